Background: an optimization exercise with open tools, aiming at small area. Do not read the settings as production practice. At most, simulation tests tie the RTL to the original design; equivalence was not proved. Order is by start time. A run may have started before the one above it ended, and the first run may already hold edits. The series may have gaps, and a smaller design here may also do less where the tests do not look. Function not checked in runs 3 to 5, 13 and 17: the RTL went through the layout flow alone. Power and IR drop assume default switching activity. No driver is modelled on the clock port, so clocking that relies on it looks cheaper here than on a real chip.

$ cat design.v
`timescale 1 ns / 1 ps
module data_fifo
  #(
    parameter DEPTH = 64,
    parameter WIDTH = 8
    )
   (
    input		 clk,
    input		 srst,
    input [WIDTH-1:0]	 din,
    input		 wr_en,
    input		 rd_en,
    output [WIDTH-1:0]	 dout,
    output		 full,
    output		 empty,
    output [11:0]	 data_count
    );
   localparam AW = $clog2(DEPTH);
   logic [WIDTH-1:0]	 mem [0:DEPTH-1];
   logic [AW-1:0]	 wr_ptr;
   logic [AW-1:0]	 rd_ptr;
   logic [AW:0]		 count;
   logic		 do_wr;
   logic		 do_rd;
   assign full  = (count == DEPTH);
   assign empty = (count == 0);
   assign do_wr = wr_en & ~full;
   assign do_rd = rd_en & ~empty;
   assign dout = mem[rd_ptr];
   assign data_count = 12'(count);
   always @(posedge clk) begin
      if (do_wr)
	mem[wr_ptr] <= din;
   end
   always @(posedge clk) begin
      if (srst) begin
	 wr_ptr <= '0;
	 rd_ptr <= '0;
	 count  <= '0;
      end
      else begin
	 if (do_wr)
	   wr_ptr <= wr_ptr + 1'b1;
	 if (do_rd)
	   rd_ptr <= rd_ptr + 1'b1;
	 count <= count + {{AW{1'b0}}, do_wr} - {{AW{1'b0}}, do_rd};
      end
   end
endmodule
`timescale 1ps / 1ps
module crc_gen
  (
   input [1:0]   data_in,
   input         crc_en,
   output [31:0] crc_out,
   input         rst,
   input         clk);
   logic [31:0]  lfsr_q,lfsr_c;
   assign crc_out = lfsr_c ^ 32'hffffffff;
   assign lfsr_c[0] = lfsr_q[2];
   assign lfsr_c[1] = lfsr_q[3];
   assign lfsr_c[2] = lfsr_q[4];
   assign lfsr_c[3] = lfsr_q[5];
   assign lfsr_c[4] = (data_in[0] ^ lfsr_q[0] ^ lfsr_q[6]);
   assign lfsr_c[5] = (data_in[1] ^ lfsr_q[1] ^ lfsr_q[7]);
   assign lfsr_c[6] = lfsr_q[8];
   assign lfsr_c[7] = (data_in[0] ^ lfsr_q[0] ^ lfsr_q[9]);
   assign lfsr_c[8] = (data_in[0] ^ data_in[1] ^ lfsr_q[0] ^ lfsr_q[1] ^ lfsr_q[10]);
   assign lfsr_c[9] = (data_in[1] ^ lfsr_q[1] ^ lfsr_q[11]);
   assign lfsr_c[10] = lfsr_q[12];
   assign lfsr_c[11] = lfsr_q[13];
   assign lfsr_c[12] = lfsr_q[14];
   assign lfsr_c[13] = lfsr_q[15];
   assign lfsr_c[14] = (data_in[0] ^ lfsr_q[0] ^ lfsr_q[16]);
   assign lfsr_c[15] = (data_in[1] ^ lfsr_q[1] ^ lfsr_q[17]);
   assign lfsr_c[16] = lfsr_q[18];
   assign lfsr_c[17] = lfsr_q[19];
   assign lfsr_c[18] = (data_in[0] ^ lfsr_q[0] ^ lfsr_q[20]);
   assign lfsr_c[19] = (data_in[0] ^ data_in[1] ^ lfsr_q[0] ^ lfsr_q[1] ^ lfsr_q[21]);
   assign lfsr_c[20] = (data_in[0] ^ data_in[1] ^ lfsr_q[0] ^ lfsr_q[1] ^ lfsr_q[22]);
   assign lfsr_c[21] = (data_in[1] ^ lfsr_q[1] ^ lfsr_q[23]);
   assign lfsr_c[22] = (data_in[0] ^ lfsr_q[0] ^ lfsr_q[24]);
   assign lfsr_c[23] = (data_in[0] ^ data_in[1] ^ lfsr_q[0] ^ lfsr_q[1] ^ lfsr_q[25]);
   assign lfsr_c[24] = (data_in[1] ^ lfsr_q[1] ^ lfsr_q[26]);
   assign lfsr_c[25] = (data_in[0] ^ lfsr_q[0] ^ lfsr_q[27]);
   assign lfsr_c[26] = (data_in[0] ^ data_in[1] ^ lfsr_q[0] ^ lfsr_q[1] ^ lfsr_q[28]);
   assign lfsr_c[27] = (data_in[1] ^ lfsr_q[1] ^ lfsr_q[29]);
   assign lfsr_c[28] = (data_in[0] ^ lfsr_q[0] ^ lfsr_q[30]);
   assign lfsr_c[29] = (data_in[0] ^ data_in[1] ^ lfsr_q[0] ^ lfsr_q[1] ^ lfsr_q[31]);
   assign lfsr_c[30] = (data_in[0] ^ data_in[1] ^ lfsr_q[0] ^ lfsr_q[1]);
   assign lfsr_c[31] = (data_in[1] ^ lfsr_q[1]);
  always @(posedge clk) begin
    if(rst) begin
      lfsr_q <= {32{1'b1}};
    end
    else begin
      lfsr_q <= crc_en ? lfsr_c : lfsr_q;
    end
  end  
endmodule  
`timescale 1ns / 1ps
module eth_header_gen
  #(
    parameter [31:0] FPGA_IP = 32'hC0A80164,
    parameter [31:0] HOST_IP = 32'hC0A80165,
    parameter [15:0] FPGA_PORT = 16'h4567,
    parameter [15:0] HOST_PORT = 16'h4567,
    parameter [47:0] FPGA_MAC = 48'he86a64e7e830,
    parameter [47:0] HOST_MAC = 48'he86a64e7e829,
    parameter [15:0] HEADER_CHECKSUM = 16'h65ba
    )
   (
    input [11:0]   payload_bytes,
    output [499:0] output_header
    );
   typedef struct      packed {
      logic [1:0][7:0] udp_checksum;
      logic [1:0][7:0] length;
      logic [1:0][7:0] port_destination;
      logic [1:0][7:0] port_source;
   } udp_header;
   typedef struct      packed {
      udp_header udp;
      logic [3:0][7:0] ip_destination;
      logic [3:0][7:0] ip_source;
      logic [1:0][7:0] header_checksum;
      logic [7:0] protocol;
      logic [7:0] time_to_live;
      logic [1:0][7:0] flags_fragment_offset;
      logic [1:0][7:0] identification;
      logic [1:0][7:0] total_length;
      logic [7:0] dcsp_ecn;
      logic [7:0] version_ihl;
   } ipv4_header;
   typedef struct      packed {
      ipv4_header ipv4;
      logic [1:0][7:0] eth_type_length;
      logic [5:0][7:0] mac_source;
      logic [5:0][7:0] mac_destination;
   } ethernet_header;
   localparam [15:0] ETHERTYPE = 16'h0800;
   localparam [7:0]  VERSION_IHL = 8'h45;
   localparam [7:0]  DCSP_ECN = 8'h00;
   localparam [15:0] IDENTIFICATION = 16'h0000;
   localparam [15:0] FLAGS_FRAGMENT_OFFSET = 16'h0000;
   localparam [7:0]  TIME_TO_LIVE = 8'h40;
   localparam [7:0]  PROTOCOL = 8'h11;
   localparam [15:0] UDP_CHECKSUM = 16'h0000;
   localparam [15:0] UDP_HEADER_BYTES = 8;  
   localparam [15:0] IPV4_HEADER_BYTES = 28;  
   logic [15:0]	     UDP_LENGTH;
   assign UDP_LENGTH = UDP_HEADER_BYTES + payload_bytes;
   logic [15:0]	     IPV4_LENGTH;
   assign IPV4_LENGTH = IPV4_HEADER_BYTES + payload_bytes;
   ethernet_header header;
   assign header.mac_source = {FPGA_MAC[7:0],FPGA_MAC[15:8],FPGA_MAC[23:16],FPGA_MAC[31:24],FPGA_MAC[39:32],FPGA_MAC[47:40]};
   assign header.mac_destination = {HOST_MAC[7:0],HOST_MAC[15:8],HOST_MAC[23:16],HOST_MAC[31:24],HOST_MAC[39:32],HOST_MAC[47:40]};
   assign header.eth_type_length = {ETHERTYPE[7:0],ETHERTYPE[15:8]};
   assign header.ipv4.version_ihl = VERSION_IHL;
   assign header.ipv4.dcsp_ecn = DCSP_ECN;
   assign header.ipv4.total_length = {IPV4_LENGTH[7:0],IPV4_LENGTH[15:8]};
   assign header.ipv4.identification = {IDENTIFICATION[7:0],IDENTIFICATION[15:8]};
   assign header.ipv4.flags_fragment_offset = {FLAGS_FRAGMENT_OFFSET[7:0],FLAGS_FRAGMENT_OFFSET[15:8]};
   assign header.ipv4.time_to_live = TIME_TO_LIVE;
   assign header.ipv4.protocol = PROTOCOL;
   assign header.ipv4.header_checksum = {HEADER_CHECKSUM[7:0],HEADER_CHECKSUM[15:8]};
   assign header.ipv4.ip_source = {FPGA_IP[7:0],FPGA_IP[15:8],FPGA_IP[23:16],FPGA_IP[31:24]};
   assign header.ipv4.ip_destination = {HOST_IP[7:0],HOST_IP[15:8],HOST_IP[23:16],HOST_IP[31:24]};
   assign header.ipv4.udp.port_source = {FPGA_PORT[7:0],FPGA_PORT[15:8]};
   assign header.ipv4.udp.port_destination = {HOST_PORT[7:0],HOST_PORT[15:8]};
   assign header.ipv4.udp.length = {UDP_LENGTH[7:0],UDP_LENGTH[15:8]};
   assign header.ipv4.udp.udp_checksum = {UDP_CHECKSUM[7:0],UDP_CHECKSUM[15:8]};
   assign output_header = {164'd0, header};
endmodule
`timescale 1ns / 1ps
module packet_gen
  #(
   parameter [31:0] FPGA_IP = 32'hC0A80164,
   parameter [31:0] HOST_IP = 32'hC0A80165,
   parameter [15:0] FPGA_PORT = 16'h4567,
   parameter [15:0] HOST_PORT = 16'h4567,
   parameter [47:0] FPGA_MAC = 48'he86a64e7e830,
   parameter [47:0] HOST_MAC = 48'he86a64e7e829,
   parameter [15:0] HEADER_CHECKSUM = 16'h65ba,
   parameter	    MII_WIDTH = 2,
   parameter	    WORD_BYTES = 1
    )
   (
    input			 CLK,
    input			 RST,
    input [WORD_BYTES*8-1:0]	 S_AXIS_TDATA,
    input			 S_AXIS_TVALID,
    input			 S_AXIS_TLAST,
    output			 S_AXIS_TREADY,
    input [11:0]		 S_AXIS_TUSER,
    output logic		 TX_EN,
    output logic [MII_WIDTH-1:0] TXD
    );
   logic			 s_axis_tfirst;
   always_ff @(posedge CLK)
     begin
	if(RST) begin
           s_axis_tfirst <= 1;
	end
	else begin
           if (S_AXIS_TVALID && S_AXIS_TREADY) begin
              if (S_AXIS_TLAST) begin
                 s_axis_tfirst <= 1;
              end
              else begin
                 s_axis_tfirst <= 0;
              end
           end
	end
     end
   typedef struct      packed {
      logic [1:0][7:0] udp_checksum;
      logic [1:0][7:0] length;
      logic [1:0][7:0] port_destination;
      logic [1:0][7:0] port_source;
   } udp_header;
   typedef struct      packed {
      udp_header udp;
      logic [3:0][7:0] ip_destination;
      logic [3:0][7:0] ip_source;
      logic [1:0][7:0] header_checksum;
      logic [7:0] protocol;
      logic [7:0] time_to_live;
      logic [1:0][7:0] flags_fragment_offset;
      logic [1:0][7:0] identification;
      logic [1:0][7:0] total_length;
      logic [7:0] dcsp_ecn;
      logic [7:0] version_ihl;
   } ipv4_header;
   typedef struct      packed {
      ipv4_header ipv4;
      logic [1:0][7:0] eth_type_length;
      logic [5:0][7:0] mac_source;
      logic [5:0][7:0] mac_destination;
   } ethernet_header;
   ethernet_header header;
   logic [336-1 : 0] header_buffer;  
   logic [WORD_BYTES*8-1:0]		data_buffer;
   logic [7*8-1:0]			preamble_buffer;
   logic [1*8-1:0]			sfd_buffer;
   logic [4*8-1:0]			fcs;
   logic [4*8-1:0]			fcs_buffer;
   localparam				HEADER_BYTES = 42;  
   logic [15:0]				DATA_BYTES;
   assign DATA_BYTES = S_AXIS_TUSER*WORD_BYTES;
   localparam				WAIT_BYTES = 12;
   localparam				SFD_BYTES = 1;
   localparam				PREAMBLE_BYTES = 7;
   localparam				FCS_BYTES = 4;
   localparam				HEADER_LENGTH = HEADER_BYTES*8/MII_WIDTH;
   localparam				WAIT_LENGTH = WAIT_BYTES*8/MII_WIDTH;
   localparam				SFD_LENGTH = SFD_BYTES*8/MII_WIDTH;
   localparam				PREAMBLE_LENGTH = PREAMBLE_BYTES*8/MII_WIDTH;
   localparam				FCS_LENGTH = FCS_BYTES*8/MII_WIDTH;
   logic [31:0]				DATA_LENGTH;
   assign DATA_LENGTH = DATA_BYTES*8/MII_WIDTH;
   localparam				DATA_COUNTER_BITS = $clog2(WORD_BYTES*8/MII_WIDTH);
   typedef enum logic [2:0]		{IDLE, PREAMBLE, SFD, HEADER, DATA, FCS, WAIT}  state_type;
   state_type current_state;
   state_type next_state;
   logic				fifo_full;
   logic				fifo_empty;
   logic [11:0]				fifo_count;
   logic [WORD_BYTES*8-1:0]		fifo_out;
   logic				fifo_rd_en;
   logic				fifo_wr_en;
   logic				packet_start_valid;
   logic				packet_valid;
   logic				fifo_has_space;
   localparam				FIFO_DEPTH = 64;
   assign fifo_has_space = (fifo_count < FIFO_DEPTH-(S_AXIS_TUSER*WORD_BYTES)) ? 1 : 0;
   assign packet_start_valid = S_AXIS_TVALID && S_AXIS_TREADY && s_axis_tfirst && fifo_has_space;
   always_ff @(posedge CLK)
     begin
	if(RST) begin
           packet_valid <= 0;
	end
	else begin
           if (packet_start_valid) begin
              packet_valid <= 1;
           end
           if (packet_valid && S_AXIS_TVALID && S_AXIS_TREADY && S_AXIS_TLAST) begin
              packet_valid <= 0;
           end
	end
     end
   assign fifo_wr_en = S_AXIS_TVALID & S_AXIS_TREADY & (packet_start_valid || packet_valid);
   assign S_AXIS_TREADY = (fifo_has_space & s_axis_tfirst) | packet_valid;
   logic [499:0]			header_full;
   assign header = header_full[335:0];
   eth_header_gen
     #(
       .FPGA_MAC(FPGA_MAC),
       .HOST_MAC(HOST_MAC),
       .FPGA_IP(FPGA_IP),
       .HOST_IP(HOST_IP),
       .FPGA_PORT(FPGA_PORT),
       .HOST_PORT(HOST_PORT),
       .HEADER_CHECKSUM(HEADER_CHECKSUM)
       )
   eth_header_gen
     (
      .payload_bytes(12'(S_AXIS_TUSER*WORD_BYTES)),
      .output_header(header_full)
      );
   data_fifo #(.DEPTH(FIFO_DEPTH)) data_fifo_i
     (
      .clk(CLK),
      .srst(RST),
      .din(S_AXIS_TDATA),
      .wr_en(fifo_wr_en),
      .rd_en(fifo_rd_en),
      .dout(fifo_out),
      .full(fifo_full),
      .empty(fifo_empty),
      .data_count(fifo_count)
      );
   logic [31:0]                         state_counter;
   always @(posedge CLK)
     begin
	if(RST) begin
           state_counter  <= '0;
	end
	else begin
           if (current_state != next_state) begin
              state_counter  <= '0;
           end
           else begin
              state_counter <= state_counter  + 'd1;
           end
	end
     end
   always @(*)
     begin
        case (current_state)
          IDLE   :
            begin
               if (fifo_count >= S_AXIS_TUSER*WORD_BYTES) begin
                  next_state = PREAMBLE;
               end
               else begin
                  next_state = current_state;
               end
            end
          PREAMBLE:
            begin
               if (state_counter == PREAMBLE_LENGTH-1) begin
                  next_state = SFD;
               end
               else begin
                  next_state = current_state;
               end
            end
          SFD:
            begin
               if (state_counter == SFD_LENGTH-1) begin
                  next_state = HEADER;
               end
               else begin
                  next_state = current_state;
               end
            end
          HEADER  :
            begin
               if (state_counter == HEADER_LENGTH-1) begin
                  next_state = DATA;
               end
               else begin
                  next_state = current_state;
               end
            end
          DATA  :
            begin
               if (state_counter == DATA_LENGTH-1) begin
                  next_state = FCS;
               end
               else begin
                  next_state = current_state;
               end
            end
          FCS  :
            begin
               if (state_counter == FCS_LENGTH-1) begin
                  next_state = WAIT;
               end
               else begin
                  next_state = current_state;
               end
            end
          WAIT   :
            begin
               if (state_counter == WAIT_LENGTH-1) begin
                  next_state = IDLE;
               end
               else begin
                  next_state = current_state;
               end
            end
          default:
            next_state = current_state;
        endcase
     end
   always @(posedge CLK)
     begin
	if(RST) begin
           current_state <= IDLE;
	end
	else begin
           current_state <= next_state;
	end
     end
   logic [MII_WIDTH-1:0]                          tx_data;
   logic					  tx_valid;
   logic					  fcs_en;
   logic					  fcs_rst;
   always @(*)
     begin
        case (current_state)
          IDLE   :
            begin
               tx_valid = 0;
               tx_data  = 0;
               fcs_en   = 0;
               fcs_rst   = 1;
            end
          PREAMBLE  :
            begin
               tx_valid = 1;
               tx_data  = preamble_buffer[MII_WIDTH-1:0];
               fcs_en   = 0;
               fcs_rst   = 0;
            end
          SFD  :
            begin
               tx_valid = 1;
               tx_data  = sfd_buffer[MII_WIDTH-1:0];
               fcs_en   = 0;
               fcs_rst   = 0;
            end
          HEADER  :
            begin
               tx_valid = 1;
               tx_data  = header_buffer[MII_WIDTH-1:0];
               fcs_en   = 1;
               fcs_rst   = 0;
            end
          DATA  :
            begin
               tx_valid = 1;
               tx_data  = data_buffer[MII_WIDTH-1:0];
               fcs_en   = 1;
               fcs_rst   = 0;
            end
          FCS:
            begin
               tx_valid = 1;
               tx_data  = fcs_buffer[MII_WIDTH-1:0];
               fcs_en   = 0;
               fcs_rst  = 0;
            end
          WAIT   :
            begin
               tx_valid = 0;
               tx_data  = 0;
               fcs_en   = 0;
               fcs_rst  = 0;
            end
          default:
            begin
               tx_valid = 0;
               tx_data  = 0;
               fcs_en   = 0;
               fcs_rst  = 0;
            end
        endcase
     end
   logic [DATA_COUNTER_BITS-1:0] data_ones;
   assign data_ones = '1;
   always_ff@(posedge CLK) begin
      if (RST == 1) begin
         header_buffer   <= 0;
         preamble_buffer <= 0;
         fifo_rd_en      <= 0;
      end
      else begin
         fifo_rd_en      <= 0;
         if (current_state == IDLE) begin
            header_buffer   <= header;
            preamble_buffer <= 56'h55555555555555;
            sfd_buffer      <= 8'hd5;
         end
         if (next_state == FCS && current_state != FCS) begin
            fcs_buffer <= fcs;
         end
         if (next_state == DATA && current_state != DATA) begin
            data_buffer <= fifo_out;
            fifo_rd_en  <= 1;
         end
         if (current_state == HEADER) begin
            header_buffer <= header_buffer >> MII_WIDTH;
         end
         if (current_state == PREAMBLE) begin
            preamble_buffer <= preamble_buffer >> MII_WIDTH;
         end
         if (current_state == SFD) begin
            sfd_buffer <= sfd_buffer >> MII_WIDTH;
         end
         if (current_state == DATA && next_state == DATA ) begin
            if (state_counter[DATA_COUNTER_BITS-1:0] == data_ones) begin
               data_buffer <= fifo_out;
               fifo_rd_en  <= 1;
            end
            else begin
               data_buffer <= data_buffer >> MII_WIDTH;
            end
         end
         if (current_state == FCS) begin
            fcs_buffer <= fcs_buffer >> MII_WIDTH;
         end
      end
   end
   crc_gen crc_gen_i
     (
      .clk(CLK),
      .rst(RST || fcs_rst),
      .data_in(tx_data),
      .crc_en(fcs_en),
      .crc_out(fcs)
      );
   always @(posedge CLK)
     begin
	if(RST) begin
           TX_EN <= 0;
	end
	else begin
           TX_EN <= tx_valid;
           TXD   <= tx_data;
	end
     end
endmodule
`timescale 1 ns / 1 ps
module packet_recv 
  #(
   parameter [31:0]  FPGA_IP = 32'hC0A80164,
   parameter [31:0]  HOST_IP = 32'hC0A80165,
   parameter [15:0]  FPGA_PORT = 16'h4567,
   parameter [15:0]  HOST_PORT = 16'h4567,
   parameter [47:0]  FPGA_MAC = 48'he86a64e7e830,
   parameter [47:0]  HOST_MAC = 48'he86a64e7e829,
   parameter CHECK_DESTINATION = 1
    )
   (
    input [1:0]	   RXD,
    input	   RXDV,
    input	   clk,
    input	   rst,
    output	   M_AXIS_TVALID,
    output [7 : 0] M_AXIS_TDATA,
    output	   M_AXIS_TLAST
  );
   localparam	   WORD_BYTES = 4;
   localparam integer MII_WIDTH = 2;
   logic [2:0][MII_WIDTH-1:0] rxd_z;
   logic [2:0]		      rxdv_z;
   logic [7:0]	    first_packet_count;
   logic	    packet_done;
   logic	    packet_start;
   localparam	    FIRST_PACKET_IGNORE = 0;
   always @(posedge clk)                                             
     begin                                                                     
	if (rst)                                                    
	  begin                 
             rxd_z <= 0;
	     rxdv_z <= 0;
	     first_packet_count <= 0;
	  end                                                                   
	else begin
	   rxd_z[0] <= RXD;
	   rxd_z[2:1] <= rxd_z[1:0];
	   rxdv_z[0] <= RXDV;
	   rxdv_z[2:1] <= rxdv_z[1:0];
	   if (packet_done & first_packet_count < FIRST_PACKET_IGNORE) begin
	      first_packet_count <= first_packet_count + 1;
	   end
	end
     end  
   typedef struct      packed {
      logic [1:0][7:0] udp_checksum;
      logic [1:0][7:0] length;
      logic [1:0][7:0] port_destination;
      logic [1:0][7:0] port_source;
   } udp_header;
   typedef struct      packed {
      udp_header udp;
      logic [3:0][7:0] ip_destination;
      logic [3:0][7:0] ip_source;
      logic [1:0][7:0] header_checksum;
      logic [7:0] protocol;
      logic [7:0] time_to_live;
      logic [1:0][7:0] flags_fragment_offset;
      logic [1:0][7:0] identification;
      logic [1:0][7:0] total_length;
      logic [7:0] dcsp_ecn;
      logic [7:0] version_ihl;
   } ipv4_header;
   typedef struct      packed {
      ipv4_header ipv4;
      logic [1:0][7:0] eth_type_length;
      logic [5:0][7:0] mac_source;
      logic [5:0][7:0] mac_destination;
   } ethernet_header;
   assign packet_start = (rxdv_z[2] == 0 && rxdv_z[1] == 1) ? 1 : 0;
   assign packet_done = (rxdv_z[2] == 1 && rxdv_z[1] == 0) ? 1 : 0;
   localparam					 HEADER_BYTES = 336/2;  
   localparam					 PREAMBLE_SFD_BYTES = 8*8/2;
   localparam					 FCS_BYTES = 4*8/2;
   logic [7:0]					 data_buffer;
   logic [63:0]					 preamble_sfd_buffer;
   logic [63:0]					 preamble_sfd_buffer_next;
   ethernet_header	header_buffer;
   typedef enum logic [1:0]			 {IDLE, PREAMBLE_SFD, HEADER, DATA }  state_type;
   state_type current_state;
   state_type next_state;
   logic [31:0]					 state_counter;
   always @(posedge clk)
     begin
	if(rst) begin
	   state_counter  <= '0;
	end
	else begin
	   if (current_state != next_state) begin
	      state_counter  <= '0;
	   end
	   else begin
	      state_counter <= state_counter  + 1'b1;
	   end
	end
     end  
   always @(*)
     begin
	next_state = current_state;
	case (current_state)
	  IDLE   :
	    begin
	       if (packet_start) begin
		  next_state = PREAMBLE_SFD;
	       end
	    end
	  PREAMBLE_SFD :
	    begin
	       if (preamble_sfd_buffer_next == 64'hd555555555555555 ) begin
		  next_state = HEADER;
	       end
	    end
	  HEADER  :
	    begin
	       if (state_counter == HEADER_BYTES-1) begin
		  next_state = DATA;
	       end
	       if (packet_done) begin
		  next_state = IDLE;
	       end
	    end
	  DATA  :
	    begin
	       if (packet_done) begin
		  next_state = IDLE;
	       end
	    end
	  default:
	    next_state = current_state;
	endcase
     end
   always @(posedge clk)
     begin
	if(rst) begin
	   current_state <= IDLE;
	end
	else begin
	   current_state <= next_state;
	end
     end
   logic data_valid;
   logic data_last;
   logic [47:0]	packet_destination;
   assign packet_destination = {header_buffer.mac_destination[0], header_buffer.mac_destination[1],
				 header_buffer.mac_destination[2], header_buffer.mac_destination[3],
				 header_buffer.mac_destination[4], header_buffer.mac_destination[5]};
   assign preamble_sfd_buffer_next[63:62] = rst ? 0 : rxd_z[2];
   assign preamble_sfd_buffer_next[61:0] = rst ? 64'b0 : preamble_sfd_buffer[63:2];
   always_ff@(posedge clk) begin
      if (rst == 1) begin
	 preamble_sfd_buffer <= 0;
	 header_buffer       <= 0;
	 data_buffer         <= 0;
	 data_valid <= 0;
	 data_last <= 0;
      end
      else begin
	 data_valid <= 0;
	 data_last <= 0;
	 if (current_state == PREAMBLE_SFD) begin
	    preamble_sfd_buffer <= preamble_sfd_buffer_next ;
	 end
	 if (current_state == HEADER) begin
	    header_buffer[(HEADER_BYTES*2)-1 -: 2] <= rxd_z[2];
	    header_buffer[(HEADER_BYTES*2)-3:0] <= header_buffer[(HEADER_BYTES*2)-1:2];
	 end
	 if (current_state == DATA) begin
	    data_buffer[7:6] <= rxd_z[2];
	    data_buffer[5:0] <= data_buffer[7:2];
	    if ((state_counter[1:0]==3) && (!CHECK_DESTINATION || (packet_destination == FPGA_MAC))) begin
	       data_valid <= 1;
	    end
	    if (packet_done) begin
	       data_last <= 1;
	    end
	 end
      end
   end
   assign M_AXIS_TVALID = data_valid;
   assign M_AXIS_TDATA = data_buffer;
   assign M_AXIS_TLAST = data_last;
endmodule
`timescale 1 ns / 1 ps
module rmii_axis_v1_0 #
  (
   parameter [7:0]  FPGA_IP_1 = 10,
   parameter [7:0]  FPGA_IP_2 = 0,
   parameter [7:0]  FPGA_IP_3 = 0,
   parameter [7:0]  FPGA_IP_4 = 240,
   parameter [7:0]  HOST_IP_1 = 10,
   parameter [7:0]  HOST_IP_2 = 0,
   parameter [7:0]  HOST_IP_3 = 0,
   parameter [7:0]  HOST_IP_4 = 10,
   parameter [15:0] FPGA_PORT = 17767,
   parameter [15:0] HOST_PORT = 17767,
   parameter [47:0] FPGA_MAC = 48'he86a64e7e830,
   parameter [47:0] HOST_MAC = 48'he86a64e7e829,
   parameter [15:0] HEADER_CHECKSUM = 16'h65b3,
   parameter	    CHECK_DESTINATION = 1
   )
   (
    input wire		aclk,
    input wire		aresetn,
    input wire		ETH_CRSDV,
    input wire [1:0]	ETH_RXD,
    output wire		ETH_TXEN,
    output wire [1:0]	ETH_TXD,
    output wire		m00_axis_tvalid,
    output wire [7 : 0]	m00_axis_tdata,
    output wire		m00_axis_tlast,
    output wire		s00_axis_tready,
    input wire [7 : 0]	s00_axis_tdata,
    input wire		s00_axis_tlast,
    input wire [11:0]	s00_axis_tuser,
    input wire		s00_axis_tvalid
    );
   localparam		WORD_BYTES = 1;
   localparam		HOST_IP = {HOST_IP_1,HOST_IP_2,HOST_IP_3,HOST_IP_4};
   localparam		FPGA_IP = {FPGA_IP_1,FPGA_IP_2,FPGA_IP_3,FPGA_IP_4};
   packet_gen
     #(
       .WORD_BYTES(WORD_BYTES),
       .FPGA_MAC(FPGA_MAC),
       .HOST_MAC(HOST_MAC),
       .FPGA_IP(FPGA_IP),
       .HOST_IP(HOST_IP),
       .FPGA_PORT(FPGA_PORT),
       .HOST_PORT(HOST_PORT),
       .HEADER_CHECKSUM(HEADER_CHECKSUM)
       )
   packet_gen_i
     (
      .CLK(aclk),
      .RST(~aresetn),
      .S_AXIS_TDATA(s00_axis_tdata),
      .S_AXIS_TVALID(s00_axis_tvalid),
      .S_AXIS_TLAST(s00_axis_tlast),
      .S_AXIS_TREADY(s00_axis_tready),
      .S_AXIS_TUSER(s00_axis_tuser),
      .TX_EN(ETH_TXEN),
      .TXD(ETH_TXD)
      );
   packet_recv
     #(
       .FPGA_MAC(FPGA_MAC),
       .HOST_MAC(HOST_MAC),
       .FPGA_IP(FPGA_IP),
       .HOST_IP(HOST_IP),
       .FPGA_PORT(FPGA_PORT),
       .HOST_PORT(HOST_PORT),
       .CHECK_DESTINATION(CHECK_DESTINATION)
       )
   packet_recv_i
     (
      .clk(aclk),
      .rst(~aresetn),
      .M_AXIS_TDATA(m00_axis_tdata),
      .M_AXIS_TVALID(m00_axis_tvalid),
      .M_AXIS_TLAST(m00_axis_tlast),
      .RXDV(ETH_CRSDV),
      .RXD(ETH_RXD)
      );
endmodule
$ cat run.sh
#!/bin/bash
# synth_recipe.tcl (not shown) runs the flow's synth.tcl, then flattens the netlist and writes it again
# the make line also repeats each setting of config.mk as NAME=value (left out here)
make -C /OpenROAD-flow-scripts/flow DESIGN_CONFIG=/design/flow/config.mk WORK_HOME=/design/flow/orfs CLKGATE_MAP_FILE= SYNTH_SCRIPT=/design/flow/synth_recipe.tcl finish
$ cat config.mk
export PLATFORM = sky130hd
export DESIGN_NAME = rmii_axis_v1_0
export DESIGN_NICKNAME = rmii_axis_v1_0
export VERILOG_FILES = /design/flow/design.v
export SDC_FILE = /design/flow/constraint.sdc
export NUM_CORES = 4
export LEC_CHECK = 0
export CAP_MARGIN = 20
export CORE_MARGIN = 2
export CORE_UTILIZATION = 40
export SLEW_MARGIN = 20
$ cat constraint.sdc
create_clock -name core_clock -period 10.0 [get_ports {aclk}]
set_input_delay 2.0000 -clock core_clock [delete_from_list [all_inputs] [get_ports {aclk}]]
set_output_delay 2.0000 -clock core_clock [all_outputs]
set_load 0.01 [all_outputs]
==> results of run 1 <==
[metal layers]
layer / routed length, um / up-vias / part of all wire / global-route usage
li1: - / 16840 / - / -
met1: 53470 / 17020 / 0.46 / 0.2179
met2: 53330 / 675 / 0.46 / 0.2522
met3: 6172 / 146 / 0.054 / 0.03345
met4: 2266 / 0 / 0.020 / 0.04582
met5: 0 / - / 0 / 0
[through the flow]
step                      hold WS, ps  cell area [um2]
after CTS                       446.3            62770
after floorplan                 411.9            56340
after global routing            457.6            62780
after global placement          425.1            58030
final                           442.9            62780
after detailed placement        422.6            58030
[kinds of logic after synthesis]
family / synth area share
AO/OA/AOI/OAI: 0.1252
XOR/XNOR: 0.02028
adder cells (fa/ha/maj): 0.007462
buffers and inverters: 0.02718
flip-flops: 0.6171
multiplexers: 0.06534
AND/OR/NAND/NOR: 0.1374
[tightest hold or removal path, stage by stage (launching register included)]
cell and delay [ps]:
dfxtp_1 310, nand2_1 50, a21boi_0 60
[power by group through the flow]
stage | logic, uW | registers (uW) | clock network, uW
finish | 655 | 6330 | 5380
global route | 728 | 6340 | 5770
CTS | 661 | 6330 | 5530
detailed placement | 658 | 6460 | 0
global placement | 653 | 6460 | 0
floorplan | 490 | 6430 | 0
[cell type report]
class / instances / area [um2]
Multi-Input combinational cell: 2947 / 20120
Clock buffer: 196 / 4108
Timing Repair Buffer: 74 / 678.2
Fill cell: 12710 / 76930
Antenna cell: 1 / 2.502
Clock inverter: 59 / 628.1
Tap cell: 1876 / 2347
Sequential cell: 1456 / 34780
Inverter: 32 / 120.1
[cells in the mapped netlist (10+ instances only)]
library cell | n | area share
a21boi_0 | 415 | 0.055
a21oi_1 | 57 | 0.0051
a22oi_1 | 217 | 0.029
and2_1 | 25 | 0.0028
and3_1 | 25 | 0.0028
buf_1 | 34 | 0.0023
buf_2 | 14 | 0.0012
clkbuf_1 | 304 | 0.020
dfxtp_1 | 895 | 0.32
edfxtp_1 | 561 | 0.30
ha_1 | 32 | 0.0071
inv_1 | 32 | 0.0021
mux2i_1 | 28 | 0.0050
mux4_2 | 148 | 0.059
nand2_1 | 975 | 0.065
nand3_1 | 77 | 0.0068
nand4_1 | 34 | 0.0038
nor2_1 | 212 | 0.014
nor2_2 | 10 | 0.0011
nor2b_1 | 227 | 0.025
nor3_1 | 23 | 0.0020
nor4_1 | 19 | 0.0021
o21ai_0 | 25 | 0.0022
o221a_2 | 116 | 0.023
o221ai_1 | 12 | 0.0019
or3_1 | 10 | 0.0011
or4_1 | 10 | 0.0013
xnor2_1 | 72 | 0.011
xor2_1 | 49 | 0.0076
[flip-flops by register name, summed over array words and instances (netlist names), 2 cells and up, named ones only]
register / cells
packet_gen_i.TXD: 2
packet_gen_i.crc_gen_i.lfsr_q: 32
packet_gen_i.current_state: 3
packet_gen_i.data_buffer: 8
packet_gen_i.data_fifo_i.count: 7
packet_gen_i.data_fifo_i.mem: 512
packet_gen_i.data_fifo_i.rd_ptr: 6
packet_gen_i.data_fifo_i.wr_ptr: 6
packet_gen_i.fcs_buffer: 32
packet_gen_i.header_buffer: 320
packet_gen_i.preamble_buffer: 28
packet_gen_i.sfd_buffer: 7
packet_gen_i.state_counter: 32
packet_recv_i.current_state: 2
packet_recv_i.data_buffer: 8
packet_recv_i.header_buffer: 336
packet_recv_i.preamble_sfd_buffer: 62
packet_recv_i.rxd_z: 6
packet_recv_i.rxdv_z: 3
packet_recv_i.state_counter: 32
[worst paths after layout]
| check | cells after the start | slack, ps | to |
|---|---|---|---|
| max | 11 | 2080 | s00_axis_tready |
| min | 2 | 440 | packet_recv_i.header_buffer[230] |
| max reg2reg | 17 | 5870 | packet_gen_i.data_fifo_i.count[6] |
| min reg2reg | 2 | 440 | packet_recv_i.header_buffer[230] |
==> run_results.csv, run 1 <==
group,metric,value,unit
die,core,0.1397,mm2
worst_setup_path,r2r-start,"packet_gen_i.data_fifo_i.count[1]",
drt,drtIter0Drc,3116,
power,p_seq_frac,0.512,
timing,final_max_slew_viol_count,0,
drt,ant_nets,0,
timing,maxSlewHeadroom,0.1865,
grt,grt_max_degree,293,
timing,fin_skew,24.17,ps
synth,syn-num-nets,4854,
outcome,status,"timing/DRC/antenna clean",
clock_network,clk_latency,770,ps
synth,syn_avg_cell_area,11.75,um2
die,initial_core_util,0.4033,
place,gp_congestion,0.8031,
worst_setup_path,crit_start,"s00_axis_tuser[4]",
cells_and_area,layout.cells.most_common,"nand2_1",
timing,period_needed,7919,ps
cells_and_area,finish.utilization,0.4494,
drt,drc,0,
cells_and_area,final_cell_mix,"971 x nand2_1, 891 x dfxtp_1, 561 x edfxtp_1",
die,die_x,379.3,um
grt,overflow,0,
clock_network,clk_pin_slew,60,ps
cells_and_area,drive_above_1_share,0.1220,
clock_network,clockBufferDepth,3,
worst_setup_path,crit_family,"buffers and inverters",
grt,grt_use_total,0.1585,
power,p_switching,2715,uW
cells_and_area,layout.nets,4717,
drt,vias,34690,
synth,synthCells,4794,
synth,ys_seq_area_frac,0.6171,
place,hpwlAfterDp,63.95,mm
grt,grt_pass1_wl,183.2,mm
worst_setup_path,critical_path_class,"input pin to primary output",
power,p_total,12370,uW
power,power_frac_clock,0.435,
clock_network,root_buffer,"clkbuf_16",
synth,ys_types,80,
power,power.density,197.0,mW/mm2
synth,synth_edf_count,561,
clock_network,post-cts-setup-buffers,0,
synth,synth_area,0.05634,mm2
place,place_inst,6385,
worst_hold_path,hold_class,"flip-flop to flip-flop",
grt,antenna_found_initial,0,
clock_network,cts-resized-gates,0,
clock_network,numClockSinks,1456,
drt,via_per_inst,5.223,
clock_network,cts_tree,"yes",
worst_setup_path,worstPathCellList,"clkdlybuf4s50_1 -> inv_1 -> ha_1 -> or4b_1 -> xnor2_1 -> ha_1 -> a2111oi_0 -> o21a_1 -> o41a_1 -> or2_2 -> clkdlybuf4s50_1",
power,peakVddDrop,0.0001361,V
power,p_sw_frac,0.2195,
timing,rsz0062_at_grt,"false",
worst_setup_path,crit_path_top_delay_cell,"clkdlybuf4s50_1",
die,die-area,0.1439,mm2
timing,fmax,126.3,MHz
place,io_buffers,40,
worst_setup_path,crit_fanout,10,
die,die_h,379.3,um
timing,setup_tns,0,ps
drt,routed_wirelength,115.2,mm
power,p_leak,0.01993,uW
drt,dr.pass1.iters,5,
worst_setup_path,max_stage_delay,610,ps
cells_and_area,area.growth.synth_to_final,11.43,%
worst_hold_path,holdCritStartpoint,"packet_recv_i.header_buffer[232]",
timing,fin_crit_sh,0.7919,
power,comb_power_share,0.053,
place,place_ws,2112,ps
synth,ys.warnings.count,4,
timing,setup_viol,0,
worst_setup_path,worstPathRequired,8000,ps
timing,worst_pin_slew,1220,ps
worst_setup_path,critPathBufInv,3,
clock_network,h-tree-depth,4,
grt,grt_pass1_vias,33080,
drt,detail_route.wl_per_cell,17.35,um
flow_run,maxCapViolCount,0,
die,row_count,137,
worst_setup_path,startpoint_type,"input pin",
die,ioPinCount,41,
synth,synthFlopType,"dfxtp_1",
power,internal_power,9654,uW
synth,async_reset_ff_frac,0,
clock_network,cts_made_buffers,146,
timing,hold_viol,0,
synth,synth-seq-cells,1456,
timing,worst_slack,2081,ps
worst_setup_path,endpoint_kind,"primary output",
clock_network,cts_hold_buffers,0,
worst_setup_path,cp.arrival,5920,ps
cells_and_area,fin_cells,6641,
==> run 2: changes to the inputs <==
==> design.v (replaced) <==
`timescale 1 ns / 1 ps
module data_fifo
  #(
    parameter DEPTH = 63,
    parameter WIDTH = 8
    )
   (
    input		 clk,
    input		 srst,
    input [WIDTH-1:0]	 din,
    input		 wr_en,
    input		 rd_en,
    output [WIDTH-1:0]	 dout,
    output [5:0]	 count
    );
   logic [WIDTH-1:0]	 mem [1:DEPTH];
   logic [5:0]		 cnt;
   assign dout  = mem[cnt];
   assign count = cnt;
   always @(posedge clk) begin
      if (wr_en) begin
	 mem[1] <= din;
	 for (int i = 2; i <= DEPTH; i++)
	   mem[i] <= mem[i-1];
      end
   end
   always @(posedge clk) begin
      if (srst)
	cnt <= '0;
      else
	cnt <= cnt + {5'd0, wr_en} - {5'd0, rd_en};
   end
endmodule
`timescale 1ps / 1ps
module crc_gen
  (
   input [1:0]	     data_in,
   input	     crc_en,
   input	     init,
   output [31:0]     lfsr,
   input	     clk);
   logic [31:0]	     lfsr_q;
   logic [1:0]	     x;
   logic [31:0]	     lfsr_c;
   assign lfsr = lfsr_q;
   assign x = crc_en ? (data_in ^ lfsr_q[1:0]) : 2'b00;
   localparam [31:0] P0 = (32'd1<<4)|(32'd1<<7)|(32'd1<<8)|(32'd1<<14)|(32'd1<<18)|(32'd1<<19)|
			  (32'd1<<20)|(32'd1<<22)|(32'd1<<23)|(32'd1<<25)|(32'd1<<26)|(32'd1<<28)|
			  (32'd1<<29)|(32'd1<<30);
   localparam [31:0] P1 = (32'd1<<5)|(32'd1<<8)|(32'd1<<9)|(32'd1<<15)|(32'd1<<19)|(32'd1<<20)|
			  (32'd1<<21)|(32'd1<<23)|(32'd1<<24)|(32'd1<<26)|(32'd1<<27)|(32'd1<<29)|
			  (32'd1<<30)|(32'd1<<31);
   assign lfsr_c = {2'b00, lfsr_q[31:2]} ^ ({32{x[0]}} & P0) ^ ({32{x[1]}} & P1);
   always @(posedge clk) begin
      if (init)
	lfsr_q <= {32{1'b1}};
      else
	lfsr_q <= lfsr_c;
   end
endmodule
`timescale 1ns / 1ps
module eth_header_gen
  #(
    parameter [31:0] FPGA_IP = 32'hC0A80164,
    parameter [31:0] HOST_IP = 32'hC0A80165,
    parameter [15:0] FPGA_PORT = 16'h4567,
    parameter [15:0] HOST_PORT = 16'h4567,
    parameter [47:0] FPGA_MAC = 48'he86a64e7e830,
    parameter [47:0] HOST_MAC = 48'he86a64e7e829,
    parameter [15:0] HEADER_CHECKSUM = 16'h65ba
    )
   (
    input [5:0]	 payload_bytes,
    input [7:0]	 pos,
    output [1:0] dibit
    );
   localparam [335:0] HDR = {
      16'h0000,                                    
      8'd8, 8'h00,                                 
      HOST_PORT[7:0], HOST_PORT[15:8],             
      FPGA_PORT[7:0], FPGA_PORT[15:8],             
      HOST_IP[7:0], HOST_IP[15:8], HOST_IP[23:16], HOST_IP[31:24],    
      FPGA_IP[7:0], FPGA_IP[15:8], FPGA_IP[23:16], FPGA_IP[31:24],    
      HEADER_CHECKSUM[7:0], HEADER_CHECKSUM[15:8], 
      8'h11, 8'h40,                                
      16'h0000, 16'h0000,                          
      8'd28, 8'h00,                                
      8'h00, 8'h45,                                
      8'h00, 8'h08,                                
      FPGA_MAC[7:0], FPGA_MAC[15:8], FPGA_MAC[23:16], FPGA_MAC[31:24], FPGA_MAC[39:32], FPGA_MAC[47:40],
      HOST_MAC[7:0], HOST_MAC[15:8], HOST_MAC[23:16], HOST_MAC[31:24], HOST_MAC[39:32], HOST_MAC[47:40]
   };
   logic [7:0]	 ipv4_len;
   logic [7:0]	 udp_len;
   assign ipv4_len = 8'd28 + {2'b00, payload_bytes};
   assign udp_len  = 8'd8  + {2'b00, payload_bytes};
   logic [1:0]	 seq [0:255];
   genvar	 p;
   generate
      for (p = 0; p < 256; p = p + 1) begin : g_seq
	 if (p < 87)
	   assign seq[p] = 2'b01;
	 else if (p == 87)
	   assign seq[p] = 2'b11;
	 else if ((p - 88) / 4 == 17)
	   assign seq[p] = ipv4_len[2*((p-88)%4) +: 2];
	 else if ((p - 88) / 4 == 39)
	   assign seq[p] = udp_len[2*((p-88)%4) +: 2];
	 else
	   assign seq[p] = HDR[2*(p-88) +: 2];
      end
   endgenerate
   assign dibit = seq[pos];
endmodule
`timescale 1ns / 1ps
module packet_gen
  #(
   parameter [31:0] FPGA_IP = 32'hC0A80164,
   parameter [31:0] HOST_IP = 32'hC0A80165,
   parameter [15:0] FPGA_PORT = 16'h4567,
   parameter [15:0] HOST_PORT = 16'h4567,
   parameter [47:0] FPGA_MAC = 48'he86a64e7e830,
   parameter [47:0] HOST_MAC = 48'he86a64e7e829,
   parameter [15:0] HEADER_CHECKSUM = 16'h65ba
    )
   (
    input		CLK,
    input		RST,
    input [7:0]		S_AXIS_TDATA,
    input		S_AXIS_TVALID,
    input		S_AXIS_TLAST,
    output		S_AXIS_TREADY,
    input [11:0]	S_AXIS_TUSER,
    output logic	TX_EN,
    output logic [1:0]	TXD
    );
   logic [5:0]		n;
   assign n = S_AXIS_TUSER[5:0];
   logic		in_pkt;      
   logic [5:0]		fifo_count;
   logic [6:0]		space_sum;
   logic		fifo_wr_en;
   logic		fifo_rd_en;
   logic [7:0]		fifo_out;
   assign space_sum = {1'b0, fifo_count} + {1'b0, n};
   assign S_AXIS_TREADY = in_pkt | ~space_sum[6];
   assign fifo_wr_en = S_AXIS_TVALID & S_AXIS_TREADY;
   always_ff @(posedge CLK) begin
      if (RST)
	in_pkt <= 1'b0;
      else if (fifo_wr_en)
	in_pkt <= ~S_AXIS_TLAST;
   end
   data_fifo data_fifo_i
     (
      .clk(CLK),
      .srst(RST),
      .din(S_AXIS_TDATA),
      .wr_en(fifo_wr_en),
      .rd_en(fifo_rd_en),
      .dout(fifo_out),
      .count(fifo_count)
      );
   localparam [1:0] IDLE = 2'd0, HDR = 2'd1, DATA = 2'd2, TAIL = 2'd3;
   logic [1:0]		state;
   logic [7:0]		pos;
   logic [7:0]		pos_inc;
   logic		pos_last;
   logic		data_end;
   assign pos_inc  = pos + 8'd1;
   assign pos_last = &pos;
   assign data_end = (&pos[1:0]) && (pos_inc[7:2] == n);
   always_ff @(posedge CLK) begin
      if (RST)
	state <= IDLE;
      else
	case (state)
	  IDLE: if (fifo_count >= n) state <= HDR;
	  HDR:  if (pos_last) state <= DATA;
	  DATA: if (data_end) state <= TAIL;
	  TAIL: if (pos_last) state <= IDLE;
	endcase
   end
   always_ff @(posedge CLK) begin
      if (state == IDLE)
	pos <= 8'd56;
      else if (state == DATA && data_end)
	pos <= 8'd192;
      else
	pos <= pos_inc;
   end
   logic [1:0]		hdr_dibit;
   logic [7:0]		data_buffer;
   logic [31:0]		crc;
   logic		byte_load;
   logic [1:0]		tx_data;
   logic		tx_valid;
   logic		crc_en;
   logic		crc_init;
   eth_header_gen
     #(
       .FPGA_MAC(FPGA_MAC),
       .HOST_MAC(HOST_MAC),
       .FPGA_IP(FPGA_IP),
       .HOST_IP(HOST_IP),
       .FPGA_PORT(FPGA_PORT),
       .HOST_PORT(HOST_PORT),
       .HEADER_CHECKSUM(HEADER_CHECKSUM)
       )
   eth_header_gen
     (
      .payload_bytes(n),
      .pos(pos),
      .dibit(hdr_dibit)
      );
   assign byte_load = (state == HDR && pos_last) || (state == DATA && (&pos[1:0]));
   always_ff @(posedge CLK) begin
      if (byte_load)
	data_buffer <= fifo_out;
      else
	data_buffer <= {2'b00, data_buffer[7:2]};
   end
   always_ff @(posedge CLK) begin
      if (RST)
	fifo_rd_en <= 1'b0;
      else
	fifo_rd_en <= byte_load && !(state == DATA && data_end);
   end
   always_comb begin
      case (state)
	HDR:     tx_data = hdr_dibit;
	DATA:    tx_data = data_buffer[1:0];
	default: tx_data = ~crc[1:0];
      endcase
   end
   assign tx_valid = (state == HDR) || (state == DATA) || (state == TAIL && pos[5:4] == 2'b00);
   assign crc_en   = (state == DATA) || (state == HDR && pos >= 8'd88);
   assign crc_init = (state == IDLE) || (state == HDR && pos < 8'd88);
   crc_gen crc_gen_i
     (
      .clk(CLK),
      .init(crc_init),
      .data_in(tx_data),
      .crc_en(crc_en),
      .lfsr(crc)
      );
   always_ff @(posedge CLK) begin
      if (RST)
	TX_EN <= 1'b0;
      else
	TX_EN <= tx_valid;
      TXD <= tx_data;
   end
endmodule
`timescale 1 ns / 1 ps
module packet_recv
  #(
   parameter [47:0]  FPGA_MAC = 48'he86a64e7e830,
   parameter CHECK_DESTINATION = 1
    )
   (
    input [1:0]	   RXD,
    input	   RXDV,
    input	   clk,
    input	   rst,
    output	   M_AXIS_TVALID,
    output [7 : 0] M_AXIS_TDATA,
    output	   M_AXIS_TLAST
  );
   logic [2:0][1:0] rxd_z;
   logic [2:0]	    rxdv_z;
   always @(posedge clk) begin
      rxd_z[0]   <= RXD;
      rxd_z[2:1] <= rxd_z[1:0];
      if (rst)
	rxdv_z <= '0;
      else
	rxdv_z <= {rxdv_z[1:0], RXDV};
   end
   logic	    packet_start;
   logic	    packet_done;
   assign packet_start = !rxdv_z[2] && rxdv_z[1];
   assign packet_done  = rxdv_z[2] && !rxdv_z[1];
   localparam [1:0] IDLE = 2'd0, PREAMBLE_SFD = 2'd1, HEADER = 2'd2, DATA = 2'd3;
   logic [1:0]	    state;
   logic [7:0]	    cnt;           
   logic [4:0]	    run;           
   logic	    sfd_found;
   logic	    mac_ok;
   logic [1:0]	    mac_dibit;
   logic [7:0]	    data_buffer;
   logic	    data_valid;
   logic	    data_last;
   assign sfd_found = (rxd_z[2] == 2'b11) && (&run);
   always @(posedge clk) begin
      if (rst)
	state <= IDLE;
      else
	case (state)
	  IDLE:         if (packet_start) state <= PREAMBLE_SFD;
	  PREAMBLE_SFD: if (sfd_found) state <= HEADER;
	  HEADER:       if (packet_done) state <= IDLE;
			else if (cnt == 8'd167) state <= DATA;
	  DATA:         if (packet_done) state <= IDLE;
	endcase
   end
   always @(posedge clk) begin
      if (state == HEADER && !packet_done && cnt != 8'd167)
	cnt <= cnt + 8'd1;
      else if (state == DATA && !packet_done)
	cnt <= cnt + 8'd1;
      else
	cnt <= '0;
   end
   always @(posedge clk) begin
      if (rst)
	run <= '0;
      else if (state == PREAMBLE_SFD) begin
	 if (rxd_z[2] == 2'b01)
	   run <= run + {4'd0, ~&run};
	 else
	   run <= '0;
      end
   end
   localparam [47:0] MAC_SEQ = {FPGA_MAC[7:0], FPGA_MAC[15:8], FPGA_MAC[23:16],
				FPGA_MAC[31:24], FPGA_MAC[39:32], FPGA_MAC[47:40]};
   assign mac_dibit = MAC_SEQ[2*cnt[4:0] +: 2];
   always @(posedge clk) begin
      if (state == HEADER && cnt < 8'd24)
	mac_ok <= (mac_ok || cnt == 8'd0) && (rxd_z[2] == mac_dibit);
   end
   always @(posedge clk) begin
      data_buffer <= {rxd_z[2], data_buffer[7:2]};
      if (rst) begin
	 data_valid <= 1'b0;
	 data_last  <= 1'b0;
      end
      else begin
	 data_valid <= state == DATA && (&cnt[1:0]) && (!CHECK_DESTINATION || mac_ok);
	 data_last  <= state == DATA && packet_done;
      end
   end
   assign M_AXIS_TVALID = data_valid;
   assign M_AXIS_TDATA  = data_buffer;
   assign M_AXIS_TLAST  = data_last;
endmodule
`timescale 1 ns / 1 ps
module rmii_axis_v1_0 #
  (
   parameter [7:0]  FPGA_IP_1 = 10,
   parameter [7:0]  FPGA_IP_2 = 0,
   parameter [7:0]  FPGA_IP_3 = 0,
   parameter [7:0]  FPGA_IP_4 = 240,
   parameter [7:0]  HOST_IP_1 = 10,
   parameter [7:0]  HOST_IP_2 = 0,
   parameter [7:0]  HOST_IP_3 = 0,
   parameter [7:0]  HOST_IP_4 = 10,
   parameter [15:0] FPGA_PORT = 17767,
   parameter [15:0] HOST_PORT = 17767,
   parameter [47:0] FPGA_MAC = 48'he86a64e7e830,
   parameter [47:0] HOST_MAC = 48'he86a64e7e829,
   parameter [15:0] HEADER_CHECKSUM = 16'h65b3,
   parameter	    CHECK_DESTINATION = 1
   )
   (
    input wire		aclk,
    input wire		aresetn,
    input wire		ETH_CRSDV,
    input wire [1:0]	ETH_RXD,
    output wire		ETH_TXEN,
    output wire [1:0]	ETH_TXD,
    output wire		m00_axis_tvalid,
    output wire [7 : 0]	m00_axis_tdata,
    output wire		m00_axis_tlast,
    output wire		s00_axis_tready,
    input wire [7 : 0]	s00_axis_tdata,
    input wire		s00_axis_tlast,
    input wire [11:0]	s00_axis_tuser,
    input wire		s00_axis_tvalid
    );
   localparam		HOST_IP = {HOST_IP_1,HOST_IP_2,HOST_IP_3,HOST_IP_4};
   localparam		FPGA_IP = {FPGA_IP_1,FPGA_IP_2,FPGA_IP_3,FPGA_IP_4};
   packet_gen
     #(
       .FPGA_MAC(FPGA_MAC),
       .HOST_MAC(HOST_MAC),
       .FPGA_IP(FPGA_IP),
       .HOST_IP(HOST_IP),
       .FPGA_PORT(FPGA_PORT),
       .HOST_PORT(HOST_PORT),
       .HEADER_CHECKSUM(HEADER_CHECKSUM)
       )
   packet_gen_i
     (
      .CLK(aclk),
      .RST(~aresetn),
      .S_AXIS_TDATA(s00_axis_tdata),
      .S_AXIS_TVALID(s00_axis_tvalid),
      .S_AXIS_TLAST(s00_axis_tlast),
      .S_AXIS_TREADY(s00_axis_tready),
      .S_AXIS_TUSER(s00_axis_tuser),
      .TX_EN(ETH_TXEN),
      .TXD(ETH_TXD)
      );
   packet_recv
     #(
       .FPGA_MAC(FPGA_MAC),
       .CHECK_DESTINATION(CHECK_DESTINATION)
       )
   packet_recv_i
     (
      .clk(aclk),
      .rst(~aresetn),
      .M_AXIS_TDATA(m00_axis_tdata),
      .M_AXIS_TVALID(m00_axis_tvalid),
      .M_AXIS_TLAST(m00_axis_tlast),
      .RXDV(ETH_CRSDV),
      .RXD(ETH_RXD)
      );
endmodule
==> run_results.csv, run 2 <==
group,metric,value,unit
grt,grt_use_total,0.2347,
clock_network,post-cts-setup-buffers,0,
timing,final_max_slew_viol_count,0,
clock_network,cts_hold_buffers,0,
timing,fin_skew,50.14,ps
timing,hold_viol,0,
die,die_x,246.8,um
synth,synthCells,1563,
cells_and_area,reg_top3,"packet_gen_i.data_fifo_i.mem: 504 flops, packet_gen_i.crc_gen_i.lfsr_q: 32 flops",
timing,setup_viol,0,
synth,syn-num-nets,1637,
clock_network,clockBufferDepth,3,
cells_and_area,fill_cells,5103,
drt,routed_wirelength,72.16,mm
cells_and_area,layout.nets,1734,
power,peakVddDrop,0.0002174,V
power,p_leak,0.009003,uW
worst_setup_path,crit_fanout,3,
worst_setup_path,ff2ff_path_depth,12,
clock_network,h-tree-depth,2,
grt,grt_pass1_wl,102.3,mm
power,p_sw_frac,0.2858,
cells_and_area,finish.utilization,0.4596,
worst_hold_path,holdCritStartpoint,"packet_recv_i.rxd_z[0]",
power,power.density,250.5,mW/mm2
grt,antenna_found_initial,3,
power,p_seq_frac,0.549,
synth,yosys.area.top_type,"edfxtp_1",
worst_setup_path,critical_path_class,"input pin to primary output",
synth,synth_area_leaders,"edfxtp_1 64%, dfxtp_1 8.1%, a22oi_1 5.1%, ha_1 2.4%, nor2_1 1.9%",
synth,synth-seq-cells,600,
worst_setup_path,crit_path_top_delay_cell,"clkdlybuf4s50_1",
die,row_count,89,
grt,grt_pass1_vias,14920,
flow_run,maxCapViolCount,0,
die,die-area,0.06091,mm2
worst_setup_path,cp.arrival,4180,ps
clock_network,cts_made_buffers,58,
synth,ys_seq_area_frac,0.7237,
synth,yosys-top-cells-count,"505 x edfxtp_1, 159 x a22oi_1, 117 x nor2_1",
drt,wl_met2,30.89,mm
synth,ys_types,77,
clock_network,clk_pin_slew,60,ps
timing,period_needed,6182,ps
clock_network,numClockSinks,600,
timing,worst_pin_slew,1304,ps
cells_and_area,seq_area,0.01707,mm2
worst_hold_path,min_path_cells,0,
worst_setup_path,worstPathRequired,8000,ps
die,core,0.05869,mm2
worst_setup_path,r2r-start,"packet_gen_i.pos[0]",
die,initial_core_util,0.4018,
power,comb_power_share,0.139,
cells_and_area,largest_reg_flops,504,
timing,maxSlewHeadroom,0.1295,
synth,synth_edf_count,505,
place,hpwlAfterDp,44.99,mm
cells_and_area,fin_cells,2483,
worst_setup_path,crit_start,"s00_axis_tuser[1]",
cells_and_area,final_cell_mix,"505 x edfxtp_1, 159 x a22oi_1, 95 x dfxtp_1",
drt,drc,0,
timing,fmax,161.8,MHz
outcome,status,"timing/DRC/antenna clean",
timing,setup_tns,0,ps
power,p_switching,1931,uW
place,io_buffers,34,
synth,synthFlopType,"edfxtp_1",
power,internal_power,4826,uW
synth,yosysMostFrequentCell,"edfxtp_1",
worst_setup_path,startpoint_type,"input pin",
worst_hold_path,hold_class,"flip-flop to flip-flop",
worst_setup_path,critPathBufInv,3,
synth,synth_area,0.02358,mm2
clock_network,root_buffer,"clkbuf_16",
clock_network,cts-resized-gates,0,
synth,yosysTopAreaCellShare,0.6431,
worst_setup_path,max_stage_delay,540,ps
grt,grt_max_degree,192,
die,die_h,246.8,um
drt,drtIter0Drc,2528,
synth,ys.warnings.count,15,
drt,vias,15760,
clock_network,cts_tree,"yes",
cells_and_area,area.growth.synth_to_final,14.37,%
cells_and_area,regMostFlops,"packet_gen_i.data_fifo_i.mem",
drt,via_per_inst,6.346,
synth,syn_avg_cell_area,15.09,um2
drt,top_layer,"met5",
drt,ant_nets,0,
cells_and_area,design_area,0.02697,mm2
die,ioPinCount,41,
drt,dr.pass1.iters,6,
cells_and_area,drive_above_1_share,0.1030,
drt,detail_route.wl_per_cell,29.06,um
grt,overflow,0,
cells_and_area,layout.cells.most_common,"edfxtp_1",
power,p_total,6757,uW
worst_setup_path,path_depth,11,
cells_and_area,multi_input_area,0.006281,mm2
clock_network,clk_latency,660,ps
synth,async_reset_ff_frac,0,
worst_setup_path,worstPathCellList,"clkdlybuf4s50_1 -> inv_1 -> ha_1 -> nand2b_1 -> a21oi_1 -> o21bai_1 -> a21oi_1 -> nor2_1 -> nor2_1 -> o21bai_1 -> clkdlybuf4s50_1",
worst_setup_path,crit_family,"buffers and inverters",
timing,fin_crit_sh,0.6182,
drt,wl_met1,27.68,mm
worst_setup_path,endpoint_kind,"primary output",
drt,met3_length,10.41,mm
power,power_frac_clock,0.312,
place,gp_congestion,0.9010,
timing,rsz0062_at_grt,"false",
place,place_inst,2373,
place,placed_area,0.02516,mm2
-- run 2: cell families after synthesis --
group / share of synthesized area
flip-flops: 0.7237
adder cells (fa/ha/maj): 0.02526
AO/OA/AOI/OAI: 0.1271
XOR/XNOR: 0.02313
buffers and inverters: 0.01427
multiplexers: 0.003502
AND/OR/NAND/NOR: 0.08304
-- run 2: power by group through the flow --
| stage | combinational (uW) | sequential [uW] | clock (uW) |
|---|---|---|---|
| 2_1_floorplan | 603 | 3630 | 0 |
| 3_3_place_gp | 895 | 3720 | 0 |
| 3_5_place_dp | 913 | 3740 | 0 |
| 4_1_cts | 915 | 3700 | 2140 |
| 5_1_grt | 1010 | 3750 | 2230 |
| 6_report | 939 | 3710 | 2110 |
-- run 2: metrics by stage --
| step | hold slack (ps) | setup WS, ps |
|---|---|---|
| floorplan | 309.6 | 1903 |
| global placement | 318.0 | 3783 |
| detailed placement | 312.1 | 3819 |
| CTS | 326.5 | 3801 |
| global route | 328.9 | 3628 |
| finish | 326.2 | 3818 |
-- run 2: area by class of cell --
| class | count | share of cell area |
|---|---|---|
| Antenna cell | 2 | 0.0001856 |
| Clock buffer | 78 | 0.05776 |
| Clock inverter | 30 | 0.008907 |
| Inverter | 33 | 0.004593 |
| Multi-Input combinational cell | 884 | 0.2329 |
| Sequential cell | 600 | 0.6328 |
| Tap cell | 773 | 0.03586 |
| Timing Repair Buffer | 83 | 0.02700 |
-- run 2: final timing paths --
path | endpoint | slack [ps]
worst min register to register | packet_recv_i.rxd_z[2] | 330
worst max-delay path | s00_axis_tready | 3820
worst max register to register | packet_gen_i.crc_gen_i.lfsr_q[8] | 5590
worst min-delay path | packet_recv_i.rxd_z[2] | 330
-- run 2: metal layers --
metal	vias up	GRT usage
li1	6460	-
met5	-	0
met1	7902	0.3172
met4	6	0.09887
met3	218	0.08096
met2	1172	0.3440
==> run 3: changes to the inputs <==
--- a/design.v
+++ b/design.v
@@ -95,21 +95,26 @@
    assign ipv4_len = 8'd28 + {2'b00, payload_bytes};
    assign udp_len  = 8'd8  + {2'b00, payload_bytes};
-   logic [1:0]	 seq [0:255];
-   genvar	 p;
-   generate
-      for (p = 0; p < 256; p = p + 1) begin : g_seq
-	 if (p < 87)
-	   assign seq[p] = 2'b01;
-	 else if (p == 87)
-	   assign seq[p] = 2'b11;
-	 else if ((p - 88) / 4 == 17)
-	   assign seq[p] = ipv4_len[2*((p-88)%4) +: 2];
-	 else if ((p - 88) / 4 == 39)
-	   assign seq[p] = udp_len[2*((p-88)%4) +: 2];
-	 else
-	   assign seq[p] = HDR[2*(p-88) +: 2];
-      end
-   endgenerate
-   assign dibit = seq[pos];
+   logic [7:0]	 b;
+   always_comb begin
+      case (pos[7:2])
+	6'd21: b = 8'hd5;
+	6'd22: b = HDR[0 +: 8];  6'd23: b = HDR[8 +: 8];  6'd24: b = HDR[16 +: 8];
+	6'd25: b = HDR[24 +: 8];  6'd26: b = HDR[32 +: 8];  6'd27: b = HDR[40 +: 8];
+	6'd28: b = HDR[48 +: 8];  6'd29: b = HDR[56 +: 8];  6'd30: b = HDR[64 +: 8];
+	6'd31: b = HDR[72 +: 8];  6'd32: b = HDR[80 +: 8]; 6'd33: b = HDR[88 +: 8];
+	6'd34: b = HDR[96 +: 8]; 6'd35: b = HDR[104 +: 8]; 6'd36: b = HDR[112 +: 8];
+	6'd37: b = HDR[120 +: 8]; 6'd38: b = HDR[128 +: 8]; 6'd39: b = ipv4_len;
+	6'd40: b = HDR[144 +: 8]; 6'd41: b = HDR[152 +: 8]; 6'd42: b = HDR[160 +: 8];
+	6'd43: b = HDR[168 +: 8]; 6'd44: b = HDR[176 +: 8]; 6'd45: b = HDR[184 +: 8];
+	6'd46: b = HDR[192 +: 8]; 6'd47: b = HDR[200 +: 8]; 6'd48: b = HDR[208 +: 8];
+	6'd49: b = HDR[216 +: 8]; 6'd50: b = HDR[224 +: 8]; 6'd51: b = HDR[232 +: 8];
+	6'd52: b = HDR[240 +: 8]; 6'd53: b = HDR[248 +: 8]; 6'd54: b = HDR[256 +: 8];
+	6'd55: b = HDR[264 +: 8]; 6'd56: b = HDR[272 +: 8]; 6'd57: b = HDR[280 +: 8];
+	6'd58: b = HDR[288 +: 8]; 6'd59: b = HDR[296 +: 8]; 6'd60: b = HDR[304 +: 8];
+	6'd61: b = udp_len;      6'd62: b = HDR[320 +: 8]; 6'd63: b = HDR[328 +: 8];
+	default: b = 8'h55;       
+      endcase
+   end
+   assign dibit = b[2*pos[1:0] +: 2];
 endmodule
 `timescale 1ns / 1ps
@@ -221,10 +226,5 @@
 	data_buffer <= {2'b00, data_buffer[7:2]};
    end
-   always_ff @(posedge CLK) begin
-      if (RST)
-	fifo_rd_en <= 1'b0;
-      else
-	fifo_rd_en <= byte_load && !(state == DATA && data_end);
-   end
+   assign fifo_rd_en = state == DATA && pos[1:0] == 2'b00;
    always_comb begin
       case (state)
@@ -284,13 +284,12 @@
    localparam [1:0] IDLE = 2'd0, PREAMBLE_SFD = 2'd1, HEADER = 2'd2, DATA = 2'd3;
    logic [1:0]	    state;
-   logic [7:0]	    cnt;           
-   logic [4:0]	    run;           
+   logic [7:0]	    cnt;
    logic	    sfd_found;
-   logic	    mac_ok;
+   logic	    mac_bad;
    logic [1:0]	    mac_dibit;
    logic [7:0]	    data_buffer;
    logic	    data_valid;
    logic	    data_last;
-   assign sfd_found = (rxd_z[2] == 2'b11) && (&run);
+   assign sfd_found = (rxd_z[2] == 2'b11) && (&cnt[4:0]);
    always @(posedge clk) begin
       if (rst)
@@ -306,20 +305,12 @@
    end
    always @(posedge clk) begin
-      if (state == HEADER && !packet_done && cnt != 8'd167)
-	cnt <= cnt + 8'd1;
-      else if (state == DATA && !packet_done)
-	cnt <= cnt + 8'd1;
-      else
-	cnt <= '0;
-   end
-   always @(posedge clk) begin
-      if (rst)
-	run <= '0;
-      else if (state == PREAMBLE_SFD) begin
-	 if (rxd_z[2] == 2'b01)
-	   run <= run + {4'd0, ~&run};
-	 else
-	   run <= '0;
-      end
+      case (state)
+	IDLE:         cnt <= '0;
+	PREAMBLE_SFD: if (rxd_z[2] == 2'b01)
+			cnt <= cnt + {7'd0, ~&cnt[4:0]};
+		      else
+			cnt <= '0;
+	default:      cnt <= cnt + 8'd1;
+      endcase
    end
    localparam [47:0] MAC_SEQ = {FPGA_MAC[7:0], FPGA_MAC[15:8], FPGA_MAC[23:16],
@@ -327,6 +318,8 @@
    assign mac_dibit = MAC_SEQ[2*cnt[4:0] +: 2];
    always @(posedge clk) begin
-      if (state == HEADER && cnt < 8'd24)
-	mac_ok <= (mac_ok || cnt == 8'd0) && (rxd_z[2] == mac_dibit);
+      if (state == PREAMBLE_SFD)
+	mac_bad <= 1'b0;
+      else if (state == HEADER && cnt < 8'd24 && rxd_z[2] != mac_dibit)
+	mac_bad <= 1'b1;
    end
    always @(posedge clk) begin
@@ -337,5 +330,5 @@
       end
       else begin
-	 data_valid <= state == DATA && (&cnt[1:0]) && (!CHECK_DESTINATION || mac_ok);
+	 data_valid <= state == DATA && (&cnt[1:0]) && (!CHECK_DESTINATION || !mac_bad);
 	 data_last  <= state == DATA && packet_done;
       end
--- a/config.mk
+++ b/config.mk
@@ -8,4 +8,4 @@
 export CAP_MARGIN = 20
 export CORE_MARGIN = 2
-export CORE_UTILIZATION = 40
+export CORE_UTILIZATION = 85
 export SLEW_MARGIN = 20
==> run_results.csv, run 3 <==
group,metric,value,unit
outcome,status,"did not finish",
outcome,haltStage,"global routing",
outcome,tool.error,"[ERROR GRT-0232] Routing congestion too high. Check the congestion heatmap in the GUI.",
grt,grt_use_total,0.8051,
place,io_buffers,34,
clock_network,h-tree-depth,2,
synth,syn_avg_cell_area,15.25,um2
clock_network,clockBufferDepth,3,
synth,synth_area,0.02322,mm2
synth,ys_types,72,
place,hpwlAfterDp,45.66,mm
synth,ys_seq_area_frac,0.7293,
synth,syn-num-nets,1600,
synth,yosysTopAreaCellShare,0.6517,
clock_network,cts-resized-gates,0,
clock_network,cts_made_buffers,53,
synth,ys.warnings.count,14,
place,place_ws,3554,ps
clock_network,post-cts-setup-buffers,0,
clock_network,cts_hold_buffers,0,
synth,yosys.area.top_type,"edfxtp_1",
clock_network,root_buffer,"clkbuf_16",
grt,grt_max_degree,189,
synth,synth_area_leaders,"edfxtp_1 65%, dfxtp_1 7.8%, a22oi_1 5.0%, ha_1 2.6%, a22o_1 1.7%",
place,gp_congestion,1.047,
clock_network,numClockSinks,594,
synth,async_reset_ff_frac,0,
die,die_x,169.3,um
die,row_count,60,
grt,overflow,13,
synth,synthCells,1523,
synth,synth_edf_count,504,
synth,synthFlopType,"edfxtp_1",
die,die_h,169.3,um
die,ioPinCount,41,
die,initial_core_util,0.8641,
synth,yosysMostFrequentCell,"edfxtp_1",
synth,synth-seq-cells,594,
synth,yosys-top-cells-count,"504 x edfxtp_1, 156 x a22oi_1, 90 x dfxtp_1",
## run 3: cell types whose count changed after synthesis, moves of 6 or more
cell      previous run  this run
nor2_1             117        82
a21oi_1             28        41
o21ai_0             17        30
clkbuf_1            28        17
nand3b_1             4        14
nand2_1             74        65
xor2_1              23        15
nand3_1             33        40
nor3b_1              1         8
xnor2_1             23        16
a221oi_1            49        43
xor3_1               6         0
## run 3: power by group through the flow
stage / Clock [uW] / Sequential, uW / Combinational (uW)
floorplan: 0 / 3650 / 654
global placement: 0 / 3740 / 913
detailed placement: 0 / 3790 / 973
CTS: 2080 / 3840 / 1090
## run 3: how the worst max path moves through the flow
stage | depth (start not counted) | to | start | slack [ps]
after floorplan | 17 | packet_gen_i.data_fifo_i.cnt[4] | s00_axis_tuser[1] | 1950
after CTS | 9 | s00_axis_tready | s00_axis_tuser[2] | 3560
after global placement | 9 | s00_axis_tready | s00_axis_tuser[2] | 3680
after detailed placement | 11 | packet_gen_i.data_fifo_i.mem[34][7] | s00_axis_tuser[2] | 3550
## run 3: kinds of logic after synthesis
logic type,after synthesis,share of synthesized area
buffers and inverters,76,0.01422
DFF,594,0.7293
xor gates and xnor gates,33,0.01363
AOI/OAI and AO/OA,408,0.1331
muxes,10,0.004472
adders and majority gates,50,0.02726
and+or+nand+nor,352,0.07807
## run 3: metal layers
| metal | overflow | track usage |
|---|---|---|
| met5 | 0 | 0.4191 |
| met4 | 9 | 0.7897 |
| met3 | 0 | 0.7146 |
| met2 | 2 | 0.9281 |
| met1 | 2 | 0.7979 |
## run 3: stage by stage
step,cell area [um2],instances,total power [uW]
after CTS,26020,2018,7007
after detailed placement,24290,1920,4758
after global placement,24270,1918,4654
after floorplan,23230,1523,4300
==> run 4: changes to the inputs <==
--- a/config.mk
+++ b/config.mk
@@ -8,4 +8,4 @@
 export CAP_MARGIN = 20
 export CORE_MARGIN = 2
-export CORE_UTILIZATION = 85
+export CORE_UTILIZATION = 65
 export SLEW_MARGIN = 20
==> run_results.csv, run 4 <==
group,metric,value,unit
clock_network,cts-resized-gates,0,
worst_setup_path,crit_fanout,8,
clock_network,cts_hold_buffers,0,
timing,final_max_slew_viol_count,0,
cells_and_area,area.growth.synth_to_final,13.25,%
grt,overflow,0,
timing,fin_skew,25.71,ps
die,die_h,193.0,um
timing,setup_viol,0,
cells_and_area,largest_reg_flops,504,
die,initial_core_util,0.6561,
synth,synth_area_leaders,"edfxtp_1 65%, dfxtp_1 7.8%, a22oi_1 5.0%, ha_1 2.6%, a22o_1 1.7%",
timing,maxSlewHeadroom,0.1544,
clock_network,post-cts-setup-buffers,0,
drt,routed_wirelength,67.84,mm
cells_and_area,regMostFlops,"packet_gen_i.data_fifo_i.mem",
power,power_frac_clock,0.313,
power,p_seq_frac,0.543,
synth,ys.warnings.count,14,
worst_setup_path,startpoint_type,"input pin",
outcome,status,"timing/DRC/antenna clean",
grt,grt_use_total,0.3678,
grt,antenna_found_initial,2,
worst_setup_path,critical_path_class,"input pin to primary output",
cells_and_area,fin_cells,2143,
clock_network,clockBufferDepth,3,
die,die_x,193.0,um
place,io_buffers,34,
place,hpwlAfterDp,43.31,mm
cells_and_area,multi_input_area,0.005996,mm2
clock_network,cts_tree,"yes",
drt,ant_nets,0,
synth,yosys.area.top_type,"edfxtp_1",
clock_network,numClockSinks,594,
synth,ys_seq_area_frac,0.7293,
worst_hold_path,hold_class,"flip-flop to flip-flop",
grt,grt_max_degree,185,
worst_setup_path,worstPathRequired,8000,ps
worst_setup_path,crit_family,"buffers and inverters",
place,place_inst,2036,
worst_setup_path,crit_path_top_delay_cell,"clkdlybuf4s50_1",
synth,synth_compound_area_frac,0.1331,
place,gp_congestion,0.9446,
die,core,0.03540,mm2
grt,grt_pass1_vias,14280,
cells_and_area,seq_area,0.01694,mm2
timing,setup_tns,0,ps
worst_setup_path,worstPathCellList,"clkdlybuf4s50_1 -> inv_1 -> ha_1 -> o21bai_1 -> a21oi_1 -> o21bai_1 -> a21oi_1 -> o21bai_1 -> clkdlybuf4s50_1",
worst_setup_path,crit_top_cell,"o21bai_1",
synth,ys_types,72,
power,peakVddDrop,0.0002222,V
power,p_leak,0.008998,uW
die,row_count,69,
drt,drc,0,
die,die-area,0.03726,mm2
worst_setup_path,cp.arrival,4400,ps
power,p_sw_frac,0.2823,
synth,synth_area,0.02322,mm2
worst_setup_path,max_stage_delay,630,ps
synth,synth-simple-area-share,0.07807,
timing,worst_pin_slew,1264,ps
synth,syn_avg_cell_area,15.25,um2
power,internal_power,4967,uW
synth,synthXorXnorAreaFrac,0.01363,
synth,synthFlopType,"edfxtp_1",
synth,synth_top_family_by_area,"compound AO/OA/AOI/OAI gates",
timing,rsz0062_at_grt,"false",
flow_run,maxCapViolCount,0,
clock_network,root_buffer,"clkbuf_16",
clock_network,cts_made_buffers,57,
timing,hold_viol,0,
power,power.density,263.1,mW/mm2
timing,period_needed,6402,ps
power,comb_power_share,0.145,
timing,fin_crit_sh,0.6402,
synth,synth_edf_count,504,
cells_and_area,final_cell_mix,"504 x edfxtp_1, 156 x a22oi_1, 90 x dfxtp_1",
timing,hold_slack,327.0,ps
cells_and_area,drive_above_1_share,0.1029,
synth,synth-seq-cells,594,
power,p_switching,1954,uW
drt,drtIter0Drc,2799,
cells_and_area,layout.cells.most_common,"edfxtp_1",
worst_setup_path,critPathBufInv,3,
synth,synthCells,1523,
die,ioPinCount,41,
drt,dr.pass1.iters,7,
clock_network,clk_pin_slew,60,ps
synth,yosysTopAreaCellShare,0.6517,
synth,yosysMostFrequentCell,"edfxtp_1",
timing,fmax,156.2,MHz
synth,synth.area.mux_share,0.004472,
cells_and_area,fill_cells,2269,
worst_setup_path,endpoint_kind,"primary output",
synth,yosys-top-cells-count,"504 x edfxtp_1, 156 x a22oi_1, 90 x dfxtp_1",
synth,synthAdderAreaFrac,0.02726,
cells_and_area,reg_top3,"packet_gen_i.data_fifo_i.mem: 504 flops, packet_gen_i.crc_gen_i.lfsr_q: 32 flops",
clock_network,h-tree-depth,2,
grt,grt_pass1_wl,95.48,mm
drt,via_per_inst,7.190,
drt,vias,15410,
synth,syn-num-nets,1600,
clock_network,clk_latency,620,ps
drt,detail_route.wl_per_cell,31.66,um
synth,async_reset_ff_frac,0,
cells_and_area,layout.nets,1711,
-- run 4: cell counts after synthesis --
No cell type changed its count.
-- run 4: metrics by stage --
stage / total power (uW) / instance area (um2) / util / setup slack, ps
global placement: 4710 / 24420 / 0.6900 / 3659
global route: 7130 / 26300 / 0.7430 / 3462
CTS: 6892 / 26300 / 0.7429 / 3622
detailed placement: 4747 / 24420 / 0.6900 / 3637
finish: 6921 / 26300 / 0.7431 / 3598
floorplan: 4300 / 23230 / - / 1946
-- run 4: cells by family after synthesis --
group,after synthesis
DFF,594
AOI/OAI and AO/OA,408
and+or+nand+nor,352
buffers and inverters,76
adders and majority gates,50
xor gates and xnor gates,33
muxes,10
-- run 4: worst paths after layout --
check	startpoint	endpoint	slack (ps)	depth (start not counted)
worst max-delay path	s00_axis_tuser[2]	s00_axis_tready	3600	9
worst min-delay path	packet_recv_i.rxd_z[1]	packet_recv_i.rxd_z[3]	330	0
worst max register to register	packet_gen_i.data_fifo_i.cnt[1]	packet_gen_i.data_fifo_i.mem[28][7]	5780	9
worst min register to register	packet_recv_i.rxd_z[1]	packet_recv_i.rxd_z[3]	330	0
-- run 4: power by group through the flow --
stage	Sequential, uW	Clock [uW]	Combinational [uW]
floorplan	3650	0	654
global placement	3760	0	954
detailed placement	3780	0	972
CTS	3740	2180	976
global route	3790	2270	1070
finish	3760	2160	1000
-- run 4: layer usage --
metal  GRT usage  up-vias  wire (um)
li1            -     6362          -
met3      0.1262      271      10380
met4      0.1652        4       3727
met5     0.01857        -        108
met1      0.5088     7508      24690
met2      0.5316     1264      28940
-- run 4: worst register-to-register path, cell delays in order, from the launching register on --
cell and delay (ps):
dfxtp_1 920, ha_1 250, nor2b_1 50, o21bai_1 140
a21oi_1 90, o21bai_1 130, a21oi_1 80, o21bai_1 290
and2_4 840, buf_4 990
-- run 4: area by class of cell --
type / instances / share of cell area
Sequential cell: 594 / 0.6439
Inverter: 38 / 0.005423
Antenna cell: 1 / 0.00009514
Clock buffer: 77 / 0.05984
Clock inverter: 29 / 0.01127
Multi-Input combinational cell: 853 / 0.2280
Timing Repair Buffer: 90 / 0.02954
Tap cell: 461 / 0.02193
==> run 5: changes to the inputs <==
--- a/design.v
+++ b/design.v
@@ -14,20 +14,51 @@
     output [5:0]	 count
     );
-   logic [WIDTH-1:0]	 mem [1:DEPTH];
+   localparam GROUPS = (DEPTH + 6) / 8;    
+   logic [WIDTH-1:0]	 mem [0:DEPTH-1];
+   logic [DEPTH-1:0]	 valid;
+   logic [DEPTH-1:0]	 mv;       
+   logic [DEPTH-1:0]	 leave;    
+   logic [GROUPS:0]	 gleave;   
    logic [5:0]		 cnt;
-   assign dout  = mem[cnt];
+   assign dout  = mem[0];
    assign count = cnt;
-   always @(posedge clk) begin
-      if (wr_en) begin
-	 mem[1] <= din;
-	 for (int i = 2; i <= DEPTH; i++)
-	   mem[i] <= mem[i-1];
+   always_comb begin
+      logic g, p;
+      gleave[0] = rd_en;
+      for (int j = 0; j < GROUPS; j++) begin
+	 g = 1'b0;
+	 p = 1'b1;
+	 for (int i = 8*j; i < 8*j+8 && i < DEPTH-1; i++) begin
+	    g = (valid[i+1] & ~valid[i]) | (valid[i+1] & g);
+	    p = p & valid[i+1];
+	 end
+	 gleave[j+1] = g | (p & gleave[j]);
+      end
+      for (int i = 0; i < DEPTH; i++) begin
+	 if (i % 8 == 0)
+	   leave[i] = gleave[i/8];
+	 else
+	   leave[i] = valid[i] & (~valid[i-1] | leave[i-1]);
       end
+      for (int i = 0; i < DEPTH-1; i++)
+	mv[i] = leave[i+1];
+      mv[DEPTH-1] = wr_en;
+   end
+   always @(posedge clk) begin
+      for (int i = 0; i < DEPTH-1; i++)
+	if (mv[i])
+	  mem[i] <= mem[i+1];
+      if (wr_en)
+	mem[DEPTH-1] <= din;
    end
    always @(posedge clk) begin
-      if (srst)
-	cnt <= '0;
-      else
-	cnt <= cnt + {5'd0, wr_en} - {5'd0, rd_en};
+      if (srst) begin
+	 valid <= '0;
+	 cnt   <= '0;
+      end
+      else begin
+	 valid <= mv | (valid & ~leave);
+	 cnt   <= cnt + {5'd0, wr_en} - {5'd0, rd_en};
+      end
    end
 endmodule
--- a/config.mk
+++ b/config.mk
@@ -9,3 +9,4 @@
 export CORE_MARGIN = 2
 export CORE_UTILIZATION = 65
+export CTS_BUF_LIST = sky130_fd_sc_hd__clkbuf_4
 export SLEW_MARGIN = 20
==> run_results.csv, run 5 <==
group,metric,value,unit
grt,met1_usage,0.2560,
clock_network,clockBufferDepth,3,
synth,synth_area,0.02290,mm2
flow_run,maxCapViolCount,0,
worst_hold_path,holdCritStartpoint,"packet_recv_i.rxd_z[3]",
grt,antenna_found_initial,1,
synth,synth_area_leaders,"edfxtp_1 66%, dfxtp_1 13%, ha_1 2.3%, nor2b_1 1.8%, o21a_1 1.3%",
cells_and_area,area.growth.synth_to_final,11.86,%
outcome,status,"timing/DRC/antenna clean",
grt,grt_pass1_vias,10940,
drt,via_per_inst,5.328,
die,ioPinCount,41,
die,core,0.03463,mm2
clock_network,cts_made_buffers,157,
drt,ant_nets,0,
clock_network,post-cts-setup-buffers,0,
synth,synthCells,1346,
cells_and_area,largest_reg_flops,504,
worst_setup_path,ff2ff_path_depth,10,
die,die-area,0.03675,mm2
timing,fin_skew,47.16,ps
power,p_leak,0.008878,uW
timing,fin_crit_sh,0.6155,
worst_setup_path,worstReg2RegEnd,"packet_gen_i.data_fifo_i.mem[61][0]",
grt,grt_max_degree,81,
synth,ys.warnings.count,6,
grt,grt_use_total,0.1886,
grt,grt_use_met3,0.05573,
grt,grt_pass1_wl,53.56,mm
worst_setup_path,r2r-start,"packet_gen_i.pos[0]",
clock_network,h-tree-depth,4,
synth,yosysTopAreaCellShare,0.6608,
worst_setup_path,worstPathRequired,8000,ps
cells_and_area,reg_top3,"packet_gen_i.data_fifo_i.mem: 504 flops, packet_gen_i.data_fifo_i.valid: 63 flops, packet_gen_i.crc_gen_i.lfsr_q: 32 flops",
worst_setup_path,reg2reg_slack,5910,ps
cells_and_area,regMostFlops,"packet_gen_i.data_fifo_i.mem",
place,placed_area,0.02357,mm2
synth,yosysMostFrequentCell,"edfxtp_1",
worst_setup_path,critical_path_class,"input pin to primary output",
clock_network,cts_tree,"yes",
worst_hold_path,whs_endpoint,"packet_recv_i.rxd_z[5]",
synth,async_reset_ff_frac,0,
synth,syn_avg_cell_area,17.01,um2
worst_hold_path,min_path_cells,0,
die,row_count,68,
grt,grt.busiest_layer,"met2",
timing,hold_viol,0,
drt,drtIter0Drc,677,
synth,yosys.area.top_type,"edfxtp_1",
synth,synth-seq-cells,657,
cells_and_area,fin_cells,2082,
cells_and_area,design_area,0.02562,mm2
timing,worst_pin_slew,999.7,ps
synth,ys_types,85,
grt,global_route.usage.met2,0.2896,
timing,final_max_slew_viol_count,0,
worst_setup_path,cp.arrival,4160,ps
synth,syn-num-nets,1416,
cells_and_area,final_cell_mix,"504 x edfxtp_1, 235 x clkbuf_4, 153 x dfxtp_1",
timing,period_needed,6155,ps
drt,dr.pass1.iters,6,
worst_setup_path,endpoint_kind,"primary output",
clock_network,cts_hold_buffers,0,
power,peakVddDrop,0.0001398,V
synth,synthFlopType,"edfxtp_1",
clock_network,numClockSinks,657,
timing,setup_viol,0,
cells_and_area,layout.nets,1579,
drt,detail_route.wl_per_cell,15.88,um
cells_and_area,fill_cells,2113,
place,gp_congestion,0.8819,
worst_hold_path,hold_class,"flip-flop to flip-flop",
synth,yosys-top-cells-count,"504 x edfxtp_1, 153 x dfxtp_1, 65 x nor2b_1",
clock_network,root_buffer,"clkbuf_4",
timing,fmax,162.5,MHz
clock_network,clk_pin_slew,60,ps
grt,overflow,0,
drt,vias,11090,
timing,maxSlewHeadroom,0.3326,
place,place_inst,1804,
die,die_x,191.7,um
die,die_h,191.7,um
place,io_buffers,34,
cells_and_area,layout.cells.most_common,"edfxtp_1",
timing,setup_tns,0,ps
timing,rsz0062_at_grt,"false",
power,power.density,216.8,mW/mm2
clock_network,cts-resized-gates,0,
worst_setup_path,crit_fanout,4,
cells_and_area,drive_above_1_share,0.1814,
worst_setup_path,startpoint_type,"input pin",
clock_network,clk_latency,810,ps
place,hpwlAfterDp,20.04,mm
synth,synth_edf_count,504,
synth,ys_seq_area_frac,0.7946,
drt,routed_wirelength,33.06,mm
die,initial_core_util,0.6614,
drt,drc,0,
## run 5: cell count changes in the layout (fill, tap and decap cells not counted), sizes merged, moves of 37 or more
cell    change
clkbuf    +159
dfxtp      +63
o21a       +37
nor2b      +51
a221oi     -40
a22oi     -152
a22o       -43
buf        -53
nor2       -57
## run 5: stage by stage
| stage | worst slack [ps] | power, uW | hold WS (ps) | utilization |
|---|---|---|---|---|
| global route | 3694 | 5853 | 344.2 | 0.7398 |
| CTS | 3807 | 5652 | 329.4 | 0.7396 |
| detailed placement | 3818 | 3476 | 315.3 | 0.6807 |
| global placement | 3819 | 3464 | 311.5 | 0.6807 |
| finish | 3845 | 5555 | 326.3 | 0.7398 |
| floorplan | 5051 | 3376 | 309.6 | - |
## run 5: worst max-delay path by stage
stage                      start         endpoint  slack, ps  cells past startpoint
2_1_floorplan  s00_axis_tuser[2]  s00_axis_tready       5050                      7
3_3_place_gp   s00_axis_tuser[1]  s00_axis_tready       3820                     10
3_5_place_dp   s00_axis_tuser[1]  s00_axis_tready       3820                     10
4_1_cts        s00_axis_tuser[1]  s00_axis_tready       3810                     10
5_1_grt        s00_axis_tuser[1]  s00_axis_tready       3690                     10
6_report       s00_axis_tuser[1]  s00_axis_tready       3840                     10
## run 5: area by class of cell
cell class	count	area, um2	area share
antenna	1	2.502	0.00009768
clock buffer	235	1764	0.06886
clock inverter	41	276.5	0.01079
inverter	42	157.7	0.006154
multi-input combinational	614	4295	0.1677
sequential	657	18200	0.7103
tap	455	569.3	0.02222
timing repair buffer	37	355.3	0.01387
## run 5: kinds of logic (layout without fill, tap and decap cells)
| logic type | Yosys count | in the layout | share of synthesized area |
|---|---|---|---|
| XOR/XNOR | 40 | 40 | 0.01563 |
| other | 0 | 1 | 0 |
| flip-flops | 657 | 657 | 0.7946 |
| adder cells (fa/ha/maj) | 44 | 44 | 0.02426 |
| multiplexers | 8 | 8 | 0.003824 |
| AO/OA/AOI/OAI | 215 | 215 | 0.06398 |
| buffers and inverters | 75 | 355 | 0.01803 |
| AND/OR/NAND/NOR | 307 | 307 | 0.07971 |
## run 5: report_power, final
group	switching [uW]	internal (uW)
Combinational	230	184
Clock	963	1180
Sequential	41.5	2960
Total	1230	4320
## run 5: layer usage
metal | wire length [um] | part of all wire
met5 | 0 | 0
met3 | 1710 | 0.052
met2 | 15600 | 0.47
met4 | 490 | 0.015
met1 | 15260 | 0.46
## run 5: critical path, cell delays in order
cell and delay [ps]:
clkdlybuf4s50_1 620, inv_1 80, ha_1 300, nor2b_1 50
o21bai_1 110, a21oi_1 80, o21bai_1 140, a21oi_1 90
o21bai_1 140, clkdlybuf4s50_1 560
==> run 6: changes to the inputs <==
--- a/design.v
+++ b/design.v
@@ -175,10 +175,8 @@
    logic		in_pkt;      
    logic [5:0]		fifo_count;
-   logic [6:0]		space_sum;
    logic		fifo_wr_en;
    logic		fifo_rd_en;
    logic [7:0]		fifo_out;
-   assign space_sum = {1'b0, fifo_count} + {1'b0, n};
-   assign S_AXIS_TREADY = in_pkt | ~space_sum[6];
+   assign S_AXIS_TREADY = in_pkt | (fifo_count <= ~n);
    assign fifo_wr_en = S_AXIS_TVALID & S_AXIS_TREADY;
    always_ff @(posedge CLK) begin
--- a/config.mk
+++ b/config.mk
@@ -9,4 +9,6 @@
 export CORE_MARGIN = 2
 export CORE_UTILIZATION = 65
-export CTS_BUF_LIST = sky130_fd_sc_hd__clkbuf_4
+export CTS_BUF_LIST = sky130_fd_sc_hd__clkbuf_16
+export CTS_CLUSTER_DIAMETER = 80
+export CTS_CLUSTER_SIZE = 28
 export SLEW_MARGIN = 20
==> run_results.csv, run 6 <==
group,metric,value,unit
synth,yosys.area.top_type,"edfxtp_1",
worst_hold_path,holdCritStartpoint,"packet_recv_i.rxd_z[0]",
clock_network,clockBufferDepth,3,
timing,hold_viol,0,
grt,grt_use_total,0.1783,
synth,synthCells,1391,
power,peakVddDrop,0.0001422,V
worst_setup_path,crit_start,"s00_axis_tuser[4]",
timing,fin_skew,18.49,ps
worst_setup_path,worstPathCellList,"clkdlybuf4s50_1 -> inv_1 -> ha_1 -> inv_1 -> a21oi_1 -> nor2_1 -> o31ai_1 -> clkdlybuf4s50_1",
worst_setup_path,crit_family,"buffers and inverters",
clock_network,h-tree-depth,1,
worst_setup_path,startpoint_type,"input pin",
die,die-area,0.03646,mm2
die,row_count,68,
worst_setup_path,r2r-start,"packet_gen_i.pos[0]",
grt,grt_pass1_wl,51.08,mm
die,initial_core_util,0.6592,
flow_run,maxCapViolCount,0,
cells_and_area,fin_cells,1895,
synth,yosysMostFrequentCell,"edfxtp_1",
clock_network,root_buffer,"clkbuf_16",
drt,routed_wirelength,32.00,mm
cells_and_area,drive_above_1_share,0.04375,
worst_setup_path,crit_path_top_delay_cell,"clkdlybuf4s50_1",
timing,rsz0062_at_grt,"false",
drt,ant_nets,0,
timing,setup_tns,0,ps
timing,worst_pin_slew,923.1,ps
clock_network,post-cts-setup-buffers,0,
die,core,0.03446,mm2
cells_and_area,area.growth.synth_to_final,7.161,%
synth,syn_avg_cell_area,16.33,um2
synth,async_reset_ff_frac,0,
clock_network,clk_latency,580,ps
place,gp_congestion,0.8005,
drt,via_per_inst,5.515,
die,ioPinCount,41,
synth,ys.warnings.count,6,
worst_setup_path,cp.arrival,4260,ps
clock_network,cts_made_buffers,28,
cells_and_area,reg_top3,"packet_gen_i.data_fifo_i.mem: 504 flops, packet_gen_i.data_fifo_i.valid: 63 flops, packet_gen_i.crc_gen_i.lfsr_q: 32 flops",
drt,drc,0,
timing,setup_viol,0,
cells_and_area,final_cell_mix,"504 x edfxtp_1, 153 x dfxtp_1, 107 x nor2_1",
clock_network,numClockSinks,657,
timing,period_needed,6262,ps
worst_setup_path,max_stage_delay,630,ps
power,power.density,194.1,mW/mm2
synth,yosysTopAreaCellShare,0.6663,
clock_network,cts_tree,"yes",
grt,grt_pass1_vias,9870,
synth,synthFlopType,"edfxtp_1",
drt,drtIter0Drc,575,
cells_and_area,design_area,0.02434,mm2
synth,ys_seq_area_frac,0.8011,
synth,synth_area_leaders,"edfxtp_1 67%, dfxtp_1 13%, ha_1 2.3%, nor2_1 1.8%, nor2b_1 1.2%",
drt,detail_route.wl_per_cell,16.89,um
grt,antenna_found_initial,0,
outcome,status,"timing/DRC/antenna clean",
grt,overflow,0,
synth,synth_edf_count,504,
worst_setup_path,crit_fanout,6,
drt,dr.pass1.iters,5,
cells_and_area,regMostFlops,"packet_gen_i.data_fifo_i.mem",
place,place_inst,1844,
synth,ys_types,71,
synth,yosys-top-cells-count,"504 x edfxtp_1, 153 x dfxtp_1, 107 x nor2_1",
worst_setup_path,endpoint_kind,"primary output",
grt,grt_max_degree,56,
worst_setup_path,critPathBufInv,4,
timing,fin_crit_sh,0.6262,
worst_setup_path,critical_path_class,"input pin to primary output",
synth,synth_area,0.02271,mm2
worst_hold_path,hold_class,"flip-flop to flip-flop",
clock_network,cts_hold_buffers,0,
timing,final_max_slew_viol_count,0,
clock_network,clk_pin_slew,90,ps
die,die_x,190.9,um
timing,fmax,159.7,MHz
cells_and_area,n_antenna_cell,0,
drt,vias,10450,
place,io_buffers,34,
cells_and_area,layout.cells.most_common,"edfxtp_1",
worst_setup_path,worstPathRequired,8000,ps
power,p_leak,0.008081,uW
die,die_h,190.9,um
synth,synth-seq-cells,657,
cells_and_area,largest_reg_flops,504,
place,hpwlAfterDp,20.74,mm
synth,syn-num-nets,1461,
clock_network,cts-resized-gates,0,
timing,maxSlewHeadroom,0.3838,
cells_and_area,fill_cells,2233,
cells_and_area,layout.nets,1489,
place,placed_area,0.02347,mm2
-- run 6: final cells by class --
cell class | count | area [um2] | share of cell area
Inverter | 44 | 166.4 | 0.006837
Clock buffer | 29 | 725.7 | 0.02981
Clock inverter | 22 | 146.4 | 0.006014
Tap cell | 455 | 569.3 | 0.02339
Sequential cell | 657 | 18200 | 0.7476
Multi-Input combinational cell | 651 | 4173 | 0.1714
Timing Repair Buffer | 37 | 362.8 | 0.01491
-- run 6: final timing paths --
check / to / slack (ps) / depth (start not counted)
setup / recovery: s00_axis_tready / 3740 / 8
hold reg to reg: packet_recv_i.rxd_z[2] / 340 / 0
hold / removal: packet_recv_i.rxd_z[2] / 340 / 0
setup reg to reg: packet_gen_i.data_fifo_i.mem[61][7] / 6150 / 10
-- run 6: cells by family (layout without fill, tap and decap cells) --
family,after synthesis,after routing,share of synthesized area
flops,657,657,0.8011
xor+xnor,40,40,0.01575
mux,9,9,0.004296
compound gates,184,184,0.05233
simple gates,375,375,0.08714
buf+inv,83,132,0.01531
fa+ha+maj,43,43,0.02402
-- run 6: layer usage --
metal / part of all wire / wire (um) / GRT usage / vias up
li1: - / - / - / 5144
met1: 0.47 / 15020 / 0.2633 / 5113
met2: 0.48 / 15350 / 0.2943 / 162
met3: 0.038 / 1204 / 0.01983 / 31
met4: 0.013 / 430 / 0.03399 / 0
met5: 0 / 0 / 0 / -
-- run 6: report_power, final --
group	switching (uW)	internal [uW]
sequential	42.6	2960
combinational	230	173
clock	756	565
total	1030	3700
-- run 6: through the flow --
step | hold slack (ps) | total power, uW | setup slack [ps] | util
finish | 336.3 | 4725 | 3738 | 0.7064
detailed placement | 313.5 | 3468 | 3707 | 0.6810
floorplan | 309.6 | 3365 | 4898 | -
CTS | 336.9 | 4784 | 3702 | 0.7064
global placement | 315.0 | 3456 | 3679 | 0.6810
global route | 341.7 | 4937 | 3575 | 0.7064
==> run 7: changes to the inputs <==
--- a/config.mk
+++ b/config.mk
@@ -9,6 +9,6 @@
 export CORE_MARGIN = 2
 export CORE_UTILIZATION = 65
-export CTS_BUF_LIST = sky130_fd_sc_hd__clkbuf_16
-export CTS_CLUSTER_DIAMETER = 80
-export CTS_CLUSTER_SIZE = 28
+export CTS_BUF_LIST = sky130_fd_sc_hd__clkbuf_8
+export CTS_CLUSTER_DIAMETER = 60
+export CTS_CLUSTER_SIZE = 18
 export SLEW_MARGIN = 20
==> run_results.csv, run 7 <==
group,metric,value,unit
place,gp_congestion,0.8005,
clock_network,cts_tree,"yes",
synth,synth.area.mux_share,0.004297,
worst_setup_path,critical_path_class,"input pin to primary output",
clock_network,root_buffer,"clkbuf_8",
synth,synthFlopType,"edfxtp_1",
synth,synth_edf_count,504,
clock_network,clockBufferDepth,3,
cells_and_area,final_cell_mix,"504 x edfxtp_1, 153 x dfxtp_1, 107 x nor2_1",
drt,via_per_inst,5.463,
clock_network,h-tree-depth,2,
cells_and_area,drive_above_1_share,0.05381,
cells_and_area,area.growth.synth_to_final,6.880,%
synth,syn-num-nets,1461,
timing,final_max_slew_viol_count,0,
die,row_count,68,
timing,fin_skew,31.59,ps
synth,yosys.area.top_type,"edfxtp_1",
timing,setup_viol,0,
drt,ant_nets,0,
synth,ys_seq_area_frac,0.8011,
synth,ys.warnings.count,6,
worst_setup_path,worstReg2RegEnd,"packet_gen_i.data_fifo_i.mem[61][2]",
grt,grt_use_total,0.1817,
cells_and_area,n_antenna_cell,0,
drt,vias,10510,
clock_network,cts_hold_buffers,0,
cells_and_area,regMostFlops,"packet_gen_i.data_fifo_i.mem",
cells_and_area,multi_input_area,0.004173,mm2
synth,ys_types,71,
die,ioPinCount,41,
synth,synth_compound_area_frac,0.05233,
synth,synthAdderAreaFrac,0.02402,
synth,synth_area_leaders,"edfxtp_1 67%, dfxtp_1 13%, ha_1 2.3%, nor2_1 1.8%, nor2b_1 1.2%",
timing,worst_pin_slew,922.6,ps
place,hpwlAfterDp,20.74,mm
synth,yosysTopAreaCellShare,0.6663,
die,initial_core_util,0.6592,
grt,grt_max_degree,56,
place,io_buffers,34,
grt,grt_pass1_wl,51.29,mm
cells_and_area,largest_reg_flops,504,
place,place_ws,3707,ps
clock_network,clk_latency,610,ps
cells_and_area,layout.cells.most_common,"edfxtp_1",
power,p_leak,0.008108,uW
die,core,0.03446,mm2
clock_network,post-cts-setup-buffers,0,
cells_and_area,fill_cells,2245,
cells_and_area,seq_area,0.01820,mm2
worst_setup_path,ff2ff_path_depth,10,
worst_hold_path,hold_class,"flip-flop to flip-flop",
timing,hold_slack,336.9,ps
timing,worst_slack,3735,ps
clock_network,numClockSinks,657,
flow_run,maxCapViolCount,0,
synth,synth-simple-area-share,0.08714,
synth,synth_top_family_by_area,"simple AND/OR/NAND/NOR gates",
worst_setup_path,worstPathRequired,8000,ps
die,die-area,0.03646,mm2
worst_setup_path,reg2reg_slack,6110,ps
worst_setup_path,r2r-start,"packet_gen_i.pos[0]",
power,peakVddDrop,0.0001662,V
timing,setup_tns,0,ps
die,die_x,190.9,um
grt,overflow,0,
synth,async_reset_ff_frac,0,
drt,drtIter0Drc,555,
worst_setup_path,endpoint_kind,"primary output",
timing,hold_viol,0,
timing,fin_crit_sh,0.6265,
outcome,status,"timing/DRC/antenna clean",
synth,synthCells,1391,
synth,syn_avg_cell_area,16.33,um2
synth,synth-seq-cells,657,
power,power.density,191.1,mW/mm2
worst_setup_path,cp.arrival,4260,ps
cells_and_area,layout.nets,1505,
timing,fmax,159.6,MHz
synth,synth_area,0.02271,mm2
worst_setup_path,crit_fanout,6,
timing,period_needed,6265,ps
worst_setup_path,endpoint,"s00_axis_tready",
timing,maxSlewHeadroom,0.3849,
clock_network,cts-resized-gates,0,
worst_setup_path,crit_start,"s00_axis_tuser[4]",
die,die_h,190.9,um
grt,grt_pass1_vias,10020,
synth,yosysMostFrequentCell,"edfxtp_1",
drt,dr.pass1.iters,4,
timing,rsz0062_at_grt,"false",
drt,drc,0,
drt,detail_route.wl_per_cell,16.70,um
clock_network,clk_pin_slew,100,ps
clock_network,cts_made_buffers,44,
cells_and_area,reg_top3,"packet_gen_i.data_fifo_i.mem: 504 flops, packet_gen_i.data_fifo_i.valid: 63 flops, packet_gen_i.crc_gen_i.lfsr_q: 32 flops",
drt,routed_wirelength,32.11,mm
synth,synthXorXnorAreaFrac,0.01575,
synth,yosys-top-cells-count,"504 x edfxtp_1, 153 x dfxtp_1, 107 x nor2_1",
grt,antenna_found_initial,0,
worst_setup_path,startpoint_type,"input pin",
==> run 7: worst min-delay path by stage <==
stage / startpoint / to / slack (ps) / depth (start not counted)
2_1_floorplan: packet_recv_i.rxd_z[0] / packet_recv_i.rxd_z[2] / 310 / 0
3_3_place_gp: packet_recv_i.rxd_z[3] / packet_recv_i.rxd_z[5] / 320 / 0
3_5_place_dp: packet_recv_i.rxd_z[0] / packet_recv_i.rxd_z[2] / 310 / 0
4_1_cts: packet_recv_i.rxd_z[0] / packet_recv_i.rxd_z[2] / 340 / 0
5_1_grt: packet_recv_i.data_buffer[6] / packet_recv_i.data_buffer[4] / 350 / 0
6_report: packet_recv_i.rxd_z[0] / packet_recv_i.rxd_z[2] / 340 / 0
==> run 7: kinds of logic (layout without fill, tap and decap cells) <==
logic type	after synthesis	after routing
buf+inv	83	160
xor+xnor	40	40
compound gates	184	184
flops	657	657
mux	9	9
simple gates	375	375
fa+ha+maj	43	43
==> run 7: through the flow <==
step / util / cells / total power, uW / cell area, um2
after global placement: 0.6810 / 1844 / 3456 / 23470
after detailed placement: 0.6810 / 1844 / 3468 / 23470
after floorplan: - / 1391 / 3365 / 22710
final: 0.7045 / 1923 / 4640 / 24280
after global routing: 0.7045 / 1923 / 4860 / 24280
after CTS: 0.7045 / 1923 / 4701 / 24280
==> run 7: worst max-delay path, cell delays in order <==
cell and delay [ps]:
clkdlybuf4s50_1 630, inv_1 150, ha_1 320, inv_1 50, a21oi_1 110, nor2_1 50, o31ai_1 320, clkdlybuf4s50_1 620
==> run 7: power by group <==
part	internal [uW]	leakage [uW]	switching (uW)
clock	459	0.000515	778
combinational	173	0.00181	230
sequential	2960	0.00578	42.5
==> run 7: routing by layer <==
| metal | up-vias | global-route usage | wire length (um) |
|---|---|---|---|
| met5 | - | 0 | 0 |
| met4 | 0 | 0.04830 | 587 |
| met3 | 44 | 0.03543 | 1257 |
| met2 | 165 | 0.2915 | 15100 |
| met1 | 5113 | 0.2592 | 15160 |
| li1 | 5183 | - | - |
==> run 7: layout make-up <==
type                    instances  share of cell area
clock buffers                  45             0.02551
clock inverters                34            0.007782
inverters                      44            0.006855
multi-input cells             651              0.1719
flip-flops and latches        657              0.7496
well taps                     455             0.02345
repair buffers                 37             0.01495
==> run 8: changes to the inputs <==
==> flow/run.sh (new file) <==
#!/bin/bash
# The standard layout (standard.sh), with two changes to how it is made:
#  - ports are buffered with the smallest buffer instead of the default
#    clkdlybuf4s50_1 (every input and output port still gets a buffer);
#  - clock tree synthesis uses larger sink clusters of clkbuf_16 leaves and
#    no dummy loads.
# Synthesis, floorplan, power grid, tap cells, placement and routing are
# the standard flow's.  The make output goes to standard.log.
set -euo pipefail
export BUFFER_PORTS_ARGS="-buffer_cell sky130_fd_sc_hd__buf_1"
export CTS_ARGS="-sink_clustering_enable -repair_clock_nets -dont_use_dummy_load -buf_list sky130_fd_sc_hd__clkbuf_16 -sink_clustering_size 30 -sink_clustering_max_diameter 80"
bash standard.sh > standard.log 2>&1
==> standard.sh (new file) <==
#!/bin/bash
# synth_recipe.tcl (not shown) runs the flow's synth.tcl, then flattens the netlist and writes it again
# the make line also repeats each setting of config.mk as NAME=value (left out here)
make -C /OpenROAD-flow-scripts/flow DESIGN_CONFIG=/design/flow/config.mk WORK_HOME=/design/flow/orfs CLKGATE_MAP_FILE= SYNTH_SCRIPT=/design/flow/synth_recipe.tcl "${@:-finish}"
--- a/config.mk
+++ b/config.mk
@@ -9,6 +9,3 @@
 export CORE_MARGIN = 2
 export CORE_UTILIZATION = 65
-export CTS_BUF_LIST = sky130_fd_sc_hd__clkbuf_8
-export CTS_CLUSTER_DIAMETER = 60
-export CTS_CLUSTER_SIZE = 18
 export SLEW_MARGIN = 20
removed: run.sh
==> run_results.csv, run 8 <==
group,metric,value,unit
outcome,status,"timing/DRC/antenna clean",
worst_setup_path,cp.arrival,3570,ps
synth,synth-simple-area-share,0.08714,
drt,dr.pass1.iters,5,
worst_setup_path,crit_start,"s00_axis_tuser[4]",
cells_and_area,layout.cells.most_common,"edfxtp_1",
synth,synth_area_leaders,"edfxtp_1 67%, dfxtp_1 13%, ha_1 2.3%, nor2_1 1.8%, nor2b_1 1.2%",
drt,detail_route.wl_per_cell,16.83,um
synth,async_reset_ff_frac,0,
drt,ant_nets,0,
drt,drc,0,
power,p_leak,0.007830,uW
timing,final_max_slew_viol_count,0,
worst_setup_path,endpoint_kind,"primary output",
grt,grt_max_degree,56,
place,place_ws,4411,ps
cells_and_area,fin_cells,1870,
place,hpwlAfterDp,20.78,mm
clock_network,root_buffer,"clkbuf_16",
worst_setup_path,reg2reg_slack,6060,ps
timing,setup_viol,0,
place,io_buffers,34,
grt,grt_use_total,0.1774,
die,die_h,190.9,um
cells_and_area,n_antenna_cell,0,
die,die_x,190.9,um
place,place_inst,1843,
cells_and_area,final_cell_mix,"504 x edfxtp_1, 153 x dfxtp_1, 107 x nor2_1",
synth,synth_compound_area_frac,0.05233,
synth,yosysTopAreaCellShare,0.6663,
worst_setup_path,endpoint,"s00_axis_tready",
grt,overflow,0,
worst_setup_path,critical_path_class,"input pin to primary output",
clock_network,cts_made_buffers,27,
synth,syn-num-nets,1461,
worst_hold_path,min_path_cells,0,
cells_and_area,regMostFlops,"packet_gen_i.data_fifo_i.mem",
drt,vias,10440,
power,peakVddDrop,0.0001891,V
clock_network,clk_latency,590,ps
worst_setup_path,crit_fanout,6,
cells_and_area,drive_above_1_share,0.03887,
worst_setup_path,ff2ff_path_depth,10,
clock_network,cts_tree,"yes",
cells_and_area,largest_reg_flops,504,
synth,synth_area,0.02271,mm2
clock_network,numClockSinks,657,
clock_network,h-tree-depth,1,
synth,synthXorXnorAreaFrac,0.01575,
grt,grt_pass1_wl,51.27,mm
synth,syn_avg_cell_area,16.33,um2
drt,routed_wirelength,31.47,mm
die,initial_core_util,0.6592,
synth,yosys-top-cells-count,"504 x edfxtp_1, 153 x dfxtp_1, 107 x nor2_1",
timing,hold_slack,314.9,ps
clock_network,clk_pin_slew,90,ps
worst_setup_path,worstPathRequired,8000,ps
die,row_count,68,
timing,worst_slack,4430,ps
synth,ys_seq_area_frac,0.8011,
timing,maxSlewHeadroom,0.3139,
timing,fin_crit_sh,0.5570,
clock_network,cts_hold_buffers,0,
timing,fin_skew,79.42,ps
timing,worst_pin_slew,1020,ps
place,gp_congestion,0.8289,
cells_and_area,area.growth.synth_to_final,5.327,%
timing,hold_viol,0,
synth,synth_top_family_by_area,"simple AND/OR/NAND/NOR gates",
synth,synthAdderAreaFrac,0.02402,
worst_setup_path,r2r-start,"packet_gen_i.pos[0]",
grt,antenna_found_initial,0,
synth,synthFlopType,"edfxtp_1",
timing,setup_tns,0,ps
die,ioPinCount,41,
clock_network,post-cts-setup-buffers,0,
synth,synth-seq-cells,657,
clock_network,cts-resized-gates,0,
cells_and_area,layout.nets,1487,
drt,drtIter0Drc,649,
clock_network,clockBufferDepth,3,
synth,yosys.area.top_type,"edfxtp_1",
synth,yosysMostFrequentCell,"edfxtp_1",
synth,synth.area.mux_share,0.004297,
die,die-area,0.03646,mm2
timing,rsz0062_at_grt,"false",
worst_hold_path,holdCritStartpoint,"packet_recv_i.data_buffer[5]",
power,power.density,191.3,mW/mm2
worst_setup_path,startpoint_type,"input pin",
flow_run,maxCapViolCount,0,
synth,ys.warnings.count,6,
grt,grt_pass1_vias,10120,
timing,period_needed,5570,ps
die,core,0.03446,mm2
synth,synthCells,1391,
synth,synth_edf_count,504,
worst_hold_path,hold_class,"flip-flop to flip-flop",
timing,fmax,179.5,MHz
power,p_total,4576,uW
drt,via_per_inst,5.580,
worst_setup_path,worstReg2RegEnd,"packet_gen_i.data_fifo_i.mem[61][5]",
cells_and_area,reg_top3,"packet_gen_i.data_fifo_i.mem: 504 flops, packet_gen_i.data_fifo_i.valid: 63 flops, packet_gen_i.crc_gen_i.lfsr_q: 32 flops",
synth,ys_types,71,
## run 8: cell counts after synthesis
Identical to the previous run, type by type.
## run 8: through the flow
stage          utilization  area, um2
6_report            0.6943      23920
2_1_floorplan            -      22710
3_3_place_gp        0.6747      23250
4_1_cts             0.6943      23920
5_1_grt             0.6943      23920
3_5_place_dp        0.6747      23250
## run 8: worst min-delay path by stage
stage               slack, ps                           end
floorplan                 310        packet_recv_i.rxd_z[2]
global placement          320        packet_recv_i.rxd_z[2]
detailed placement        310        packet_recv_i.rxd_z[5]
CTS                       320  packet_recv_i.data_buffer[3]
global route              310  packet_recv_i.data_buffer[3]
finish                    310  packet_recv_i.data_buffer[3]
## run 8: power breakdown
group,internal [uW],switching (uW)
Combinational,161,231
Sequential,2960,41.7
Clock,484,701
Total,3600,974
## run 8: logic make-up (layout without fill, tap and decap cells)
group,Yosys count,in the layout
flip-flops,657,657
AND/OR/NAND/NOR,375,375
AO/OA/AOI/OAI,184,184
buffers and inverters,83,107
adder cells (fa/ha/maj),43,43
XOR/XNOR,40,40
multiplexers,9,9
## run 8: routing by layer
metal	up-vias	routed length, um	global-route usage
li1	5119	-	-
met1	5118	14880	0.2607
met2	169	14870	0.2921
met3	29	1276	0.02166
met4	0	445	0.03518
met5	-	0	0
## run 8: area by class of cell
type	count	area, um2
Clock buffer	27	675.6
Fill cell	2288	10530
Inverter	44	166.4
Multi-Input combinational cell	651	4173
Sequential cell	657	18200
Tap cell	455	569.3
Timing Repair Buffer	36	142.6
## run 8: worst max-delay path, cell delays in order
cell and delay (ps):
buf_1 310, inv_1 170, ha_1 330, inv_1 50, a21oi_1 120, nor2_1 50, o31ai_1 340, buf_1 190
==> run 9: changes to the inputs <==
--- a/config.mk
+++ b/config.mk
@@ -8,4 +8,4 @@
 export CAP_MARGIN = 20
 export CORE_MARGIN = 2
-export CORE_UTILIZATION = 65
+export CORE_UTILIZATION = 75
 export SLEW_MARGIN = 20
==> run_results.csv, run 9 <==
group,metric,value,unit
grt,overflow,0,
cells_and_area,regMostFlops,"packet_gen_i.data_fifo_i.mem",
timing,fin_crit_sh,0.5535,
cells_and_area,drive_above_1_share,0.03955,
worst_setup_path,critical_path_class,"input pin to primary output",
synth,async_reset_ff_frac,0,
synth,synth_edf_count,504,
clock_network,h-tree-depth,1,
timing,setup_viol,0,
clock_network,numClockSinks,657,
flow_run,maxCapViolCount,0,
power,peakVddDrop,0.0001779,V
drt,ant_nets,0,
worst_setup_path,worstPathRequired,8000,ps
drt,drtIter0Drc,1066,
worst_setup_path,crit_path_top_delay_cell,"ha_1",
drt,dr.pass1.iters,5,
clock_network,cts_hold_buffers,0,
clock_network,cts_made_buffers,26,
grt,antenna_found_initial,0,
grt,grt_pass1_vias,10860,
outcome,status,"timing/DRC/antenna clean",
power,p_total,4582,uW
cells_and_area,layout.nets,1488,
die,ioPinCount,41,
timing,hold_viol,0,
timing,hold_slack,332.6,ps
worst_setup_path,crit_fanout,6,
worst_setup_path,max_stage_delay,340,ps
clock_network,clk_latency,570,ps
synth,synth-seq-cells,657,
die,row_count,63,
synth,yosysMostFrequentCell,"edfxtp_1",
synth,yosysTopAreaCellShare,0.6663,
synth,syn_avg_cell_area,16.33,um2
synth,yosys.area.top_type,"edfxtp_1",
place,io_buffers,34,
grt,grt_use_total,0.2421,
clock_network,post-cts-setup-buffers,0,
cells_and_area,largest_reg_flops,504,
timing,fin_skew,38.90,ps
grt,grt_pass1_wl,57.59,mm
die,core,0.02972,mm2
synth,synth_area_leaders,"edfxtp_1 67%, dfxtp_1 13%, ha_1 2.3%, nor2_1 1.8%, nor2b_1 1.2%",
cells_and_area,area.growth.synth_to_final,4.914,%
timing,period_needed,5535,ps
cells_and_area,layout.cells.most_common,"edfxtp_1",
synth,yosys-top-cells-count,"504 x edfxtp_1, 153 x dfxtp_1, 107 x nor2_1",
worst_setup_path,worstPathCellList,"buf_1 -> inv_1 -> ha_1 -> inv_1 -> a21oi_1 -> nor2_1 -> o31ai_1 -> buf_1",
synth,syn-num-nets,1461,
clock_network,cts_tree,"yes",
synth,ys_types,71,
synth,synthCells,1391,
die,die-area,0.03169,mm2
clock_network,clk_pin_slew,80,ps
worst_setup_path,cp.arrival,3530,ps
worst_hold_path,hold_class,"flip-flop to flip-flop",
timing,worst_pin_slew,1065,ps
cells_and_area,final_cell_mix,"504 x edfxtp_1, 153 x dfxtp_1, 107 x nor2_1",
synth,ys.warnings.count,6,
place,gp_congestion,0.8334,
cells_and_area,reg_top3,"packet_gen_i.data_fifo_i.mem: 504 flops, packet_gen_i.data_fifo_i.valid: 63 flops, packet_gen_i.crc_gen_i.lfsr_q: 32 flops",
timing,setup_tns,0,ps
place,hpwlAfterDp,24.16,mm
die,initial_core_util,0.7643,
timing,rsz0062_at_grt,"false",
drt,via_per_inst,6.000,
synth,synth_area,0.02271,mm2
worst_setup_path,endpoint_kind,"primary output",
timing,final_max_slew_viol_count,0,
die,die_h,178.0,um
drt,vias,10840,
cells_and_area,n_antenna_cell,0,
die,die_x,178.0,um
drt,detail_route.wl_per_cell,20.80,um
clock_network,cts-resized-gates,0,
clock_network,clockBufferDepth,3,
grt,grt_max_degree,56,
power,power.density,192.3,mW/mm2
timing,fmax,180.7,MHz
synth,synthFlopType,"edfxtp_1",
timing,maxSlewHeadroom,0.2833,
worst_setup_path,startpoint_type,"input pin",
synth,ys_seq_area_frac,0.8011,
place,place_inst,1778,
clock_network,root_buffer,"clkbuf_16",
power,p_leak,0.007826,uW
drt,routed_wirelength,37.57,mm
cells_and_area,fin_cells,1806,
drt,drc,0,
[run 9: path summary, 6_finish.rpt]
path | startpoint | to | slack (ps) | cells after the start
setup / recovery | s00_axis_tuser[4] | s00_axis_tready | 4470 | 8
hold / removal | packet_recv_i.rxd_z[1] | packet_recv_i.rxd_z[3] | 330 | 0
setup reg to reg | packet_gen_i.pos[0] | packet_gen_i.data_fifo_i.mem[61][6] | 5980 | 10
hold reg to reg | packet_recv_i.rxd_z[1] | packet_recv_i.rxd_z[3] | 330 | 0
[run 9: area by class of cell]
cell class                 instances  area [um2]
sequential                       657       18200
inverter                          44       166.4
multi-input combinational        651        4173
clock buffer                      26       650.6
timing repair buffer              38       155.1
tap                              390       488.0
fill                            1429        5887
[run 9: worst max-delay path: cells and delay by family]
family,cells,cell delay (ps)
buffers and inverters,4,710
AOI/OAI and AO/OA,2,420
adders and majority gates,1,340
and+or+nand+nor,1,60
[run 9: per-layer routing]
metal,vias up,routed length [um],global-route usage,share of wire
met5,-,0,0,0
met4,0,775,0.05943,0.021
met3,64,2019,0.02643,0.054
met2,376,19550,0.4381,0.52
met1,5269,15230,0.3183,0.41
li1,5127,-,-,-
[run 9: cell families after synthesis]
logic type,Yosys count,synth area share
DFF,657,0.8011
buffers and inverters,83,0.01531
AOI/OAI and AO/OA,184,0.05233
muxes,9,0.004296
xor gates and xnor gates,40,0.01575
adders and majority gates,43,0.02402
and+or+nand+nor,375,0.08714
[run 9: power breakdown]
group / switching [uW] / internal, uW / total [uW]
sequential: 45.0 / 2960 / 3000
clock: 711 / 468 / 1180
combinational: 240 / 161 / 401
[run 9: through the flow]
stage                     area, um2  utilization  setup slack [ps]
after floorplan               22710            -              4898
after global placement        23170       0.7795              4522
after detailed placement      23170       0.7795              4474
after CTS                     23820       0.8014              4468
after global routing          23830       0.8019              4285
final                         23830       0.8019              4465
==> run 10: changes to the inputs <==
--- a/flow/run.sh
+++ b/flow/run.sh
@@ -9,4 +9,4 @@
 set -euo pipefail
 export BUFFER_PORTS_ARGS="-buffer_cell sky130_fd_sc_hd__buf_1"
-export CTS_ARGS="-sink_clustering_enable -repair_clock_nets -dont_use_dummy_load -buf_list sky130_fd_sc_hd__clkbuf_16 -sink_clustering_size 30 -sink_clustering_max_diameter 80"
+export CTS_ARGS="-sink_clustering_enable -repair_clock_nets -dont_use_dummy_load -buf_list sky130_fd_sc_hd__clkbuf_16 -sink_clustering_size 38 -sink_clustering_max_diameter 70"
 bash standard.sh > standard.log 2>&1
--- a/config.mk
+++ b/config.mk
@@ -8,4 +8,4 @@
 export CAP_MARGIN = 20
 export CORE_MARGIN = 2
-export CORE_UTILIZATION = 75
+export CORE_UTILIZATION = 65
 export SLEW_MARGIN = 20
==> run_results.csv, run 10 <==
group,metric,value,unit
outcome,status,"timing/DRC/antenna clean",
clock_network,post-cts-setup-buffers,0,
clock_network,numClockSinks,657,
cells_and_area,layout.nets,1494,
die,initial_core_util,0.6592,
synth,synth-seq-cells,657,
timing,fin_skew,70.50,ps
drt,drtIter0Drc,684,
cells_and_area,design_area,0.02410,mm2
timing,setup_viol,0,
timing,worst_pin_slew,1028,ps
timing,hold_viol,0,
clock_network,cts_made_buffers,34,
cells_and_area,largest_reg_flops,504,
place,gp_congestion,0.8289,
die,die-area,0.03646,mm2
cells_and_area,regMostFlops,"packet_gen_i.data_fifo_i.mem",
clock_network,cts_hold_buffers,0,
timing,setup_tns,0,ps
cells_and_area,layout.cells.most_common,"edfxtp_1",
synth,yosys.area.top_type,"edfxtp_1",
synth,synthFlopType,"edfxtp_1",
drt,ant_nets,0,
clock_network,clockBufferDepth,3,
clock_network,cts-resized-gates,0,
drt,detail_route.wl_per_cell,16.97,um
drt,drc,0,
timing,fin_crit_sh,0.5572,
synth,yosysTopAreaCellShare,0.6663,
cells_and_area,fin_cells,1877,
grt,overflow,0,
synth,syn-num-nets,1461,
clock_network,clk_latency,540,ps
worst_hold_path,hold_class,"flip-flop to flip-flop",
drt,vias,10480,
synth,synth_edf_count,504,
die,core,0.03446,mm2
synth,async_reset_ff_frac,0,
timing,final_max_slew_viol_count,0,
timing,maxSlewHeadroom,0.3086,
worst_setup_path,worstPathRequired,8000,ps
worst_setup_path,cp.arrival,3570,ps
grt,grt_use_total,0.1801,
place,place_inst,1843,
drt,dr.pass1.iters,5,
worst_setup_path,ff2ff_path_depth,10,
clock_network,h-tree-depth,2,
worst_setup_path,critical_path_class,"input pin to primary output",
worst_setup_path,startpoint_type,"input pin",
synth,yosys-top-cells-count,"504 x edfxtp_1, 153 x dfxtp_1, 107 x nor2_1",
synth,synth_area,0.02271,mm2
timing,fmax,179.5,MHz
synth,ys_types,71,
drt,routed_wirelength,31.86,mm
timing,rsz0062_at_grt,"false",
place,place_ws,4411,ps
place,placed_area,0.02325,mm2
synth,synthCells,1391,
drt,via_per_inst,5.581,
cells_and_area,reg_top3,"packet_gen_i.data_fifo_i.mem: 504 flops, packet_gen_i.data_fifo_i.valid: 63 flops, packet_gen_i.crc_gen_i.lfsr_q: 32 flops",
timing,period_needed,5572,ps
die,ioPinCount,41,
cells_and_area,n_antenna_cell,0,
grt,grt_pass1_vias,10190,
clock_network,clk_pin_slew,80,ps
grt,antenna_found_initial,0,
grt,grt_max_degree,56,
cells_and_area,final_cell_mix,"504 x edfxtp_1, 153 x dfxtp_1, 107 x nor2_1",
worst_hold_path,min_path_cells,0,
die,die_x,190.9,um
power,peakVddDrop,0.0001705,V
cells_and_area,drive_above_1_share,0.04360,
grt,grt_pass1_wl,51.67,mm
synth,yosysMostFrequentCell,"edfxtp_1",
clock_network,root_buffer,"clkbuf_16",
worst_setup_path,crit_fanout,6,
worst_setup_path,endpoint_kind,"primary output",
die,die_h,190.9,um
place,io_buffers,34,
power,p_leak,0.007916,uW
timing,worst_slack,4428,ps
power,power.density,196.3,mW/mm2
synth,syn_avg_cell_area,16.33,um2
flow_run,maxCapViolCount,0,
synth,synth_area_leaders,"edfxtp_1 67%, dfxtp_1 13%, ha_1 2.3%, nor2_1 1.8%, nor2b_1 1.2%",
cells_and_area,area.growth.synth_to_final,6.098,%
clock_network,cts_tree,"yes",
die,row_count,68,
synth,ys.warnings.count,6,
cells_and_area,finish.utilization,0.6994,
synth,ys_seq_area_frac,0.8011,
place,hpwlAfterDp,20.78,mm
run 10: routing by layer:
layer | wire, um | track usage | vias up
met5 | 0 | 0 | -
met4 | 513 | 0.04085 | 0
met3 | 1193 | 0.02552 | 39
met2 | 15160 | 0.2931 | 176
met1 | 14990 | 0.2635 | 5124
li1 | - | - | 5136
run 10: metrics by stage:
stage | hold slack (ps) | total power, uW
floorplan | 309.6 | 3365
global placement | 316.3 | 3442
detailed placement | 312.1 | 3456
CTS | 317.7 | 4786
global route | 332.1 | 4935
finish | 315.9 | 4730
run 10: area by class of cell:
class	instances	area, um2
well taps	455	569.3
inverters	44	166.4
flip-flops and latches	657	18200
multi-input cells	651	4173
fillers	2273	10360
clock buffers	34	850.8
repair buffers	36	142.6
run 10: logic make-up (layout without fill, tap and decap cells):
family          Yosys count  after routing  share of synthesized area
simple gates            375            375                    0.08714
xor+xnor                 40             40                    0.01575
buf+inv                  83            114                    0.01531
compound gates          184            184                    0.05233
mux                       9              9                   0.004296
flops                   657            657                     0.8011
fa+ha+maj                43             43                    0.02402
run 10: final timing paths:
kind                          startpoint  slack, ps                                   to
setup / recovery       s00_axis_tuser[4]       4430                      s00_axis_tready
hold / removal    packet_recv_i.rxd_z[3]        320               packet_recv_i.rxd_z[5]
setup reg to reg     packet_gen_i.pos[0]       6050  packet_gen_i.data_fifo_i.mem[61][1]
hold reg to reg   packet_recv_i.rxd_z[3]        320               packet_recv_i.rxd_z[5]
run 10: critical path: stages:
cell	delay (ps)
buf_1	310
inv_1	170
ha_1	330
inv_1	50
a21oi_1	120
nor2_1	50
o31ai_1	340
buf_1	190
run 10: power breakdown:
| group | internal (uW) | switching, uW | total [uW] |
|---|---|---|---|
| logic | 162 | 233 | 394 |
| registers | 2960 | 42.0 | 3000 |
| clock network | 609 | 727 | 1340 |
==> run 11: changes to the inputs <==
--- a/flow/run.sh
+++ b/flow/run.sh
@@ -9,4 +9,4 @@
 set -euo pipefail
 export BUFFER_PORTS_ARGS="-buffer_cell sky130_fd_sc_hd__buf_1"
-export CTS_ARGS="-sink_clustering_enable -repair_clock_nets -dont_use_dummy_load -buf_list sky130_fd_sc_hd__clkbuf_16 -sink_clustering_size 38 -sink_clustering_max_diameter 70"
+export CTS_ARGS="-sink_clustering_enable -repair_clock_nets -dont_use_dummy_load -buf_list sky130_fd_sc_hd__clkbuf_8 -sink_clustering_size 20 -sink_clustering_max_diameter 60"
 bash standard.sh > standard.log 2>&1
==> run_results.csv, run 11 <==
group,metric,value,unit
cells_and_area,layout.nets,1500,
die,die-area,0.03646,mm2
worst_setup_path,startpoint_type,"input pin",
timing,final_max_slew_viol_count,0,
cells_and_area,drive_above_1_share,0.04762,
cells_and_area,seq_area,0.01820,mm2
grt,overflow,0,
clock_network,numClockSinks,657,
cells_and_area,largest_reg_flops,504,
place,place_inst,1843,
power,internal_power,3482,uW
clock_network,cts_tree,"yes",
synth,synth_area,0.02271,mm2
drt,vias,10400,
timing,setup_viol,0,
cells_and_area,fill_cells,2320,
drt,detail_route.wl_per_cell,16.85,um
clock_network,root_buffer,"clkbuf_8",
synth,synth_area_leaders,"edfxtp_1 67%, dfxtp_1 13%, ha_1 2.3%, nor2_1 1.8%, nor2b_1 1.2%",
cells_and_area,fin_cells,1883,
timing,rsz0062_at_grt,"false",
worst_hold_path,hold_class,"flip-flop to flip-flop",
clock_network,clk_latency,590,ps
power,p_switching,974.1,uW
grt,grt_use_total,0.1800,
timing,fin_skew,38.49,ps
clock_network,h-tree-depth,2,
drt,drc,0,
cells_and_area,area.growth.synth_to_final,4.776,%
cells_and_area,n_antenna_cell,0,
timing,fmax,179.8,MHz
synth,yosysMostFrequentCell,"edfxtp_1",
power,p_seq_frac,0.673,
grt,grt_max_degree,56,
die,core,0.03446,mm2
timing,period_needed,5560,ps
synth,ys.warnings.count,6,
worst_setup_path,cp.arrival,3560,ps
synth,synthFlopType,"edfxtp_1",
clock_network,clockBufferDepth,3,
place,io_buffers,34,
synth,synth_edf_count,504,
grt,grt_pass1_wl,51.34,mm
worst_setup_path,endpoint_kind,"primary output",
clock_network,post-cts-setup-buffers,0,
cells_and_area,layout.cells.most_common,"edfxtp_1",
synth,yosys-top-cells-count,"504 x edfxtp_1, 153 x dfxtp_1, 107 x nor2_1",
flow_run,maxCapViolCount,0,
power,peakVddDrop,0.0001531,V
drt,drtIter0Drc,692,
drt,via_per_inst,5.523,
synth,ys_seq_area_frac,0.8011,
cells_and_area,final_cell_mix,"504 x edfxtp_1, 153 x dfxtp_1, 107 x nor2_1",
clock_network,cts-resized-gates,0,
synth,synth-seq-cells,657,
synth,synthCells,1391,
drt,dr.pass1.iters,5,
die,ioPinCount,41,
timing,hold_viol,0,
synth,syn-num-nets,1461,
worst_setup_path,crit_fanout,6,
synth,yosysTopAreaCellShare,0.6663,
die,die_x,190.9,um
power,power_frac_clock,0.239,
clock_network,cts_made_buffers,40,
power,comb_power_share,0.088,
timing,setup_tns,0,ps
cells_and_area,reg_top3,"packet_gen_i.data_fifo_i.mem: 504 flops, packet_gen_i.data_fifo_i.valid: 63 flops, packet_gen_i.crc_gen_i.lfsr_q: 32 flops",
die,initial_core_util,0.6592,
timing,worst_pin_slew,902.2,ps
worst_setup_path,critical_path_class,"input pin to primary output",
synth,async_reset_ff_frac,0,
timing,fin_crit_sh,0.5560,
cells_and_area,multi_input_area,0.004173,mm2
place,gp_congestion,0.8289,
synth,yosys.area.top_type,"edfxtp_1",
die,die_h,190.9,um
power,p_sw_frac,0.2186,
cells_and_area,regMostFlops,"packet_gen_i.data_fifo_i.mem",
die,row_count,68,
timing,maxSlewHeadroom,0.3985,
synth,ys_types,71,
drt,routed_wirelength,31.72,mm
grt,antenna_found_initial,0,
worst_setup_path,worstPathRequired,8000,ps
clock_network,cts_hold_buffers,0,
power,p_leak,0.007786,uW
power,power.density,187.2,mW/mm2
drt,ant_nets,0,
clock_network,clk_pin_slew,120,ps
place,hpwlAfterDp,20.78,mm
cells_and_area,finish.utilization,0.6907,
synth,syn_avg_cell_area,16.33,um2
outcome,status,"timing/DRC/antenna clean",
grt,grt_pass1_vias,10140,
[run 11: kinds of logic after synthesis]
| family | share of synthesized area |
|---|---|
| AO/OA/AOI/OAI | 0.05233 |
| XOR/XNOR | 0.01575 |
| adder cells (fa/ha/maj) | 0.02402 |
| buffers and inverters | 0.01531 |
| flip-flops | 0.8011 |
| multiplexers | 0.004296 |
| AND/OR/NAND/NOR | 0.08714 |
[run 11: metrics by stage]
step	instance area, um2	hold WS, ps	setup slack (ps)	total power (uW)
after floorplan	22710	309.6	4898	3365
after CTS	23800	293.5	4407	4515
final	23800	292.3	4440	4456
after global placement	23250	316.3	4443	3442
after detailed placement	23250	312.1	4411	3456
after global routing	23800	292.0	4200	4660
[run 11: path summary, 6_finish.rpt]
path	startpoint	end	slack (ps)	cells past startpoint
min reg2reg	packet_recv_i.rxd_z[2]	packet_recv_i.rxd_z[4]	290	0
max reg2reg	packet_gen_i.pos[0]	packet_gen_i.data_fifo_i.mem[61][7]	5980	10
max	s00_axis_tuser[4]	s00_axis_tready	4440	8
min	packet_recv_i.rxd_z[2]	packet_recv_i.rxd_z[4]	290	0
[run 11: critical path, cell delays in order]
cell and delay, ps:
buf_1 300, inv_1 160, ha_1 330, inv_1 50, a21oi_1 120, nor2_1 50
o31ai_1 340, buf_1 190
[run 11: layout make-up]
cell class / instances / share of cell area
sequential: 657 / 0.7646
multi-input combinational: 651 / 0.1753
tap: 455 / 0.02392
clock buffer: 40 / 0.02313
inverter: 44 / 0.006992
timing repair buffer: 36 / 0.005993
[run 11: routing by layer]
layer | vias to the layer above | GRT usage | wire length (um) | share of wire
met5 | - | 0 | 0 | 0
met4 | 0 | 0.04562 | 464 | 0.015
met3 | 37 | 0.03084 | 1286 | 0.041
met2 | 146 | 0.2933 | 15110 | 0.48
met1 | 5075 | 0.2566 | 14860 | 0.47
li1 | 5142 | - | - | -
[run 11: power by group through the flow]
stage                     Clock (uW)  Combinational (uW)  Sequential [uW]
after CTS                       1120                 396             3000
final                           1060                 393             3000
after global placement             0                 382             3060
after global routing            1200                 450             3010
after floorplan                    0                 317             3050
after detailed placement           0                 393             3060
==> run 12: changes to the inputs <==
==> flow/run.sh (replaced) <==
#!/bin/bash
# The standard layout (standard.sh), with two changes to how it is made:
#  - ports are buffered with the smallest buffer instead of the default
#    clkdlybuf4s50_1 (every input and output port still gets a buffer);
#  - clock tree synthesis uses larger sink clusters of clkbuf_8 leaves and
#    no dummy loads.
# Synthesis, floorplan, power grid, tap cells, placement and routing are
# the standard flow's.  The make output goes to standard.log.
set -euo pipefail
export BUFFER_PORTS_ARGS="-buffer_cell sky130_fd_sc_hd__buf_1"
export CTS_ARGS="-sink_clustering_enable -repair_clock_nets -dont_use_dummy_load -buf_list sky130_fd_sc_hd__clkbuf_8 -sink_clustering_size 18 -sink_clustering_max_diameter 50"
bash standard.sh > standard.log 2>&1
==> run_results.csv, run 12 <==
group,metric,value,unit
flow_run,maxCapViolCount,0,
synth,syn-num-nets,1461,
worst_setup_path,endpoint_kind,"primary output",
clock_network,numClockSinks,657,
place,place_inst,1843,
worst_setup_path,worstPathRequired,8000,ps
synth,syn_avg_cell_area,16.33,um2
cells_and_area,layout.cells.most_common,"edfxtp_1",
synth,synth_edf_count,504,
clock_network,cts-resized-gates,0,
grt,grt_pass1_vias,10190,
synth,ys.warnings.count,6,
cells_and_area,n_antenna_cell,0,
timing,worst_pin_slew,896.5,ps
cells_and_area,final_cell_mix,"504 x edfxtp_1, 153 x dfxtp_1, 107 x nor2_1",
cells_and_area,fin_cells,1890,
power,power.density,189.8,mW/mm2
synth,synth-seq-cells,657,
power,peakVddDrop,0.0001451,V
cells_and_area,drive_above_1_share,0.05226,
synth,yosysTopAreaCellShare,0.6663,
synth,synth_area_leaders,"edfxtp_1 67%, dfxtp_1 13%, ha_1 2.3%, nor2_1 1.8%, nor2b_1 1.2%",
die,row_count,68,
synth,synthCells,1391,
cells_and_area,fill_cells,2315,
synth,ys_seq_area_frac,0.8011,
drt,ant_nets,0,
synth,synth_area,0.02271,mm2
timing,hold_slack,327.7,ps
timing,setup_tns,0,ps
cells_and_area,area.growth.synth_to_final,5.200,%
worst_setup_path,crit_fanout,6,
timing,final_max_slew_viol_count,0,
synth,async_reset_ff_frac,0,
timing,fin_crit_sh,0.5574,
timing,hold_viol,0,
die,die-area,0.03646,mm2
drt,routed_wirelength,31.99,mm
die,die_h,190.9,um
drt,via_per_inst,5.573,
clock_network,cts_made_buffers,47,
drt,vias,10530,
synth,synthFlopType,"edfxtp_1",
drt,dr.pass1.iters,5,
worst_setup_path,startpoint_type,"input pin",
grt,grt_max_degree,56,
cells_and_area,largest_reg_flops,504,
timing,setup_viol,0,
outcome,status,"timing/DRC/antenna clean",
place,hpwlAfterDp,20.78,mm
clock_network,clockBufferDepth,3,
timing,period_needed,5574,ps
place,gp_congestion,0.8289,
power,p_leak,0.007836,uW
clock_network,post-cts-setup-buffers,0,
grt,grt_pass1_wl,51.62,mm
clock_network,clk_pin_slew,60,ps
place,io_buffers,34,
grt,overflow,0,
worst_hold_path,hold_class,"flip-flop to flip-flop",
worst_setup_path,cp.arrival,3570,ps
cells_and_area,regMostFlops,"packet_gen_i.data_fifo_i.mem",
cells_and_area,layout.nets,1507,
timing,rsz0062_at_grt,"false",
timing,fin_skew,50.58,ps
synth,ys_types,71,
drt,drc,0,
die,die_x,190.9,um
synth,yosysMostFrequentCell,"edfxtp_1",
worst_setup_path,critical_path_class,"input pin to primary output",
clock_network,root_buffer,"clkbuf_8",
clock_network,clk_latency,630,ps
die,core,0.03446,mm2
drt,detail_route.wl_per_cell,16.92,um
grt,grt_use_total,0.1826,
timing,maxSlewHeadroom,0.4015,
clock_network,cts_hold_buffers,0,
die,initial_core_util,0.6592,
die,ioPinCount,41,
synth,yosys.area.top_type,"edfxtp_1",
clock_network,cts_tree,"yes",
clock_network,h-tree-depth,2,
drt,drtIter0Drc,696,
timing,fmax,179.4,MHz
grt,antenna_found_initial,0,
synth,yosys-top-cells-count,"504 x edfxtp_1, 153 x dfxtp_1, 107 x nor2_1",
cells_and_area,reg_top3,"packet_gen_i.data_fifo_i.mem: 504 flops, packet_gen_i.data_fifo_i.valid: 63 flops, packet_gen_i.crc_gen_i.lfsr_q: 32 flops",
[run 12: cell counts after synthesis]
Identical to the previous run, type by type.
[run 12: cells by family (layout without fill, tap and decap cells)]
logic type	count (synthesis)	after routing	share of synthesized area
AOI/OAI and AO/OA	184	184	0.05233
xor gates and xnor gates	40	40	0.01575
adders and majority gates	43	43	0.02402
buffers and inverters	83	127	0.01531
DFF	657	657	0.8011
muxes	9	9	0.004296
and+or+nand+nor	375	375	0.08714
[run 12: layer usage]
metal	GRT usage	vias up	share of wire
li1	-	5155	-
met1	0.2578	5160	0.47
met2	0.2912	169	0.47
met3	0.03984	49	0.042
met4	0.05158	0	0.019
met5	0	-	0
[run 12: final cells by class]
| class | instances | area [um2] | area share |
|---|---|---|---|
| Timing Repair Buffer | 36 | 142.6 | 0.005969 |
| Inverter | 44 | 166.4 | 0.006964 |
| Clock buffer | 47 | 646.9 | 0.02707 |
| Multi-Input combinational cell | 651 | 4173 | 0.1746 |
| Sequential cell | 657 | 18200 | 0.7615 |
| Tap cell | 455 | 569.3 | 0.02382 |
[run 12: where the power goes]
group	internal (uW)	switching, uW	leakage, uW
Clock	422	721	0.000338
Sequential	2960	41.9	0.00578
Combinational	161	232	0.00172
Total	3540	995	0.00784
[run 12: metrics by stage]
step / utilization / power (uW) / setup slack (ps) / instance area (um2)
finish: 0.6935 / 4536 / 4426 / 23900
global route: 0.6935 / 4743 / 4200 / 23900
CTS: 0.6934 / 4601 / 4407 / 23890
detailed placement: 0.6747 / 3456 / 4411 / 23250
global placement: 0.6747 / 3442 / 4443 / 23250
floorplan: - / 3365 / 4898 / 22710
[run 12: final timing paths]
check,startpoint,to,slack [ps],cells after the start
setup / recovery,s00_axis_tuser[4],s00_axis_tready,4430,8
hold / removal,packet_recv_i.rxd_z[3],packet_recv_i.rxd_z[5],330,0
setup reg to reg,packet_gen_i.pos[0],packet_gen_i.data_fifo_i.mem[61][3],6030,10
hold reg to reg,packet_recv_i.rxd_z[3],packet_recv_i.rxd_z[5],330,0
[run 12: critical path, stage by stage]
cell	delay, ps
buf_1	310
inv_1	170
ha_1	330
inv_1	50
a21oi_1	120
nor2_1	50
o31ai_1	340
buf_1	190
==> run 13: changes to the inputs <==
--- a/design.v
+++ b/design.v
@@ -68,5 +68,5 @@
    input [1:0]	     data_in,
    input	     crc_en,
-   input	     init,
+   input [1:0]	     seed,
    output [31:0]     lfsr,
    input	     clk);
@@ -75,5 +75,5 @@
    logic [31:0]	     lfsr_c;
    assign lfsr = lfsr_q;
-   assign x = crc_en ? (data_in ^ lfsr_q[1:0]) : 2'b00;
+   assign x = crc_en ? (data_in ^ lfsr_q[1:0]) : seed;
    localparam [31:0] P0 = (32'd1<<4)|(32'd1<<7)|(32'd1<<8)|(32'd1<<14)|(32'd1<<18)|(32'd1<<19)|
 			  (32'd1<<20)|(32'd1<<22)|(32'd1<<23)|(32'd1<<25)|(32'd1<<26)|(32'd1<<28)|
@@ -84,8 +84,5 @@
    assign lfsr_c = {2'b00, lfsr_q[31:2]} ^ ({32{x[0]}} & P0) ^ ({32{x[1]}} & P1);
    always @(posedge clk) begin
-      if (init)
-	lfsr_q <= {32{1'b1}};
-      else
-	lfsr_q <= lfsr_c;
+      lfsr_q <= lfsr_c;
    end
 endmodule
@@ -225,11 +222,10 @@
    end
    logic [1:0]		hdr_dibit;
-   logic [7:0]		data_buffer;
+   logic [5:0]		data_buffer;
    logic [31:0]		crc;
-   logic		byte_load;
    logic [1:0]		tx_data;
    logic		tx_valid;
    logic		crc_en;
-   logic		crc_init;
+   logic [1:0]		crc_seed;
    eth_header_gen
      #(
@@ -248,10 +244,9 @@
       .dibit(hdr_dibit)
       );
-   assign byte_load = (state == HDR && pos_last) || (state == DATA && (&pos[1:0]));
    always_ff @(posedge CLK) begin
-      if (byte_load)
-	data_buffer <= fifo_out;
+      if (fifo_rd_en)
+	data_buffer <= fifo_out[7:2];
       else
-	data_buffer <= {2'b00, data_buffer[7:2]};
+	data_buffer <= {2'b00, data_buffer[5:2]};
    end
    assign fifo_rd_en = state == DATA && pos[1:0] == 2'b00;
@@ -259,5 +254,5 @@
       case (state)
 	HDR:     tx_data = hdr_dibit;
-	DATA:    tx_data = data_buffer[1:0];
+	DATA:    tx_data = pos[1:0] == 2'b00 ? fifo_out[1:0] : data_buffer[1:0];
 	default: tx_data = ~crc[1:0];
       endcase
@@ -265,9 +260,31 @@
    assign tx_valid = (state == HDR) || (state == DATA) || (state == TAIL && pos[5:4] == 2'b00);
    assign crc_en   = (state == DATA) || (state == HDR && pos >= 8'd88);
-   assign crc_init = (state == IDLE) || (state == HDR && pos < 8'd88);
+   logic [1:0]		crc_seed_t;
+   always_comb begin
+      case (pos[4:0])
+	5'd8: crc_seed_t = 2'd2;
+	5'd9: crc_seed_t = 2'd0;
+	5'd10: crc_seed_t = 2'd2;
+	5'd11: crc_seed_t = 2'd3;
+	5'd12: crc_seed_t = 2'd1;
+	5'd13: crc_seed_t = 2'd0;
+	5'd14: crc_seed_t = 2'd0;
+	5'd15: crc_seed_t = 2'd3;
+	5'd16: crc_seed_t = 2'd0;
+	5'd17: crc_seed_t = 2'd0;
+	5'd18: crc_seed_t = 2'd1;
+	5'd19: crc_seed_t = 2'd2;
+	5'd20: crc_seed_t = 2'd1;
+	5'd21: crc_seed_t = 2'd2;
+	5'd22: crc_seed_t = 2'd1;
+	5'd23: crc_seed_t = 2'd2;
+	default: crc_seed_t = 2'd0;
+      endcase
+   end
+   assign crc_seed = pos[7:5] == 3'b010 ? crc_seed_t : 2'b00;
    crc_gen crc_gen_i
      (
       .clk(CLK),
-      .init(crc_init),
+      .seed(crc_seed),
       .data_in(tx_data),
       .crc_en(crc_en),
@@ -333,12 +350,14 @@
 	endcase
    end
+   logic [7:0]	    cnt_inc;
+   assign cnt_inc = cnt + 8'd1;
    always @(posedge clk) begin
       case (state)
 	IDLE:         cnt <= '0;
 	PREAMBLE_SFD: if (rxd_z[2] == 2'b01)
-			cnt <= cnt + {7'd0, ~&cnt[4:0]};
+			cnt <= cnt_inc | {3'b000, {5{&cnt[4:0]}}};
 		      else
 			cnt <= '0;
-	default:      cnt <= cnt + 8'd1;
+	default:      cnt <= cnt_inc;
       endcase
    end
==> run_results.csv, run 13 <==
group,metric,value,unit
outcome,status,"timing/DRC/antenna clean",
drt,ant_nets,0,
timing,final_max_slew_viol_count,0,
worst_setup_path,critical_path_class,"input pin to primary output",
timing,rsz0062_at_grt,"false",
synth,synthFlopType,"edfxtp_1",
synth,yosysTopAreaCellShare,0.6642,
cells_and_area,reg_top3,"packet_gen_i.data_fifo_i.mem: 504 flops, packet_gen_i.data_fifo_i.valid: 63 flops, packet_gen_i.crc_gen_i.lfsr_q: 32 flops",
clock_network,post-cts-setup-buffers,0,
die,die_x,191.2,um
clock_network,clk_pin_slew,90,ps
die,row_count,68,
timing,fin_crit_sh,0.5667,
synth,synth_area,0.02279,mm2
die,die_h,191.2,um
timing,worst_pin_slew,1049,ps
worst_setup_path,ff2ff_path_depth,10,
power,p_leak,0.008034,uW
grt,grt_use_total,0.1741,
clock_network,cts_hold_buffers,0,
synth,ys_seq_area_frac,0.7969,
worst_setup_path,worstPathRequired,8000,ps
timing,setup_viol,0,
worst_setup_path,worstReg2RegEnd,"packet_gen_i.data_fifo_i.mem[59][4]",
timing,setup_tns,0,ps
timing,worst_slack,4333,ps
die,initial_core_util,0.6596,
worst_setup_path,cp.arrival,3670,ps
place,place_ws,4312,ps
cells_and_area,area.growth.synth_to_final,4.975,%
grt,grt_max_degree,82,
cells_and_area,regMostFlops,"packet_gen_i.data_fifo_i.mem",
worst_setup_path,startpoint_type,"input pin",
cells_and_area,largest_reg_flops,504,
worst_setup_path,crit_fanout,5,
die,die-area,0.03657,mm2
flow_run,maxCapViolCount,0,
worst_hold_path,whs_endpoint,"packet_gen_i.crc_gen_i.lfsr_q[1]",
clock_network,cts_tree,"yes",
cells_and_area,layout.nets,1428,
clock_network,clk_latency,630,ps
clock_network,root_buffer,"clkbuf_8",
cells_and_area,final_cell_mix,"504 x edfxtp_1, 151 x dfxtp_1, 59 x nor2b_1",
worst_hold_path,holdCritStartpoint,"packet_gen_i.crc_gen_i.lfsr_q[3]",
synth,yosys.area.top_type,"edfxtp_1",
synth,synth_area_leaders,"edfxtp_1 66%, dfxtp_1 13%, ha_1 2.3%, o21a_1 1.7%, nor2b_1 1.6%",
place,gp_congestion,0.8195,
drt,dr.pass1.iters,4,
synth,synth-seq-cells,655,
synth,syn-num-nets,1375,
cells_and_area,fill_cells,2294,
place,placed_area,0.02329,mm2
drt,drc,0,
synth,async_reset_ff_frac,0,
timing,period_needed,5667,ps
power,peakVddDrop,0.0001413,V
worst_hold_path,hold_class,"flip-flop to flip-flop",
drt,routed_wirelength,31.08,mm
clock_network,clockBufferDepth,3,
synth,yosys-top-cells-count,"504 x edfxtp_1, 151 x dfxtp_1, 59 x nor2b_1",
cells_and_area,design_area,0.02392,mm2
timing,fmax,176.5,MHz
place,hpwlAfterDp,20.25,mm
power,power.density,191.4,mW/mm2
worst_setup_path,r2r-start,"packet_gen_i.pos[1]",
cells_and_area,drive_above_1_share,0.06268,
clock_network,numClockSinks,655,
timing,hold_viol,0,
cells_and_area,n_antenna_cell,0,
timing,fin_skew,80.80,ps
drt,via_per_inst,5.552,
place,io_buffers,34,
grt,antenna_found_initial,0,
cells_and_area,finish.utilization,0.6924,
clock_network,cts-resized-gates,0,
timing,hold_slack,318.3,ps
drt,detail_route.wl_per_cell,17.16,um
grt,overflow,0,
synth,syn_avg_cell_area,17.46,um2
worst_setup_path,reg2reg_slack,6060,ps
timing,maxSlewHeadroom,0.2941,
synth,synthCells,1305,
worst_setup_path,endpoint_kind,"primary output",
clock_network,h-tree-depth,2,
worst_hold_path,min_path_cells,0,
die,core,0.03454,mm2
cells_and_area,layout.cells.most_common,"edfxtp_1",
synth,synth_edf_count,504,
grt,grt_pass1_wl,49.24,mm
drt,vias,10050,
synth,ys.warnings.count,6,
grt,grt_pass1_vias,9912,
clock_network,cts_made_buffers,46,
synth,yosysMostFrequentCell,"edfxtp_1",
synth,ys_types,86,
drt,drtIter0Drc,610,
die,ioPinCount,41,
==> run 13: layout make-up <==
cell class | count | area, um2 | area share
Timing Repair Buffer | 42 | 186.4 | 0.007794
Clock buffer | 46 | 633.1 | 0.02647
Multi-Input combinational cell | 574 | 4227 | 0.1767
Sequential cell | 655 | 18160 | 0.7591
Inverter | 39 | 146.4 | 0.006120
Tap cell | 455 | 569.3 | 0.02380
==> run 13: how the worst max path moves through the flow <==
stage | startpoint | endpoint | cells past startpoint
final | s00_axis_tuser[4] | s00_axis_tready | 7
after global routing | s00_axis_tuser[4] | s00_axis_tready | 7
after CTS | s00_axis_tuser[4] | s00_axis_tready | 7
after detailed placement | s00_axis_tuser[4] | s00_axis_tready | 7
after global placement | s00_axis_tuser[4] | s00_axis_tready | 7
after floorplan | s00_axis_tuser[5] | s00_axis_tready | 6
==> run 13: logic make-up (layout without fill, tap and decap cells) <==
kind of cell,after synthesis,after routing,share of synthesized area
AO/OA/AOI/OAI,190,190,0.06101
AND/OR/NAND/NOR,283,283,0.07084
flip-flops,655,655,0.7969
multiplexers,9,9,0.004283
buffers and inverters,76,127,0.01763
adder cells (fa/ha/maj),43,43,0.02394
XOR/XNOR,49,49,0.02542
==> run 13: worst max-delay path, stage by stage <==
cell and delay (ps):
buf_1 240, inv_1 180, ha_1 350, nor3_1 270, a211oi_1 120, a311o_1 360
buf_1 140
==> run 13: routing by layer <==
metal | wire [um] | track usage | vias to the layer above | part of all wire
met5 | 0 | 0 | - | 0
met4 | 820 | 0.06834 | 0 | 0.026
met3 | 1094 | 0.02992 | 55 | 0.035
met2 | 14640 | 0.2828 | 149 | 0.47
met1 | 14520 | 0.2385 | 4941 | 0.47
li1 | - | - | 4909 | -
==> run 13: stage by stage <==
stage,instances,power [uW]
floorplan,1305,3424
global placement,1764,3498
detailed placement,1765,3515
CTS,1811,4647
global route,1811,4782
finish,1811,4579
==> run 13: power breakdown <==
part | switching, uW | total, uW | leakage [uW] | internal, uW
registers | 48.7 | 3050 | 0.00577 | 3000
clock network | 716 | 1130 | 0.000331 | 413
logic | 209 | 403 | 0.00193 | 194
total | 974 | 4580 | 0.00803 | 3610
==> run 14: changes to the inputs <==
==> design.v: back to that of run 6 <==
--- a/flow/run.sh
+++ b/flow/run.sh
@@ -9,4 +9,4 @@
 set -euo pipefail
 export BUFFER_PORTS_ARGS="-buffer_cell sky130_fd_sc_hd__buf_1"
-export CTS_ARGS="-sink_clustering_enable -repair_clock_nets -dont_use_dummy_load -buf_list sky130_fd_sc_hd__clkbuf_8 -sink_clustering_size 18 -sink_clustering_max_diameter 50"
+export CTS_ARGS="-sink_clustering_enable -repair_clock_nets -dont_use_dummy_load -buf_list sky130_fd_sc_hd__clkbuf_8 -sink_clustering_size 20 -sink_clustering_max_diameter 60"
 bash standard.sh > standard.log 2>&1
==> run_results.csv, run 14 <==
group,metric,value,unit
synth,synth_area_leaders,"edfxtp_1 67%, dfxtp_1 13%, ha_1 2.3%, nor2_1 1.8%, nor2b_1 1.2%",
drt,drtIter0Drc,692,
grt,grt_use_total,0.1800,
grt,antenna_found_initial,0,
worst_setup_path,r2r-start,"packet_gen_i.pos[0]",
cells_and_area,design_area,0.02380,mm2
place,gp_congestion,0.8289,
drt,vias,10400,
clock_network,numClockSinks,657,
cells_and_area,drive_above_1_share,0.04762,
timing,final_max_slew_viol_count,0,
worst_setup_path,startpoint_type,"input pin",
clock_network,clk_latency,590,ps
timing,fmax,179.8,MHz
cells_and_area,final_cell_mix,"504 x edfxtp_1, 153 x dfxtp_1, 107 x nor2_1",
die,initial_core_util,0.6592,
grt,grt_max_degree,56,
clock_network,cts_tree,"yes",
flow_run,maxCapViolCount,0,
grt,grt_pass1_wl,51.34,mm
drt,via_per_inst,5.523,
worst_setup_path,max_stage_delay,340,ps
worst_setup_path,worstPathCellList,"buf_1 -> inv_1 -> ha_1 -> inv_1 -> a21oi_1 -> nor2_1 -> o31ai_1 -> buf_1",
worst_hold_path,holdCritStartpoint,"packet_recv_i.rxd_z[2]",
synth,yosys.area.top_type,"edfxtp_1",
outcome,status,"timing/DRC/antenna clean",
worst_setup_path,crit_start,"s00_axis_tuser[4]",
timing,fin_skew,38.49,ps
grt,grt_pass1_vias,10140,
synth,synth_edf_count,504,
timing,hold_viol,0,
drt,drc,0,
worst_setup_path,worstPathRequired,8000,ps
timing,fin_crit_sh,0.5560,
worst_setup_path,cp.arrival,3560,ps
cells_and_area,n_antenna_cell,0,
place,hpwlAfterDp,20.78,mm
worst_setup_path,endpoint_kind,"primary output",
synth,synth-seq-cells,657,
power,power.density,187.2,mW/mm2
power,p_leak,0.007786,uW
clock_network,root_buffer,"clkbuf_8",
clock_network,cts-resized-gates,0,
cells_and_area,layout.cells.most_common,"edfxtp_1",
clock_network,cts_made_buffers,40,
worst_setup_path,critical_path_class,"input pin to primary output",
timing,rsz0062_at_grt,"false",
clock_network,post-cts-setup-buffers,0,
synth,async_reset_ff_frac,0,
cells_and_area,layout.nets,1500,
drt,dr.pass1.iters,5,
synth,ys_seq_area_frac,0.8011,
cells_and_area,reg_top3,"packet_gen_i.data_fifo_i.mem: 504 flops, packet_gen_i.data_fifo_i.valid: 63 flops, packet_gen_i.crc_gen_i.lfsr_q: 32 flops",
synth,syn-num-nets,1461,
synth,yosysTopAreaCellShare,0.6663,
die,die-area,0.03646,mm2
grt,overflow,0,
cells_and_area,area.growth.synth_to_final,4.776,%
cells_and_area,regMostFlops,"packet_gen_i.data_fifo_i.mem",
worst_hold_path,hold_class,"flip-flop to flip-flop",
timing,worst_pin_slew,902.2,ps
die,core,0.03446,mm2
place,io_buffers,34,
drt,detail_route.wl_per_cell,16.85,um
place,place_inst,1843,
drt,ant_nets,0,
timing,setup_viol,0,
cells_and_area,largest_reg_flops,504,
timing,period_needed,5560,ps
worst_setup_path,crit_fanout,6,
synth,syn_avg_cell_area,16.33,um2
synth,synthCells,1391,
synth,ys_types,71,
clock_network,cts_hold_buffers,0,
timing,maxSlewHeadroom,0.3985,
drt,routed_wirelength,31.72,mm
die,ioPinCount,41,
place,placed_area,0.02325,mm2
worst_setup_path,crit_path_top_delay_cell,"o31ai_1",
timing,setup_tns,0,ps
synth,yosys-top-cells-count,"504 x edfxtp_1, 153 x dfxtp_1, 107 x nor2_1",
cells_and_area,fill_cells,2320,
clock_network,clockBufferDepth,3,
synth,ys.warnings.count,6,
cells_and_area,fin_cells,1883,
die,row_count,68,
power,peakVddDrop,0.0001531,V
die,die_h,190.9,um
clock_network,clk_pin_slew,120,ps
clock_network,h-tree-depth,2,
synth,synthFlopType,"edfxtp_1",
die,die_x,190.9,um
synth,synth_area,0.02271,mm2
synth,yosysMostFrequentCell,"edfxtp_1",
run 14: cell types whose count changed after synthesis, sizes merged, moves of 7 or more:
| cell | delta |
|---|---|
| nand3 | +7 |
| nand2b | +11 |
| a31oi | +7 |
| nor3 | +12 |
| nor2b | -16 |
| o21a | -29 |
| nor2 | +71 |
| o21ai | +16 |
| nand3b | +11 |
| a21oi | +7 |
run 14: logic make-up after synthesis:
logic type,after synthesis,share of synthesized area
flip-flops,657,0.8011
AND/OR/NAND/NOR,375,0.08714
buffers and inverters,83,0.01531
AO/OA/AOI/OAI,184,0.05233
XOR/XNOR,40,0.01575
multiplexers,9,0.004296
adder cells (fa/ha/maj),43,0.02402
run 14: metal layers:
metal	global-route usage	share of wire	up-vias	wire (um)
li1	-	-	5142	-
met5	0	0	-	0
met3	0.03084	0.041	37	1286
met2	0.2933	0.48	146	15110
met1	0.2566	0.47	5075	14860
met4	0.04562	0.015	0	464
run 14: cell type report:
| type | instances | area, um2 | share of cell area |
|---|---|---|---|
| clock buffer | 40 | 550.5 | 0.02313 |
| tap | 455 | 569.3 | 0.02392 |
| inverter | 44 | 166.4 | 0.006992 |
| sequential | 657 | 18200 | 0.7646 |
| timing repair buffer | 36 | 142.6 | 0.005993 |
| multi-input combinational | 651 | 4173 | 0.1753 |
run 14: path summary, 6_finish.rpt:
check	end	slack [ps]	depth (start not counted)
max	s00_axis_tready	4440	8
min	packet_recv_i.rxd_z[4]	290	0
max reg2reg	packet_gen_i.data_fifo_i.mem[61][7]	5980	10
min reg2reg	packet_recv_i.rxd_z[4]	290	0
run 14: power by group:
| part | internal, uW | switching [uW] |
|---|---|---|
| registers | 2960 | 41.8 |
| clock network | 363 | 701 |
| logic | 161 | 232 |
run 14: critical path, delay by kind of cell:
family,cells,cell delay (ps)
fa+ha+maj,1,330
buf+inv,4,700
simple gates,1,50
compound gates,2,460
run 14: metrics by stage:
step                      hold WS [ps]  total power (uW)  setup WS [ps]    util
final                            292.3              4456           4440  0.6907
after detailed placement         312.1              3456           4411  0.6747
after CTS                        293.5              4515           4407  0.6906
after floorplan                  309.6              3365           4898       -
after global routing             292.0              4660           4200  0.6907
after global placement           316.3              3442           4443  0.6747
==> run 15: changes to the inputs <==
==> flow/run.sh (replaced) <==
#!/bin/bash
# The standard layout (standard.sh), with two changes to how it is made:
#  - ports are buffered with the smallest buffer instead of the default
#    clkdlybuf4s50_1 (every input and output port still gets a buffer);
#  - clock tree synthesis uses larger sink clusters of clkbuf_16 leaves and
#    no dummy loads.
# Synthesis, floorplan, power grid, tap cells, placement and routing are
# the standard flow's.  The make output goes to standard.log.
set -euo pipefail
export BUFFER_PORTS_ARGS="-buffer_cell sky130_fd_sc_hd__buf_1"
export CTS_ARGS="-sink_clustering_enable -repair_clock_nets -dont_use_dummy_load -buf_list sky130_fd_sc_hd__clkbuf_4 -sink_clustering_size 12 -sink_clustering_max_diameter 40"
bash standard.sh > standard.log 2>&1
==> run_results.csv, run 15 <==
group,metric,value,unit
cells_and_area,layout.nets,1532,
power,peakVddDrop,0.0001333,V
timing,setup_viol,0,
synth,syn_avg_cell_area,16.33,um2
worst_setup_path,r2r-start,"packet_gen_i.pos[1]",
synth,synth_area_leaders,"edfxtp_1 67%, dfxtp_1 13%, ha_1 2.3%, nor2_1 1.8%, nor2b_1 1.2%",
die,initial_core_util,0.6592,
cells_and_area,reg_top3,"packet_gen_i.data_fifo_i.mem: 504 flops, packet_gen_i.data_fifo_i.valid: 63 flops, packet_gen_i.crc_gen_i.lfsr_q: 32 flops",
synth,yosysTopAreaCellShare,0.6663,
timing,final_max_slew_viol_count,0,
worst_setup_path,endpoint,"s00_axis_tready",
timing,hold_viol,0,
power,power.density,187.3,mW/mm2
clock_network,cts_made_buffers,72,
die,die_h,190.9,um
synth,synthFlopType,"edfxtp_1",
clock_network,clk_pin_slew,90,ps
drt,detail_route.wl_per_cell,16.90,um
grt,grt_max_degree,56,
worst_setup_path,worstReg2RegEnd,"packet_gen_i.data_fifo_i.mem[61][2]",
die,die_x,190.9,um
synth,yosys-top-cells-count,"504 x edfxtp_1, 153 x dfxtp_1, 107 x nor2_1",
worst_setup_path,crit_start,"s00_axis_tuser[4]",
flow_run,maxCapViolCount,0,
cells_and_area,final_cell_mix,"504 x edfxtp_1, 153 x dfxtp_1, 107 x nor2_1",
die,die-area,0.03646,mm2
drt,ant_nets,0,
worst_setup_path,worstPathRequired,8000,ps
worst_setup_path,endpoint_kind,"primary output",
drt,routed_wirelength,32.39,mm
place,gp_congestion,0.8289,
timing,fin_skew,98.29,ps
worst_setup_path,critical_path_class,"input pin to primary output",
place,io_buffers,34,
place,hpwlAfterDp,20.78,mm
synth,syn-num-nets,1461,
timing,maxSlewHeadroom,0.3982,
clock_network,h-tree-depth,3,
timing,worst_pin_slew,902.7,ps
drt,dr.pass1.iters,5,
outcome,status,"timing/DRC/antenna clean",
synth,yosysMostFrequentCell,"edfxtp_1",
worst_setup_path,ff2ff_path_depth,10,
clock_network,numClockSinks,657,
worst_setup_path,reg2reg_slack,6070,ps
clock_network,post-cts-setup-buffers,0,
synth,async_reset_ff_frac,0,
worst_setup_path,cp.arrival,3560,ps
grt,grt_pass1_vias,10440,
die,ioPinCount,41,
synth,ys_types,71,
synth,synth-seq-cells,657,
synth,synth_edf_count,504,
drt,drc,0,
drt,vias,10650,
worst_hold_path,hold_class,"flip-flop to flip-flop",
cells_and_area,drive_above_1_share,0.06849,
clock_network,clk_latency,760,ps
cells_and_area,largest_reg_flops,504,
grt,overflow,0,
timing,period_needed,5563,ps
cells_and_area,layout.cells.most_common,"edfxtp_1",
clock_network,clockBufferDepth,3,
worst_hold_path,holdCritStartpoint,"packet_recv_i.rxd_z[1]",
grt,grt_use_total,0.1863,
clock_network,root_buffer,"clkbuf_4",
clock_network,cts_hold_buffers,0,
drt,drtIter0Drc,642,
timing,fmax,179.8,MHz
grt,grt_pass1_wl,52.58,mm
timing,rsz0062_at_grt,"false",
cells_and_area,regMostFlops,"packet_gen_i.data_fifo_i.mem",
timing,setup_tns,0,ps
worst_setup_path,startpoint_type,"input pin",
synth,synthCells,1391,
synth,ys_seq_area_frac,0.8011,
cells_and_area,fill_cells,2341,
synth,synth_area,0.02271,mm2
power,p_leak,0.007829,uW
worst_setup_path,crit_fanout,6,
clock_network,cts_tree,"yes",
clock_network,cts-resized-gates,0,
synth,yosys.area.top_type,"edfxtp_1",
place,placed_area,0.02325,mm2
die,row_count,68,
drt,via_per_inst,5.559,
grt,antenna_found_initial,2,
synth,ys.warnings.count,6,
cells_and_area,design_area,0.02379,mm2
cells_and_area,area.growth.synth_to_final,4.743,%
timing,fin_crit_sh,0.5563,
die,core,0.03446,mm2
run 15: kinds of logic after synthesis:
family	count (synthesis)	share of synthesized area
AO/OA/AOI/OAI	184	0.05233
XOR/XNOR	40	0.01575
adder cells (fa/ha/maj)	43	0.02402
buffers and inverters	83	0.01531
flip-flops	657	0.8011
multiplexers	9	0.004296
AND/OR/NAND/NOR	375	0.08714
run 15: metrics by stage:
step                hold WS, ps  total power (uW)  utilization  std cells  setup slack [ps]
global route              267.9              4689       0.6905       1916              4200
floorplan                 309.6              3365            -       1391              4898
finish                    269.1              4457       0.6905       1916              4437
global placement          316.3              3442       0.6747       1843              4443
detailed placement        312.1              3456       0.6747       1843              4411
CTS                       265.0              4530       0.6903       1915              4407
run 15: report_power, final:
group          switching [uW]  total [uW]  internal, uW
combinational             232         393           161
sequential               41.8        3000          2960
clock                     732        1060           333
total                    1010        4460          3450
run 15: worst min path at each step:
stage / endpoint / cells after the start
after floorplan: packet_recv_i.rxd_z[2] / 0
after global placement: packet_recv_i.rxd_z[2] / 0
after detailed placement: packet_recv_i.rxd_z[5] / 0
after CTS: packet_recv_i.rxd_z[3] / 0
after global routing: packet_recv_i.rxd_z[2] / 0
final: packet_recv_i.rxd_z[3] / 0
run 15: final cells by class:
type / count / area (um2) / share of cell area
Sequential cell: 657 / 18200 / 0.7649
Timing Repair Buffer: 36 / 142.6 / 0.005995
Antenna cell: 1 / 2.502 / 0.0001052
Clock buffer: 72 / 540.5 / 0.02272
Inverter: 44 / 166.4 / 0.006994
Tap cell: 455 / 569.3 / 0.02393
Multi-Input combinational cell: 651 / 4173 / 0.1754
run 15: critical path, stage by stage:
cell and delay (ps):
buf_1 310, inv_1 170, ha_1 330, inv_1 50, a21oi_1 120, nor2_1 50, o31ai_1 340, buf_1 190
run 15: metal layers:
layer	vias to the layer above	part of all wire	track usage
met2	209	0.46	0.2919
met5	-	0	0
met3	52	0.053	0.04076
met4	0	0.019	0.06440
li1	5228	-	-
met1	5163	0.46	0.2630
==> run 16: changes to the inputs <==
--- a/flow/run.sh
+++ b/flow/run.sh
@@ -9,4 +9,4 @@
 set -euo pipefail
 export BUFFER_PORTS_ARGS="-buffer_cell sky130_fd_sc_hd__buf_1"
-export CTS_ARGS="-sink_clustering_enable -repair_clock_nets -dont_use_dummy_load -buf_list sky130_fd_sc_hd__clkbuf_4 -sink_clustering_size 12 -sink_clustering_max_diameter 40"
+export CTS_ARGS="-sink_clustering_enable -repair_clock_nets -dont_use_dummy_load -buf_list sky130_fd_sc_hd__clkbuf_16 -sink_clustering_size 36 -sink_clustering_max_diameter 50"
 bash standard.sh > standard.log 2>&1
==> run_results.csv, run 16 <==
group,metric,value,unit
place,io_buffers,34,
power,p_total,4849,uW
grt,overflow,0,
synth,async_reset_ff_frac,0,
clock_network,clk_latency,550,ps
synth,synth_edf_count,504,
synth,synth-seq-cells,657,
flow_run,maxCapViolCount,0,
timing,fmax,179.6,MHz
die,die_x,190.9,um
clock_network,cts_made_buffers,40,
drt,drtIter0Drc,603,
timing,fin_crit_sh,0.5568,
die,core,0.03446,mm2
clock_network,cts-resized-gates,0,
worst_hold_path,hold_class,"flip-flop to flip-flop",
drt,vias,10410,
drt,routed_wirelength,31.86,mm
synth,yosys-top-cells-count,"504 x edfxtp_1, 153 x dfxtp_1, 107 x nor2_1",
power,peakVddDrop,0.0002121,V
timing,worst_slack,4432,ps
cells_and_area,layout.cells.most_common,"edfxtp_1",
clock_network,cts_hold_buffers,0,
place,place_inst,1843,
cells_and_area,n_antenna_cell,0,
cells_and_area,area.growth.synth_to_final,6.759,%
die,die-area,0.03646,mm2
cells_and_area,regMostFlops,"packet_gen_i.data_fifo_i.mem",
worst_setup_path,r2r-start,"packet_gen_i.pos[0]",
synth,synthAdderAreaFrac,0.02402,
drt,via_per_inst,5.530,
clock_network,clk_pin_slew,60,ps
grt,grt_pass1_vias,10120,
die,ioPinCount,41,
cells_and_area,reg_top3,"packet_gen_i.data_fifo_i.mem: 504 flops, packet_gen_i.data_fifo_i.valid: 63 flops, packet_gen_i.crc_gen_i.lfsr_q: 32 flops",
synth,ys_types,71,
synth,ys.warnings.count,6,
synth,syn_avg_cell_area,16.33,um2
worst_setup_path,crit_family,"buffers and inverters",
clock_network,root_buffer,"clkbuf_16",
die,initial_core_util,0.6592,
synth,synthCells,1391,
timing,fin_skew,42.57,ps
cells_and_area,final_cell_mix,"504 x edfxtp_1, 153 x dfxtp_1, 107 x nor2_1",
die,die_h,190.9,um
synth,synthXorXnorAreaFrac,0.01575,
synth,synth_compound_area_frac,0.05233,
synth,yosysTopAreaCellShare,0.6663,
drt,dr.pass1.iters,5,
synth,ys_seq_area_frac,0.8011,
worst_setup_path,crit_start,"s00_axis_tuser[4]",
clock_network,post-cts-setup-buffers,0,
cells_and_area,fill_cells,2268,
clock_network,cts_tree,"yes",
cells_and_area,largest_reg_flops,504,
place,place_ws,4411,ps
drt,ant_nets,0,
worst_setup_path,worstPathRequired,8000,ps
clock_network,clockBufferDepth,3,
power,p_leak,0.007991,uW
cells_and_area,layout.nets,1500,
synth,yosys.area.top_type,"edfxtp_1",
worst_setup_path,crit_fanout,6,
synth,synth_area_leaders,"edfxtp_1 67%, dfxtp_1 13%, ha_1 2.3%, nor2_1 1.8%, nor2b_1 1.2%",
worst_setup_path,critPathBufInv,4,
worst_setup_path,max_stage_delay,340,ps
worst_hold_path,holdCritStartpoint,"packet_recv_i.rxd_z[3]",
timing,period_needed,5568,ps
worst_setup_path,startpoint_type,"input pin",
clock_network,numClockSinks,657,
timing,setup_tns,0,ps
synth,synth_top_family_by_area,"simple AND/OR/NAND/NOR gates",
grt,grt_pass1_wl,51.33,mm
timing,setup_viol,0,
drt,detail_route.wl_per_cell,16.92,um
cells_and_area,fin_cells,1883,
timing,rsz0062_at_grt,"false",
drt,drc,0,
timing,maxSlewHeadroom,0.4005,
clock_network,h-tree-depth,2,
synth,synth.area.mux_share,0.004297,
synth,syn-num-nets,1461,
grt,grt_use_total,0.1793,
place,gp_congestion,0.8289,
timing,hold_viol,0,
timing,worst_pin_slew,899.2,ps
cells_and_area,design_area,0.02425,mm2
timing,final_max_slew_viol_count,0,
die,row_count,68,
synth,synthFlopType,"edfxtp_1",
worst_setup_path,endpoint_kind,"primary output",
grt,grt_max_degree,56,
synth,yosysMostFrequentCell,"edfxtp_1",
grt,antenna_found_initial,0,
synth,synth_area,0.02271,mm2
cells_and_area,drive_above_1_share,0.04762,
worst_setup_path,worstPathCellList,"buf_1 -> inv_1 -> ha_1 -> inv_1 -> a21oi_1 -> nor2_1 -> o31ai_1 -> buf_1",
synth,synth-simple-area-share,0.08714,
worst_setup_path,cp.arrival,3570,ps
place,placed_area,0.02325,mm2
place,hpwlAfterDp,20.78,mm
outcome,status,"timing/DRC/antenna clean",
worst_setup_path,critical_path_class,"input pin to primary output",
worst_setup_path,crit_path_top_delay_cell,"o31ai_1",
power,power.density,200.0,mW/mm2
run 16: where the power goes:
| part | internal [uW] | switching, uW | total [uW] |
|---|---|---|---|
| combinational | 161 | 232 | 393 |
| clock | 710 | 746 | 1460 |
| sequential | 2960 | 41.7 | 3000 |
| total | 3830 | 1020 | 4850 |
run 16: stage by stage:
step                      hold slack (ps)  utilization
after floorplan                     309.6            -
after global placement              316.3       0.6747
after detailed placement            312.1       0.6747
after CTS                           325.6       0.7037
after global routing                338.8       0.7037
final                               325.3       0.7037
run 16: final cells by class:
class | instances | area [um2] | area share
well taps | 455 | 569.3 | 0.02348
flip-flops and latches | 657 | 18200 | 0.7504
repair buffers | 36 | 142.6 | 0.005882
clock buffers | 40 | 1001 | 0.04128
multi-input cells | 651 | 4173 | 0.1721
inverters | 44 | 166.4 | 0.006862
run 16: path summary, 6_finish.rpt:
path	endpoint	slack, ps	cells after the start
worst max-delay path	s00_axis_tready	4430	8
worst min-delay path	packet_recv_i.rxd_z[5]	330	0
worst max register to register	packet_gen_i.data_fifo_i.mem[61][1]	6030	10
worst min register to register	packet_recv_i.rxd_z[5]	330	0
run 16: kinds of logic after synthesis:
family,count (synthesis)
AOI/OAI and AO/OA,184
xor gates and xnor gates,40
adders and majority gates,43
buffers and inverters,83
DFF,657
muxes,9
and+or+nand+nor,375
run 16: worst register-to-register path: stages, from the launching register on:
cell and delay, ps:
dfxtp_1 510, inv_1 170, ha_1 260, a21boi_2 250, and4_1 380, nand4_1 340, nor4_2 580, nand4_1 350
nor3_2 420, and3_1 260, nor2b_1 160
run 16: layer usage:
| metal | wire length (um) | global-route usage |
|---|---|---|
| met5 | 0 | 0 |
| met4 | 518 | 0.04144 |
| met3 | 1296 | 0.02974 |
| met2 | 14990 | 0.2907 |
| met1 | 15060 | 0.2597 |
==> run 17: changes to the inputs <==
==> design.v: back to that of run 13 <==
==> flow/run.sh (replaced) <==
#!/bin/bash
# The standard layout (standard.sh), with two changes to how it is made:
#  - ports are buffered with the smallest buffer instead of the default
#    clkdlybuf4s50_1 (every input and output port still gets a buffer);
#  - clock tree synthesis uses larger sink clusters of clkbuf_8 leaves and
#    no dummy loads.
# Synthesis, floorplan, power grid, tap cells, placement and routing are
# the standard flow's.  The make output goes to standard.log.
set -euo pipefail
export BUFFER_PORTS_ARGS="-buffer_cell sky130_fd_sc_hd__buf_1"
export CTS_ARGS="-sink_clustering_enable -repair_clock_nets -dont_use_dummy_load -buf_list sky130_fd_sc_hd__clkbuf_8 -sink_clustering_size 20 -sink_clustering_max_diameter 60"
bash standard.sh > standard.log 2>&1
==> run_results.csv, run 17 <==
group,metric,value,unit
outcome,status,"timing/DRC/antenna clean",
worst_setup_path,crit_fanout,5,
timing,fin_crit_sh,0.5669,
grt,grt_pass1_vias,9872,
worst_setup_path,r2r-start,"packet_gen_i.pos[1]",
timing,maxSlewHeadroom,0.2559,
synth,yosysTopAreaCellShare,0.6642,
power,p_total,4529,uW
timing,period_needed,5669,ps
worst_setup_path,critical_path_class,"input pin to primary output",
clock_network,cts-resized-gates,0,
drt,drc,0,
timing,fin_skew,67.11,ps
flow_run,maxCapViolCount,0,
place,hpwlAfterDp,20.25,mm
cells_and_area,area.growth.synth_to_final,4.733,%
timing,hold_viol,0,
place,io_buffers,34,
grt,antenna_found_initial,0,
clock_network,cts_hold_buffers,0,
grt,grt_max_degree,82,
worst_hold_path,whs_endpoint,"packet_recv_i.data_buffer[0]",
synth,synth_edf_count,504,
clock_network,cts_tree,"yes",
cells_and_area,largest_reg_flops,504,
synth,synth-seq-cells,655,
synth,synthCells,1305,
die,die_x,191.2,um
die,initial_core_util,0.6596,
synth,yosysMostFrequentCell,"edfxtp_1",
worst_hold_path,holdCritStartpoint,"packet_recv_i.data_buffer[2]",
worst_setup_path,worstPathRequired,8000,ps
grt,grt_pass1_wl,49.10,mm
drt,via_per_inst,5.552,
grt,grt_use_total,0.1722,
cells_and_area,layout.cells.most_common,"edfxtp_1",
worst_setup_path,cp.arrival,3670,ps
worst_setup_path,worstReg2RegEnd,"packet_gen_i.data_fifo_i.mem[59][4]",
place,place_inst,1765,
die,die-area,0.03657,mm2
worst_setup_path,endpoint_kind,"primary output",
drt,detail_route.wl_per_cell,17.10,um
synth,yosys.area.top_type,"edfxtp_1",
drt,top_layer,"met4",
cells_and_area,final_cell_mix,"504 x edfxtp_1, 151 x dfxtp_1, 59 x nor2b_1",
synth,syn_avg_cell_area,17.46,um2
power,power.density,189.8,mW/mm2
cells_and_area,layout.nets,1424,
cells_and_area,drive_above_1_share,0.05991,
clock_network,clk_latency,590,ps
synth,synth_area_leaders,"edfxtp_1 66%, dfxtp_1 13%, ha_1 2.3%, o21a_1 1.7%, nor2b_1 1.6%",
synth,synthFlopType,"edfxtp_1",
cells_and_area,n_antenna_cell,0,
cells_and_area,finish.utilization,0.6909,
synth,async_reset_ff_frac,0,
power,p_leak,0.008005,uW
drt,wl_met2,14.61,mm
cells_and_area,fin_cells,1807,
synth,ys_types,86,
clock_network,clockBufferDepth,3,
grt,overflow,0,
drt,wl_met1,14.35,mm
synth,ys_seq_area_frac,0.7969,
worst_setup_path,reg2reg_slack,6040,ps
cells_and_area,regMostFlops,"packet_gen_i.data_fifo_i.mem",
clock_network,cts_made_buffers,42,
clock_network,post-cts-setup-buffers,0,
timing,fmax,176.4,MHz
drt,met3_length,1.209,mm
clock_network,h-tree-depth,2,
die,ioPinCount,41,
clock_network,clk_pin_slew,110,ps
drt,dr.pass1.iters,5,
drt,vias,10030,
worst_hold_path,min_path_cells,0,
drt,routed_wirelength,30.90,mm
drt,ant_nets,0,
cells_and_area,fill_cells,2289,
drt,drtIter0Drc,544,
worst_setup_path,startpoint_type,"input pin",
clock_network,root_buffer,"clkbuf_8",
timing,setup_tns,0,ps
synth,yosys-top-cells-count,"504 x edfxtp_1, 151 x dfxtp_1, 59 x nor2b_1",
die,die_h,191.2,um
timing,final_max_slew_viol_count,0,
die,core,0.03454,mm2
synth,synth_area,0.02279,mm2
die,row_count,68,
place,gp_congestion,0.8195,
worst_hold_path,hold_class,"flip-flop to flip-flop",
synth,syn-num-nets,1375,
synth,ys.warnings.count,6,
power,peakVddDrop,0.0001617,V
cells_and_area,reg_top3,"packet_gen_i.data_fifo_i.mem: 504 flops, packet_gen_i.data_fifo_i.valid: 63 flops, packet_gen_i.crc_gen_i.lfsr_q: 32 flops",
timing,setup_viol,0,
timing,worst_pin_slew,1106,ps
worst_setup_path,ff2ff_path_depth,10,
clock_network,numClockSinks,655,
timing,rsz0062_at_grt,"false",
## run 17: cell type report
cell class,count,area (um2),share of cell area
multi-input combinational,574,4227,0.1771
tap,455,569.3,0.02386
sequential,655,18160,0.7609
timing repair buffer,42,186.4,0.007812
inverter,39,146.4,0.006134
clock buffer,42,578.1,0.02422
## run 17: metal layers
metal	global-route usage	up-vias
met5	0	-
met4	0.05473	0
met3	0.02919	53
met2	0.2837	166
met1	0.2380	4918
li1	-	4895
## run 17: worst max path at each step
stage	startpoint	slack, ps	endpoint	cells past startpoint
global placement	s00_axis_tuser[4]	4310	s00_axis_tready	7
CTS	s00_axis_tuser[4]	4310	s00_axis_tready	7
detailed placement	s00_axis_tuser[4]	4310	s00_axis_tready	7
finish	s00_axis_tuser[4]	4330	s00_axis_tready	7
global route	s00_axis_tuser[4]	4230	s00_axis_tready	7
floorplan	s00_axis_tuser[5]	4730	s00_axis_tready	6
## run 17: cell families (layout without fill, tap and decap cells)
kind of cell               after synthesis  count (layout)  share of synthesized area
and+or+nand+nor                        283             283                    0.07084
xor gates and xnor gates                49              49                    0.02542
buffers and inverters                   76             123                    0.01763
adders and majority gates               43              43                    0.02394
AOI/OAI and AO/OA                      190             190                    0.06101
muxes                                    9               9                   0.004283
DFF                                    655             655                     0.7969
## run 17: critical path, cell delays in order
cell	delay [ps]
buf_1	240
inv_1	180
ha_1	350
nor3_1	270
a211oi_1	120
a311o_1	360
buf_1	140
## run 17: stage by stage
step	setup WS, ps	area [um2]	hold WS, ps
floorplan	4728	22790	309.6
global placement	4309	23280	310.1
detailed placement	4312	23290	312.1
CTS	4305	23860	336.0
global route	4229	23860	339.9
finish	4331	23860	334.4
## run 17: power by group
| group | switching [uW] | internal (uW) |
|---|---|---|
| sequential | 48.4 | 3000 |
| clock | 700 | 379 |
| combinational | 209 | 194 |
| total | 957 | 3570 |
==> run 18: changes to the inputs <==
==> design.v: back to that of run 6 <==
--- a/flow/run.sh
+++ b/flow/run.sh
@@ -3,5 +3,5 @@
 #  - ports are buffered with the smallest buffer instead of the default
 #    clkdlybuf4s50_1 (every input and output port still gets a buffer);
-#  - clock tree synthesis uses larger sink clusters of clkbuf_8 leaves and
+#  - clock tree synthesis uses larger sink clusters of clkbuf_16 leaves and
 #    no dummy loads.
 # Synthesis, floorplan, power grid, tap cells, placement and routing are
--- a/config.mk
+++ b/config.mk
@@ -8,4 +8,4 @@
 export CAP_MARGIN = 20
 export CORE_MARGIN = 2
-export CORE_UTILIZATION = 65
+export CORE_UTILIZATION = 75
 export SLEW_MARGIN = 20
==> run_results.csv, run 18 <==
group,metric,value,unit
synth,ys_types,71,
clock_network,cts_made_buffers,40,
clock_network,clk_latency,590,ps
drt,drtIter0Drc,901,
worst_hold_path,whs_endpoint,"packet_recv_i.rxd_z[3]",
grt,grt_max_degree,56,
worst_setup_path,ff2ff_path_depth,10,
synth,synth_area,0.02271,mm2
cells_and_area,layout.cells.most_common,"edfxtp_1",
power,peakVddDrop,0.0001564,V
clock_network,numClockSinks,657,
timing,period_needed,5533,ps
synth,yosys-top-cells-count,"504 x edfxtp_1, 153 x dfxtp_1, 107 x nor2_1",
grt,overflow,0,
grt,grt_pass1_vias,10580,
timing,setup_viol,0,
drt,vias,10750,
timing,worst_slack,4467,ps
outcome,status,"timing/DRC/antenna clean",
die,ioPinCount,41,
synth,synth-seq-cells,657,
cells_and_area,finish.utilization,0.7985,
drt,dr.pass1.iters,5,
worst_setup_path,worstPathRequired,8000,ps
clock_network,clockBufferDepth,3,
flow_run,maxCapViolCount,0,
cells_and_area,regMostFlops,"packet_gen_i.data_fifo_i.mem",
power,p_leak,0.007788,uW
worst_setup_path,crit_fanout,6,
power,power.density,188.4,mW/mm2
cells_and_area,final_cell_mix,"504 x edfxtp_1, 153 x dfxtp_1, 107 x nor2_1",
worst_setup_path,reg2reg_slack,5980,ps
cells_and_area,layout.nets,1501,
clock_network,cts-resized-gates,0,
synth,ys_seq_area_frac,0.8011,
worst_setup_path,r2r-start,"packet_gen_i.pos[0]",
synth,yosys.area.top_type,"edfxtp_1",
drt,via_per_inst,5.906,
synth,synth_edf_count,504,
worst_setup_path,cp.arrival,3530,ps
die,core,0.02972,mm2
worst_hold_path,hold_class,"flip-flop to flip-flop",
worst_setup_path,endpoint_kind,"primary output",
place,hpwlAfterDp,24.16,mm
timing,fin_crit_sh,0.5533,
die,initial_core_util,0.7643,
drt,ant_nets,0,
drt,routed_wirelength,35.63,mm
clock_network,h-tree-depth,2,
clock_network,root_buffer,"clkbuf_8",
worst_hold_path,holdCritStartpoint,"packet_recv_i.rxd_z[1]",
timing,maxSlewHeadroom,0.2894,
drt,detail_route.wl_per_cell,19.57,um
worst_setup_path,crit_start,"s00_axis_tuser[4]",
die,die_h,178.0,um
timing,hold_viol,0,
clock_network,post-cts-setup-buffers,0,
synth,yosysTopAreaCellShare,0.6663,
clock_network,cts_tree,"yes",
worst_setup_path,startpoint_type,"input pin",
cells_and_area,drive_above_1_share,0.04829,
cells_and_area,area.growth.synth_to_final,4.462,%
drt,drc,0,
worst_hold_path,min_path_cells,0,
synth,yosysMostFrequentCell,"edfxtp_1",
die,row_count,63,
synth,ys.warnings.count,6,
clock_network,cts_hold_buffers,0,
clock_network,clk_pin_slew,110,ps
synth,async_reset_ff_frac,0,
synth,syn-num-nets,1461,
timing,fmax,180.7,MHz
cells_and_area,fill_cells,1467,
die,die-area,0.03169,mm2
worst_setup_path,worstReg2RegEnd,"packet_gen_i.data_fifo_i.mem[61][4]",
timing,worst_pin_slew,1056,ps
cells_and_area,largest_reg_flops,504,
synth,synthCells,1391,
grt,grt_use_total,0.2315,
timing,final_max_slew_viol_count,0,
place,gp_congestion,0.8334,
synth,synthFlopType,"edfxtp_1",
place,place_ws,4474,ps
die,die_x,178.0,um
timing,setup_tns,0,ps
timing,fin_skew,60.40,ps
synth,syn_avg_cell_area,16.33,um2
worst_setup_path,critical_path_class,"input pin to primary output",
grt,grt_pass1_wl,55.04,mm
cells_and_area,reg_top3,"packet_gen_i.data_fifo_i.mem: 504 flops, packet_gen_i.data_fifo_i.valid: 63 flops, packet_gen_i.crc_gen_i.lfsr_q: 32 flops",
timing,rsz0062_at_grt,"false",
synth,synth_area_leaders,"edfxtp_1 67%, dfxtp_1 13%, ha_1 2.3%, nor2_1 1.8%, nor2b_1 1.2%",
place,io_buffers,34,
grt,antenna_found_initial,1,
==> run 18: changes by cell type in the layout (fill, tap and decap cells not counted), moves of 8 or more <==
cell / before / now
o21a_1: 51 / 22
nor3_1: 15 / 26
nor2_1: 36 / 107
a21boi_0: 13 / 5
nand2b_1: 11 / 24
o21ai_0: 17 / 34
nor2b_1: 59 / 43
nand3b_1: 2 / 13
a31oi_1: 4 / 12
==> run 18: per-stage QoR <==
step | area, um2 | std cells | hold WS (ps) | power [uW]
6_report | 23730 | 1821 | 285.4 | 4471
5_1_grt | 23720 | 1819 | 291.4 | 4646
4_1_cts | 23720 | 1818 | 286.8 | 4503
3_5_place_dp | 23170 | 1778 | 314.7 | 3461
3_3_place_gp | 23170 | 1778 | 312.8 | 3438
2_1_floorplan | 22710 | 1391 | 309.6 | 3365
==> run 18: per-layer routing <==
layer	global-route usage	share of wire	up-vias
met5	0	0	-
met4	0.06967	0.023	0
met3	0.03517	0.047	56
met2	0.4004	0.51	275
met1	0.3093	0.42	5281
li1	-	-	5142
==> run 18: logic make-up after synthesis <==
kind of cell / share of synthesized area
AND/OR/NAND/NOR: 0.08714
multiplexers: 0.004296
AO/OA/AOI/OAI: 0.05233
XOR/XNOR: 0.01575
buffers and inverters: 0.01531
adder cells (fa/ha/maj): 0.02402
flip-flops: 0.8011
==> run 18: final cells by class <==
cell class	count	area (um2)	area share
flip-flops and latches	657	18200	0.7669
repair buffers	37	147.6	0.006222
inverters	44	166.4	0.007013
clock buffers	40	550.5	0.02320
diodes	2	5.005	0.0002109
multi-input cells	651	4173	0.1759
well taps	390	488.0	0.02057
==> run 18: worst max-delay path, cell delays in order <==
cell and delay (ps):
buf_1 280, inv_1 170, ha_1 330, inv_1 60, a21oi_1 130, nor2_1 60
o31ai_1 310, buf_1 190
==> run 18: worst max path at each step <==
stage | slack, ps | endpoint | cells past startpoint
after floorplan | 4900 | s00_axis_tready | 7
after global placement | 4520 | s00_axis_tready | 7
after detailed placement | 4470 | s00_axis_tready | 8
after CTS | 4470 | s00_axis_tready | 8
after global routing | 4280 | s00_axis_tready | 8
final | 4470 | s00_axis_tready | 8
==> run 18: power breakdown <==
part	switching (uW)	total, uW	leakage, uW	internal (uW)
sequential	44.9	3000	0.00578	2960
clock	706	1070	0.000288	363
combinational	239	400	0.00172	161
total	990	4470	0.00779	3480

-- what the ideal ports hide --
In the flow no input, the clock included, has a driving cell. The finished layouts below were timed again as built, in two steps.
Step 1, drivers: a clkbuf_16 drives aclk and a buf_2 each remaining input, both assumed.
Step 2 moves the port delays by t, midway between the first and last clock arrival at a register: inputs arrive t later, outputs are due t later. That takes back most of the time a late clock gives input paths.
Three values: ideal ports, drivers, drivers and shift; two values: the first two.
run | t (ns) | setup WS [ns] | worst hold slack (ns) | latest minus earliest clock arrival (ns) | worst data-port slew with drivers (ns)
run 1 | 0.823 | 2.081 / 2.053 / 2.053 | 0.443 / 0.443 / 0.443 | 0.033 / 0.032 | 0.07
run 2 | 0.689 | 3.818 / 3.793 / 3.793 | 0.326 / 0.326 / 0.326 | 0.057 / 0.056 | 0.04
run 4 | 0.667 | 3.598 / 3.570 / 3.570 | 0.327 / 0.327 / 0.327 | 0.027 / 0.027 | 0.04
run 5 | 0.834 | 3.845 / 3.822 / 3.822 | 0.326 / 0.326 / 0.326 | 0.048 / 0.048 | 0.03
run 6 | 0.623 | 3.738 / 3.711 / 3.711 | 0.336 / 0.336 / 0.336 | 0.019 / 0.019 | 0.03
run 7 | 0.647 | 3.735 / 3.708 / 3.708 | 0.337 / 0.337 / 0.337 | 0.040 / 0.041 | 0.03
run 8 | 0.601 | 4.430 / 4.403 / 4.403 | 0.315 / 0.315 / 0.315 | 0.089 / 0.088 | 0.03
run 9 | 0.602 | 4.465 / 4.436 / 4.436 | 0.333 / 0.333 / 0.333 | 0.039 / 0.038 | 0.03
run 10 | 0.559 | 4.428 / 4.402 / 4.402 | 0.316 / 0.316 / 0.316 | 0.071 / 0.071 | 0.03
run 11 | 0.619 | 4.440 / 4.413 / 4.413 | 0.292 / 0.292 / 0.292 | 0.039 / 0.039 | 0.03
run 12 | 0.649 | 4.426 / 4.399 / 4.399 | 0.328 / 0.328 / 0.328 | 0.051 / 0.051 | 0.03
run 13 | 0.641 | 4.333 / 4.308 / 4.308 | 0.318 / 0.318 / 0.318 | 0.086 / 0.086 | 0.03
run 14 | 0.619 | 4.440 / 4.413 / 4.413 | 0.292 / 0.292 / 0.292 | 0.039 / 0.039 | 0.03
run 15 | 0.758 | 4.437 / 4.410 / 4.410 | 0.269 / 0.269 / 0.269 | 0.116 / 0.116 | 0.03
run 16 | 0.577 | 4.432 / 4.406 / 4.406 | 0.325 / 0.325 / 0.325 | 0.044 / 0.045 | 0.03
run 17 | 0.602 | 4.331 / 4.306 / 4.306 | 0.334 / 0.334 / 0.334 | 0.083 / 0.083 | 0.03
run 18 | 0.607 | 4.467 / 4.438 / 4.438 | 0.285 / 0.285 / 0.285 | 0.067 / 0.067 | 0.03
After both steps every run listed still meets setup and hold.
